What follows belongs to an exercise in optimizing a design on an open flow for small area; a production flow would make more cautious choices. Where RTL was checked, it was by simulation tests only, not by an equivalence proof against the original. Order is by start time. A run may have started before the one above it ended, and the first run may already hold edits. Some runs may be left out. An edit can pass the tests and still lose a function that they never use. Only the layout flow was run in run 3; the RTL was not checked for function there.

[flow/design.v]
module swap_v_layout
#(
    parameter W = 6,
    parameter H = 6,
    parameter S = 1
)
(
    input   wire[(W*H*S - 1):0] src,
    output  wire[(W*H*S - 1):0] dst
);
genvar i;
generate
    for (i = 0; i < H; i = i + 1) 
    begin : loop
        assign dst[(W*S*(i + 1) - 1):(W*S*i)] = src[(W*S*(H - i) - 1):(W*S*(H - i - 1))];
    end
endgenerate
endmodule
module swap_h_layout
#(
    parameter W = 6,
    parameter H = 6,
    parameter S = 1
)
(
    input   wire[(W*H*S - 1):0] src,
    output  wire[(W*H*S - 1):0] dst
);
genvar i, j;
generate
    for (i = 0; i < H; i = i + 1)
    begin : row_loop
        localparam line = i * W * S;
        for (j = 0; j < W; j = j + 1)
        begin : block_loop
            assign dst[line + S * (j + 1) - 1 : line + (S * j)] = 
                   src[line + S * (W - j) - 1 : line + (S * (W - j - 1))];
        end
    end
endgenerate
endmodule
module rotate_l_layout
#(
    parameter W = 6,
    parameter H = 6,
    parameter S = 1
)
(
    input   wire[(W*H*S - 1):0] src,
    output  wire[(W*H*S - 1):0] dst
);
genvar i, j;
generate
    for (i = 0; i < H; i = i + 1)
    begin : row_loop
        for (j = 0; j < W; j = j + 1)
        begin : block_loop
            localparam ij = W - j - 1;
            assign dst[(ij * H + i + 1) * S - 1 : (ij * H + i) * S] = 
                   src[(i * W + j + 1) * S - 1 : (i * W + j) * S];
        end
    end
endgenerate
endmodule
module rotate_r_layout
#(
    parameter W = 6,
    parameter H = 6,
    parameter S = 1
)
(
    input   wire[(W*H*S - 1):0] src,
    output  wire[(W*H*S - 1):0] dst
);
genvar i, j;
generate
    for (i = 0; i < H; i = i + 1)
    begin : row_loop
        for (j = 0; j < W; j = j + 1)
        begin : block_loop
            localparam ii = H - i - 1;
            assign dst[(j * H + ii + 1) * S - 1 : (j * H + ii) * S] = 
                   src[(i * W + j + 1) * S - 1 : (i * W + j) * S];
        end
    end
endgenerate
endmodule
/*verilator lint_off UNOPTFLAT*/
module wall_layout
(
    input wire[3:0] x,
    input wire[3:0] y,
    input wire left,
    input wire top,
    input wire right,
    input wire bottom,
    output wire value
);
localparam EMPTY    = 4'b0000;
localparam SINGLE   = 4'b0001;
localparam ANGLED   = 4'b0011;
localparam STRAIGHT = 4'b0101;
localparam TRIPLE   = 4'b0111;
localparam FULL     = 4'b1111;
wire[5:0] sx;
wire[5:0] sy;
wire v_line;
wire h_line;
wire[35:0] core[15:0];
assign core[EMPTY] =   {6'b000000, 
                        6'b000000,
                        6'b000000,
                        6'b000000,
                        6'b000000,
                        6'b000000};
assign core[SINGLE] =  {6'b000000,
                        6'b001100,
                        6'b010010,
                        6'b010010,
                        6'b010010,
                        6'b010010};
swap_v_layout   T(.src(core[SINGLE]), .dst(core[4'b0100]));
rotate_l_layout R(.src(core[SINGLE]), .dst(core[4'b0010]));
rotate_r_layout L(.src(core[SINGLE]), .dst(core[4'b1000]));
assign core[ANGLED] =  {6'b000000, 
                        6'b000001,
                        6'b000110,
                        6'b001000,
                        6'b001000,
                        6'b010001};
swap_h_layout   LB(.src(core[ANGLED]), .dst(core[4'b1001]));
swap_v_layout   TR(.src(core[ANGLED]), .dst(core[4'b0110]));
swap_h_layout   LT(.src(core[4'b0110]), .dst(core[4'b1100]));
assign core[STRAIGHT]= {6'b010010,
                        6'b010010,
                        6'b010010,
                        6'b010010,
                        6'b010010,
                        6'b010010};
rotate_l_layout   LR(.src(core[STRAIGHT]), .dst(core[4'b1010]));
assign core[TRIPLE] =  {6'b010001,
                        6'b010000,
                        6'b010000,
                        6'b010000,
                        6'b010000,
                        6'b010001};
swap_h_layout     TRB(.src(core[TRIPLE]), .dst(core[4'b1101]));
rotate_l_layout   LTR(.src(core[TRIPLE]), .dst(core[4'b1110]));
rotate_r_layout   LRB(.src(core[TRIPLE]), .dst(core[4'b1011]));
assign core[FULL] =    {6'b100001, 
                        6'b000000,
                        6'b001100,
                        6'b001100,
                        6'b000000,
                        6'b100001};
assign sx = 10 - x;
assign sy = 10 - y; 
assign v_line = (top & (y < 5)) | (bottom & (y > 10));
assign h_line = (left & (x < 5)) | (right & (x > 10));
assign value =  ((x > 4) & (x < 11) & (y > 4) & (y < 11)) ? 
                core[{left, top, right, bottom}][(sy << 2) + (sy << 1) + sx] :
                ((h_line & ((y == 6) | (y == 9))) | (v_line & ((x == 6) | (x == 9))));
endmodule
module food_layout
(
    input wire[3:0] x,
    input wire[3:0] y,
    input wire[1:0] ftype,
    output wire[1:0] value
);
wire[31:0] pixels[3:0];
assign pixels[0] = {8'b00000000,
                    8'b00000000,
                    8'b00000000,
                    8'b00000000};
assign pixels[1] = {8'b00000000,
                    8'b00101000,
                    8'b00101000,
                    8'b00000000};
assign pixels[2] = {8'b00101000,
                    8'b10010110,
                    8'b10010110,
                    8'b00101000};
assign pixels[3] = {8'b10101010,
                    8'b10111110,
                    8'b10111110,
                    8'b10101010};
wire[4:0] index;
wire[1:0] sx;
assign sx = 4'd9 - x;
wire[1:0] sy;
assign sy = 4'd9 - y;
assign index = {sy, sx, 1'b0};
assign value = ((x > 5) & (x < 10) & (y > 5) & (y < 10)) ? {pixels[ftype][index + 1], pixels[ftype][index]} : 0;
endmodule
module delay
(
    input wire clk,
    input wire set,
    input wire rst,
    input wire[7:0] ms,
    output wire free
);
localparam low_counter_size = $clog2(100000 / 1000) - 1;
localparam[low_counter_size:0] ticks_per_ms = 100000 / 1000;
reg[7:0] counter;
reg[low_counter_size:0] low_counter;
assign free = (counter == 0); 
always @(posedge clk)
begin
    if(rst)
        {counter, low_counter} <= 0;
    else if(set)
        {counter, low_counter} <= {ms, ticks_per_ms};
    else if(low_counter > 0)
        low_counter <= low_counter - 1;
    else if(counter > 0)
        {counter, low_counter} <= {counter - 8'd1, ticks_per_ms};
end
endmodule
module random_byte
(
    input wire clk,
    input wire rst,
    input wire[7:0] seed,
    output reg[7:0] value
);
wire[7:0] stage1;
wire[7:0] stage2;
wire[7:0] stage3;
assign stage1 = value ^ (value << 5);
assign stage2 = stage1 ^ (stage1 >> 1);
assign stage3 = stage2 ^ (stage2 << 3);
always @(posedge clk)
begin
    if (rst) 
        value <= seed ? seed : 1;
    else
        value <= stage3;
end
endmodule
module food_generator
(
    input wire clk,
    input wire rst,
    input wire[7:0] rnd,
    input wire[3:0] player_x,
    input wire[3:0] player_y,
    output reg[299:0] food,
    output wire busy
);
localparam RARE_FOOD_PROBABILITY = 21;
reg[7:0] index;
reg[2:0] crux_index;
wire main_stage;
wire second_stage;
assign busy = (crux_index < 4);
assign main_stage = (index < 150);
assign second_stage = (~main_stage) & busy;
wire[3:0] crux_x;
assign crux_x = ((rnd[2:0] < 5) ? rnd[2:0] : (rnd[2:0] - 5)) + (crux_index[0] ? 5 : 0);  
wire[3:0] crux_y;
assign crux_y = ((rnd[2:0] < 7) ? rnd[2:0] : (rnd[2:0] - 7)) + (crux_index[1] ? 8 : 0);  
wire[7:0] crux_place;
assign crux_place = ({3'h0, crux_y} << 3) + ({3'h0, crux_y} << 1) + crux_x;
wire skip;  
assign skip = (crux_index[0] == (player_x > 4)) & (crux_index[1] == (player_y > 7));
wire rare;
assign rare = (rnd < RARE_FOOD_PROBABILITY);
always @(posedge clk)
begin
    if(rst)
        index <= 0;
    else if(main_stage)
        index <= index + 1;
end
always @(posedge clk)
begin
    if(rst)
        crux_index <= 0;
    else if(second_stage)
        crux_index <= crux_index + 1;
end
always @(posedge clk)
begin
    if(main_stage)
    begin
        food[{index, 1'b1}] <= rare;
        food[{index, 1'b0}] <= ~rare;
    end
    else if(second_stage & (~skip))
    begin
        food[{crux_place, 1'b1}] <= 1;
        food[{crux_place, 1'b0}] <= 1;
    end
end
endmodule
module maze_generator
(
    input wire clk,
    input wire rst,
    input wire[7:0] rnd,
    input wire[3:0] h_expansion,
    input wire[3:0] v_expansion,
    output reg[159:0] h_walls,
    output reg[164:0] v_walls,
    output wire busy
);
localparam H_INDEX_LIMIT = 160;
localparam V_INDEX_LIMIT = 165;
localparam VISITED_INDEX_LIMIT = 150;
localparam DIR_UP = 0;
localparam DIR_RIGHT = 1;
localparam DIR_DOWN = 2;
localparam DIR_LEFT = 3;
assign busy = filling_stage | walking_stage | expansion_stage;
reg visited[149:0];
reg[7:0] filling_h_index;
reg[7:0] filling_v_index;
reg[7:0] visited_index;
wire filling_stage;
assign filling_stage = (filling_v_index < V_INDEX_LIMIT);
wire walking_stage;
assign walking_stage = (~filling_stage) & (have_valid_direction | (stack_ptr > 0));
reg[3:0] x, y;
wire[7:0] position;
assign position = ({3'h0, y} << 3) + ({3'h0, y} << 1) + x;
wire[1:0] valid_directions[0:3];
assign valid_directions[DIR_UP]    = ((y > 0)  & ~visited[position - 10]);
assign valid_directions[DIR_RIGHT] = ((x < 9)  & ~visited[position + 1]);
assign valid_directions[DIR_DOWN]  = ((y < 14) & ~visited[position + 10]);
assign valid_directions[DIR_LEFT]  = ((x > 0)  & ~visited[position - 1]);
wire have_valid_direction;
assign have_valid_direction = valid_directions[0] | valid_directions[1] | valid_directions[2] | valid_directions[3];
reg[3:0] stack_x[149:0];
reg[3:0] stack_y[149:0];
reg[7:0] stack_ptr;
wire[1:0] direction;
assign direction = valid_directions[rnd[1:0]] ? rnd & 2'b11 : 
                   valid_directions[(rnd + 1) & 2'b11] ? (rnd + 1) & 2'b11 : 
                   valid_directions[(rnd + 2) & 2'b11] ? (rnd + 2) & 2'b11 : (rnd + 3) & 2'b11;
wire[1:0] dx[3:0];
assign dx[DIR_UP]    = 2'd1;
assign dx[DIR_RIGHT] = 2'd2;
assign dx[DIR_DOWN]  = 2'd1;
assign dx[DIR_LEFT]  = 2'd0;
wire[1:0] dy[3:0];
assign dy[DIR_UP]    = 2'd0;
assign dy[DIR_RIGHT] = 2'd1;
assign dy[DIR_DOWN]  = 2'd2;
assign dy[DIR_LEFT]  = 2'd1;
reg[3:0] expansion_h_index;
reg[3:0] expansion_v_index;
wire expansion_stage;
assign expansion_stage = (~filling_stage) & (~walking_stage) & (expansion_h_index < h_expansion) & (expansion_v_index < v_expansion);
wire[3:0] rnd_9;
assign rnd_9 = (rnd[3:0] < 9) ? rnd[3:0] : (rnd[3:0] - 9);
wire[3:0] rnd_10;
assign rnd_10 = (rnd[3:0] < 10) ? rnd[3:0] : (rnd[3:0] - 10);
wire[3:0] rnd_1_14;
assign rnd_1_14 = (rnd[3:0] < 14) ? (rnd[3:0] + 1) : (rnd[3:0] - 13);
wire[3:0] rnd_15;
assign rnd_15 = (rnd[3:0] < 15) ? rnd[3:0] : 0;
always @(posedge clk)
begin
    if(rst)
        filling_h_index <= 0;
    else if(filling_h_index < H_INDEX_LIMIT)
        filling_h_index <= filling_h_index + 1;
end
always @(posedge clk)
begin
    if(rst)
        filling_v_index <= 0;
    else if(filling_v_index < V_INDEX_LIMIT)
        filling_v_index <= filling_v_index + 1;
end
always @(posedge clk)
begin
    if(rst)
        visited_index <= 0;
    else if(visited_index < VISITED_INDEX_LIMIT)
        visited_index <= visited_index + 1;
end
always @(posedge clk)
begin
    if(filling_h_index < H_INDEX_LIMIT)  
        h_walls[filling_h_index] <= 1;
    else if(walking_stage & ~direction[0] & have_valid_direction)  
        h_walls[position + (direction == DIR_DOWN ? 10 : 0)] <= 0;
    else if(expansion_stage & (expansion_h_index < h_expansion))  
        h_walls[({4'h0, rnd_1_14} << 3) + ({4'h0, rnd_1_14} << 1) + rnd_10] <= 0;
end
always @(posedge clk)
begin
    if(filling_v_index < V_INDEX_LIMIT)  
        v_walls[filling_v_index] <= 1;
    else if(walking_stage & direction[0] & have_valid_direction)  
        v_walls[position + y + (direction == DIR_RIGHT)] <= 0;
    else if(expansion_stage & (expansion_v_index < v_expansion))  
        v_walls[({4'h0, rnd_15} << 3) + ({4'h0, rnd_15} << 1) + rnd_15 + rnd_9 + 1] <= 0;
end
always @(posedge clk)
begin
    if(visited_index < VISITED_INDEX_LIMIT)  
        visited[visited_index] <= 0;
    else if(walking_stage)
        visited[position] <= 1;
end
always @(posedge clk)
begin
    if(rst)
        stack_ptr <= 0;
    else if(walking_stage)
        stack_ptr <= have_valid_direction ? (stack_ptr + 1) : (stack_ptr - 1);
end
always @(posedge clk)
begin
    if(walking_stage & have_valid_direction)
    begin
        stack_x[stack_ptr] <= x;
        stack_y[stack_ptr] <= y;
    end
end
always @(posedge clk)
begin
    if(rst)
    begin
        x <= 0;
    end
    else if(walking_stage)
    begin
        if(have_valid_direction)
            x <= x + dx[direction] - 1;
        else
            x <= stack_x[stack_ptr - 1];
    end
end
always @(posedge clk)
begin
    if(rst)
    begin
        y <= 0;
    end
    else if(walking_stage)
    begin
        if(have_valid_direction)
            y <= y + dy[direction] - 1;
        else
            y <= stack_y[stack_ptr - 1];
    end
end
always @(posedge clk)
begin
    if(rst)
        expansion_h_index <= 0;
    else if(expansion_stage & (expansion_h_index < h_expansion))
        expansion_h_index <= expansion_h_index + 1;
end
always @(posedge clk)
begin
    if(rst)
        expansion_v_index <= 0;
    else if(expansion_stage & (expansion_v_index < v_expansion))
        expansion_v_index <= expansion_v_index + 1;
end
endmodule
module tft_spi
(
    input wire rst,
    input wire clk,
    input wire [7:0]data,
    input wire dc,
    input wire transmit,
    output reg tft_mosi,
    output reg tft_cs,
    output reg tft_dc,
    output wire tft_clk,
    output reg busy
);
reg [7:0] transmiting_byte;
reg [2:0] transmit_counter;
assign tft_clk = ~tft_cs;
always @(posedge clk)
begin
    if (rst)
    begin
        transmiting_byte <= 0;
        transmit_counter <= 0;
        tft_mosi <= 1;
        busy <= 0;
        tft_cs <= 1;
    end
    else
    begin
        if (~busy)
        begin
            tft_mosi <= 1;
            tft_cs <= 1;
        end
        if (transmit && ~busy)
        begin
            transmit_counter <= 7;
            transmiting_byte <= data;
            busy <= 1;
            tft_dc <= dc;
        end
        if (busy)
        begin
            tft_mosi <= transmiting_byte[transmit_counter];
            transmit_counter <= transmit_counter - 1;
            busy <= transmit_counter != 0;
            tft_cs <= 0;
        end
    end
end
endmodule
module tft_init
(
    input wire clk,
    input wire rst,
    input wire enable,
    input wire tft_busy,
    output reg tft_dc,
    output reg[7:0] tft_data,
    output reg tft_transmit,
    output wire busy
);
localparam DC_COUNT = 46;
localparam[1:0] COMM = 2'b00;
localparam[1:0] DATA = 2'b01;
localparam[1:0] WAIT = 2'b10;
wire[9:0] init_sequence[(DC_COUNT - 1):0];
assign init_sequence[0]  = {WAIT, 8'hff};
assign init_sequence[1]  = {COMM, 8'hc0};
assign init_sequence[2]  = {DATA, 8'h17};
assign init_sequence[3]  = {DATA, 8'h15};
assign init_sequence[4]  = {COMM, 8'hc1};
assign init_sequence[5]  = {DATA, 8'h41};
assign init_sequence[6]  = {COMM, 8'hc5};
assign init_sequence[7]  = {DATA, 8'h00};
assign init_sequence[8]  = {DATA, 8'h12};
assign init_sequence[9]  = {DATA, 8'h80};
assign init_sequence[10] = {COMM, 8'h36};
assign init_sequence[11] = {DATA, 8'h48};
assign init_sequence[12] = {COMM, 8'h3a};
assign init_sequence[13] = {DATA, 8'h66};
assign init_sequence[14] = {COMM, 8'hb0};
assign init_sequence[15] = {DATA, 8'h80};
assign init_sequence[16] = {COMM, 8'hb1};
assign init_sequence[17] = {DATA, 8'ha0};
assign init_sequence[18] = {COMM, 8'hb6};
assign init_sequence[19] = {DATA, 8'h02};
assign init_sequence[20] = {DATA, 8'h02};
assign init_sequence[21] = {COMM, 8'he9};
assign init_sequence[22] = {DATA, 8'h00};
assign init_sequence[23] = {COMM, 8'hf7};
assign init_sequence[24] = {DATA, 8'ha9};
assign init_sequence[25] = {DATA, 8'h51};
assign init_sequence[26] = {DATA, 8'h2c};
assign init_sequence[27] = {DATA, 8'h82};
assign init_sequence[28] = {COMM, 8'h11};
assign init_sequence[29] = {WAIT, 8'hff};
assign init_sequence[30] = {COMM, 8'h29};
assign init_sequence[31] = {COMM, 8'h00};
assign init_sequence[32] = {COMM, 8'h34};
assign init_sequence[33] = {WAIT, 8'hff};
assign init_sequence[34] = {COMM, 8'h2a};
assign init_sequence[35] = {DATA, 8'h00};
assign init_sequence[36] = {DATA, 8'h00};
assign init_sequence[37] = {DATA, 8'h01};
assign init_sequence[38] = {DATA, 8'h3f};
assign init_sequence[39] = {COMM, 8'h2b};
assign init_sequence[40] = {DATA, 8'h00};
assign init_sequence[41] = {DATA, 8'h00};
assign init_sequence[42] = {DATA, 8'h01};
assign init_sequence[43] = {DATA, 8'hdf};
assign init_sequence[44] = {COMM, 8'h2c};
assign init_sequence[45] = {WAIT, 8'h00};
reg[7:0] index;
reg set_wait_delay;
reg[7:0] wait_delay_value;
wire not_wait;
assign busy = (index < DC_COUNT) & enable;
delay wait_delay
(
    .clk(clk),
    .set(set_wait_delay),
    .rst(rst),
    .ms(wait_delay_value),
    .free(not_wait)
);
wire ready;
assign ready = busy & (~tft_busy) & (~tft_transmit) & not_wait & (~set_wait_delay);
wire wait_bit_is_up;
assign wait_bit_is_up = init_sequence[index][9];
always @(posedge clk)
begin
    if(rst)
        index <= 0;
    else if(ready)
        index <= index + 1;
end
always @(posedge clk)
begin
    if(rst)
        set_wait_delay <= 0;
    else
        set_wait_delay <= ready & wait_bit_is_up;
end
always @(posedge clk)
begin
    if(rst)
        tft_transmit <= 0;
    else
        tft_transmit <= ready & (~wait_bit_is_up);
end
always @(posedge clk)
begin
    if(ready)
    begin
        wait_delay_value <= init_sequence[index][7:0];
        tft_dc <= init_sequence[index][8];
        tft_data <= init_sequence[index][7:0];
    end
end
endmodule
module scene_exhibitor
(
    input wire clk,
    input wire rst,
    input wire tft_busy,
    input wire enable,
    input wire[159:0] h_walls,
    input wire[164:0] v_walls,
    input wire[299:0] food,
    output wire tft_dc,
    output reg[7:0] tft_data,
    output reg tft_transmit,
    output wire busy
);
localparam HALF_TILE_SIZE = 16;
localparam WIDTH = 320;
localparam HEIGHT = 480;
reg[8:0] x_index;
reg[8:0] y_index;
reg[1:0] color_index;
wire[8:0] x_shifted;
wire[8:0] y_shifted;
assign x_shifted = x_index + HALF_TILE_SIZE;
assign y_shifted = y_index + HALF_TILE_SIZE;
wire[11:0] gradient_index;
assign gradient_index = ({1'h0, x_index} << 1) + x_index + ({1'h0, y_index} << 1);  
wire[7:0] wall_color;
assign wall_color = color_index == 0 ? 8'h78 - gradient_index[11:4] : 
                        color_index == 1 ? gradient_index[11:4] : 8'ha5;
assign tft_dc = 1;
assign busy = (y_index < HEIGHT) & enable;
wire[7:0] food_colors[11:0];  
assign food_colors[{2'd0, 2'd0}] = 8'h00;
assign food_colors[{2'd1, 2'd0}] = 8'h00;
assign food_colors[{2'd2, 2'd0}] = 8'h00;
assign food_colors[{2'd0, 2'd1}] = 8'hff;
assign food_colors[{2'd1, 2'd1}] = 8'ha5;
assign food_colors[{2'd2, 2'd1}] = 8'h00;
assign food_colors[{2'd0, 2'd2}] = 8'hff;
assign food_colors[{2'd1, 2'd2}] = 8'hc0;
assign food_colors[{2'd2, 2'd2}] = 8'hcb;
assign food_colors[{2'd0, 2'd3}] = 8'hff;
assign food_colors[{2'd1, 2'd3}] = 8'h00;
assign food_colors[{2'd2, 2'd3}] = 8'h00;
wire[7:0] line;
assign line = ({3'h0, y_index[8:5]} << 3) + ({3'h0, y_index[8:5]} << 1);
wire[7:0] line_shifted;
assign line_shifted = ({3'h0, y_shifted[8:5]} << 3) + ({3'h0, y_shifted[8:5]} << 1);
wire wall_value;
wall_layout w_layout
(
    .x(x_shifted[4:1]),  
    .y(y_shifted[4:1]),  
    .left(x_shifted[8:5] == 0 ? 0 : h_walls[line_shifted + x_shifted[8:5] - 1]),
    .top(y_shifted[8:5] == 0 ? 0 : v_walls[line_shifted + y_shifted[8:5] + x_shifted[8:5] - 11]),
    .right(x_shifted[8:5] == 10 ? 0 : h_walls[line_shifted + x_shifted[8:5]]),
    .bottom(y_shifted[8:5] == 15 ? 0 : v_walls[line_shifted + y_shifted[8:5] + x_shifted[8:5]]),
    .value(wall_value)
);
wire[1:0] food_value;
food_layout f_layout
(
    .x(x_index[4:1]),  
    .y(y_index[4:1]),  
    .ftype({food[{line + x_index[8:5], 1'b1}], food[{line + x_index[8:5], 1'b0}]}),
    .value(food_value)
);
wire exceeded_x_index;
assign exceeded_x_index = (x_index == WIDTH);
wire ready;
assign ready = busy & (~tft_busy) & (~tft_transmit) & (~exceeded_x_index);
always @(posedge clk)
begin
    if(rst)
        color_index <= 0;
    else if(ready)
        color_index <= color_index == 2 ? 0 : color_index + 1;
end
always @(posedge clk)
begin
    if(rst)
        x_index <= 0;
    else if(exceeded_x_index)
        x_index <= 0;
    else if(ready)
        x_index <= x_index + (color_index == 2 ? 1 : 0);
end
always @(posedge clk)
begin
    if(rst)
        y_index <= 0;
    else
        y_index <= y_index + exceeded_x_index;
end
always @(posedge clk)
begin
    if(rst)
        tft_transmit <= 0;
    else
        tft_transmit <= ready;
end
always @(posedge clk)
begin
    if(food_value)
        tft_data <= food_colors[{color_index, food_value}];
    else if(wall_value)
        tft_data <= wall_color;
    else
        tft_data <= 0;  
end
endmodule
module rotator
#(
    parameter size = 22
)
(
    input wire[$clog2(size)-1:0] x,
    input wire[$clog2(size)-1:0] y,
    input wire[1:0] direction,
    output wire[$clog2(size * size) - 1:0] index
);
assign index = direction == 0 ? (size - y - 1) * size + (size - x - 1) :
               direction == 1 ? x * size + (size - y - 1) :
               direction == 2 ? y * size + x :
               direction == 3 ? (size - x - 1) * size + y : 0;
endmodule
module player
#(
    parameter size = 22
)
(
    input wire rst,
    input wire clk,
    input wire enable,
    input wire tft_busy,
    output reg tft_dc,
    output reg[7:0] tft_data,
    output reg tft_transmit,
    output reg busy,
    input wire[8:0] x,
    input wire[8:0] y,
    input wire draw,
    input wire[2:0] direction
);
wire[7:0] player_color[2:0];
wire[483:0] sprite[2:0];
reg[$clog2(size) - 1 : 0] pixel_counter_x, pixel_counter_y;
reg[3:0] selection_counter;
reg[7:0] sub_pixel_counter;
reg[8:0] x_min, y_min, x_max, y_max;
reg[8:0] x_new, y_new;
reg drawing_background;
assign player_color[0] = 8'hff;
assign player_color[1] = 8'hff;
assign player_color[2] = 8'h00;
assign sprite[0] = {
22'b0000000111111110000000,
22'b0000011111111111100000,
22'b0000111111111111110000,
22'b0001111111111111111000,
22'b0011111111111111111100,
22'b0111111111111101111110,
22'b0111111111111111111110,
22'b1111111111111111111111,
22'b1111111111111111111111,
22'b1111111111111111111111,
22'b1111111111111111111111,
22'b1111111111111111111111,
22'b1111111111111111111111,
22'b1111111111111111111111,
22'b1111111111111111111111,
22'b0111111111111111111110,
22'b0111111111111111111110,
22'b0011111111111111111100,
22'b0001111111111111111000,
22'b0000111111111111110000,
22'b0000011111111111100000,
22'b0000000111111110000000
};
assign sprite[1] = {
22'b0000000000000000000000,
22'b0000010000000000100000,
22'b0000111000000001110000,
22'b0001111000000001111000,
22'b0011111100000011111100,
22'b0111111100000011111110,
22'b0111111110000111111110,
22'b1111111110000111011111,
22'b1111111111001111111111,
22'b1111111111001111111111,
22'b1111111111111111111111,
22'b1111111111111111111111,
22'b1111111111111111111111,
22'b1111111111111111111111,
22'b1111111111111111111111,
22'b0111111111111111111110,
22'b0111111111111111111110,
22'b0011111111111111111100,
22'b0001111111111111111000,
22'b0000111111111111110000,
22'b0000011111111111100000,
22'b0000000111111110000000
};
assign sprite[2] = {
22'b0000000000000000000000,
22'b0000000000000000000000,
22'b0000000000000000000000,
22'b0000000000000000000000,
22'b0011000000000000001100,
22'b0111100000000000011110,
22'b0111110000000000111110,
22'b1111111000000001111111,
22'b1111111100000011111111,
22'b1111111110000111111111,
22'b1111111111001111110111,
22'b1111111111111111111111,
22'b1111111111111111111111,
22'b1111111111111111111111,
22'b1111111111111111111111,
22'b0111111111111111111110,
22'b0111111111111111111110,
22'b0011111111111111111100,
22'b0001111111111111111000,
22'b0000111111111111110000,
22'b0000011111111111100000,
22'b0000000111111110000000
};
reg [11:0]animation_step;
wire [$clog2(size * size) - 1:0] pixel_index;
rotator #(.size(size)) rotator
(
    .x(pixel_counter_x),
    .y(pixel_counter_y),
    .direction(direction + 1),
    .index(pixel_index)
);
always @(posedge clk)
begin
    if (~rst & enable)
    begin
        if (!busy)
        begin
            if (x_new == x && y_new == y)
            begin
                x_min <= x_new;
                x_max <= x_new + size - 1;
                y_min <= y_new;
                y_max <= y_new + size - 1;
            end
            else if (x_new == x)
            begin
                x_min <= x_new;
                x_max <= x_new + size - 1;
                if (y_new < y)
                begin
                    y_min <= y_new;
                    y_max <= y - 1;
                end
                else
                begin
                    y_min <= size + y + 1;
                    y_max <= size + y_new - 1;
                end
            end
            else if (y_new == y)
            begin
                y_min <= y_new;
                y_max <= y_new + size - 1;
                if (x_new < x)
                begin
                    x_min <= x_new;
                    x_max <= x - 1;
                end
                else
                begin
                    x_min <= size + x + 1;
                    x_max <= size + x_new - 1;
                end
            end
            else
            begin
                x_min <= x_new;
                x_max <= x_new + size - 1;
                y_min <= y_new;
                y_max <= y_new + size - 1;
            end
        end
        else if (~tft_busy & ~tft_transmit)
        begin
            if (selection_counter == 12 & pixel_counter_x == 0 & pixel_counter_y == size)
            begin
                if (drawing_background)
                begin
                    x_min <= x_new;
                    y_min <= y_new;
                    x_max <= x_new + size - 1;
                    y_max <= y_new + size - 1;
                end
            end
        end
    end
end
always @(posedge clk)
begin
    if (~rst & enable & busy & ~tft_busy & ~tft_transmit)
    begin
        if (selection_counter > 0 & selection_counter < 12)
        begin
            case(selection_counter)
                1:  {tft_transmit, tft_dc, tft_data} <= {1'b1, 1'b0, 8'h2a};
                2:  {tft_transmit, tft_dc, tft_data} <= {1'b1, 1'b1, 7'b0, x_min[8:8]};
                3:  {tft_transmit, tft_dc, tft_data} <= {1'b1, 1'b1,       x_min[7:0]};
                4:  {tft_transmit, tft_dc, tft_data} <= {1'b1, 1'b1, 7'b0, x_max[8:8]};
                5:  {tft_transmit, tft_dc, tft_data} <= {1'b1, 1'b1,       x_max[7:0]};
                6:  {tft_transmit, tft_dc, tft_data} <= {1'b1, 1'b0, 8'h2b};
                7:  {tft_transmit, tft_dc, tft_data} <= {1'b1, 1'b1, 7'b0, y_min[8:8]};
                8:  {tft_transmit, tft_dc, tft_data} <= {1'b1, 1'b1,       y_min[ 7:0]};
                9:  {tft_transmit, tft_dc, tft_data} <= {1'b1, 1'b1, 7'b0, y_max[8:8]};
                10: {tft_transmit, tft_dc, tft_data} <= {1'b1, 1'b1,       y_max[ 7:0]};
                11: {tft_transmit, tft_dc, tft_data} <= {1'b1, 1'b0, 8'h2c};
            endcase
        end
        else if (selection_counter == 12 & pixel_counter_x != size & pixel_counter_y != size)
        begin
            if (drawing_background)
            begin
                {tft_transmit, tft_dc, tft_data} <= {1'b1, 1'b1, 8'h00};
            end
            else
            begin
                {tft_transmit, tft_dc, tft_data} <= {1'b1, 1'b1, sprite[animation_step[11:10] < 3 ? animation_step[11:10] : 1][pixel_index] ? player_color[sub_pixel_counter] : 8'h00};
            end
        end
    end
    else
    begin
        tft_transmit <= 0;
    end
end
always @(posedge clk)
begin
    if (rst)
    begin
        drawing_background <= 0;
        animation_step <= 0;
    end
    else if (enable)
    begin
        if (!busy)
        begin
            animation_step <= animation_step + 1;
            if (x_new == x && y_new == y)
            begin
                drawing_background <= 0;
            end
            else
            begin
                drawing_background <= 1;
            end
        end
        else if (~tft_busy & ~tft_transmit)
        begin
            if (selection_counter == 12 & pixel_counter_x == 0 & pixel_counter_y == size)
            begin
                if (drawing_background)
                begin
                    drawing_background <= 0;
                end
                else
                begin
                    drawing_background <= 1;
                end
            end
        end
    end
end
always @(posedge clk)
begin
    if (rst)
    begin
        pixel_counter_x <= 0;
        pixel_counter_y <= 0;
        sub_pixel_counter <= 0;
    end
    else if (enable)
    begin
        if (!busy)
        begin
            pixel_counter_x <= 0;
            pixel_counter_y <= 0;
        end
        else if (~tft_busy & ~tft_transmit)
        begin
            if (selection_counter == 12 & pixel_counter_x != size & pixel_counter_y != size)
            begin
                sub_pixel_counter <= sub_pixel_counter == 2 ? 0 : sub_pixel_counter + 1;
                pixel_counter_x <= sub_pixel_counter == 2 ? (pixel_counter_x == size - 1 ? 0 : pixel_counter_x + 1) : pixel_counter_x;
                pixel_counter_y <= sub_pixel_counter == 2 ? (pixel_counter_x == size - 1 ? pixel_counter_y + 1 : pixel_counter_y) : pixel_counter_y;
            end
            else if (pixel_counter_x == 0 & pixel_counter_y == size)
            begin
                if (drawing_background)
                begin
                    pixel_counter_x <= 0;
                    pixel_counter_y <= 0;
                end
            end
        end
    end
end
always @(posedge clk)
begin
    if (rst)
    begin
        busy <= 0;
    end
    else if (enable)
    begin
        if (!busy)
        begin
            busy <= 1;
        end
        else if (~tft_busy & ~tft_transmit)
        begin
            if (selection_counter == 12 & pixel_counter_x == 0 & pixel_counter_y == size & ~drawing_background)
            begin
                busy <= 0;
            end
        end
    end
end
always @(posedge clk)
begin
    if (rst)
    begin
        x_new <= 5;
        y_new <= 5;
    end
    else if (enable)
    begin
        if (!busy)
        begin
            x_new <= x;
            y_new <= y;
        end
    end
end
always @(posedge clk)
begin
    if (rst)
    begin
        selection_counter <= 0;
    end
    else if (enable)
    begin
        if (!busy)
        begin
            selection_counter <= 1;
        end
        else if (~tft_busy & ~tft_transmit)
        begin
            if (selection_counter > 0 & selection_counter < 12)
            begin
                selection_counter <= selection_counter + 1;
            end
            else if (pixel_counter_x == 0 & pixel_counter_y == size)
            begin
                if (drawing_background)
                begin
                    selection_counter <= 1;
                end
            end
        end
    end
end
endmodule
module segment_display
(
    input wire[31:0] number,
    output wire[6:0] disp
);
assign disp =
        number ==  0 ? 7'b1000000 :
        number ==  1 ? 7'b1111001 :
        number ==  2 ? 7'b0100100 :
        number ==  3 ? 7'b0110000 :
        number ==  4 ? 7'b0011001 :
        number ==  5 ? 7'b0010010 :
        number ==  6 ? 7'b0000010 :
        number ==  7 ? 7'b1111000 :
        number ==  8 ? 7'b0000000 :
        number ==  9 ? 7'b0010000 :
        number == 10 ? 7'b0001000 :
        number == 11 ? 7'b0000011 :
        number == 12 ? 7'b1000110 :
        number == 13 ? 7'b0100001 :
        number == 14 ? 7'b0000110 :
        number == 15 ? 7'b0001110 : 7'b1000000;
endmodule
module Maze
(
    input clk,                       
    input true_rst,                  
    input wire button_1,             
    input wire button_2,             
    input wire button_3,             
    input wire button_4,             
    input wire[7:0] seed,
    output wire tft_clk,             
    output wire tft_mosi,            
    output wire tft_dc,              
    output wire tft_rst,             
    output wire tft_cs,              
    output wire[6:0] hex_disp_1,     
    output wire[6:0] hex_disp_2,     
    output wire[6:0] hex_disp_3,     
    output wire[6:0] hex_disp_4      
);
localparam FOOD_0_COST = 1;
localparam FOOD_1_COST = 4;
localparam FOOD_2_COST = 16;
localparam FOOD_3_COST = 64;
wire[7:0] init_data_out, player_data_out, scene_data_out, spi_data_in;
wire init_dc_out, player_dc_out, scene_dc_out, spi_dc_in;
wire init_transmit_out, player_transmit_out, scene_transmit_out, spi_transmit_in;
wire init_busy, player_busy, scene_busy;
wire[1:0] direction_wire;
reg[$clog2(2)-1:0] player_counter;
reg init_enable, player_enable, scene_enable;
reg[149:0] visited_cells;
reg[$clog2(100000)-1:0] sub_seconds_counter;
reg[15:0] seconds_counter;
reg[15:0] score;
reg[15:0] final_score;
reg soft_rst;
reg[7:0] random_seed;
wire spi_clk;
wire spi_mosi;
wire spi_dc;
wire spi_cs;
wire spi_busy;
wire rst;
wire first_cell_step;
wire direction_1_free, direction_2_free, direction_3_free, direction_4_free;
assign first_cell_step = setting_direction & (player_pos_x[4:0] == 0) & (player_pos_y[4:0] == 0);
assign spi_cs = 0;
assign tft_rst = ~rst;
assign tft_clk = spi_clk;
assign tft_mosi = spi_mosi;
assign tft_dc = spi_dc;
assign tft_cs = spi_cs;
assign rst = ~(true_rst & soft_rst);
assign direction_1_free = v_walls[player_pos_y[8:5] * 11 + player_pos_x[8:5] + 1] == 0;
assign direction_2_free = h_walls[player_pos_y[8:5] * 10 + player_pos_x[8:5] + 10] == 0;
assign direction_3_free = v_walls[player_pos_y[8:5] * 11 + player_pos_x[8:5]] == 0;
assign direction_4_free = h_walls[player_pos_y[8:5] * 10 + player_pos_x[8:5]] == 0;
assign direction_wire = button_1_reg & direction_1_free ? 0 : 
                        button_2_reg & direction_2_free ? 1 :
                        button_3_reg & direction_3_free ? 2 :
                        button_4_reg & direction_4_free ? 3 : direction;
tft_spi spi_transmitter
(
    .rst(rst),
    .clk(clk),
    .data(spi_data_in),
    .dc(spi_dc_in),
    .transmit(spi_transmit_in),
    .tft_mosi(spi_mosi),
    .tft_dc(spi_dc),
    .tft_clk(spi_clk),
    .busy(spi_busy)
);
tft_init tft_initializer
(
    .clk(clk),
    .rst(rst),
    .tft_busy(spi_busy),
    .tft_dc(init_dc_out),
    .tft_data(init_data_out),
    .tft_transmit(init_transmit_out),
    .busy(init_busy),
    .enable(init_enable)
);
wire[7:0] rnd_value;
random_byte rnd
(
    .clk(clk),
    .rst(rst),
    .seed(random_seed),
    .value(rnd_value)
);
wire[299:0] food;
wire food_gen_busy;
food_generator food_gen
(
    .clk(clk),
    .rst(rst),
    .rnd(rnd_value),
    .player_x(player_pos_x[8:5]),
    .player_y(player_pos_y[8:5]),
    .food(food),
    .busy(food_gen_busy)
);
wire[159:0] h_walls;
wire[164:0] v_walls;
wire maze_gen_busy;
maze_generator maze_gen
(
    .clk(clk),
    .rst(rst),
    .rnd(rnd_value),
    .h_expansion(15),
    .v_expansion(15),
    .h_walls(h_walls),
    .v_walls(v_walls),
    .busy(maze_gen_busy)
);
scene_exhibitor scene
(
    .clk(clk),
    .rst(rst),
    .tft_busy(spi_busy),
    .busy(scene_busy),
    .tft_dc(scene_dc_out),
    .tft_data(scene_data_out),
    .tft_transmit(scene_transmit_out),
    .enable(scene_enable),
    .h_walls(h_walls),
    .v_walls(v_walls),
    .food(food)
);
reg[8:0] player_pos_x, player_pos_y;
reg[1:0] direction;
reg button_1_reg, button_2_reg, button_3_reg, button_4_reg;
reg setting_direction;
reg path_free;
player player
(
    .clk(clk),
    .rst(rst),
    .tft_busy(spi_busy),
    .busy(player_busy),
    .tft_dc(player_dc_out),
    .tft_data(player_data_out),
    .tft_transmit(player_transmit_out),
    .enable(player_enable),
    .x(player_pos_x[8:0] + 5),
    .y(player_pos_y[8:0] + 5),
    .direction(direction)
);
segment_display display_1
(
    .number(final_score[3:0]),
    .disp(hex_disp_1)
);
segment_display display_2
(
    .number(final_score[7:4]),
    .disp(hex_disp_2)
);
segment_display display_3
(
    .number(final_score[11:8]),
    .disp(hex_disp_3)
);
segment_display display_4
(
    .number(final_score[15:12]),
    .disp(hex_disp_4)
);
assign spi_data_in = 
    init_enable ? init_data_out :
    scene_enable ? scene_data_out :
    player_enable ? player_data_out : 
    0;
assign spi_dc_in = 
    init_enable ? init_dc_out :
    scene_enable ? scene_dc_out :
    player_enable ? player_dc_out : 
    0;
assign spi_transmit_in = 
    init_enable ? init_transmit_out :
    scene_enable ? scene_transmit_out :
    player_enable ? player_transmit_out :
    0;
always @(posedge clk)
begin
    button_1_reg <= ~button_1;
    button_2_reg <= ~button_2;
    button_3_reg <= ~button_3;
    button_4_reg <= ~button_4;
end
always @(posedge clk)
begin
    if (rst)
    begin
        soft_rst <= 1;
    end
    else if (visited_cells == {150 {1'b1}})
    begin
        soft_rst <= 0;
    end
end
always @(posedge clk)
begin
    if (rst)
    begin
        final_score <= 0;
    end
    else
    begin
        final_score <= seconds_counter > score ? 0 : score - seconds_counter;
    end
end
always @(posedge clk)
begin
    if (rst)
    begin
        init_enable <= 0;
        scene_enable <= 0;
        player_enable <= 0;
    end
    else
    begin
        if (~food_gen_busy & ~maze_gen_busy & ~init_enable & ~scene_enable & ~player_enable) 
        begin
            init_enable <= 1;
        end
        if (init_enable & ~init_busy)
        begin
            init_enable <= 0;
            scene_enable <= 1;
        end
        if (scene_enable & ~scene_busy)
        begin
            scene_enable <= 0;
            player_enable <= 1;
        end
    end
end
always @(posedge clk)
begin
    if (rst)
    begin
        setting_direction <= 1;
    end
    else
    begin
        if (player_enable & ~player_busy)
        begin
            if (first_cell_step)
            begin
                setting_direction <= 0;
            end
            else if (player_counter == 0)
            begin
                setting_direction <= 1;
            end
        end
    end
end
always @(posedge clk)
begin
    if (rst)
    begin
        direction <= 2;
    end
    else if (first_cell_step)
    begin
        direction <= direction_wire;
    end
end
always @(posedge clk)
begin
    if (rst)
    begin
        path_free <= 0;
    end
    else if (first_cell_step) 
    begin
        path_free <= ((direction_wire == 0) & (direction_1_free)) |
                     ((direction_wire == 1) & (direction_2_free)) |
                     ((direction_wire == 2) & (direction_3_free)) |
                     ((direction_wire == 3) & (direction_4_free));
    end
end
always @(posedge clk)
begin
    if (rst)
    begin
        visited_cells <= 0;
        score <= 150;
    end
    else
    begin
        if (player_enable & ~player_busy)
        begin              
            if (first_cell_step & visited_cells[player_pos_x[8:5] * 15 + player_pos_y[8:5]] == 0)
            begin
                case ({food[((player_pos_x[8:5] + player_pos_y[8:5] * 10) << 1) + 1], food[(player_pos_x[8:5] + player_pos_y[8:5] * 10) << 1]})
                    0: score <= score + FOOD_0_COST;
                    1: score <= score + FOOD_1_COST;
                    2: score <= score + FOOD_2_COST;
                    3: score <= score + FOOD_3_COST;
                endcase
                visited_cells[player_pos_x[8:5] * 15 + player_pos_y[8:5]] <= 1;
            end
        end
    end
end
always @(posedge clk)
begin
    if (rst)
    begin
        player_pos_x <= 0;
        player_pos_y <= 0;
        player_counter <= 0;
    end
    else
    begin
        if (player_enable & ~player_busy)
        begin
            if (~first_cell_step)
            begin
                player_counter <= player_counter == 0 ? 2 - 1 : player_counter - 1;
                if (player_counter == 0)
                begin
                    if (path_free)
                    begin
                        case (direction)
                            0: player_pos_x <= player_pos_x[8:5] < 9 ? player_pos_x + 1 : player_pos_x;
                            1: player_pos_y <= player_pos_y[8:5] < 14 ? player_pos_y + 1 : player_pos_y;
                            2: player_pos_x <= player_pos_x > 0 ? player_pos_x - 1 : player_pos_x;
                            3: player_pos_y <= player_pos_y > 0 ? player_pos_y - 1 : player_pos_y;
                        endcase
                    end
                end
            end
        end
    end
end
always @(posedge clk)
begin
    if (rst)
    begin
        sub_seconds_counter <= 100000 - 1;
        seconds_counter <= 0;
    end
    begin
        if (player_enable)
        begin
            sub_seconds_counter <= sub_seconds_counter == 0 ? 100000 - 1 : sub_seconds_counter - 1;
            seconds_counter <= sub_seconds_counter == 0 ? seconds_counter + 1 : seconds_counter;
        end
    end
end
always @(posedge clk)
begin
    if (~true_rst)
    begin
        random_seed <= seed;
    end
    else if (rst)
    begin
        random_seed <= random_seed + 1;
    end
end
endmodule
[flow/run.sh]
#!/bin/bash
# synth_recipe.tcl (not shown) runs the flow's synth.tcl, then flattens the netlist and writes it again
# the make line also repeats each setting of config.mk as NAME=value (left out here)
make -C /OpenROAD-flow-scripts/flow DESIGN_CONFIG=/design/flow/config.mk WORK_HOME=/design/flow/orfs CLKGATE_MAP_FILE= SYNTH_SCRIPT=/design/flow/synth_recipe.tcl finish
[flow/config.mk]
export PLATFORM = sky130hd
export DESIGN_NAME = Maze
export DESIGN_NICKNAME = Maze
export VERILOG_FILES = /design/flow/design.v
export SDC_FILE = /design/flow/constraint.sdc
export NUM_CORES = 4
export LEC_CHECK = 0
export CAP_MARGIN = 20
export CORE_MARGIN = 2
export CORE_UTILIZATION = 40
export PLACE_DENSITY = 0.6
export SLEW_MARGIN = 20
[flow/constraint.sdc]
create_clock -name core_clock -period 12.0 [get_ports {clk}]
set_input_delay 2.4000 -clock core_clock [delete_from_list [all_inputs] [get_ports {clk}]]
set_output_delay 2.4000 -clock core_clock [all_outputs]
set_load 0.01 [all_outputs]
==> results of run 1 <==
layout by cell type, fill, tap and decap left out, types with 279 or more instances in the layout:
cell / count
a21oi_1: 970
a221oi_1: 279
clkbuf_16: 295
dfxtp_1: 392
edfxtp_1: 2071
ha_1: 368
inv_1: 337
mux4_2: 1105
nand2_1: 725
nor2_1: 1433
o21ai_0: 677
xnor2_1: 279
critical path: cells and delay by family (launching register included):
| kind | cells | cell delay, ns |
|---|---|---|
| AO/OA/AOI/OAI | 8 | 2.07 |
| XOR/XNOR | 2 | 0.88 |
| AND/OR/NAND/NOR | 11 | 3.15 |
| adder cells (fa/ha/maj) | 6 | 1.85 |
| buffers and inverters | 2 | 0.32 |
| flip-flops | 1 | 0.80 |
| multiplexers | 4 | 1.19 |
per-layer routing:
layer / up-vias / global-route usage (%)
met3: 1116 / 4.60
li1: 46639 / -
met2: 6279 / 40.2
met4: 4 / 10.3
met5: - / 0
met1: 55063 / 33.4
cell type report:
cell class                 instances  area share (%)
antenna                            1         0.00156
clock buffer                     367            4.86
clock inverter                   143           0.961
inverter                         348           0.817
multi-input combinational       8407            44.3
sequential                      2474            43.9
tap                             4794            3.74
timing repair buffer             272            1.45
through the flow:
step | worst slack [ns] | cells | util, % | hold WS, ns | area (um^2)
after global placement | 1.67 | 16289 | 41.6 | 0.464 | 151000
after detailed placement | 1.65 | 16289 | 41.6 | 0.469 | 151000
after CTS | 1.60 | 16799 | 44.2 | 0.479 | 160000
final | 1.45 | 16806 | 44.3 | 0.478 | 160000
after global routing | 0.956 | 16806 | 44.3 | 0.509 | 160000
after floorplan | 0.343 | 12047 | - | 0.453 | 145000
cells in the mapped netlist, types with 63 or more instances:
cell type | number | share of area (%)
a31oi_1 | 72 | 0.31
nand2_1 | 730 | 1.9
a21oi_1 | 971 | 3.3
a221oi_1 | 279 | 1.7
ha_1 | 384 | 3.3
edfxtp_1 | 2071 | 43
mux2_2 | 70 | 0.54
or3_1 | 66 | 0.28
nor2_1 | 1448 | 3.7
o21ai_0 | 680 | 2.3
nand2b_1 | 85 | 0.37
a211oi_1 | 127 | 0.66
and3_1 | 82 | 0.35
a21o_1 | 73 | 0.38
o22ai_1 | 111 | 0.48
mux4_2 | 1105 | 17
nor3_1 | 175 | 0.60
inv_1 | 339 | 0.88
fa_1 | 63 | 0.87
nand4_1 | 90 | 0.39
nand3_1 | 227 | 0.78
and2_1 | 64 | 0.28
mux2i_1 | 173 | 1.2
nor2b_1 | 93 | 0.40
clkbuf_1 | 622 | 1.6
dfxtp_1 | 403 | 5.6
o221ai_1 | 216 | 1.3
xnor2_1 | 288 | 1.7
xor2_1 | 170 | 1.0
buf_1 | 131 | 0.34
worst max path at each step:
stage                        from                     to
floorplan           maze_gen.y[0]    maze_gen.h_walls[0]
global placement    maze_gen.y[1]  maze_gen.h_walls[106]
detailed placement  maze_gen.y[1]  maze_gen.h_walls[106]
CTS                 maze_gen.y[0]  maze_gen.h_walls[106]
global route        maze_gen.y[0]  maze_gen.h_walls[106]
finish              maze_gen.y[1]  maze_gen.h_walls[106]
kinds of logic after synthesis:
family	after synthesis	share of synthesized area (%)
and+or+nand+nor	3243	10.0
AOI/OAI and AO/OA	2903	12.6
DFF	2474	48.4
muxes	1348	18.9
buffers and inverters	1166	3.09
xor gates and xnor gates	462	2.83
adders and majority gates	448	4.18
other	2	0.00517
==> summary.md, run 1 <==
| Metric | Value |
|---|---|
| HPWL Detailed | `324 mm` |
| Worst Path Required | `12.63 ns` |
| Area of the multi-input gates | `71000 um^2` |
| Worst r2r src | `maze_gen.y[1]` |
| Clock latency (worst-skew pair) | `0.93 ns` |
| Vias in the first global route | `105637` |
| Core box area | `362000 um^2` |
| CP startpoint kind | `flop` |
| Yosys reg bits | `2474` |
| CTS tree | `built` |
| Die Area | `368000 um^2` |
| Pin count of the biggest net entering global routing | `199` |
| Gpl congestion | `0.975` |
| Gr ovfl total | `0` |
| Yosys warns | `25` |
| Root Driver | `clkbuf_16` |
| Worst Hold Class | `reg -> reg` |
| Wire length on met3 | `45.3 mm` |
| Worst Reg-to-Reg Cells | `33` |
| FF-to-FF End | `maze_gen.h_walls[106]` |
| Row count | `221` |
| Layout overhead on the synthesized area | `10.4%` |
| First-pass iteration count of the detailed router | `7` |
| Worst-Margin Slew | `1.24 ns` |
| IO Count | `47` |
| Gate Count Post-Synth | `12046` |
| Top flop regs | `maze_gen.stack_x x600, maze_gen.stack_y x600, food_gen.food x300` |
| Main synth FF type | `edfxtp_1` |
| Post-synthesis cell type count | `104` |
| DR WL/cell | `28.2 um` |
| WL met2 | `221 mm` |
| Period Utilization, post-route | `88.0%` |
| Most used cell, CP | `ha_1` |
| Antenna violations before repair | `5` |
| Crit path max fanout | `60` |
| Slew HR | `17.3%` |
| NumNets Final | `12251` |
| Arrival time at the worst endpoint | `11.18 ns` |
| Worst reg2reg setup slack | `1.45 ns` |
| Via density | `6.49` |
| Worst hold start | `player.animation_step[1]` |
| Vias | `109101` |
| Outcome | `no timing/DRC/antenna violations` |
| Post-CTS Repair Setup Buffers | `0` |
| Clk_skew | `0.0676 ns` |
| First-pass GRT wire length | `701 mm` |
| Storage cell area | `70300 um^2` |
| Post_cts resized | `0` |
| Worst hold path endpoint | `player.animation_step[1]` |
| Clock buffer depth | `4` |
| Setup crit end kind | `flop` |
| Syn avg cell area | `12.1 um^2` |
| Final TNS setup | `0 ns` |
| H-Tree Level Count | `5` |
| Die width | `607 um` |
| I/O Buffers | `45` |
| Post-synth EDFFs | `2071` |
| Hold Fails Final Rpt | `0` |
| Filler Cells Inserted | `32572` |
| Count of pins over their slew limit | `0` |
| Cts bufs inserted | `287` |
| Worst Hold Depth | `2` |
| Netlist Area Pre-Place | `145000 um^2` |
| Final ANT Viol Nets | `0` |
| Sink Count | `2474` |
| CP peak stage delay | `0.80 ns` |
| Share of cells above drive strength 1 | `16.3%` |
| GRT Resource Usage Total | `25.1%` |
| DRC errors left | `0` |
| Met1 WL | `185 mm` |
| Initial Util | `40.1%` |
| Sequential area share after synthesis | `48.4%` |
| Maximum clock rate | `94.7 MHz` |
| WL final | `474 mm` |
| Hold buffers post-CTS | `0` |
| Setup violators final | `0` |
| Setup CP Type | `reg -> reg` |
| Min cycle time layout | `10.55 ns` |
| RSZ-0062 raised after global routing | `no` |
| Max-cap violations | `0` |
| Clk slew on worst S/H paths | `0.06 ns` |
| Top sig layer | `met5` |
| Detailed Route Iter0 Violations | `13919` |
| CP max stage cell | `dfxtp_4` |
| DIE HEIGHT | `607 um` |
| Asr flop ratio synth | `0%` |
Power of run 1 is not shown: the default activity estimate is doubtful for this run.
==> run 2: changes to the inputs <==
==> flow/design.v (replaced) <==
module swap_v_layout
#(
    parameter W = 6,
    parameter H = 6,
    parameter S = 1
)
(
    input   wire[(W*H*S - 1):0] src,
    output  wire[(W*H*S - 1):0] dst
);
genvar i;
generate
    for (i = 0; i < H; i = i + 1) 
    begin : loop
        assign dst[(W*S*(i + 1) - 1):(W*S*i)] = src[(W*S*(H - i) - 1):(W*S*(H - i - 1))];
    end
endgenerate
endmodule
module swap_h_layout
#(
    parameter W = 6,
    parameter H = 6,
    parameter S = 1
)
(
    input   wire[(W*H*S - 1):0] src,
    output  wire[(W*H*S - 1):0] dst
);
genvar i, j;
generate
    for (i = 0; i < H; i = i + 1)
    begin : row_loop
        localparam line = i * W * S;
        for (j = 0; j < W; j = j + 1)
        begin : block_loop
            assign dst[line + S * (j + 1) - 1 : line + (S * j)] = 
                   src[line + S * (W - j) - 1 : line + (S * (W - j - 1))];
        end
    end
endgenerate
endmodule
module rotate_l_layout
#(
    parameter W = 6,
    parameter H = 6,
    parameter S = 1
)
(
    input   wire[(W*H*S - 1):0] src,
    output  wire[(W*H*S - 1):0] dst
);
genvar i, j;
generate
    for (i = 0; i < H; i = i + 1)
    begin : row_loop
        for (j = 0; j < W; j = j + 1)
        begin : block_loop
            localparam ij = W - j - 1;
            assign dst[(ij * H + i + 1) * S - 1 : (ij * H + i) * S] = 
                   src[(i * W + j + 1) * S - 1 : (i * W + j) * S];
        end
    end
endgenerate
endmodule
module rotate_r_layout
#(
    parameter W = 6,
    parameter H = 6,
    parameter S = 1
)
(
    input   wire[(W*H*S - 1):0] src,
    output  wire[(W*H*S - 1):0] dst
);
genvar i, j;
generate
    for (i = 0; i < H; i = i + 1)
    begin : row_loop
        for (j = 0; j < W; j = j + 1)
        begin : block_loop
            localparam ii = H - i - 1;
            assign dst[(j * H + ii + 1) * S - 1 : (j * H + ii) * S] = 
                   src[(i * W + j + 1) * S - 1 : (i * W + j) * S];
        end
    end
endgenerate
endmodule
/*verilator lint_off UNOPTFLAT*/
module wall_layout
(
    input wire[3:0] x,
    input wire[3:0] y,
    input wire left,
    input wire top,
    input wire right,
    input wire bottom,
    output wire value
);
localparam EMPTY    = 4'b0000;
localparam SINGLE   = 4'b0001;
localparam ANGLED   = 4'b0011;
localparam STRAIGHT = 4'b0101;
localparam TRIPLE   = 4'b0111;
localparam FULL     = 4'b1111;
wire[5:0] sx;
wire[5:0] sy;
wire v_line;
wire h_line;
wire[35:0] core[15:0];
assign core[EMPTY] =   {6'b000000, 
                        6'b000000,
                        6'b000000,
                        6'b000000,
                        6'b000000,
                        6'b000000};
assign core[SINGLE] =  {6'b000000,
                        6'b001100,
                        6'b010010,
                        6'b010010,
                        6'b010010,
                        6'b010010};
swap_v_layout   T(.src(core[SINGLE]), .dst(core[4'b0100]));
rotate_l_layout R(.src(core[SINGLE]), .dst(core[4'b0010]));
rotate_r_layout L(.src(core[SINGLE]), .dst(core[4'b1000]));
assign core[ANGLED] =  {6'b000000, 
                        6'b000001,
                        6'b000110,
                        6'b001000,
                        6'b001000,
                        6'b010001};
swap_h_layout   LB(.src(core[ANGLED]), .dst(core[4'b1001]));
swap_v_layout   TR(.src(core[ANGLED]), .dst(core[4'b0110]));
swap_h_layout   LT(.src(core[4'b0110]), .dst(core[4'b1100]));
assign core[STRAIGHT]= {6'b010010,
                        6'b010010,
                        6'b010010,
                        6'b010010,
                        6'b010010,
                        6'b010010};
rotate_l_layout   LR(.src(core[STRAIGHT]), .dst(core[4'b1010]));
assign core[TRIPLE] =  {6'b010001,
                        6'b010000,
                        6'b010000,
                        6'b010000,
                        6'b010000,
                        6'b010001};
swap_h_layout     TRB(.src(core[TRIPLE]), .dst(core[4'b1101]));
rotate_l_layout   LTR(.src(core[TRIPLE]), .dst(core[4'b1110]));
rotate_r_layout   LRB(.src(core[TRIPLE]), .dst(core[4'b1011]));
assign core[FULL] =    {6'b100001, 
                        6'b000000,
                        6'b001100,
                        6'b001100,
                        6'b000000,
                        6'b100001};
assign sx = 10 - x;
assign sy = 10 - y; 
assign v_line = (top & (y < 5)) | (bottom & (y > 10));
assign h_line = (left & (x < 5)) | (right & (x > 10));
assign value =  ((x > 4) & (x < 11) & (y > 4) & (y < 11)) ? 
                core[{left, top, right, bottom}][(sy << 2) + (sy << 1) + sx] :
                ((h_line & ((y == 6) | (y == 9))) | (v_line & ((x == 6) | (x == 9))));
endmodule
module food_layout
(
    input wire[3:0] x,
    input wire[3:0] y,
    input wire[1:0] ftype,
    output wire[1:0] value
);
wire[31:0] pixels[3:0];
assign pixels[0] = {8'b00000000,
                    8'b00000000,
                    8'b00000000,
                    8'b00000000};
assign pixels[1] = {8'b00000000,
                    8'b00101000,
                    8'b00101000,
                    8'b00000000};
assign pixels[2] = {8'b00101000,
                    8'b10010110,
                    8'b10010110,
                    8'b00101000};
assign pixels[3] = {8'b10101010,
                    8'b10111110,
                    8'b10111110,
                    8'b10101010};
wire[4:0] index;
wire[1:0] sx;
assign sx = 4'd9 - x;
wire[1:0] sy;
assign sy = 4'd9 - y;
assign index = {sy, sx, 1'b0};
assign value = ((x > 5) & (x < 10) & (y > 5) & (y < 10)) ? {pixels[ftype][index + 1], pixels[ftype][index]} : 0;
endmodule
module delay
(
    input wire clk,
    input wire set,
    input wire rst,
    input wire[7:0] ms,
    output wire free
);
localparam low_counter_size = $clog2(100000 / 1000) - 1;
localparam[low_counter_size:0] ticks_per_ms = 100000 / 1000;
reg[7:0] counter;
reg[low_counter_size:0] low_counter;
assign free = (counter == 0); 
always @(posedge clk)
begin
    if(rst)
        {counter, low_counter} <= 0;
    else if(set)
        {counter, low_counter} <= {ms, ticks_per_ms};
    else if(low_counter > 0)
        low_counter <= low_counter - 1;
    else if(counter > 0)
        {counter, low_counter} <= {counter - 8'd1, ticks_per_ms};
end
endmodule
module tft_spi
(
    input wire rst,
    input wire clk,
    input wire [7:0]data,
    input wire transmit,
    output reg tft_mosi,
    output wire tft_clk,
    output reg busy
);
reg [2:0] transmit_counter;
reg tft_cs;
assign tft_clk = ~tft_cs;
always @(posedge clk)
begin
    if (rst)
    begin
        transmit_counter <= 0;
        tft_mosi <= 1;
        busy <= 0;
        tft_cs <= 1;
    end
    else
    begin
        if (~busy)
        begin
            tft_mosi <= 1;
            tft_cs <= 1;
        end
        if (transmit && ~busy)
        begin
            transmit_counter <= 7;
            busy <= 1;
        end
        if (busy)
        begin
            tft_mosi <= data[transmit_counter];
            transmit_counter <= transmit_counter - 1;
            busy <= transmit_counter != 0;
            tft_cs <= 0;
        end
    end
end
endmodule
module tft_init
(
    input wire clk,
    input wire rst,
    input wire enable,
    input wire tft_busy,
    input wire tft_transmit,
    input wire[7:0] wait_ms,
    output wire ready,
    output wire[7:0] data,
    output wire dc,
    output wire send,
    output wire busy
);
localparam DC_COUNT = 46;
reg[9:0] entry;
always @(*)
begin
    case (index)
        0:  entry = {2'b10, 8'hff};
        1:  entry = {2'b00, 8'hc0};
        2:  entry = {2'b01, 8'h17};
        3:  entry = {2'b01, 8'h15};
        4:  entry = {2'b00, 8'hc1};
        5:  entry = {2'b01, 8'h41};
        6:  entry = {2'b00, 8'hc5};
        7:  entry = {2'b01, 8'h00};
        8:  entry = {2'b01, 8'h12};
        9:  entry = {2'b01, 8'h80};
        10: entry = {2'b00, 8'h36};
        11: entry = {2'b01, 8'h48};
        12: entry = {2'b00, 8'h3a};
        13: entry = {2'b01, 8'h66};
        14: entry = {2'b00, 8'hb0};
        15: entry = {2'b01, 8'h80};
        16: entry = {2'b00, 8'hb1};
        17: entry = {2'b01, 8'ha0};
        18: entry = {2'b00, 8'hb6};
        19: entry = {2'b01, 8'h02};
        20: entry = {2'b01, 8'h02};
        21: entry = {2'b00, 8'he9};
        22: entry = {2'b01, 8'h00};
        23: entry = {2'b00, 8'hf7};
        24: entry = {2'b01, 8'ha9};
        25: entry = {2'b01, 8'h51};
        26: entry = {2'b01, 8'h2c};
        27: entry = {2'b01, 8'h82};
        28: entry = {2'b00, 8'h11};
        29: entry = {2'b10, 8'hff};
        30: entry = {2'b00, 8'h29};
        31: entry = {2'b00, 8'h00};
        32: entry = {2'b00, 8'h34};
        33: entry = {2'b10, 8'hff};
        34: entry = {2'b00, 8'h2a};
        35: entry = {2'b01, 8'h00};
        36: entry = {2'b01, 8'h00};
        37: entry = {2'b01, 8'h01};
        38: entry = {2'b01, 8'h3f};
        39: entry = {2'b00, 8'h2b};
        40: entry = {2'b01, 8'h00};
        41: entry = {2'b01, 8'h00};
        42: entry = {2'b01, 8'h01};
        43: entry = {2'b01, 8'hdf};
        44: entry = {2'b00, 8'h2c};
        45: entry = {2'b10, 8'h00};
        default: entry = 10'bxxxxxxxxxx;
    endcase
end
reg[5:0] index;
reg set_wait_delay;
wire not_wait;
assign busy = (index < DC_COUNT) & enable;
delay wait_delay
(
    .clk(clk),
    .set(set_wait_delay),
    .rst(rst),
    .ms(wait_ms),
    .free(not_wait)
);
assign ready = busy & (~tft_busy) & (~tft_transmit) & not_wait & (~set_wait_delay);
wire wait_bit_is_up = entry[9];
assign data = entry[7:0];
assign dc = entry[8];
assign send = ~wait_bit_is_up;
always @(posedge clk)
begin
    if(rst)
        index <= 0;
    else if(ready)
        index <= index + 1;
end
always @(posedge clk)
begin
    if(rst)
        set_wait_delay <= 0;
    else
        set_wait_delay <= ready & wait_bit_is_up;
end
endmodule
module scene_exhibitor
(
    input wire clk,
    input wire rst,
    input wire tft_busy,
    input wire tft_transmit,
    input wire enable,
    input wire left,
    input wire top,
    input wire right,
    input wire bottom,
    input wire[1:0] ftype,
    output reg[8:0] x_index,
    output reg[8:0] y_index,
    output wire cell_next,       
    output wire cell_back,       
    output wire scene_end,       
    output wire ready,
    output reg[7:0] data,
    output wire busy
);
localparam HEIGHT = 480;
reg[1:0] color_index;
wire[8:0] x_shifted;
wire[8:0] y_shifted;
assign x_shifted = x_index + 9'd16;
assign y_shifted = y_index + 9'd16;
wire[11:0] gradient_index;
assign gradient_index = ({1'h0, x_index} << 1) + x_index + ({1'h0, y_index} << 1);  
wire[7:0] wall_color;
assign wall_color = color_index == 0 ? 8'h78 - gradient_index[11:4] :
                        color_index == 1 ? gradient_index[11:4] : 8'ha5;
assign busy = (y_index < HEIGHT) & enable;
reg[7:0] food_color;
always @(*)
begin
    case ({color_index, food_value})
        {2'd0, 2'd1}: food_color = 8'hff;
        {2'd1, 2'd1}: food_color = 8'ha5;
        {2'd0, 2'd2}: food_color = 8'hff;
        {2'd1, 2'd2}: food_color = 8'hc0;
        {2'd2, 2'd2}: food_color = 8'hcb;
        {2'd0, 2'd3}: food_color = 8'hff;
        default: food_color = 8'h00;
    endcase
end
wire wall_value;
wall_layout w_layout
(
    .x(x_shifted[4:1]),
    .y(y_shifted[4:1]),
    .left(left),
    .top(top),
    .right(right),
    .bottom(bottom),
    .value(wall_value)
);
wire[1:0] food_value;
food_layout f_layout
(
    .x(x_index[4:1]),
    .y(y_index[4:1]),
    .ftype(ftype),
    .value(food_value)
);
always @(*)
begin
    if(food_value != 0)
        data = food_color;
    else if(wall_value)
        data = wall_color;
    else
        data = 0;  
end
wire exceeded_x_index;
assign exceeded_x_index = (x_index == 320);
assign ready = busy & (~tft_busy) & (~tft_transmit) & (~exceeded_x_index);
assign cell_next = ready & (color_index == 2) & (x_index[4:0] == 5'd31);
assign cell_back = exceeded_x_index & (y_index[4:0] != 5'd31);
assign scene_end = exceeded_x_index & (y_index == 9'd479);
always @(posedge clk)
begin
    if(rst)
        color_index <= 0;
    else if(ready)
        color_index <= color_index == 2 ? 2'd0 : color_index + 2'd1;
end
always @(posedge clk)
begin
    if(rst)
        x_index <= 0;
    else if(exceeded_x_index)
        x_index <= 0;
    else if(ready)
        x_index <= x_index + (color_index == 2 ? 9'd1 : 9'd0);
end
always @(posedge clk)
begin
    if(rst)
        y_index <= 0;
    else
        y_index <= y_index + exceeded_x_index;
end
endmodule
module player
#(
    parameter size = 22
)
(
    input wire rst,
    input wire clk,
    input wire enable,
    input wire tft_busy,
    input wire tft_transmit,
    output reg tft_dc,
    output reg[7:0] tft_data,
    output wire send,
    output reg busy,
    input wire[8:0] x,
    input wire[8:0] y,
    input wire[1:0] direction
);
    function [21:0] sprite_row;
        input [1:0] anim;
        input [4:0] r;
        begin
            case ({anim, r})
                {2'd0, 5'd0}: sprite_row = 22'b0000000111111110000000;
                {2'd0, 5'd1}: sprite_row = 22'b0000011111111111100000;
                {2'd0, 5'd2}: sprite_row = 22'b0000111111111111110000;
                {2'd0, 5'd3}: sprite_row = 22'b0001111111111111111000;
                {2'd0, 5'd4}: sprite_row = 22'b0011111111111111111100;
                {2'd0, 5'd5}: sprite_row = 22'b0111111111111101111110;
                {2'd0, 5'd6}: sprite_row = 22'b0111111111111111111110;
                {2'd0, 5'd7}: sprite_row = 22'b1111111111111111111111;
                {2'd0, 5'd8}: sprite_row = 22'b1111111111111111111111;
                {2'd0, 5'd9}: sprite_row = 22'b1111111111111111111111;
                {2'd0, 5'd10}: sprite_row = 22'b1111111111111111111111;
                {2'd0, 5'd11}: sprite_row = 22'b1111111111111111111111;
                {2'd0, 5'd12}: sprite_row = 22'b1111111111111111111111;
                {2'd0, 5'd13}: sprite_row = 22'b1111111111111111111111;
                {2'd0, 5'd14}: sprite_row = 22'b1111111111111111111111;
                {2'd0, 5'd15}: sprite_row = 22'b0111111111111111111110;
                {2'd0, 5'd16}: sprite_row = 22'b0111111111111111111110;
                {2'd0, 5'd17}: sprite_row = 22'b0011111111111111111100;
                {2'd0, 5'd18}: sprite_row = 22'b0001111111111111111000;
                {2'd0, 5'd19}: sprite_row = 22'b0000111111111111110000;
                {2'd0, 5'd20}: sprite_row = 22'b0000011111111111100000;
                {2'd0, 5'd21}: sprite_row = 22'b0000000111111110000000;
                {2'd1, 5'd0}: sprite_row = 22'b0000000000000000000000;
                {2'd1, 5'd1}: sprite_row = 22'b0000010000000000100000;
                {2'd1, 5'd2}: sprite_row = 22'b0000111000000001110000;
                {2'd1, 5'd3}: sprite_row = 22'b0001111000000001111000;
                {2'd1, 5'd4}: sprite_row = 22'b0011111100000011111100;
                {2'd1, 5'd5}: sprite_row = 22'b0111111100000011111110;
                {2'd1, 5'd6}: sprite_row = 22'b0111111110000111111110;
                {2'd1, 5'd7}: sprite_row = 22'b1111111110000111011111;
                {2'd1, 5'd8}: sprite_row = 22'b1111111111001111111111;
                {2'd1, 5'd9}: sprite_row = 22'b1111111111001111111111;
                {2'd1, 5'd10}: sprite_row = 22'b1111111111111111111111;
                {2'd1, 5'd11}: sprite_row = 22'b1111111111111111111111;
                {2'd1, 5'd12}: sprite_row = 22'b1111111111111111111111;
                {2'd1, 5'd13}: sprite_row = 22'b1111111111111111111111;
                {2'd1, 5'd14}: sprite_row = 22'b1111111111111111111111;
                {2'd1, 5'd15}: sprite_row = 22'b0111111111111111111110;
                {2'd1, 5'd16}: sprite_row = 22'b0111111111111111111110;
                {2'd1, 5'd17}: sprite_row = 22'b0011111111111111111100;
                {2'd1, 5'd18}: sprite_row = 22'b0001111111111111111000;
                {2'd1, 5'd19}: sprite_row = 22'b0000111111111111110000;
                {2'd1, 5'd20}: sprite_row = 22'b0000011111111111100000;
                {2'd1, 5'd21}: sprite_row = 22'b0000000111111110000000;
                {2'd2, 5'd0}: sprite_row = 22'b0000000000000000000000;
                {2'd2, 5'd1}: sprite_row = 22'b0000000000000000000000;
                {2'd2, 5'd2}: sprite_row = 22'b0000000000000000000000;
                {2'd2, 5'd3}: sprite_row = 22'b0000000000000000000000;
                {2'd2, 5'd4}: sprite_row = 22'b0011000000000000001100;
                {2'd2, 5'd5}: sprite_row = 22'b0111100000000000011110;
                {2'd2, 5'd6}: sprite_row = 22'b0111110000000000111110;
                {2'd2, 5'd7}: sprite_row = 22'b1111111000000001111111;
                {2'd2, 5'd8}: sprite_row = 22'b1111111100000011111111;
                {2'd2, 5'd9}: sprite_row = 22'b1111111110000111111111;
                {2'd2, 5'd10}: sprite_row = 22'b1111111111001111110111;
                {2'd2, 5'd11}: sprite_row = 22'b1111111111111111111111;
                {2'd2, 5'd12}: sprite_row = 22'b1111111111111111111111;
                {2'd2, 5'd13}: sprite_row = 22'b1111111111111111111111;
                {2'd2, 5'd14}: sprite_row = 22'b1111111111111111111111;
                {2'd2, 5'd15}: sprite_row = 22'b0111111111111111111110;
                {2'd2, 5'd16}: sprite_row = 22'b0111111111111111111110;
                {2'd2, 5'd17}: sprite_row = 22'b0011111111111111111100;
                {2'd2, 5'd18}: sprite_row = 22'b0001111111111111111000;
                {2'd2, 5'd19}: sprite_row = 22'b0000111111111111110000;
                {2'd2, 5'd20}: sprite_row = 22'b0000011111111111100000;
                {2'd2, 5'd21}: sprite_row = 22'b0000000111111110000000;
                default: sprite_row = 22'b0;
            endcase
        end
    endfunction
reg[4:0] pixel_counter_x, pixel_counter_y;
reg[3:0] selection_counter;
reg[1:0] sub_pixel_counter;
reg[8:0] x_min, y_min, x_max, y_max;
reg[8:0] x_new, y_new;
reg drawing_background;
reg[11:0] animation_step;
wire[1:0] anim = (animation_step[11:10] == 2'd3) ? 2'd1 : animation_step[11:10];
reg[4:0] rot_r, rot_c;
always @(*)
begin
    case (direction)
        2'd3: begin rot_r = pixel_counter_y;       rot_c = pixel_counter_x;       end
        2'd0: begin rot_r = 5'd21 - pixel_counter_x; rot_c = pixel_counter_y;     end
        2'd1: begin rot_r = 5'd21 - pixel_counter_y; rot_c = 5'd21 - pixel_counter_x; end
        default: begin rot_r = pixel_counter_x;    rot_c = 5'd21 - pixel_counter_y; end
    endcase
end
wire[21:0] srow = sprite_row(anim, rot_r);
wire sprite_bit = srow[5'd21 - rot_c];
wire at_end = (pixel_counter_x == 0) & (pixel_counter_y == size);
wire in_sprite = (pixel_counter_x != size) & (pixel_counter_y != size);
wire step = ~tft_busy & ~tft_transmit;
always @(posedge clk)
begin
    if (~rst & enable)
    begin
        if (!busy)
        begin
            if (x_new == x && y_new == y)
            begin
                x_min <= x_new;
                x_max <= x_new + size - 1;
                y_min <= y_new;
                y_max <= y_new + size - 1;
            end
            else if (x_new == x)
            begin
                x_min <= x_new;
                x_max <= x_new + size - 1;
                if (y_new < y)
                begin
                    y_min <= y_new;
                    y_max <= y - 1;
                end
                else
                begin
                    y_min <= size + y + 1;
                    y_max <= size + y_new - 1;
                end
            end
            else if (y_new == y)
            begin
                y_min <= y_new;
                y_max <= y_new + size - 1;
                if (x_new < x)
                begin
                    x_min <= x_new;
                    x_max <= x - 1;
                end
                else
                begin
                    x_min <= size + x + 1;
                    x_max <= size + x_new - 1;
                end
            end
            else
            begin
                x_min <= x_new;
                x_max <= x_new + size - 1;
                y_min <= y_new;
                y_max <= y_new + size - 1;
            end
        end
        else if (step)
        begin
            if (selection_counter == 12 & at_end & drawing_background)
            begin
                x_min <= x_new;
                y_min <= y_new;
                x_max <= x_new + size - 1;
                y_max <= y_new + size - 1;
            end
        end
    end
end
wire send_command = (selection_counter > 0) & (selection_counter < 12);
wire send_pixel = (selection_counter == 12) & in_sprite;
assign send = ~rst & enable & busy & step & (send_command | send_pixel);
always @(*)
begin
    if (send_command)
    begin
        case(selection_counter)
            1:  {tft_dc, tft_data} = {1'b0, 8'h2a};
            2:  {tft_dc, tft_data} = {1'b1, 7'b0, x_min[8:8]};
            3:  {tft_dc, tft_data} = {1'b1,       x_min[7:0]};
            4:  {tft_dc, tft_data} = {1'b1, 7'b0, x_max[8:8]};
            5:  {tft_dc, tft_data} = {1'b1,       x_max[7:0]};
            6:  {tft_dc, tft_data} = {1'b0, 8'h2b};
            7:  {tft_dc, tft_data} = {1'b1, 7'b0, y_min[8:8]};
            8:  {tft_dc, tft_data} = {1'b1,       y_min[ 7:0]};
            9:  {tft_dc, tft_data} = {1'b1, 7'b0, y_max[8:8]};
            10: {tft_dc, tft_data} = {1'b1,       y_max[ 7:0]};
            default: {tft_dc, tft_data} = {1'b0, 8'h2c};
        endcase
    end
    else
        {tft_dc, tft_data} = {1'b1, (~drawing_background & sprite_bit & (sub_pixel_counter != 2)) ? 8'hff : 8'h00};
end
always @(posedge clk)
begin
    if (rst)
    begin
        drawing_background <= 0;
        animation_step <= 0;
    end
    else if (enable)
    begin
        if (!busy)
        begin
            animation_step <= animation_step + 1;
            drawing_background <= ~(x_new == x && y_new == y);
        end
        else if (step & selection_counter == 12 & at_end)
        begin
            drawing_background <= ~drawing_background;
        end
    end
end
always @(posedge clk)
begin
    if (rst)
    begin
        pixel_counter_x <= 0;
        pixel_counter_y <= 0;
        sub_pixel_counter <= 0;
    end
    else if (enable)
    begin
        if (!busy)
        begin
            pixel_counter_x <= 0;
            pixel_counter_y <= 0;
        end
        else if (step)
        begin
            if (selection_counter == 12 & in_sprite)
            begin
                sub_pixel_counter <= sub_pixel_counter == 2 ? 2'd0 : sub_pixel_counter + 2'd1;
                if (sub_pixel_counter == 2)
                begin
                    pixel_counter_x <= pixel_counter_x == size - 1 ? 5'd0 : pixel_counter_x + 5'd1;
                    pixel_counter_y <= pixel_counter_x == size - 1 ? pixel_counter_y + 5'd1 : pixel_counter_y;
                end
            end
            else if (at_end & drawing_background)
            begin
                pixel_counter_x <= 0;
                pixel_counter_y <= 0;
            end
        end
    end
end
always @(posedge clk)
begin
    if (rst)
        busy <= 0;
    else if (enable)
    begin
        if (!busy)
            busy <= 1;
        else if (step & selection_counter == 12 & at_end & ~drawing_background)
            busy <= 0;
    end
end
always @(posedge clk)
begin
    if (rst)
    begin
        x_new <= 5;
        y_new <= 5;
    end
    else if (enable & !busy)
    begin
        x_new <= x;
        y_new <= y;
    end
end
always @(posedge clk)
begin
    if (rst)
        selection_counter <= 0;
    else if (enable)
    begin
        if (!busy)
            selection_counter <= 1;
        else if (step)
        begin
            if (selection_counter > 0 & selection_counter < 12)
                selection_counter <= selection_counter + 1;
            else if (at_end & drawing_background)
                selection_counter <= 1;
        end
    end
end
endmodule
module segment_display
(
    input wire[31:0] number,
    output wire[6:0] disp
);
assign disp =
        number ==  0 ? 7'b1000000 :
        number ==  1 ? 7'b1111001 :
        number ==  2 ? 7'b0100100 :
        number ==  3 ? 7'b0110000 :
        number ==  4 ? 7'b0011001 :
        number ==  5 ? 7'b0010010 :
        number ==  6 ? 7'b0000010 :
        number ==  7 ? 7'b1111000 :
        number ==  8 ? 7'b0000000 :
        number ==  9 ? 7'b0010000 :
        number == 10 ? 7'b0001000 :
        number == 11 ? 7'b0000011 :
        number == 12 ? 7'b1000110 :
        number == 13 ? 7'b0100001 :
        number == 14 ? 7'b0000110 :
        number == 15 ? 7'b0001110 : 7'b1000000;
endmodule
module Maze
(
    input clk,                       
    input true_rst,                  
    input wire button_1,             
    input wire button_2,             
    input wire button_3,             
    input wire button_4,             
    input wire[7:0] seed,
    output wire tft_clk,             
    output wire tft_mosi,            
    output wire tft_dc,              
    output wire tft_rst,             
    output wire tft_cs,              
    output wire[6:0] hex_disp_1,     
    output wire[6:0] hex_disp_2,     
    output wire[6:0] hex_disp_3,     
    output wire[6:0] hex_disp_4      
);
    function [7:0] rnd_p1;
        input [7:0] v;
        begin
            rnd_p1[0] = v[0] ^ v[1];
            rnd_p1[1] = v[1] ^ v[2];
            rnd_p1[2] = v[2] ^ v[3];
            rnd_p1[3] = v[0] ^ v[1] ^ v[3] ^ v[4];
            rnd_p1[4] = v[0] ^ v[1] ^ v[2] ^ v[4] ^ v[5];
            rnd_p1[5] = v[0] ^ v[1] ^ v[2] ^ v[3] ^ v[5] ^ v[6];
            rnd_p1[6] = v[1] ^ v[2] ^ v[3] ^ v[4] ^ v[6] ^ v[7];
            rnd_p1[7] = v[0] ^ v[2] ^ v[4] ^ v[5] ^ v[7];
        end
    endfunction
    function [7:0] rnd_m1;
        input [7:0] v;
        begin
            rnd_m1[0] = v[0] ^ v[1] ^ v[5] ^ v[6] ^ v[7];
            rnd_m1[1] = v[1] ^ v[5] ^ v[6] ^ v[7];
            rnd_m1[2] = v[5] ^ v[6] ^ v[7];
            rnd_m1[3] = v[2] ^ v[5] ^ v[6] ^ v[7];
            rnd_m1[4] = v[0] ^ v[2] ^ v[3] ^ v[5] ^ v[6] ^ v[7];
            rnd_m1[5] = v[2] ^ v[3] ^ v[4];
            rnd_m1[6] = v[0] ^ v[3] ^ v[4] ^ v[5];
            rnd_m1[7] = v[1] ^ v[4] ^ v[5] ^ v[6];
        end
    endfunction
    function [7:0] rnd_p10;
        input [7:0] v;
        begin
            rnd_p10[0] = v[0] ^ v[4] ^ v[6] ^ v[7];
            rnd_p10[1] = v[1] ^ v[2] ^ v[3] ^ v[7];
            rnd_p10[2] = v[1] ^ v[3] ^ v[5];
            rnd_p10[3] = v[3] ^ v[4] ^ v[6];
            rnd_p10[4] = v[0] ^ v[2] ^ v[4] ^ v[5] ^ v[6] ^ v[7];
            rnd_p10[5] = v[2] ^ v[3] ^ v[4] ^ v[5] ^ v[7];
            rnd_p10[6] = v[0] ^ v[1] ^ v[3] ^ v[5] ^ v[6];
            rnd_p10[7] = v[0] ^ v[2] ^ v[3] ^ v[6] ^ v[7];
        end
    endfunction
    function [7:0] rnd_m10;
        input [7:0] v;
        begin
            rnd_m10[0] = v[1] ^ v[3] ^ v[5] ^ v[6];
            rnd_m10[1] = v[1] ^ v[2] ^ v[6] ^ v[7];
            rnd_m10[2] = v[0] ^ v[1] ^ v[2] ^ v[5] ^ v[7];
            rnd_m10[3] = v[2] ^ v[4] ^ v[5] ^ v[6];
            rnd_m10[4] = v[1] ^ v[4] ^ v[6];
            rnd_m10[5] = v[1] ^ v[2] ^ v[4] ^ v[5] ^ v[7];
            rnd_m10[6] = v[1] ^ v[2] ^ v[3] ^ v[5];
            rnd_m10[7] = v[0] ^ v[1] ^ v[2] ^ v[4];
        end
    endfunction
    function [7:0] rnd_p105;
        input [7:0] v;
        begin
            rnd_p105[0] = v[0] ^ v[1] ^ v[2] ^ v[3] ^ v[5] ^ v[6] ^ v[7];
            rnd_p105[1] = v[0] ^ v[3] ^ v[4] ^ v[5] ^ v[6] ^ v[7];
            rnd_p105[2] = v[1] ^ v[4] ^ v[6] ^ v[7];
            rnd_p105[3] = v[3] ^ v[7];
            rnd_p105[4] = v[4] ^ v[5];
            rnd_p105[5] = v[2] ^ v[3] ^ v[5] ^ v[7];
            rnd_p105[6] = v[0] ^ v[2] ^ v[3] ^ v[5];
            rnd_p105[7] = v[0] ^ v[2] ^ v[6] ^ v[7];
        end
    endfunction
localparam DIR_UP = 0;
localparam DIR_RIGHT = 1;
localparam DIR_DOWN = 2;
localparam DIR_LEFT = 3;
wire rst;
reg soft_rst;
assign rst = ~(true_rst & soft_rst);
assign tft_rst = ~rst;
assign tft_cs = 0;
reg init_enable, scene_enable, player_enable;
reg[7:0] random_seed;
reg[7:0] rnd;
wire[7:0] seed_value = random_seed ? random_seed : 8'd1;
always @(posedge clk)
begin
    if (rst)
        rnd <= seed_value;
    else
        rnd <= rnd_p1(rnd);
end
always @(posedge clk)
begin
    if (~true_rst)
        random_seed <= seed;
    else if (rst)
        random_seed <= random_seed + 1;
end
reg[7:0] g;                  
wire filling_stage = (g < 165);
always @(posedge clk)
begin
    if (rst)
        g <= 0;
    else if (filling_stage)
        g <= g + 1;
end
reg[2:0] crux1, crux2, crux3;
always @(posedge clk)
begin
    if (g == 151) crux1 <= rnd[2:0];
    if (g == 152) crux2 <= rnd[2:0];
    if (g == 153) crux3 <= rnd[2:0];
end
reg[3:0] expansion_index;
wire expansion_done = (expansion_index == 15);
reg[8:0] player_pos_x, player_pos_y;     
wire[3:0] px = player_pos_x[8:5];
wire[3:0] py = player_pos_y[8:5];
wire[8:0] scene_x, scene_y;
wire[8:0] sxs = scene_x + 9'd16;
wire[8:0] sys = scene_y + 9'd16;
wire[3:0] bx = scene_enable ? sxs[8:5] : px;
wire[3:0] by = scene_enable ? sys[8:5] : py;
wire[14:0] BXg;
wire[19:0] BYg;
genvar i, j;
generate
    for (i = 0; i < 15; i = i + 1)
    begin : bx_dec
        if (i >= 2 && i <= 12)
            assign BXg[i] = (bx == i - 2);
        else
            assign BXg[i] = 1'b0;
    end
    for (i = 0; i < 20; i = i + 1)
    begin : by_dec
        if (i >= 2 && i <= 17)
            assign BYg[i] = (by == i - 2);
        else
            assign BYg[i] = 1'b0;
    end
endgenerate
reg[139:0] hw;       
reg[134:0] vw;       
wire[15:0] Hm, H0, Hp;
wire[10:0] Vm, V0, Vp;
generate
    for (i = 0; i < 16; i = i + 1)
    begin : h_first
        if (i == 0 || i == 15)
        begin : border
            assign Hm[i] = 1'b1;
            assign H0[i] = 1'b1;
            assign Hp[i] = 1'b1;
        end
        else
        begin : inner
            wire[9:0] row = hw[(i - 1) * 10 +: 10];
            assign Hm[i] = |(row & BXg[12:3]);
            assign H0[i] = |(row & BXg[11:2]);
            assign Hp[i] = |(row & BXg[10:1]);
        end
    end
    for (i = 0; i < 11; i = i + 1)
    begin : v_first
        if (i == 0 || i == 10)
        begin : border
            assign Vm[i] = 1'b1;
            assign V0[i] = 1'b1;
            assign Vp[i] = 1'b1;
        end
        else
        begin : inner
            wire[14:0] col;
            for (j = 0; j < 15; j = j + 1)
            begin : bits
                assign col[j] = vw[j * 9 + i - 1];
            end
            assign Vm[i] = |(col & BYg[17:3]);
            assign V0[i] = |(col & BYg[16:2]);
            assign Vp[i] = |(col & BYg[15:1]);
        end
    end
endgenerate
wire h_0_m1 = |(H0 & BYg[18:3]);     
wire h_0_0  = |(H0 & BYg[17:2]);     
wire h_0_p1 = |(H0 & BYg[16:1]);     
wire h_0_p2 = |(H0 & BYg[15:0]);     
wire h_m_0  = |(Hm & BYg[17:2]);     
wire h_m_p1 = |(Hm & BYg[16:1]);     
wire h_p_0  = |(Hp & BYg[17:2]);     
wire h_p_p1 = |(Hp & BYg[16:1]);     
wire v_0_m1 = |(V0 & BXg[13:3]);     
wire v_0_0  = |(V0 & BXg[12:2]);     
wire v_0_p1 = |(V0 & BXg[11:1]);     
wire v_0_p2 = |(V0 & BXg[10:0]);     
wire v_m_0  = |(Vm & BXg[12:2]);     
wire v_m_p1 = |(Vm & BXg[11:1]);     
wire v_p_0  = |(Vp & BXg[12:2]);     
wire v_p_p1 = |(Vp & BXg[11:1]);     
reg[149:0] flags;    
wire[9:0] Frow;      
wire[14:0] Fcol;     
generate
    for (i = 0; i < 10; i = i + 1)
    begin : f_row
        wire[14:0] col;
        for (j = 0; j < 15; j = j + 1)
        begin : bits
            assign col[j] = flags[j * 10 + i];
        end
        assign Frow[i] = |(col & BYg[16:2]);
    end
    for (i = 0; i < 15; i = i + 1)
    begin : f_col
        assign Fcol[i] = |(flags[i * 10 +: 10] & BXg[11:2]);
    end
endgenerate
wire f_self  = |(Frow & BXg[11:2]);
wire f_left  = |(Frow & BXg[12:3]);
wire f_right = |(Frow & BXg[10:1]);
wire f_up    = |(Fcol & BYg[17:3]);
wire f_down  = |(Fcol & BYg[15:1]);
wire[3:0] valid_directions;
assign valid_directions[DIR_UP]    = (py > 0)  & h_0_m1 & h_0_0 & v_m_0 & v_m_p1;
assign valid_directions[DIR_RIGHT] = (px < 9)  & v_0_p1 & v_0_p2 & h_p_0 & h_p_p1;
assign valid_directions[DIR_DOWN]  = (py < 14) & h_0_p1 & h_0_p2 & v_p_0 & v_p_p1;
assign valid_directions[DIR_LEFT]  = (px > 0)  & v_0_m1 & v_0_0 & h_m_0 & h_m_p1;
wire have_valid_direction = |valid_directions;
wire[1:0] r0 = rnd[1:0];
wire[1:0] direction_gen = valid_directions[r0] ? r0 :
                          valid_directions[r0 + 2'd1] ? r0 + 2'd1 :
                          valid_directions[r0 + 2'd2] ? r0 + 2'd2 : r0 + 2'd3;
wire gen_active = ~filling_stage & ~expansion_done;
wire walking_stage = gen_active & (have_valid_direction | (px != 0) | (py != 0));
wire expansion_stage = gen_active & ~walking_stage;
wire maze_gen_busy = filling_stage | gen_active;
wire push = walking_stage & have_valid_direction;
wire pop = walking_stage & ~have_valid_direction;
wire back_up    = ~h_0_0 & f_up;
wire back_right = ~v_0_p1 & f_right;
wire back_down  = ~h_0_p1 & f_down;
always @(posedge clk)
begin
    if (rst)
        expansion_index <= 0;
    else if (expansion_stage)
        expansion_index <= expansion_index + 1;
end
wire[3:0] e = rnd[3:0];
wire[3:0] rnd_9    = (e < 9)  ? e : (e - 4'd9);
wire[3:0] rnd_10   = (e < 10) ? e : (e - 4'd10);
wire[3:0] rnd_1_14 = (e < 14) ? (e + 4'd1) : (e - 4'd13);
wire[3:0] rnd_15   = (e < 15) ? e : 4'd0;
wire push_up    = push & (direction_gen == DIR_UP);
wire push_down  = push & (direction_gen == DIR_DOWN);
wire push_right = push & (direction_gen == DIR_RIGHT);
wire push_left  = push & (direction_gen == DIR_LEFT);
wire push_h = push_up | push_down;
wire push_v = push_right | push_left;
wire[15:0] h_row_en;
wire[9:0] h_col_en;
wire[14:0] v_row_en;
wire[10:0] v_col_en;
generate
    for (i = 1; i < 15; i = i + 1)
    begin : h_row
        assign h_row_en[i] = (push_up & BYg[i + 2]) | (push_down & BYg[i + 1]) | (expansion_stage & (rnd_1_14 == i));
    end
    for (i = 0; i < 10; i = i + 1)
    begin : h_col
        assign h_col_en[i] = (push_h & BXg[i + 2]) | (expansion_stage & (rnd_10 == i));
    end
    for (i = 0; i < 15; i = i + 1)
    begin : v_row
        assign v_row_en[i] = (push_v & BYg[i + 2]) | (expansion_stage & (rnd_15 == i));
    end
    for (i = 1; i < 10; i = i + 1)
    begin : v_col
        assign v_col_en[i] = (push_left & BXg[i + 2]) | (push_right & BXg[i + 1]) | (expansion_stage & (rnd_9 + 4'd1 == i));
    end
endgenerate
assign h_row_en[0] = 1'b0;
assign h_row_en[15] = 1'b0;
assign v_col_en[0] = 1'b0;
assign v_col_en[10] = 1'b0;
generate
    for (i = 0; i < 140; i = i + 1)
    begin : h_loop
        wire clr = h_row_en[i / 10 + 1] & h_col_en[i % 10];
        if (i == 0)
        begin : special
            always @(posedge clk)
                if (g == 10)
                    hw[i] <= 1'b1;
                else if (clr)
                    hw[i] <= 1'b0;
        end
        else
        begin : normal
            always @(posedge clk)
                if (rst)
                    hw[i] <= 1'b1;
                else if (clr)
                    hw[i] <= 1'b0;
        end
    end
    for (i = 0; i < 135; i = i + 1)
    begin : v_loop
        wire clr = v_row_en[i / 9] & v_col_en[i % 9 + 1];
        if (i == 0)
        begin : special
            always @(posedge clk)
                if (g == 1)
                    vw[i] <= 1'b1;
                else if (clr)
                    vw[i] <= 1'b0;
        end
        else
        begin : normal
            always @(posedge clk)
                if (rst)
                    vw[i] <= 1'b1;
                else if (clr)
                    vw[i] <= 1'b0;
        end
    end
endgenerate
wire first_cell_step;
reg[1:0] direction;
reg button_1_reg, button_2_reg, button_3_reg, button_4_reg;
reg setting_direction;
reg path_free;
reg player_counter;
reg[16:0] sub_seconds_counter;
reg[15:0] seconds_counter;
reg[13:0] score;
reg[13:0] final_score;
wire player_busy;
assign first_cell_step = setting_direction & (player_pos_x[4:0] == 0) & (player_pos_y[4:0] == 0);
wire direction_1_free = player_enable ? ~v_0_p1 : ~vw[0];
wire direction_2_free = player_enable ? ~h_0_p1 : ~hw[0];
wire direction_3_free = player_enable & ~v_0_0;
wire direction_4_free = player_enable & ~h_0_0;
wire[1:0] direction_wire = button_1_reg & direction_1_free ? 2'd0 :
                           button_2_reg & direction_2_free ? 2'd1 :
                           button_3_reg & direction_3_free ? 2'd2 :
                           button_4_reg & direction_4_free ? 2'd3 : direction;
wire play_step = player_enable & ~player_busy;
wire eat = play_step & first_cell_step & ~f_self;
wire flag_we = gen_active | eat;
wire flag_wd = gen_active ? have_valid_direction : 1'b1;
generate
    for (i = 0; i < 150; i = i + 1)
    begin : flag_loop
        wire sel = flag_we & BYg[i / 10 + 2] & BXg[i % 10 + 2];
        always @(posedge clk)
        begin
            if (rst)
                flags[i] <= 1'b0;
            else if (sel)
                flags[i] <= flag_wd;
        end
    end
endgenerate
reg[7:0] food_rnd;       
wire scene_cell_next, scene_cell_back, scene_end;
wire[3:0] fx = scene_enable ? scene_x[8:5] : px;
wire[3:0] fy = scene_enable ? scene_y[8:5] : py;
wire[3:0] crux1_x = ((crux1 < 5) ? {1'b0, crux1} : {1'b0, crux1} - 4'd5) + 4'd5;
wire[3:0] crux1_y =  (crux1 < 7) ? {1'b0, crux1} : 4'd0;
wire[3:0] crux2_x =  (crux2 < 5) ? {1'b0, crux2} : {1'b0, crux2} - 4'd5;
wire[3:0] crux2_y = ((crux2 < 7) ? {1'b0, crux2} : 4'd0) + 4'd8;
wire[3:0] crux3_x = ((crux3 < 5) ? {1'b0, crux3} : {1'b0, crux3} - 4'd5) + 4'd5;
wire[3:0] crux3_y = ((crux3 < 7) ? {1'b0, crux3} : 4'd0) + 4'd8;
wire is_crux = ((fx == crux1_x) & (fy == crux1_y)) |
               ((fx == crux2_x) & (fy == crux2_y)) |
               ((fx == crux3_x) & (fy == crux3_y));
wire is_rare = food_rnd < 21;
wire[1:0] food_type = is_crux ? 2'd3 : (is_rare ? 2'd2 : 2'd1);
wire move = play_step & ~first_cell_step & (player_counter == 0) & path_free;
always @(posedge clk)
begin
    if (rst)
        food_rnd <= seed_value;
    else if (scene_cell_next)
        food_rnd <= rnd_p1(food_rnd);
    else if (scene_end)
        food_rnd <= rnd_p105(food_rnd);
    else if (scene_cell_back)
        food_rnd <= rnd_m10(food_rnd);
    else if (move)
    begin
        case (direction)
            0: if (player_pos_x[8:5] < 9 && player_pos_x[4:0] == 31) food_rnd <= rnd_p1(food_rnd);
            1: if (player_pos_y[8:5] < 14 && player_pos_y[4:0] == 31) food_rnd <= rnd_p10(food_rnd);
            2: if (player_pos_x > 0 && player_pos_x[4:0] == 0) food_rnd <= rnd_m1(food_rnd);
            3: if (player_pos_y > 0 && player_pos_y[4:0] == 0) food_rnd <= rnd_m10(food_rnd);
        endcase
    end
end
wire spi_busy;
reg tx;              
reg[7:0] tx_data;
reg tx_dc;
wire init_ready, init_dc, init_send, init_busy;
wire[7:0] init_data;
wire scene_ready, scene_busy;
wire[7:0] scene_data;
wire player_send, player_dc;
wire[7:0] player_data;
always @(posedge clk)
begin
    if (rst)
        tx <= 0;
    else
        tx <= (init_ready & init_send) | scene_ready | player_send;
end
always @(posedge clk)
begin
    if (init_ready)
        {tx_dc, tx_data} <= {init_dc, init_data};
    else if (scene_ready)
        {tx_dc, tx_data} <= {1'b1, scene_data};
    else if (player_send)
        {tx_dc, tx_data} <= {player_dc, player_data};
end
assign tft_dc = tx_dc;
tft_spi spi_transmitter
(
    .rst(rst),
    .clk(clk),
    .data(tx_data),
    .transmit(tx),
    .tft_mosi(tft_mosi),
    .tft_clk(tft_clk),
    .busy(spi_busy)
);
tft_init tft_initializer
(
    .clk(clk),
    .rst(rst),
    .enable(init_enable),
    .tft_busy(spi_busy),
    .tft_transmit(tx),
    .wait_ms(tx_data),
    .ready(init_ready),
    .data(init_data),
    .dc(init_dc),
    .send(init_send),
    .busy(init_busy)
);
scene_exhibitor scene
(
    .clk(clk),
    .rst(rst),
    .tft_busy(spi_busy),
    .tft_transmit(tx),
    .enable(scene_enable),
    .left(sxs[8:5] == 0 ? 1'b0 : h_m_0),
    .top(sys[8:5] == 0 ? 1'b0 : v_m_0),
    .right(sxs[8:5] == 10 ? 1'b0 : h_0_0),
    .bottom(sys[8:5] == 15 ? 1'b0 : v_0_0),
    .ftype(food_type),
    .x_index(scene_x),
    .y_index(scene_y),
    .cell_next(scene_cell_next),
    .cell_back(scene_cell_back),
    .scene_end(scene_end),
    .ready(scene_ready),
    .data(scene_data),
    .busy(scene_busy)
);
player player
(
    .clk(clk),
    .rst(rst),
    .tft_busy(spi_busy),
    .tft_transmit(tx),
    .busy(player_busy),
    .tft_dc(player_dc),
    .tft_data(player_data),
    .send(player_send),
    .enable(player_enable),
    .x(player_pos_x + 9'd5),
    .y(player_pos_y + 9'd5),
    .direction(direction)
);
segment_display display_1(.number(final_score[3:0]), .disp(hex_disp_1));
segment_display display_2(.number(final_score[7:4]), .disp(hex_disp_2));
segment_display display_3(.number(final_score[11:8]), .disp(hex_disp_3));
segment_display display_4(.number({2'b00, final_score[13:12]}), .disp(hex_disp_4));
always @(posedge clk)
begin
    button_1_reg <= ~button_1;
    button_2_reg <= ~button_2;
    button_3_reg <= ~button_3;
    button_4_reg <= ~button_4;
end
always @(posedge clk)
begin
    if (rst)
        soft_rst <= 1;
    else if (player_enable & (&flags))
        soft_rst <= 0;
end
always @(posedge clk)
begin
    if (rst)
        final_score <= 0;
    else
        final_score <= ({2'b00, score} < seconds_counter) ? 14'd0 : score - seconds_counter[13:0];
end
always @(posedge clk)
begin
    if (rst)
    begin
        init_enable <= 0;
        scene_enable <= 0;
        player_enable <= 0;
    end
    else
    begin
        if (~maze_gen_busy & ~init_enable & ~scene_enable & ~player_enable)
            init_enable <= 1;
        if (init_enable & ~init_busy)
        begin
            init_enable <= 0;
            scene_enable <= 1;
        end
        if (scene_enable & ~scene_busy)
        begin
            scene_enable <= 0;
            player_enable <= 1;
        end
    end
end
always @(posedge clk)
begin
    if (rst)
        setting_direction <= 1;
    else if (play_step)
    begin
        if (first_cell_step)
            setting_direction <= 0;
        else if (player_counter == 0)
            setting_direction <= 1;
    end
end
always @(posedge clk)
begin
    if (rst)
        direction <= 2;
    else if (first_cell_step)
        direction <= direction_wire;
end
always @(posedge clk)
begin
    if (rst)
        path_free <= 0;
    else if (first_cell_step)
        path_free <= ((direction_wire == 0) & direction_1_free) |
                     ((direction_wire == 1) & direction_2_free) |
                     ((direction_wire == 2) & direction_3_free) |
                     ((direction_wire == 3) & direction_4_free);
end
always @(posedge clk)
begin
    if (rst)
        score <= 150;
    else if (eat)
    begin
        case (food_type)
            2'd1: score <= score + 4;
            2'd2: score <= score + 16;
            default: score <= score + 64;
        endcase
    end
end
always @(posedge clk)
begin
    if (rst)
    begin
        player_pos_x <= 0;
        player_pos_y <= 0;
        player_counter <= 0;
    end
    else if (push)
    begin
        case (direction_gen)
            DIR_UP:    player_pos_y[8:5] <= py - 1;
            DIR_RIGHT: player_pos_x[8:5] <= px + 1;
            DIR_DOWN:  player_pos_y[8:5] <= py + 1;
            default:   player_pos_x[8:5] <= px - 1;
        endcase
    end
    else if (pop)
    begin
        if (back_up)
            player_pos_y[8:5] <= py - 1;
        else if (back_right)
            player_pos_x[8:5] <= px + 1;
        else if (back_down)
            player_pos_y[8:5] <= py + 1;
        else
            player_pos_x[8:5] <= px - 1;
    end
    else if (play_step & ~first_cell_step)
    begin
        player_counter <= ~player_counter;
        if (player_counter == 0)
        begin
            if (path_free)
            begin
                case (direction)
                    0: player_pos_x <= player_pos_x[8:5] < 9 ? player_pos_x + 1 : player_pos_x;
                    1: player_pos_y <= player_pos_y[8:5] < 14 ? player_pos_y + 1 : player_pos_y;
                    2: player_pos_x <= player_pos_x > 0 ? player_pos_x - 1 : player_pos_x;
                    3: player_pos_y <= player_pos_y > 0 ? player_pos_y - 1 : player_pos_y;
                endcase
            end
        end
    end
end
always @(posedge clk)
begin
    if (rst)
    begin
        sub_seconds_counter <= 100000 - 1;
        seconds_counter <= 0;
    end
    begin
        if (player_enable)
        begin
            sub_seconds_counter <= sub_seconds_counter == 0 ? 100000 - 1 : sub_seconds_counter - 1;
            seconds_counter <= sub_seconds_counter == 0 ? seconds_counter + 1 : seconds_counter;
        end
    end
end
endmodule
==> run 2 against run 1 <==
- critical path depth shrank 14
- synthesized cell count shrank 48%
- die area shrank 66%
- first-iteration DRC count shrank 40%
- setup slack gained 2.1 ns
- clock skew shrank 0.029 ns
- sequential share of layout area shrank 15 points
- highest routed layer is now met4
- count of clock-buffer cells in the layout shrank 267
- non-clock buffer count shrank 86
- critical endpoint is now hw[129]
- via count shrank 53%
- hold slack gained 0.0025 ns
- still clean
- utilization shrank 0.18 points
==> summary.md, run 2 <==
| Metric | Value |
|---|---|
| Outcome | `no timing/DRC/antenna violations (unchanged)` |
| Dominant cell type by area after synthesis | `dfxtp_1 (was edfxtp_1)` |
| NumNets Final | `6148 (was 12251)` |
| Clk_skew | `0.0381 ns (was 0.0676 ns)` |
| Die Area | `126000 um^2 (was 368000 um^2)` |
| Die width | `355 um (was 607 um)` |
| Vias in the first global route | `47431 (was 105637)` |
| Post-synthesis compound-gate area fraction | `30.8% (was 12.6%)` |
| Worst Hold Class | `reg -> reg (unchanged)` |
| Synth Area in Adders | `3.98% (was 4.18%)` |
| Post-synth EDFFs | `103 (was 2071)` |
| Layout overhead on the synthesized area | `9.20% (was 10.4%)` |
| DRC errors left | `0 (unchanged)` |
| Post-synthesis cell type count | `121 (was 104)` |
| Share of cells above drive strength 1 | `7.95% (was 16.3%)` |
| Vias | `51656 (was 109101)` |
| First-pass GRT wire length | `308 mm (was 701 mm)` |
| Top-area cell type share of the netlist area | `24.7% (was 42.8%)` |
| DR WL/cell | `26.9 um (was 28.2 um)` |
| Period Utilization, post-route | `70.9% (was 88.0%)` |
| CP Depth | `19 (was 33)` |
| Synth cell count leaders | `644 x a21oi_1, 609 x dfxtp_1, 558 x nand2_1 (was 2071 x edfxtp_1, 1448 x nor2_1, 1105 x mux4_2)` |
| Post-CTS Repair Setup Buffers | `0 (unchanged)` |
| Clk slew on worst S/H paths | `0.06 ns (about the same)` |
| Top flop regs | `flags x150, hw x140, vw x135 (was maze_gen.stack_x x600, maze_gen.stack_y x600, food_gen.food x300)` |
| Critical path buffers and inverters | `3 (was 2)` |
| Most used cell, CP | `buf_4 (was ha_1)` |
| Worst reg2reg setup slack | `3.50 ns (was 1.45 ns)` |
| Worst Reg-to-Reg Cells | `19 (was 33)` |
| Detailed Route Iter0 Violations | `8406 (was 13919)` |
| CP peak stage delay | `1.01 ns (was 0.80 ns)` |
| Setup crit end kind | `flop (unchanged)` |
| Crit path max-delay family | `compound AO/OA/AOI/OAI gates (was simple AND/OR/NAND/NOR gates)` |
| Post-Synth XOR/XNOR Area | `5.29% (was 2.83%)` |
| Worst Path Required | `12.55 ns (was 12.63 ns)` |
| Final TNS setup | `0 ns (unchanged)` |
| RSZ-0062 raised after global routing | `no (unchanged)` |
| Clock buffer depth | `3 (was 4)` |
| Largest family of logic cells by synthesized area | `compound AO/OA/AOI/OAI gates (was multiplexers)` |
| Main synth FF type | `dfxtp_1 (was edfxtp_1)` |
| Yosys reg bits | `712 (was 2474)` |
| Via density | `6.73 (was 6.49)` |
| CP Launch Point | `scene.y_index[6] (was maze_gen.y[1])` |
| Cts bufs inserted | `82 (was 287)` |
| Worst-Margin Slew | `1.27 ns (was 1.24 ns)` |
| Post-synthesis mux area share | `3.42% (was 18.9%)` |
| Crit path max fanout | `33 (was 60)` |
| Largest cells by area after synthesis | `dfxtp_1 25%, a21oi_1 6.5%, edfxtp_1 6.3%, nand2_1 4.3%, nor2_1 4.2% (was edfxtp_1 43%, mux4_2 17%, dfxtp_1 5.6%, nor2_1 3.7%, a21oi_1 3.3%)` |
| CTS tree | `built (unchanged)` |
| IO Count | `47 (unchanged)` |
| Placed cell area | `50800 um^2 (was 151000 um^2)` |
| Syn avg cell area | `7.87 um^2 (was 12.1 um^2)` |
| Post_cts resized | `0 (unchanged)` |
| Min cycle time layout | `8.50 ns (was 10.55 ns)` |
| Worst r2r src | `scene.y_index[6] (was maze_gen.y[1])` |
| Sink Count | `712 (was 2474)` |
| Pin count of the biggest net entering global routing | `93 (was 199)` |
| Crit path to | `hw[129] (was maze_gen.h_walls[106])` |
| Yosys warns | `12 (was 25)` |
| DIE HEIGHT | `355 um (was 607 um)` |
| Max-cap violations | `0 (unchanged)` |
| I/O Buffers | `44 (was 45)` |
| FF-to-FF End | `hw[129] (was maze_gen.h_walls[106])` |
| Largest Register | `flags` |
| Count of pins over their slew limit | `0 (unchanged)` |
| CP cell instances | `a31oi_1 -> o21a_1 -> o211ai_1 -> buf_4 -> nor2_2 -> buf_4 -> a2111oi_0 -> a31oi_1 -> a21oi_1 -> nand4_1 -> o41ai_2 -> o31ai_2 -> nor4_4 -> buf_4 -> nand2_2 -> or3_1 -> o22a_1 -> nor2_2 -> a21oi_1` |
| Clock latency (worst-skew pair) | `0.74 ns (was 0.93 ns)` |
| HPWL Detailed | `140 mm (was 324 mm)` |
| Max reg flops | `150` |
| First-pass iteration count of the detailed router | `10 (was 7)` |
| Setup violators final | `0 (unchanged)` |
| Gate Count Post-Synth | `6258 (was 12046)` |
| Hold buffers post-CTS | `0 (unchanged)` |
| WL final | `207 mm (was 474 mm)` |
| GRT Resource Usage Total | `31.5% (was 25.1%)` |
| Netlist Area Pre-Place | `49300 um^2 (was 145000 um^2)` |
| Most frequent cells in the layout | `643 x a21oi_1, 608 x dfxtp_1, 554 x nand2_1, 538 x nor2_1, 392 x o21ai_0 (was 2071 x edfxtp_1, 1433 x nor2_1, 1105 x mux4_2, 970 x a21oi_1, 725 x nand2_1)` |
| Root Driver | `clkbuf_16 (unchanged)` |
| Antenna violations before repair | `2 (was 5)` |
| Count leader, synth | `a21oi_1 (was edfxtp_1)` |
| Finished Cell Area | `53800 um^2 (was 160000 um^2)` |
| Slew HR | `14.5% (was 17.3%)` |
| Arrival time at the worst endpoint | `9.05 ns (was 11.18 ns)` |
| Asr flop ratio synth | `0% (unchanged)` |
| Setup CP Type | `reg -> reg (unchanged)` |
| Initial Util | `40.4% (was 40.1%)` |
| Core box area | `122000 um^2 (was 362000 um^2)` |
| Commonest non-fill, non-tap cell in the layout | `a21oi_1 (was edfxtp_1)` |
| H-Tree Level Count | `3 (was 5)` |
| Hold Fails Final Rpt | `0 (unchanged)` |
| CP startpoint kind | `flop (unchanged)` |
| Row count | `128 (was 221)` |
| Filler Cells Inserted | `12212 (was 32572)` |
| Gr ovfl total | `0 (unchanged)` |
| Gpl congestion | `1.01 (was 0.975)` |
| Maximum clock rate | `118 MHz (was 94.7 MHz)` |
| Sequential area share after synthesis | `31.0% (was 48.4%)` |
| Simple-gate portion of the synthesized area | `19.8% (was 10.0%)` |
| Final ANT Viol Nets | `0 (unchanged)` |
| CP max stage cell | `a2111oi_0 (was dfxtp_4)` |
## run 2: cell types whose count changed after synthesis, sizes merged, moves of 209 or more
cell    change
o21ai     -281
edfxtp   -1968
nor2      -888
ha        -244
clkbuf    -247
o221ai    -209
mux4     -1093
a21oi     -324
## run 2: metal layers
metal / vias to the layer above / part of all wire [%] / global-route usage, %
met1: 24730 / 41 / 42.4
li1: 22992 / - / -
met5: - / 0 / 0
met2: 3221 / 42 / 46.7
met4: 0 / 6.1 / 16.9
met3: 713 / 11 / 7.14
## run 2: layout make-up
class / instances / area [um^2] / share of cell area [%]
Inverter: 142 / 533 / 0.990
Multi-Input combinational cell: 4860 / 31500 / 58.6
Clock buffer: 100 / 2270 / 4.23
Clock inverter: 50 / 637 / 1.18
Tap cell: 1625 / 2030 / 3.78
Antenna cell: 2 / 5.00 / 0.00930
Sequential cell: 712 / 15300 / 28.4
Timing Repair Buffer: 186 / 1530 / 2.84
## run 2: tightest hold or removal path: stages, from the launching register on
cell	delay [ns]
dfxtp_1	0.32
nand2_1	0.06
a21oi_1	0.05
## run 2: cells by family after synthesis
| kind of cell | count (synthesis) |
|---|---|
| other | 1 |
| adders and majority gates | 151 |
| muxes | 148 |
| AOI/OAI and AO/OA | 2239 |
| DFF | 712 |
| xor gates and xnor gates | 291 |
| and+or+nand+nor | 2029 |
| buffers and inverters | 687 |
## run 2: worst min-delay path by stage
stage | slack [ns] | startpoint | end | cells after the start
after floorplan | 0.44 | hw[120] | hw[120] | 1
after global placement | 0.47 | player.animation_step[1] | player.animation_step[1] | 2
after detailed placement | 0.47 | player.animation_step[1] | player.animation_step[1] | 2
after CTS | 0.48 | player.animation_step[1] | player.animation_step[1] | 2
after global routing | 0.51 | player.animation_step[1] | player.animation_step[1] | 2
final | 0.48 | player.animation_step[1] | player.animation_step[1] | 2
## run 2: metrics by stage
step / hold WS (ns) / instances / worst slack (ns) / util, %
after floorplan: 0.442 / 6259 / 6.04 / -
after global placement: 0.466 / 7523 / 3.97 / 41.7
after detailed placement: 0.474 / 7523 / 4.00 / 41.7
after CTS: 0.482 / 7673 / 3.95 / 44.1
after global routing: 0.512 / 7676 / 3.31 / 44.1
final: 0.480 / 7677 / 3.50 / 44.1
Power of run 2 is not shown: the default activity estimate is doubtful for this run.
==> run 3: changes to the inputs <==
--- a/flow/design.v
+++ b/flow/design.v
@@ -481,6 +481,7 @@
     output wire send,
     output reg busy,
-    input wire[8:0] x,
-    input wire[8:0] y,
+    input wire[8:0] pos_x,           
+    input wire[8:0] pos_y,
+    input wire[2:0] move,            
     input wire[1:0] direction
 );
@@ -563,6 +564,6 @@
 reg[3:0] selection_counter;
 reg[1:0] sub_pixel_counter;
-reg[8:0] x_min, y_min, x_max, y_max;
-reg[8:0] x_new, y_new;
+reg[2:0] move_last;      
+reg[2:0] move_prev;      
 reg drawing_background;
 reg[11:0] animation_step;
@@ -583,67 +584,22 @@
 wire in_sprite = (pixel_counter_x != size) & (pixel_counter_y != size);
 wire step = ~tft_busy & ~tft_transmit;
-always @(posedge clk)
+wire y_axis = (selection_counter > 5);
+wire is_max = y_axis ? (selection_counter > 8) : (selection_counter > 3);
+wire[8:0] base = y_axis ? pos_y : pos_x;
+wire last_inc = move_last[2] & (move_last[1:0] == (y_axis ? 2'd1 : 2'd0));
+wire last_dec = move_last[2] & (move_last[1:0] == (y_axis ? 2'd3 : 2'd2));
+wire prev_inc = drawing_background & move_prev[2] & (move_prev[1:0] == (y_axis ? 2'd1 : 2'd0));
+wire prev_dec = drawing_background & move_prev[2] & (move_prev[1:0] == (y_axis ? 2'd3 : 2'd2));
+reg[8:0] offset;
+always @(*)
 begin
-    if (~rst & enable)
-    begin
-        if (!busy)
-        begin
-            if (x_new == x && y_new == y)
-            begin
-                x_min <= x_new;
-                x_max <= x_new + size - 1;
-                y_min <= y_new;
-                y_max <= y_new + size - 1;
-            end
-            else if (x_new == x)
-            begin
-                x_min <= x_new;
-                x_max <= x_new + size - 1;
-                if (y_new < y)
-                begin
-                    y_min <= y_new;
-                    y_max <= y - 1;
-                end
-                else
-                begin
-                    y_min <= size + y + 1;
-                    y_max <= size + y_new - 1;
-                end
-            end
-            else if (y_new == y)
-            begin
-                y_min <= y_new;
-                y_max <= y_new + size - 1;
-                if (x_new < x)
-                begin
-                    x_min <= x_new;
-                    x_max <= x - 1;
-                end
-                else
-                begin
-                    x_min <= size + x + 1;
-                    x_max <= size + x_new - 1;
-                end
-            end
-            else
-            begin
-                x_min <= x_new;
-                x_max <= x_new + size - 1;
-                y_min <= y_new;
-                y_max <= y_new + size - 1;
-            end
-        end
-        else if (step)
-        begin
-            if (selection_counter == 12 & at_end & drawing_background)
-            begin
-                x_min <= x_new;
-                y_min <= y_new;
-                x_max <= x_new + size - 1;
-                y_max <= y_new + size - 1;
-            end
-        end
-    end
+    if (prev_inc)
+        offset = 9'd4;                           
+    else if (prev_dec)
+        offset = is_max ? 9'd27 : 9'd28;         
+    else
+        offset = is_max ? 9'd26 : 9'd5;          
 end
+wire[8:0] corner = base + offset - {8'd0, last_inc} + {8'd0, last_dec};
 wire send_command = (selection_counter > 0) & (selection_counter < 12);
 wire send_pixel = (selection_counter == 12) & in_sprite;
@@ -655,14 +611,8 @@
         case(selection_counter)
             1:  {tft_dc, tft_data} = {1'b0, 8'h2a};
-            2:  {tft_dc, tft_data} = {1'b1, 7'b0, x_min[8:8]};
-            3:  {tft_dc, tft_data} = {1'b1,       x_min[7:0]};
-            4:  {tft_dc, tft_data} = {1'b1, 7'b0, x_max[8:8]};
-            5:  {tft_dc, tft_data} = {1'b1,       x_max[7:0]};
             6:  {tft_dc, tft_data} = {1'b0, 8'h2b};
-            7:  {tft_dc, tft_data} = {1'b1, 7'b0, y_min[8:8]};
-            8:  {tft_dc, tft_data} = {1'b1,       y_min[ 7:0]};
-            9:  {tft_dc, tft_data} = {1'b1, 7'b0, y_max[8:8]};
-            10: {tft_dc, tft_data} = {1'b1,       y_max[ 7:0]};
-            default: {tft_dc, tft_data} = {1'b0, 8'h2c};
+            11: {tft_dc, tft_data} = {1'b0, 8'h2c};
+            2, 4, 7, 9: {tft_dc, tft_data} = {1'b1, 7'b0, corner[8]};
+            default: {tft_dc, tft_data} = {1'b1, corner[7:0]};
         endcase
     end
@@ -674,4 +624,17 @@
     if (rst)
     begin
+        move_last <= 0;
+        move_prev <= 0;
+    end
+    else if (enable & !busy)
+    begin
+        move_last <= move;
+        move_prev <= move_last;
+    end
+end
+always @(posedge clk)
+begin
+    if (rst)
+    begin
         drawing_background <= 0;
         animation_step <= 0;
@@ -682,5 +645,5 @@
         begin
             animation_step <= animation_step + 1;
-            drawing_background <= ~(x_new == x && y_new == y);
+            drawing_background <= move_last[2];
         end
         else if (step & selection_counter == 12 & at_end)
@@ -739,17 +702,4 @@
 begin
     if (rst)
-    begin
-        x_new <= 5;
-        y_new <= 5;
-    end
-    else if (enable & !busy)
-    begin
-        x_new <= x;
-        y_new <= y;
-    end
-end
-always @(posedge clk)
-begin
-    if (rst)
         selection_counter <= 0;
     else if (enable)
@@ -1185,4 +1135,9 @@
 wire[1:0] food_type = is_crux ? 2'd3 : (is_rare ? 2'd2 : 2'd1);
 wire move = play_step & ~first_cell_step & (player_counter == 0) & path_free;
+wire move_x_inc = move & (direction == 0) & (player_pos_x[8:5] < 9);
+wire move_y_inc = move & (direction == 1) & (player_pos_y[8:5] < 14);
+wire move_x_dec = move & (direction == 2) & (player_pos_x > 0);
+wire move_y_dec = move & (direction == 3) & (player_pos_y > 0);
+wire[2:0] player_move = {move_x_inc | move_y_inc | move_x_dec | move_y_dec, direction};
 always @(posedge clk)
 begin
@@ -1288,6 +1243,7 @@
     .send(player_send),
     .enable(player_enable),
-    .x(player_pos_x + 9'd5),
-    .y(player_pos_y + 9'd5),
+    .pos_x(player_pos_x),
+    .pos_y(player_pos_y),
+    .move(player_move),
     .direction(direction)
 );
==> flow/flow/run.sh (new file) <==
#!/bin/bash
# Layout flow: the standard synthesis, its combinational logic mapped again
# with an area-oriented ABC script (registers untouched), then the standard flow's
# standard floorplan-to-finish steps.  Each tool's output goes to its own log.
set -euo pipefail
W=$(pwd)
ORFS_WORK=$(grep -o 'WORK_HOME=[^ ]*' standard.sh | head -1 | cut -d= -f2- | tr -d "'")
R=$ORFS_WORK/results/$FLOW_PLATFORM/Maze/base
YOSYS=$FLOW_HOME/../tools/install/yosys/bin/yosys
[ -x "$YOSYS" ] || YOSYS=yosys
LIB=$FLOW_HOME/platforms/$FLOW_PLATFORM/lib/sky130_fd_sc_hd__tt_025C_1v80.lib

# 1. standard synthesis (stops at the synthesized netlist)
bash standard.sh "$R/1_2_yosys.v" > "$W/synth_standard.log" 2>&1
cp "$R/1_2_yosys.v" "$W/netlist_standard.v"

# 2. remap the combinational logic
SEQ=$(awk '/^[ \t]*cell[ \t]*\(/ { gsub(/[()" \t{]/, "", $0); sub(/^cell/, "", $0); name=$0 }
           /^[ \t]*(ff|latch|statetable)[ \t]*\(/ { if (name != "") { print name; name="" } }' "$LIB" | sort -u | tr '\n' ' ')
sed -e "s|@LIB@|$LIB|g" -e "s|@SEQ@|$SEQ|" -e "s|@IN@|$W/netlist_standard.v|" \
    -e "s|@OUT@|$W/netlist_remapped.v|" -e "s|@SCRIPT@|$W/flow/area.abc|" -e "s|@TOP@|$FLOW_TOP|" \
    "$W/flow/remap.ys" > "$W/remap.ys"
"$YOSYS" -l "$W/remap.log" -q -s "$W/remap.ys" > /dev/null 2>&1
# keep the standard netlist if the remap lost any register
n_std=$(grep -c '_DFF\|sky130_fd_sc_hd__[a-z]*df[a-z]*_[0-9]' "$W/netlist_standard.v" || true)
n_new=$(grep -c '_DFF\|sky130_fd_sc_hd__[a-z]*df[a-z]*_[0-9]' "$W/netlist_remapped.v" || true)
if [ "$n_std" = "$n_new" ] && [ "$n_new" -gt 0 ]; then
  cp "$W/netlist_remapped.v" "$R/1_2_yosys.v"
  touch "$R/1_2_yosys.v"
fi

# 3. standard floorplan, placement, clock tree, routing and finish
bash standard.sh finish > "$W/layout_standard.log" 2>&1
==> flow/flow/area.abc (new file) <==
strash
&get -n
&st
&dch
&nf -a
&put
mfs2
strash
&get -n
&st
&syn2
&dch
&nf -a
&put
mfs2
strash
&get -n
&st
&syn2
&dch
&nf -a
&put
==> flow/flow/remap.ys (new file) <==
# Maps the standard synthesis's combinational logic again; registers (and their
# names and cell types) are kept as they are.
read_liberty -ignore_miss_func @LIB@
blackbox @SEQ@
read_verilog @IN@
hierarchy -top @TOP@
flatten
opt_clean -purge
techmap
opt -fast
abc -script @SCRIPT@ -liberty @LIB@ -dont_use sky130_fd_sc_hd__probe_p_8 -dont_use sky130_fd_sc_hd__probec_p_8 -dont_use sky130_fd_sc_hd__lpflow_*
opt_clean -purge
splitnets
opt_clean -purge
hilomap -singleton -hicell sky130_fd_sc_hd__conb_1 HI -locell sky130_fd_sc_hd__conb_1 LO
insbuf -buf sky130_fd_sc_hd__buf_4 A X
check
stat -liberty @LIB@
write_verilog -noattr -nohex -nodec @OUT@
==> flow/standard.sh (new file) <==
#!/bin/bash
# synth_recipe.tcl (not shown) runs the flow's synth.tcl, then flattens the netlist and writes it again
# the make line also repeats each setting of config.mk as NAME=value (left out here)
make -C /OpenROAD-flow-scripts/flow DESIGN_CONFIG=/design/flow/config.mk WORK_HOME=/design/flow/orfs CLKGATE_MAP_FILE= SYNTH_SCRIPT=/design/flow/synth_recipe.tcl "${@:-finish}"
removed: flow/run.sh
==> run 3 against run 2 <==
- area after synthesis down 21%
- routed wire length fell by 13%
- register-to-register slack got worse by 1.1 ns
- critical path type unchanged
- flip-flop and latch count fell by 48
==> summary.md, run 3 <==
| Metric | Value |
|---|---|
| Clk slew on worst S/H paths | `0.06 ns (about the same)` |
| Setup crit end kind | `flop (unchanged)` |
| Slew HR | `11.2% (was 14.5%)` |
| Period Utilization, post-route | `80.4% (was 70.9%)` |
| Vias | `45496 (was 51656)` |
| Worst Path Required | `12.52 ns (was 12.55 ns)` |
| Placed cell area | `42300 um^2 (was 50800 um^2)` |
| Antenna violations before repair | `7 (was 2)` |
| Top flop regs | `flags x150, hw x140, vw x135 (unchanged)` |
| Final ANT Viol Nets | `0 (unchanged)` |
| Clk_skew | `0.0303 ns (was 0.0381 ns)` |
| CTS tree | `built (unchanged)` |
| Root Driver | `clkbuf_16 (unchanged)` |
| WL final | `180 mm (was 207 mm)` |
| Final TNS setup | `0 ns (unchanged)` |
| Syn avg cell area | `7.75 um^2 (was 7.87 um^2)` |
| Share of cells above drive strength 1 | `5.94% (was 7.95%)` |
| DRC errors left | `0 (unchanged)` |
| Crit path max fanout | `52 (was 33)` |
| Hold Fails Final Rpt | `0 (unchanged)` |
| H-Tree Level Count | `3 (unchanged)` |
| Die width | `316 um (was 355 um)` |
| CP startpoint kind | `flop (unchanged)` |
| Post_cts resized | `0 (unchanged)` |
| Cells after DPL | `6487 (was 7523)` |
| Worst Hold Class | `reg -> reg (unchanged)` |
| Most frequent cells in the layout | `722 x nand2_1, 595 x dfxtp_1, 569 x o21ai_0, 504 x a21oi_1, 445 x nor2_1 (was 643 x a21oi_1, 608 x dfxtp_1, 554 x nand2_1, 538 x nor2_1, 392 x o21ai_0)` |
| Commonest non-fill, non-tap cell in the layout | `nand2_1 (was a21oi_1)` |
| Max-cap violations | `0 (unchanged)` |
| Gr ovfl total | `0 (unchanged)` |
| First-pass iteration count of the detailed router | `13 (was 10)` |
| Clock latency (worst-skew pair) | `0.69 ns (was 0.74 ns)` |
| Min cycle time layout | `9.65 ns (was 8.50 ns)` |
| Core box area | `96700 um^2 (was 122000 um^2)` |
| Post-CTS Repair Setup Buffers | `0 (unchanged)` |
| Finished Cell Area | `44900 um^2 (was 53800 um^2)` |
| Die Area | `100000 um^2 (was 126000 um^2)` |
| Maximum clock rate | `104 MHz (was 118 MHz)` |
| Row count | `114 (was 128)` |
| Cts bufs inserted | `78 (was 82)` |
| Detailed Route Iter0 Violations | `7774 (was 8406)` |
| Hold buffers post-CTS | `0 (unchanged)` |
| Yosys warns | `12 (unchanged)` |
| Arrival time at the worst endpoint | `10.16 ns (was 9.05 ns)` |
| First-pass GRT wire length | `267 mm (was 308 mm)` |
| Worst-Margin Slew | `1.32 ns (was 1.27 ns)` |
| Max reg flops | `150 (unchanged)` |
| Sink Count | `664 (was 712)` |
| RSZ-0062 raised after global routing | `no (unchanged)` |
| Final core occ | `46.5% (was 44.1%)` |
| IO Count | `47 (unchanged)` |
| I/O Buffers | `44 (unchanged)` |
| Clock buffer depth | `3 (unchanged)` |
| Largest Register | `flags (unchanged)` |
| Setup violators final | `0 (unchanged)` |
| Layout overhead on the synthesized area | `15.2% (was 9.20%)` |
| Pin count of the biggest net entering global routing | `88 (was 93)` |
| HPWL Detailed | `120 mm (was 140 mm)` |
| Setup CP Type | `reg -> reg (unchanged)` |
| Gpl congestion | `1.05 (was 1.01)` |
| DR WL/cell | `27.1 um (was 26.9 um)` |
| Outcome | `no timing/DRC/antenna violations (unchanged)` |
| Vias in the first global route | `41605 (was 47431)` |
| Count of pins over their slew limit | `0 (unchanged)` |
| Initial Util | `40.3% (was 40.4%)` |
| NumNets Final | `5305 (was 6148)` |
| GRT Resource Usage Total | `34.6% (was 31.5%)` |
| DIE HEIGHT | `316 um (was 355 um)` |
| Netlist Area Pre-Place | `39000 um^2 (was 49300 um^2)` |
| Post-layout instance count excluding filler cells | `6635 (was 7677)` |
| Via density | `6.86 (was 6.73)` |
| Gate Count Post-Synth | `5035 (was 6258)` |
[run 3: cell type report]
cell class / count / area [um^2]
fillers: 9665 / 51800
inverters: 71 / 274
well taps: 1276 / 1600
flip-flops and latches: 664 / 14000
multi-input cells: 4297 / 25100
repair buffers: 179 / 1450
clock buffers: 106 / 2180
clock inverters: 38 / 400
diodes: 4 / 10.0
[run 3: per-stage QoR]
stage	hold slack (ns)	worst slack (ns)
detailed placement	0.447	2.58
CTS	0.460	2.53
global route	0.485	2.25
floorplan	0.425	0.226
finish	0.460	2.35
global placement	0.440	2.53
[run 3: worst max-delay path, stage by stage, from the launching register on]
cell       delay [ns]
dfxtp_4          0.78
nand4_1          0.39
mux2_1           0.76
o211ai_1         0.59
buf_4            0.31
nor2_1           0.24
a2111oi_0        0.99
nor2_1           0.11
nor4_1           0.27
nand3_1          0.10
nor4_1           0.63
nor4_1           0.24
nor4_4           0.73
nand2_2          0.68
or2_1            0.71
nor3_1           1.00
nor2_1           0.51
o21ai_0          0.31
nand2_1          0.08
[run 3: routing by layer]
metal | GRT usage (%) | up-vias | share of wire (%)
met3 | 9.92 | 909 | 12
li1 | - | 20098 | -
met1 | 44.0 | 21105 | 38
met2 | 51.6 | 3382 | 42
met5 | 0 | - | 0.0083
met4 | 21.5 | 2 | 7.6
[run 3: path summary, 6_finish.rpt]
check / from / to / slack, ns / depth (start not counted)
max: scene_enable / vw[106] / 2.35 / 18
min reg2reg: player_counter / player_counter / 0.46 / 1
max reg2reg: scene_enable / vw[106] / 2.35 / 18
min: player_counter / player_counter / 0.46 / 1
Power of run 3 is not shown: the default activity estimate is doubtful for this run.
==> run 4: changes to the inputs <==
--- a/flow/design.v
+++ b/flow/design.v
@@ -202,19 +202,16 @@
     output wire free
 );
-localparam low_counter_size = $clog2(100000 / 1000) - 1;
-localparam[low_counter_size:0] ticks_per_ms = 100000 / 1000;
-reg[7:0] counter;
-reg[low_counter_size:0] low_counter;
-assign free = (counter == 0); 
+localparam ticks_per_ms = 100000 / 1000 + 1;
+localparam counter_size = $clog2(255 * ticks_per_ms + 1);
+reg[counter_size - 1:0] counter;
+assign free = (counter == 0);
 always @(posedge clk)
 begin
     if(rst)
-        {counter, low_counter} <= 0;
+        counter <= 0;
     else if(set)
-        {counter, low_counter} <= {ms, ticks_per_ms};
-    else if(low_counter > 0)
-        low_counter <= low_counter - 1;
+        counter <= ms[0] ? 255 * ticks_per_ms : 0;
     else if(counter > 0)
-        {counter, low_counter} <= {counter - 8'd1, ticks_per_ms};
+        counter <= counter - 1;
 end
 endmodule
@@ -1111,10 +1108,6 @@
         wire sel = flag_we & BYg[i / 10 + 2] & BXg[i % 10 + 2];
         always @(posedge clk)
-        begin
-            if (rst)
-                flags[i] <= 1'b0;
-            else if (sel)
+            if (sel)
                 flags[i] <= flag_wd;
-        end
     end
 endgenerate
--- a/flow/config.mk
+++ b/flow/config.mk
@@ -9,4 +9,6 @@
 export CORE_MARGIN = 2
 export CORE_UTILIZATION = 40
+export CTS_CLUSTER_DIAMETER = 100
+export CTS_CLUSTER_SIZE = 20
 export PLACE_DENSITY = 0.6
 export SLEW_MARGIN = 20
==> run 4 against run 3 <==
- register-to-register slack improved by 0.87 ns
- highest routed layer unchanged
- count of clock-buffer cells in the layout shrank 43
- design area fell by 2.7%
- still clean
- routed wire length down 3.7%
- setup slack improved by 0.87 ns
- via count is 5.8% lower
- flip-flop and latch count unchanged
==> summary.md, run 4 <==
| Metric | Value |
|---|---|
| Outcome | `no timing/DRC/antenna violations (unchanged)` |
| CP peak stage delay | `0.99 ns (was 1.00 ns)` |
| Count of pins over their slew limit | `0 (unchanged)` |
| Core box area | `96700 um^2 (unchanged)` |
| Crit path max-delay family | `simple AND/OR/NAND/NOR gates (unchanged)` |
| Netlist Area Pre-Place | `39000 um^2 (about the same)` |
| Most frequent cells in the layout | `670 x nand2_1, 550 x o21ai_0, 489 x nor2_1, 446 x dfxtp_1, 308 x a21oi_1 (was 722 x nand2_1, 595 x dfxtp_1, 569 x o21ai_0, 504 x a21oi_1, 445 x nor2_1)` |
| Clock latency (worst-skew pair) | `0.67 ns (was 0.69 ns)` |
| Met1 GRT Util | `43.8% (was 44.0%)` |
| Maximum clock rate | `114 MHz (was 104 MHz)` |
| Commonest non-fill, non-tap cell in the layout | `nand2_1 (unchanged)` |
| DRC errors left | `0 (unchanged)` |
| IO Count | `47 (unchanged)` |
| H-Tree Level Count | `2 (was 3)` |
| Finished Cell Area | `43700 um^2 (was 44900 um^2)` |
| Antenna Cells | `0 (was 4)` |
| Hold buffers post-CTS | `0 (unchanged)` |
| NumNets Final | `4951 (was 5305)` |
| First-pass iteration count of the detailed router | `14 (was 13)` |
| Gr ovfl total | `0 (unchanged)` |
| Met3 usage | `7.79% (was 9.92%)` |
| Share of cells above drive strength 1 | `5.36% (was 5.94%)` |
| Critical path buffers and inverters | `1 (unchanged)` |
| Final TNS setup | `0 ns (unchanged)` |
| Crit path max fanout | `73 (was 52)` |
| Arrival time at the worst endpoint | `9.28 ns (was 10.16 ns)` |
| CP cell instances | `nand3_1 -> o21ai_0 -> nand2_1 -> mux2_1 -> a222oi_1 -> a21oi_1 -> a211o_1 -> nor4_1 -> nand3_1 -> and4b_1 -> nor4_1 -> buf_4 -> nand3_4 -> nor3_1 -> a32oi_1 -> o21ai_0 -> nand2_1 (was nand4_1 -> mux2_1 -> o211ai_1 -> buf_4 -> nor2_1 -> a2111oi_0 -> nor2_1 -> nor4_1 -> nand3_1 -> nor4_1 -> nor4_1 -> nor4_4 -> nand2_2 -> or2_1 -> nor3_1 -> nor2_1 -> o21ai_0 -> nand2_1)` |
| DIE HEIGHT | `316 um (about the same)` |
| Vias in the first global route | `38967 (was 41605)` |
| Worst Hold Depth | `2 (was 1)` |
| RSZ-0062 raised after global routing | `no (unchanged)` |
| Post-layout instance count excluding filler cells | `6243 (was 6635)` |
| Met2 Usage GRT | `50.2% (was 51.6%)` |
| First-pass GRT wire length | `256 mm (was 267 mm)` |
| Yosys warns | `12 (unchanged)` |
| Via density | `6.87 (was 6.86)` |
| GR peak layer | `met2 (unchanged)` |
| CP Depth | `17 (was 18)` |
| CTS tree | `built (unchanged)` |
| CP max stage cell | `nor3_1 (unchanged)` |
| Die width | `316 um (about the same)` |
| GRT Resource Usage Total | `33.4% (was 34.6%)` |
| WL final | `173 mm (was 180 mm)` |
| Clk_skew | `0.0662 ns (was 0.0303 ns)` |
| HPWL Detailed | `117 mm (was 120 mm)` |
| Gate Count Post-Synth | `4714 (was 5035)` |
| Clock buffer depth | `3 (unchanged)` |
| Clk slew on worst S/H paths | `0.09 ns (was 0.06 ns)` |
| Slew HR | `17.7% (was 11.2%)` |
| Gpl congestion | `1.04 (was 1.05)` |
| Post-CTS Repair Setup Buffers | `0 (unchanged)` |
| Sink Count | `664 (unchanged)` |
| Antenna violations before repair | `4 (was 7)` |
| Cells after DPL | `6167 (was 6487)` |
| Hold_ws | `0.462 ns (was 0.460 ns)` |
| Period Utilization, post-route | `73.1% (was 80.4%)` |
| Setup crit end kind | `flop (unchanged)` |
| Storage cell area | `15500 um^2 (was 14000 um^2)` |
| Syn avg cell area | `8.28 um^2 (was 7.75 um^2)` |
| I/O Buffers | `44 (unchanged)` |
| Worst Reg-to-Reg Cells | `17 (was 18)` |
| Worst Hold Class | `reg -> reg (unchanged)` |
| Post_cts resized | `0 (unchanged)` |
| Placed cell area | `42500 um^2 (was 42300 um^2)` |
| Worst Path Required | `12.51 ns (was 12.52 ns)` |
| Largest Register | `flags (unchanged)` |
| Filler Cells Inserted | `9677 (was 9665)` |
| Cts bufs inserted | `41 (was 78)` |
| Setup CP Type | `reg -> reg (unchanged)` |
| Max reg flops | `150 (unchanged)` |
| Hold Fails Final Rpt | `0 (unchanged)` |
| Pin count of the biggest net entering global routing | `95 (was 88)` |
| Setup violators final | `0 (unchanged)` |
| Area of the multi-input gates | `23700 um^2 (was 25100 um^2)` |
| Layout overhead on the synthesized area | `12.1% (was 15.2%)` |
| Vias | `42879 (was 45496)` |
| Min cycle time layout | `8.78 ns (was 9.65 ns)` |
| Initial Util | `40.4% (was 40.3%)` |
| Die Area | `100000 um^2 (about the same)` |
| Worst-Margin Slew | `1.23 ns (was 1.32 ns)` |
| Detailed Route Iter0 Violations | `6935 (was 7774)` |
| Root Driver | `clkbuf_16 (unchanged)` |
| CP startpoint kind | `flop (unchanged)` |
| DR WL/cell | `27.7 um (was 27.1 um)` |
| Top flop regs | `flags x150, hw x140, vw x135 (unchanged)` |
| Final ANT Viol Nets | `0 (unchanged)` |
| Max-cap violations | `0 (unchanged)` |
| Row count | `114 (unchanged)` |
==> run 4: path summary, 6_finish.rpt <==
kind                                           from                  end  slack [ns]
worst max-delay path               scene.x_index[5]               hw[28]        3.22
worst min-delay path            player.move_prev[2]  player.move_prev[2]        0.46
worst max register to register     scene.x_index[5]               hw[28]        3.22
worst min register to register  player.move_prev[2]  player.move_prev[2]        0.46
==> run 4: worst min-delay path, cell delays in order, from the launching register on <==
cell	delay, ns
dfxtp_1	0.32
nand2_1	0.05
a21oi_1	0.05
==> run 4: stage by stage <==
stage | utilization (%) | setup slack, ns
after floorplan | - | 0.636
after global placement | 43.9 | 3.65
after detailed placement | 43.9 | 3.57
after CTS | 45.2 | 3.56
after global routing | 45.2 | 2.89
final | 45.2 | 3.22
==> run 4: per-layer routing <==
metal	up-vias	share of wire, %
met5	-	0.017
met4	4	7.1
met3	775	12
met2	3006	42
met1	20307	39
li1	18787	-
==> run 4: final cells by class <==
class / count / share of cell area [%]
Timing Repair Buffer: 183 / 3.40
Clock inverter: 10 / 0.240
Clock buffer: 63 / 2.58
Sequential cell: 664 / 35.4
Multi-Input combinational cell: 3986 / 54.2
Tap cell: 1276 / 3.65
Inverter: 61 / 0.541
Power of run 4 is not shown: the default activity estimate is doubtful for this run.
==> run 5: changes to the inputs <==
--- a/flow/design.v
+++ b/flow/design.v
@@ -850,9 +850,10 @@
 reg[7:0] g;                  
 wire filling_stage = (g < 165);
+wire expansion_stage;
 always @(posedge clk)
 begin
     if (rst)
         g <= 0;
-    else if (filling_stage)
+    else if (filling_stage | expansion_stage)
         g <= g + 1;
 end
@@ -864,6 +865,5 @@
     if (g == 153) crux3 <= rnd[2:0];
 end
-reg[3:0] expansion_index;
-wire expansion_done = (expansion_index == 15);
+wire expansion_done = (g == 180);
 reg[8:0] player_pos_x, player_pos_y;     
 wire[3:0] px = player_pos_x[8:5];
@@ -986,5 +986,5 @@
 wire gen_active = ~filling_stage & ~expansion_done;
 wire walking_stage = gen_active & (have_valid_direction | (px != 0) | (py != 0));
-wire expansion_stage = gen_active & ~walking_stage;
+assign expansion_stage = gen_active & ~walking_stage;
 wire maze_gen_busy = filling_stage | gen_active;
 wire push = walking_stage & have_valid_direction;
@@ -993,11 +993,4 @@
 wire back_right = ~v_0_p1 & f_right;
 wire back_down  = ~h_0_p1 & f_down;
-always @(posedge clk)
-begin
-    if (rst)
-        expansion_index <= 0;
-    else if (expansion_stage)
-        expansion_index <= expansion_index + 1;
-end
 wire[3:0] e = rnd[3:0];
 wire[3:0] rnd_9    = (e < 9)  ? e : (e - 4'd9);
==> flow/flow/area.abc (replaced) <==
strash
&get -n
&deepsyn -T 240
&put
strash
&get -n
&st
&dch
&nf -a
&put
strash
&get -n
&st
&syn2
&dch
&nf -a
&put
==> run 5 against run 4 <==
- non-clock buffer count grew 5
- clock skew fell by 0.023 ns
- area after synthesis shrank 2.2%
- critical path depth rose by 1
- design area decreased by 2.0%
- via count fell by 2.7%
- critical path type unchanged
- largest cell class unchanged
==> summary.md, run 5 <==
| Metric | Value |
|---|---|
| Outcome | `no timing/DRC/antenna violations (unchanged)` |
| Met2 Usage GRT | `51.9% (was 50.2%)` |
| Post_cts resized | `0 (unchanged)` |
| DRC errors left | `0 (unchanged)` |
| GRT Resource Usage Total | `34.5% (was 33.4%)` |
| Arrival time at the worst endpoint | `9.69 ns (was 9.28 ns)` |
| CP Depth | `18 (was 17)` |
| Worst Path Required | `12.57 ns (was 12.51 ns)` |
| Netlist Area Pre-Place | `38200 um^2 (was 39000 um^2)` |
| Max reg flops | `150 (unchanged)` |
| I/O Buffers | `44 (unchanged)` |
| Maximum clock rate | `110 MHz (was 114 MHz)` |
| DIE HEIGHT | `313 um (was 316 um)` |
| Detailed Route Iter0 Violations | `6743 (was 6935)` |
| Via density | `6.85 (was 6.87)` |
| WL final | `175 mm (was 173 mm)` |
| Layout overhead on the synthesized area | `12.3% (was 12.1%)` |
| Clk_skew | `0.0428 ns (was 0.0662 ns)` |
| CP cell instances | `nand3_1 -> o21ai_0 -> a22oi_1 -> buf_4 -> a22oi_1 -> a31oi_1 -> a2111oi_0 -> o2bb2ai_1 -> nor4_1 -> nand4b_1 -> o41ai_1 -> or3_1 -> o211ai_1 -> clkinv_1 -> a21oi_1 -> buf_4 -> o21ai_0 -> nand2_1 (was nand3_1 -> o21ai_0 -> nand2_1 -> mux2_1 -> a222oi_1 -> a21oi_1 -> a211o_1 -> nor4_1 -> nand3_1 -> and4b_1 -> nor4_1 -> buf_4 -> nand3_4 -> nor3_1 -> a32oi_1 -> o21ai_0 -> nand2_1)` |
| First-pass GRT wire length | `258 mm (was 256 mm)` |
| Vias | `41711 (was 42879)` |
| Antenna violations before repair | `5 (was 4)` |
| Storage cell area | `15400 um^2 (was 15500 um^2)` |
| Most frequent cells in the layout | `549 x nor2_1, 522 x nand2_1, 442 x dfxtp_1, 414 x o21ai_0, 305 x a21oi_1 (was 670 x nand2_1, 550 x o21ai_0, 489 x nor2_1, 446 x dfxtp_1, 308 x a21oi_1)` |
| Clock buffer depth | `3 (unchanged)` |
| Count of pins over their slew limit | `0 (unchanged)` |
| Die Area | `97900 um^2 (was 100000 um^2)` |
| Critical path buffers and inverters | `3 (was 1)` |
| Crit path max fanout | `23 (was 73)` |
| Yosys warns | `12 (unchanged)` |
| Crit path max-delay family | `compound AO/OA/AOI/OAI gates (was simple AND/OR/NAND/NOR gates)` |
| Share of cells above drive strength 1 | `5.31% (was 5.36%)` |
| Gate Count Post-Synth | `4559 (was 4714)` |
| Setup CP Type | `reg -> reg (unchanged)` |
| Gpl congestion | `1.05 (was 1.04)` |
| Met1 GRT Util | `45.0% (was 43.8%)` |
| Hold buffers post-CTS | `0 (unchanged)` |
| NumNets Final | `4802 (was 4951)` |
| Area of the multi-input gates | `22700 um^2 (was 23700 um^2)` |
| Core box area | `94700 um^2 (was 96700 um^2)` |
| Final ANT Viol Nets | `0 (unchanged)` |
| H-Tree Level Count | `2 (unchanged)` |
| GR peak layer | `met2 (unchanged)` |
| CP startpoint kind | `flop (unchanged)` |
| Period Utilization, post-route | `76.0% (was 73.1%)` |
| Worst Hold Class | `reg -> reg (unchanged)` |
| Worst Reg-to-Reg Cells | `18 (was 17)` |
| Commonest non-fill, non-tap cell in the layout | `nor2_1 (was nand2_1)` |
| Met3 usage | `8.46% (was 7.79%)` |
| Worst-Margin Slew | `1.24 ns (was 1.23 ns)` |
| Top flop regs | `flags x150, hw x140, vw x135 (unchanged)` |
| Vias in the first global route | `38481 (was 38967)` |
| Worst Hold Depth | `1 (was 2)` |
| Slew HR | `16.9% (was 17.7%)` |
| CTS tree | `built (unchanged)` |
| Syn avg cell area | `8.37 um^2 (was 8.28 um^2)` |
| Largest Register | `flags (unchanged)` |
| Setup crit end kind | `flop (unchanged)` |
| Pin count of the biggest net entering global routing | `107 (was 95)` |
| Die width | `313 um (was 316 um)` |
| Initial Util | `40.3% (was 40.4%)` |
| HPWL Detailed | `120 mm (was 117 mm)` |
| Clk slew on worst S/H paths | `0.09 ns (about the same)` |
| RSZ-0062 raised after global routing | `no (unchanged)` |
| Clock latency (worst-skew pair) | `0.66 ns (was 0.67 ns)` |
| DR WL/cell | `28.8 um (was 27.7 um)` |
| Setup violators final | `0 (unchanged)` |
| Min cycle time layout | `9.12 ns (was 8.78 ns)` |
| CP peak stage delay | `1.03 ns (was 0.99 ns)` |
| Sink Count | `660 (was 664)` |
| Gr ovfl total | `0 (unchanged)` |
| Hold Fails Final Rpt | `0 (unchanged)` |
| Row count | `113 (was 114)` |
| Root Driver | `clkbuf_16 (unchanged)` |
| Post-CTS Repair Setup Buffers | `0 (unchanged)` |
| First-pass iteration count of the detailed router | `10 (was 14)` |
| Max-cap violations | `0 (unchanged)` |
| CP max stage cell | `a21oi_1 (was nor3_1)` |
| Final TNS setup | `0 ns (unchanged)` |
| Filler Cells Inserted | `9431 (was 9677)` |
| Cts bufs inserted | `42 (was 41)` |
| IO Count | `47 (unchanged)` |
[run 5: per-stage QoR]
step / cells / utilization [%] / cell area [um^2] / worst slack [ns] / hold slack [ns]
after global placement: 6007 / 43.8 / 41500 / 3.58 / 0.442
after floorplan: 4560 / - / 38200 / 0.527 / 0.427
final: 6085 / 45.2 / 42900 / 2.88 / 0.465
after global routing: 6082 / 45.2 / 42800 / 2.66 / 0.475
after detailed placement: 6008 / 43.9 / 41500 / 3.18 / 0.445
after CTS: 6081 / 45.2 / 42800 / 3.17 / 0.461
[run 5: worst register-to-register path, stage by stage (launching register included)]
cell       delay, ns
dfxtp_1         0.82
nand3_1         0.53
o21ai_0         0.87
a22oi_1         0.57
buf_4           0.34
a22oi_1         0.21
a31oi_1         0.11
a2111oi_0       0.97
o2bb2ai_1       0.18
nor4_1          0.69
nand4b_1        0.31
o41ai_1         0.17
or3_1           0.63
o211ai_1        0.57
clkinv_1        0.52
a21oi_1         1.03
buf_4           0.33
o21ai_0         0.12
nand2_1         0.08
[run 5: metal layers]
layer	routed length, um	up-vias
met5	13	-
met4	12000	2
met3	20000	768
met2	74700	2787
met1	68700	19858
li1	-	18296
[run 5: final timing paths]
| kind | endpoint | slack, ns | startpoint |
|---|---|---|---|
| setup / recovery | hw[98] | 2.88 | scene.y_index[5] |
| hold / removal | player_counter | 0.47 | player_counter |
| setup reg to reg | hw[98] | 2.88 | scene.y_index[5] |
| hold reg to reg | player_counter | 0.47 | player_counter |
[run 5: cell type report]
| type | count | share of cell area [%] |
|---|---|---|
| timing repair buffer | 188 | 3.54 |
| sequential | 660 | 35.9 |
| tap | 1265 | 3.69 |
| clock buffer | 63 | 2.73 |
| clock inverter | 10 | 0.242 |
| multi-input combinational | 3808 | 53.1 |
| inverter | 88 | 0.791 |
| antenna | 3 | 0.0175 |
Power of run 5 is not shown: the default activity estimate is doubtful for this run.
==> run 6: changes to the inputs <==
--- a/flow/design.v
+++ b/flow/design.v
@@ -86,5 +86,4 @@
 endgenerate
 endmodule
-/*verilator lint_off UNOPTFLAT*/
 module wall_layout
 (
@@ -97,68 +96,23 @@
     output wire value
 );
-localparam EMPTY    = 4'b0000;
-localparam SINGLE   = 4'b0001;
-localparam ANGLED   = 4'b0011;
-localparam STRAIGHT = 4'b0101;
-localparam TRIPLE   = 4'b0111;
-localparam FULL     = 4'b1111;
-wire[5:0] sx;
-wire[5:0] sy;
-wire v_line;
-wire h_line;
-wire[35:0] core[15:0];
-assign core[EMPTY] =   {6'b000000, 
-                        6'b000000,
-                        6'b000000,
-                        6'b000000,
-                        6'b000000,
-                        6'b000000};
-assign core[SINGLE] =  {6'b000000,
-                        6'b001100,
-                        6'b010010,
-                        6'b010010,
-                        6'b010010,
-                        6'b010010};
-swap_v_layout   T(.src(core[SINGLE]), .dst(core[4'b0100]));
-rotate_l_layout R(.src(core[SINGLE]), .dst(core[4'b0010]));
-rotate_r_layout L(.src(core[SINGLE]), .dst(core[4'b1000]));
-assign core[ANGLED] =  {6'b000000, 
-                        6'b000001,
-                        6'b000110,
-                        6'b001000,
-                        6'b001000,
-                        6'b010001};
-swap_h_layout   LB(.src(core[ANGLED]), .dst(core[4'b1001]));
-swap_v_layout   TR(.src(core[ANGLED]), .dst(core[4'b0110]));
-swap_h_layout   LT(.src(core[4'b0110]), .dst(core[4'b1100]));
-assign core[STRAIGHT]= {6'b010010,
-                        6'b010010,
-                        6'b010010,
-                        6'b010010,
-                        6'b010010,
-                        6'b010010};
-rotate_l_layout   LR(.src(core[STRAIGHT]), .dst(core[4'b1010]));
-assign core[TRIPLE] =  {6'b010001,
-                        6'b010000,
-                        6'b010000,
-                        6'b010000,
-                        6'b010000,
-                        6'b010001};
-swap_h_layout     TRB(.src(core[TRIPLE]), .dst(core[4'b1101]));
-rotate_l_layout   LTR(.src(core[TRIPLE]), .dst(core[4'b1110]));
-rotate_r_layout   LRB(.src(core[TRIPLE]), .dst(core[4'b1011]));
-assign core[FULL] =    {6'b100001, 
-                        6'b000000,
-                        6'b001100,
-                        6'b001100,
-                        6'b000000,
-                        6'b100001};
-assign sx = 10 - x;
-assign sy = 10 - y; 
-assign v_line = (top & (y < 5)) | (bottom & (y > 10));
-assign h_line = (left & (x < 5)) | (right & (x > 10));
-assign value =  ((x > 4) & (x < 11) & (y > 4) & (y < 11)) ? 
-                core[{left, top, right, bottom}][(sy << 2) + (sy << 1) + sx] :
-                ((h_line & ((y == 6) | (y == 9))) | (v_line & ((x == 6) | (x == 9))));
+localparam[4095:0] PATTERN = {
+    256'b0000001001000000000000100100000000000010010000000000001001000000000000100100000000000100001000001111100000011111000000011000000000000001100000001111100000011111000001000010000000000010010000000000001001000000000000100100000000000010010000000000001001000000,
+    256'b0000000000000000000000000000000000000000000000000000000000000000000000000000000000000000000000001111111111111111000000000000000000000000000000001111100000011111000001000010000000000010010000000000001001000000000000100100000000000010010000000000001001000000,
+    256'b0000001001000000000000100100000000000010010000000000001001000000000000100100000000000010001000000000001000011111000000100000000000000010000000000000001000011111000000100010000000000010010000000000001001000000000000100100000000000010010000000000001001000000,
+    256'b0000000000000000000000000000000000000000000000000000000000000000000000000000000000000000000000000000000000111111000000001100000000000001000000000000000100011111000000100010000000000010010000000000001001000000000000100100000000000010010000000000001001000000,
+    256'b0000001001000000000000100100000000000010010000000000001001000000000000100100000000000100001000001111100000011111000000000000000000000000000000001111111111111111000000000000000000000000000000000000000000000000000000000000000000000000000000000000000000000000,
+    256'b0000000000000000000000000000000000000000000000000000000000000000000000000000000000000000000000001111111111111111000000000000000000000000000000001111111111111111000000000000000000000000000000000000000000000000000000000000000000000000000000000000000000000000,
+    256'b0000001001000000000000100100000000000010010000000000001001000000000000100100000000000010001000000000000100011111000000010000000000000000110000000000000000111111000000000000000000000000000000000000000000000000000000000000000000000000000000000000000000000000,
+    256'b0000000000000000000000000000000000000000000000000000000000000000000000000000000000000000000000000000000111111111000000100000000000000010000000000000000111111111000000000000000000000000000000000000000000000000000000000000000000000000000000000000000000000000,
+    256'b0000001001000000000000100100000000000010010000000000001001000000000000100100000000000100010000001111100001000000000000000100000000000000010000001111100001000000000001000100000000000010010000000000001001000000000000100100000000000010010000000000001001000000,
+    256'b0000000000000000000000000000000000000000000000000000000000000000000000000000000000000000000000001111110000000000000000110000000000000000100000001111100010000000000001000100000000000010010000000000001001000000000000100100000000000010010000000000001001000000,
+    256'b0000001001000000000000100100000000000010010000000000001001000000000000100100000000000010010000000000001001000000000000100100000000000010010000000000001001000000000000100100000000000010010000000000001001000000000000100100000000000010010000000000001001000000,
+    256'b0000000000000000000000000000000000000000000000000000000000000000000000000000000000000000000000000000000110000000000000100100000000000010010000000000001001000000000000100100000000000010010000000000001001000000000000100100000000000010010000000000001001000000,
+    256'b0000001001000000000000100100000000000010010000000000001001000000000000100100000000000100010000001111100010000000000000001000000000000011000000001111110000000000000000000000000000000000000000000000000000000000000000000000000000000000000000000000000000000000,
+    256'b0000000000000000000000000000000000000000000000000000000000000000000000000000000000000000000000001111111110000000000000000100000000000000010000001111111110000000000000000000000000000000000000000000000000000000000000000000000000000000000000000000000000000000,
+    256'b0000001001000000000000100100000000000010010000000000001001000000000000100100000000000010010000000000001001000000000000100100000000000010010000000000000110000000000000000000000000000000000000000000000000000000000000000000000000000000000000000000000000000000,
+    256'b0000000000000000000000000000000000000000000000000000000000000000000000000000000000000000000000000000000000000000000000000000000000000000000000000000000000000000000000000000000000000000000000000000000000000000000000000000000000000000000000000000000000000000
+};
+assign value = PATTERN[{left, top, right, bottom, y, x}];
 endmodule
 module food_layout
==> run 6 against run 5 <==
- largest cell class unchanged
- synthesized cell count down 3.0%
- setup slack worse by 0.36 ns
- routed wire length decreased by 8.6%
- via count shrank 3.9%
- first-iteration DRC count shrank 6.6%
- die area down 2.7%
- global-route usage down 1.8 points
- still clean
- clock skew increased by 0.036 ns
==> summary.md, run 6 <==
| Metric | Value |
|---|---|
| Outcome | `no timing/DRC/antenna violations (unchanged)` |
| Post-CTS Repair Setup Buffers | `0 (unchanged)` |
| Arrival time at the worst endpoint | `10.03 ns (was 9.69 ns)` |
| WL final | `160 mm (was 175 mm)` |
| Root Driver | `clkbuf_16 (unchanged)` |
| Setup CP Type | `reg -> reg (unchanged)` |
| Maximum clock rate | `105 MHz (was 110 MHz)` |
| DR WL/cell | `27.1 um (was 28.8 um)` |
| Final ANT Viol Nets | `0 (unchanged)` |
| Share of cells above drive strength 1 | `5.64% (was 5.31%)` |
| Worst Path Required | `12.55 ns (was 12.57 ns)` |
| Setup violators final | `0 (unchanged)` |
| Clock buffer depth | `3 (unchanged)` |
| Row count | `111 (was 113)` |
| Netlist Area Pre-Place | `37100 um^2 (was 38200 um^2)` |
| NumNets Final | `4667 (was 4802)` |
| Clk slew on worst S/H paths | `0.09 ns (about the same)` |
| Gpl congestion | `1.04 (was 1.05)` |
| Yosys warns | `11 (was 12)` |
| Vias | `40099 (was 41711)` |
| Detailed Route Iter0 Violations | `6301 (was 6743)` |
| Die width | `309 um (was 313 um)` |
| Gr ovfl total | `0 (unchanged)` |
| Sink Count | `660 (unchanged)` |
| DRC errors left | `0 (unchanged)` |
| I/O Buffers | `44 (unchanged)` |
| Slew HR | `19.6% (was 16.9%)` |
| Top flop regs | `flags x150, hw x140, vw x135 (unchanged)` |
| Vias in the first global route | `36675 (was 38481)` |
| Gate Count Post-Synth | `4423 (was 4559)` |
| CTS tree | `built (unchanged)` |
| Hold buffers post-CTS | `0 (unchanged)` |
| Clk_skew | `0.0788 ns (was 0.0428 ns)` |
| HPWL Detailed | `108 mm (was 120 mm)` |
| Setup crit end kind | `flop (unchanged)` |
| Pin count of the biggest net entering global routing | `92 (was 107)` |
| Core box area | `91800 um^2 (was 94700 um^2)` |
| Max reg flops | `150 (unchanged)` |
| Layout overhead on the synthesized area | `12.6% (was 12.3%)` |
| Filler Cells Inserted | `9150 (was 9431)` |
| Worst-Margin Slew | `1.20 ns (was 1.24 ns)` |
| GRT Resource Usage Total | `32.7% (was 34.5%)` |
| Most frequent cells in the layout | `628 x nand2_1, 517 x nor2_1, 493 x o21ai_0, 442 x dfxtp_1, 244 x a21oi_1 (was 549 x nor2_1, 522 x nand2_1, 442 x dfxtp_1, 414 x o21ai_0, 305 x a21oi_1)` |
| Count of pins over their slew limit | `0 (unchanged)` |
| RSZ-0062 raised after global routing | `no (unchanged)` |
| Period Utilization, post-route | `79.0% (was 76.0%)` |
| Min cycle time layout | `9.49 ns (was 9.12 ns)` |
| Die Area | `95300 um^2 (was 97900 um^2)` |
| Post_cts resized | `0 (unchanged)` |
| First-pass iteration count of the detailed router | `13 (was 10)` |
| Clock latency (worst-skew pair) | `0.67 ns (was 0.66 ns)` |
| Hold Fails Final Rpt | `0 (unchanged)` |
| Antenna violations before repair | `6 (was 5)` |
| Largest Register | `flags (unchanged)` |
| IO Count | `47 (unchanged)` |
| Syn avg cell area | `8.39 um^2 (was 8.37 um^2)` |
| Final TNS setup | `0 ns (unchanged)` |
| Commonest non-fill, non-tap cell in the layout | `nand2_1 (was nor2_1)` |
| Crit path max fanout | `35 (was 23)` |
| DIE HEIGHT | `309 um (was 313 um)` |
| Worst Hold Class | `reg -> reg (unchanged)` |
| Cts bufs inserted | `42 (unchanged)` |
| Via density | `6.76 (was 6.85)` |
| Max-cap violations | `0 (unchanged)` |
| CP startpoint kind | `flop (unchanged)` |
| H-Tree Level Count | `2 (unchanged)` |
| First-pass GRT wire length | `239 mm (was 258 mm)` |
| Initial Util | `40.4% (was 40.3%)` |
-- run 6: cell type report --
cell class | instances | area (um^2) | share of cell area [%]
multi-input cells | 3689 | 21800 | 52.2
diodes | 2 | 5.00 | 0.0120
well taps | 1243 | 1560 | 3.72
clock inverters | 12 | 134 | 0.320
inverters | 71 | 268 | 0.640
clock buffers | 62 | 1130 | 2.69
flip-flops and latches | 660 | 15400 | 36.8
repair buffers | 189 | 1520 | 3.63
-- run 6: layer usage --
metal / part of all wire [%] / global-route usage [%]
met4: 7.3 / 20.1
met1: 39 / 42.8
met2: 42 / 48.6
met5: 0.015 / 0
met3: 12 / 7.84
-- run 6: worst paths after layout --
check	cells past startpoint	slack (ns)	end	start
worst max register to register	20	2.51	vw[48]	scene_enable
worst min-delay path	2	0.47	hw[126]	hw[126]
worst min register to register	2	0.47	hw[126]	hw[126]
worst max-delay path	20	2.51	vw[48]	scene_enable
-- run 6: critical path: stages (launching register included) --
cell and delay [ns]:
dfxtp_2 0.64, mux2i_2 0.33, buf_4 0.41, nand3_1 0.85
and4_1 0.57, buf_4 0.32, nand2_1 0.14, nor4b_1 0.61
a21oi_1 0.29, or4_1 0.57, or3_1 0.37, o41ai_1 0.54
nor4_1 0.22, nor4bb_2 0.70, nor2_1 0.17, and2_0 0.53
nand2_1 0.48, a2bb2oi_1 0.62, nor2b_1 0.68, o21ai_0 0.20
nand2_1 0.11
-- run 6: metrics by stage --
stage	area [um^2]	worst slack (ns)	hold WS [ns]	instances	utilization, %
floorplan	37100	1.32	0.435	4424	-
global placement	40400	2.56	0.446	5842	44.0
detailed placement	40500	2.56	0.452	5850	44.1
CTS	41800	2.49	0.467	5924	45.5
global route	41800	2.32	0.481	5926	45.5
finish	41800	2.51	0.467	5928	45.5
Power of run 6 is not shown: the default activity estimate is doubtful for this run.
==> run 7: changes to the inputs <==
==> flow/flow/area.abc (replaced) <==
strash
&get -n
&deepsyn -T 480
&put
strash
&get -n
&st
&dch
&nf -a
&put
strash
&get -n
&st
&syn2
&dch
&nf -a
&put
--- a/flow/config.mk
+++ b/flow/config.mk
@@ -8,7 +8,7 @@
 export CAP_MARGIN = 20
 export CORE_MARGIN = 2
-export CORE_UTILIZATION = 40
+export CORE_UTILIZATION = 60
 export CTS_CLUSTER_DIAMETER = 100
 export CTS_CLUSTER_SIZE = 20
-export PLACE_DENSITY = 0.6
+export PLACE_DENSITY = 0.75
 export SLEW_MARGIN = 20
==> run 7 against run 6 <==
- die area shrank 33%
- cell count shrank 5.9%
- sequential share of layout area grew 0.37 points
- utilization grew 22 points
- setup slack gained 0.81 ns
- area after synthesis grew 0.67%
- count of clock-buffer cells in the layout is the same
==> summary.md, run 7 <==
| Metric | Value |
|---|---|
| Worst Hold Class | `reg -> reg (unchanged)` |
| Gpl congestion | `1.12 (was 1.04)` |
| Count of pins over their slew limit | `0 (unchanged)` |
| Setup WS pre-CTS | `3.88 ns (was 2.56 ns)` |
| Min cycle time layout | `8.68 ns (was 9.49 ns)` |
| Die width | `254 um (was 309 um)` |
| Die Area | `64300 um^2 (was 95300 um^2)` |
| DR WL/cell | `28.6 um (was 27.1 um)` |
| Pin count of the biggest net entering global routing | `81 (was 92)` |
| Setup crit end kind | `flop (unchanged)` |
| Layout overhead on the synthesized area | `10.7% (was 12.6%)` |
| Clk slew on worst S/H paths | `0.11 ns (was 0.09 ns)` |
| Period Utilization, post-route | `72.3% (was 79.0%)` |
| Largest Register | `flags (unchanged)` |
| HPWL Detailed | `105 mm (was 108 mm)` |
| Commonest non-fill, non-tap cell in the layout | `nand2_1 (unchanged)` |
| Setup CP Type | `reg -> reg (unchanged)` |
| Slew HR | `15.1% (was 19.6%)` |
| IO Count | `47 (unchanged)` |
| Max reg flops | `150 (unchanged)` |
| Initial Util | `60.7% (was 40.4%)` |
| Sink Count | `660 (unchanged)` |
| Gate Count Post-Synth | `4501 (was 4423)` |
| Top flop regs | `flags x150, hw x140, vw x135 (unchanged)` |
| Arrival time at the worst endpoint | `9.23 ns (was 10.03 ns)` |
| Vias | `41794 (was 40099)` |
| Hold_ws | `0.470 ns (was 0.467 ns)` |
| Cts bufs inserted | `39 (was 42)` |
| Maximum clock rate | `115 MHz (was 105 MHz)` |
| Post-CTS Repair Setup Buffers | `0 (unchanged)` |
| Detailed Route Iter0 Violations | `8005 (was 6301)` |
| CP startpoint kind | `flop (unchanged)` |
| First-pass iteration count of the detailed router | `12 (was 13)` |
| DIE HEIGHT | `254 um (was 309 um)` |
| CTS tree | `built (unchanged)` |
| Setup violators final | `0 (unchanged)` |
| Netlist Area Pre-Place | `37400 um^2 (was 37100 um^2)` |
| Vias in the first global route | `37837 (was 36675)` |
| Via density | `7.49 (was 6.76)` |
| Core box area | `61600 um^2 (was 91800 um^2)` |
| Worst-Margin Slew | `1.27 ns (was 1.20 ns)` |
| Row count | `91 (was 111)` |
| Outcome | `no timing/DRC/antenna violations (unchanged)` |
| Clk_skew | `0.0342 ns (was 0.0788 ns)` |
| WL final | `159 mm (was 160 mm)` |
| Antenna violations before repair | `3 (was 6)` |
| Syn avg cell area | `8.30 um^2 (was 8.39 um^2)` |
| Gr ovfl total | `0 (unchanged)` |
| Share of cells above drive strength 1 | `5.15% (was 5.64%)` |
| Crit path max fanout | `51 (was 35)` |
| NumNets Final | `4732 (was 4667)` |
| GRT Resource Usage Total | `48.1% (was 32.7%)` |
| Root Driver | `clkbuf_16 (unchanged)` |
| I/O Buffers | `44 (unchanged)` |
| Clock latency (worst-skew pair) | `0.63 ns (was 0.67 ns)` |
| Final TNS setup | `0 ns (unchanged)` |
| Final ANT Viol Nets | `0 (unchanged)` |
| Hold buffers post-CTS | `0 (unchanged)` |
| RSZ-0062 raised after global routing | `no (unchanged)` |
| Max-cap violations | `0 (unchanged)` |
| H-Tree Level Count | `2 (unchanged)` |
| Filler Cells Inserted | `5269 (was 9150)` |
| Hold Fails Final Rpt | `0 (unchanged)` |
| Fin worst setup slack | `3.32 ns (was 2.51 ns)` |
| Worst Path Required | `12.55 ns (about the same)` |
| DRC errors left | `0 (unchanged)` |
| Clock buffer depth | `3 (unchanged)` |
| Most frequent cells in the layout | `636 x nand2_1, 534 x nor2_1, 491 x o21ai_0, 442 x dfxtp_1, 263 x a21oi_1 (was 628 x nand2_1, 517 x nor2_1, 493 x o21ai_0, 442 x dfxtp_1, 244 x a21oi_1)` |
| First-pass GRT wire length | `236 mm (was 239 mm)` |
| Yosys warns | `11 (unchanged)` |
| Post_cts resized | `0 (unchanged)` |
## run 7: cell types whose count changed in the layout (fill, tap and decap cells not counted), moves of 11 or more
cell | before | now
xor2_1 | 68 | 82
o2bb2ai_1 | 15 | 4
nor2_1 | 517 | 534
nand4_1 | 118 | 99
and2_0 | 33 | 44
xnor2_1 | 119 | 97
nor3_1 | 94 | 125
nand3_1 | 135 | 168
a221oi_1 | 36 | 50
a21oi_1 | 244 | 263
## run 7: final cells by class
class | instances | area (um^2) | share of cell area, %
Antenna cell | 2 | 5.00 | 0.0121
Clock buffer | 62 | 1100 | 2.67
Clock inverter | 2 | 25.0 | 0.0605
Inverter | 67 | 251 | 0.608
Multi-Input combinational cell | 3771 | 22100 | 53.4
Sequential cell | 660 | 15400 | 37.2
Tap cell | 837 | 1050 | 2.53
Timing Repair Buffer | 179 | 1460 | 3.52
## run 7: per-layer routing
metal / GRT usage, % / wire (um)
met1: 60.5 / 55800
met2: 69.4 / 64300
met3: 15.5 / 24300
met4: 34.8 / 14900
met5: 0 / 27
## run 7: final timing paths
| kind | from | depth (start not counted) | end | slack (ns) |
|---|---|---|---|---|
| worst max-delay path | scene_enable | 20 | hw[87] | 3.32 |
| worst min-delay path | vw[56] | 2 | vw[56] | 0.47 |
| worst max register to register | scene_enable | 20 | hw[87] | 3.32 |
| worst min register to register | vw[56] | 2 | vw[56] | 0.47 |
## run 7: stage by stage
stage / utilization [%] / area (um^2) / std cells
2_1_floorplan: - / 37400 / 4502
6_report: 67.2 / 41400 / 5580
3_3_place_gp: 65.3 / 40200 / 5513
4_1_cts: 67.1 / 41300 / 5577
5_1_grt: 67.2 / 41400 / 5578
3_5_place_dp: 65.3 / 40200 / 5513
## run 7: worst max-delay path, stage by stage, from the launching register on
cell and delay, ns:
dfxtp_2 0.33, buf_4 0.55, clkinv_1 0.84, o21ai_4 0.41, buf_4 0.44, buf_4 0.48
nand3_1 0.21, a32o_1 0.30, nor3_1 0.63, o221ai_1 0.20, nor4bb_1 0.55, and2_0 0.56
nor4_1 0.23, or4_1 0.56, o311ai_1 0.11, buf_4 0.25, nand2b_1 0.63, nor2_1 0.08
nor3_1 0.88, o21ai_0 0.20, nand2_1 0.12
Power of run 7 is not shown: the default activity estimate is doubtful for this run.
==> run 8: changes to the inputs <==
==> flow/run.sh (new file) <==
#!/bin/bash
# synth_recipe.tcl (not shown) runs the flow's synth.tcl, then flattens the netlist and writes it again
# the make line also repeats each setting of config.mk as NAME=value (left out here)
make -C /OpenROAD-flow-scripts/flow DESIGN_CONFIG=/design/flow/config.mk WORK_HOME=/design/flow/orfs CLKGATE_MAP_FILE= SYNTH_SCRIPT=/design/flow/synth_recipe.tcl finish
--- a/flow/config.mk
+++ b/flow/config.mk
@@ -8,7 +8,7 @@
 export CAP_MARGIN = 20
 export CORE_MARGIN = 2
-export CORE_UTILIZATION = 60
+export CORE_UTILIZATION = 40
 export CTS_CLUSTER_DIAMETER = 100
 export CTS_CLUSTER_SIZE = 20
-export PLACE_DENSITY = 0.75
+export PLACE_DENSITY = 0.6
 export SLEW_MARGIN = 20
removed: flow/flow/run.sh
removed: flow/flow/area.abc
removed: flow/flow/remap.ys
removed: flow/standard.sh
==> run 8 against run 7 <==
- still clean on timing, DRC and antenna
- utilization decreased by 24 points
- via count up 10%
- cell count is 25% higher
- sequential share of layout area decreased by 5.6 points
- maximum frequency shrank 3.5%
- design area grew 18%
- first-iteration DRC count is 17% lower
- global-route usage decreased by 18 points
==> summary.md, run 8 <==
| Metric | Value |
|---|---|
| Outcome | `no timing/DRC/antenna violations (unchanged)` |
| Commonest non-fill, non-tap cell in the layout | `nand2_1 (unchanged)` |
| Final core occ | `42.8% (was 67.2%)` |
| CP startpoint kind | `flop (unchanged)` |
| Setup WS pre-CTS | `2.89 ns (was 3.88 ns)` |
| Pin count of the biggest net entering global routing | `88 (was 81)` |
| Top flop regs | `flags x150, hw x140, vw x135 (unchanged)` |
| Top-area cell type share of the netlist area | `19.4%` |
| DRC errors left | `0 (unchanged)` |
| Sink Count | `660 (unchanged)` |
| Hold buffers post-CTS | `0 (unchanged)` |
| Count leader, synth | `nand2_1` |
| Maximum clock rate | `111 MHz (was 115 MHz)` |
| Gr ovfl total | `0 (unchanged)` |
| Syn avg cell area | `8.10 um^2 (was 8.30 um^2)` |
| Clock buffer depth | `3 (unchanged)` |
| Gpl congestion | `1.03 (was 1.12)` |
| Via density | `6.60 (was 7.49)` |
| Period Utilization, post-route | `74.9% (was 72.3%)` |
| Worst-Margin Slew | `1.19 ns (was 1.27 ns)` |
| Setup violators final | `0 (unchanged)` |
| Die width | `342 um (was 254 um)` |
| CP max stage cell | `a21oi_1 (was nor3_1)` |
| Layout overhead on the synthesized area | `6.50% (was 10.7%)` |
| Final ANT Viol Nets | `0 (unchanged)` |
| Max reg flops | `150 (unchanged)` |
| Count of pins over their slew limit | `0 (unchanged)` |
| Yosys reg bits | `660` |
| Yosys warns | `11 (unchanged)` |
| Most used cell, CP | `a21o_1 (was buf_4)` |
| IO Count | `47 (unchanged)` |
| Final TNS setup | `0 ns (unchanged)` |
| I/O Buffers | `44 (unchanged)` |
| CP peak stage delay | `0.92 ns (was 0.88 ns)` |
| Critical path buffers and inverters | `2 (was 5)` |
| Sequential area share after synthesis | `33.6%` |
| Main synth FF type | `dfxtp_1` |
| Post-synthesis cell type count | `120` |
| Dominant cell type by area after synthesis | `dfxtp_1` |
| Share of cells above drive strength 1 | `6.90% (was 5.15%)` |
| Core box area | `114000 um^2 (was 61600 um^2)` |
| Antenna violations before repair | `2 (was 3)` |
| Post_cts resized | `0 (unchanged)` |
| Synth cell count leaders | `700 x nand2_1, 606 x nor2_1, 443 x dfxtp_1` |
| Gate Count Post-Synth | `5650 (was 4501)` |
| First-pass GRT wire length | `271 mm (was 236 mm)` |
| Clock latency (worst-skew pair) | `0.68 ns (was 0.63 ns)` |
| Root Driver | `clkbuf_16 (unchanged)` |
| DIE HEIGHT | `342 um (was 254 um)` |
| Slew HR | `20.4% (was 15.1%)` |
| Min cycle time layout | `8.99 ns (was 8.68 ns)` |
| Initial Util | `40.2% (was 60.7%)` |
| Worst Path Required | `12.57 ns (was 12.55 ns)` |
| Arrival time at the worst endpoint | `9.57 ns (was 9.23 ns)` |
| Post-synth EDFFs | `217` |
| Setup CP Type | `reg -> reg (unchanged)` |
| Asr flop ratio synth | `0%` |
| Worst Hold Class | `reg -> reg (unchanged)` |
| Most frequent cells in the layout | `699 x nand2_1, 601 x nor2_1, 441 x dfxtp_1, 411 x a21oi_1, 361 x o21ai_0 (was 636 x nand2_1, 534 x nor2_1, 491 x o21ai_0, 442 x dfxtp_1, 263 x a21oi_1)` |
| NumNets Final | `5593 (was 4732)` |
| RSZ-0062 raised after global routing | `no (unchanged)` |
| H-Tree Level Count | `2 (unchanged)` |
| HPWL Detailed | `125 mm (was 105 mm)` |
| CP cell instances | `clkinv_1 -> ha_1 -> buf_4 -> nand2b_1 -> nor2_1 -> a21oi_1 -> nor3_2 -> a221o_1 -> a21o_1 -> a222oi_1 -> o2111ai_1 -> nor4_2 -> nor3_2 -> or2_2 -> a41oi_1 -> a21o_1 -> and3_1 -> a221o_1 -> nand2b_1 -> a21o_1 (was buf_4 -> clkinv_1 -> o21ai_4 -> buf_4 -> buf_4 -> nand3_1 -> a32o_1 -> nor3_1 -> o221ai_1 -> nor4bb_1 -> and2_0 -> nor4_1 -> or4_1 -> o311ai_1 -> buf_4 -> nand2b_1 -> nor2_1 -> nor3_1 -> o21ai_0 -> nand2_1)` |
| CTS tree | `built (unchanged)` |
| Hold Fails Final Rpt | `0 (unchanged)` |
| Setup crit end kind | `flop (unchanged)` |
| Netlist Area Pre-Place | `45800 um^2 (was 37400 um^2)` |
| Vias | `46161 (was 41794)` |
| Vias in the first global route | `42130 (was 37837)` |
| Crit path max-delay family | `compound AO/OA/AOI/OAI gates (was simple AND/OR/NAND/NOR gates)` |
| DR WL/cell | `26.2 um (was 28.6 um)` |
| Largest cells by area after synthesis | `dfxtp_1 19%, edfxtp_1 14%, nand2_1 5.7%, nor2_1 5.0%, a21oi_1 4.5%` |
| Largest Register | `flags (unchanged)` |
| Max-cap violations | `0 (unchanged)` |
| Clk slew on worst S/H paths | `0.10 ns (was 0.11 ns)` |
| Detailed Route Iter0 Violations | `6634 (was 8005)` |
| WL final | `183 mm (was 159 mm)` |
| Hold_ws | `0.471 ns (was 0.470 ns)` |
| Die Area | `117000 um^2 (was 64300 um^2)` |
| Post-CTS Repair Setup Buffers | `0 (unchanged)` |
| Clk_skew | `0.0456 ns (was 0.0342 ns)` |
| Row count | `124 (was 91)` |
| Crit path max fanout | `24 (was 51)` |
| GRT Resource Usage Total | `29.9% (was 48.1%)` |
| First-pass iteration count of the detailed router | `10 (was 12)` |
| Fin worst setup slack | `3.01 ns (was 3.32 ns)` |
| Cts bufs inserted | `42 (was 39)` |
## run 8: cell count changes in the layout (fill, tap and decap cells not counted), moves of 57 or more
cell	change
ha_1	+120
inv_1	+123
clkinv_1	-57
mux2i_1	+119
a22oi_1	+68
nand2_1	+63
o21ai_0	-130
a21oi_1	+148
nor2_1	+67
## run 8: path summary, 6_finish.rpt
| path | from | end | slack, ns | cells past startpoint |
|---|---|---|---|---|
| worst min-delay path | player.move_prev[2] | player.move_prev[2] | 0.47 | 2 |
| worst min register to register | player.move_prev[2] | player.move_prev[2] | 0.47 | 2 |
| worst max register to register | scene.x_index[4] | vw[20] | 3.01 | 20 |
| worst max-delay path | scene.x_index[4] | vw[20] | 3.01 | 20 |
## run 8: tightest hold or removal path: stages, from the launching register on
cell	delay, ns
dfxtp_1	0.32
nand2_1	0.05
a21oi_1	0.06
## run 8: metal layers
metal | global-route usage (%) | share of wire [%]
met5 | 0 | 0.013
met1 | 39.3 | 40
met4 | 16.6 | 6.7
met3 | 7.16 | 11
met2 | 44.9 | 42
## run 8: kinds of logic (layout without fill, tap and decap cells)
group	Yosys count	after routing	synth area share, %
flops	660	660	33.6
fa+ha+maj	129	129	3.67
other cells	1	6	0.00819
buf+inv	573	400	5.59
compound gates	1784	1784	26.6
simple gates	2053	2053	20.8
mux	200	200	4.62
xor+xnor	250	250	5.05
## run 8: stage by stage
stage | instance area, um^2 | cells
finish | 48800 | 6994
global route | 48700 | 6990
CTS | 48700 | 6988
detailed placement | 47400 | 6916
global placement | 47400 | 6915
floorplan | 45800 | 5651
## run 8: final cells by class
| class | instances | area [um^2] |
|---|---|---|
| Fill cell | 11586 | 65100 |
| Multi-Input combinational cell | 4418 | 28000 |
| Sequential cell | 660 | 15400 |
| Tap cell | 1512 | 1890 |
| Timing Repair Buffer | 193 | 1610 |
| Clock buffer | 61 | 1170 |
| Inverter | 135 | 513 |
| Clock inverter | 11 | 131 |
| Antenna cell | 4 | 10.0 |
Power of run 8 is not shown: the default activity estimate is doubtful for this run.

[static timing again, ports no longer ideal]
The flow's constraints put no driver on any port. The routed layouts listed below were extracted and timed again, unchanged, in two steps.
Step 1 assumes that a clkbuf_16 drives the clock port and a buf_2 every other input.
Step 2, shift: input delay + t, output delay - t, t = (earliest + latest rising clock arrival at the registers) / 2. This alone moves slack from input paths to output paths.
a / b / c = ideal ports / drivers / drivers and shift; a / b = the first two.
| run | shift t [ns] | setup slack, ns | worst hold slack (ns) | worst setup path after step 2 | pins driven straight from the clock port |
|---|---|---|---|---|---|
| run 1 | 0.992 | 1.445 / 1.445 / 1.445 | 0.478 / 0.478 / 0.478 | register to register | 1 |
| run 2 | 0.796 | 3.496 / 3.496 / 3.496 | 0.480 / 0.480 / 0.480 | register to register | 1 |
| run 3 | 0.750 | 2.354 / 2.354 / 2.354 | 0.460 / 0.460 / 0.460 | register to register | 1 |
| run 4 | 0.710 | 3.224 / 3.224 / 3.224 | 0.462 / 0.462 / 0.462 | register to register | 1 |
| run 5 | 0.710 | 2.878 / 2.878 / 2.878 | 0.465 / 0.465 / 0.465 | register to register | 1 |
| run 6 | 0.702 | 2.515 / 2.515 / 2.515 | 0.467 / 0.467 / 0.467 | register to register | 1 |
| run 7 | 0.676 | 3.321 / 3.321 / 3.321 | 0.470 / 0.470 / 0.470 | register to register | 1 |
| run 8 | 0.726 | 3.007 / 3.007 / 3.007 | 0.471 / 0.471 / 0.471 | register to register | 1 |
After both steps setup and hold are still met in every run listed.
